Background: an optimization exercise with open tools, aiming at small area. Do not read the settings as production practice. RTL that was checked went through simulation tests only; none was proved equivalent to the original. Runs are listed by start time; runs that overlapped did not see each other's results, and the first one shown may already differ from the original design. The series may have gaps, and a smaller design here may also do less where the tests do not look. For run 1, only the layout was checked, not whether the RTL still works.

### design.v
module oneD_DCT( input clk,rst,
               input signed [9:0] x0,x1,x2,x3,x4,x5,x6,x7,
               output reg signed [9:0] xo0,xo1,xo2,xo3,xo4,xo5,xo6,xo7);
reg signed [9:0] a0,a1,a2,a3,a4,a5,a6,a7;
wire signed [9:0] b0,b1,b2,b3,b4,b5,b6,b7;
wire signed [9:0] c0,c1,c2,c3,c4,c5,c6,c7;
wire signed [9:0] d0,d1,d2,d3,d4,d5,d6,d7,d8;
wire signed [9:0] e0,e1,e2,e3,e4,e5,e6,e7,e8;
wire signed [9:0] f0,f1,f2,f3,f4,f5,f6,f7;
wire signed [9:0] s0,s1,s2,s3,s4,s5,s6,s7;
localparam  signed [9:0] m1 =10'b0010110101 ,    
           		m2 =10'b0001100001 ,             
          		m3 =10'b0010001010 ;             
localparam signed [9:0] m4 =10'b0101001110 ;     
always@(posedge clk)
begin
    if(rst)
        begin
            a0 <= 0;
            a1 <= 0;
            a2 <= 0;
            a3 <= 0;
            a4 <= 0;
            a5 <= 0;
            a6 <= 0;
            a7 <= 0;
            xo0 <= 10'd0;
            xo1 <= 10'd0;
            xo2 <= 10'd0;
            xo3 <= 10'd0;
            xo4 <= 10'd0;
            xo5 <= 10'd0;
            xo6 <= 10'd0;
            xo7 <= 10'd0;
        end
    else 
	begin
            a0 <= x0;
            a1 <= x1;
            a2 <= x2;
            a3 <= x3;
            a4 <= x4;
            a5 <= x5;
            a6 <= x6;
            a7 <= x7;
            xo0 <= s0;
            xo1 <= s1;
            xo2 <= s2;
            xo3 <= s3;
            xo4 <= s4;
            xo5 <= s5;
            xo6 <= s6;
            xo7 <= s7;
            end
end
assign b0 = a0 + a7;
assign b1 = a1 + a6;
assign b2 = a2 - a4;
assign b3 = a1 - a6;
assign b4 = a2 + a5;
assign b5 = a3 + a4;
assign b6 = a2 - a5;
assign b7 = a0 - a7;
assign c0 = b0 + b5;
assign c1 = b1 - b4;
assign c2 = b2 + b6;
assign c3 = b1 + b4;
assign c4 = b0 - b5;
assign c5 = b3 + b7;
assign c6 = b3 + b6;
assign c7 = b7;
assign d0 = c0 + c3;
assign d1 = c0 - c3;
assign d2 = c2;
assign d3 = c1 + c4;
assign d4 = c2 - c5;
assign d5 = c4;
assign d6 = c5;
assign d7 = c6;
assign d8 = c7;
assign e0 = d0;
assign e1 = d1;
wire signed [19:0] p2 = m3 * d2;
wire signed [19:0] p3 = m1 * d7;
wire signed [19:0] p4 = m4 * d6;
wire signed [19:0] p6 = m1 * d3;
wire signed [19:0] p7 = m2 * d4;
assign e2 = p2[17:8] + (p2[19] & (|p2[7:0]));    
assign e3 = p3[17:8] + (p3[19] & (|p3[7:0]));    
assign e4 = p4[17:8] + (p4[19] & (|p4[7:0]));    
assign e5 = d5;
assign e6 = p6[17:8] + (p6[19] & (|p6[7:0]));    
assign e7 = p7[17:8] + (p7[19] & (|p7[7:0]));    
assign e8 = d8;
assign f0 = e0;
assign f1 = e1;
assign f2 = e5 + e6;
assign f3 = e5 - e6;
assign f4 = e3 + e8;
assign f5 = e8 - e3;
assign f6 = e2 + e7;
assign f7 = e4 + e7;
assign s0 = f0;
assign s1 = f4 + f7;
assign s2 = f2;
assign s3 = f5 - f6;
assign s4 = f1;
assign s5 = f5 + f6;
assign s6 = f3;
assign s7 = f4 - f7;
endmodule
module top (    input clk,rst, enin, enout,
                input signed [9:0] datain,
                output reg signed [9:0] dataout);
reg signed [9:0] seg [7:0][7:0];   
reg signed [9:0] seg_r [7:0][7:0];   
reg signed [9:0] seg_c [7:0][7:0];   
reg signed [9:0] seg_q [7:0][7:0];   
reg [3:0] i,j,u,v;    
integer ri,rj;    
reg [2:0] k,n;
wire [2:0] l;
reg [1:0] s;
reg [9:0]  x0,x1,x2,x3,x4,x5,x6,x7;
wire [9:0] xo0,xo1,xo2,xo3,xo4,xo5,xo6,xo7;
function signed [9:0] q50;
    input [2:0] r, c;
    case ({r, c})
        6'o00: q50 = 10'd16;
        6'o01: q50 = 10'd11;
        6'o02: q50 = 10'd10;
        6'o03: q50 = 10'd16;
        6'o04: q50 = 10'd24;
        6'o05: q50 = 10'd40;
        6'o06: q50 = 10'd51;
        6'o07: q50 = 10'd61;
        6'o10: q50 = 10'd12;
        6'o11: q50 = 10'd12;
        6'o12: q50 = 10'd14;
        6'o13: q50 = 10'd19;
        6'o14: q50 = 10'd26;
        6'o15: q50 = 10'd58;
        6'o16: q50 = 10'd60;
        6'o17: q50 = 10'd55;
        6'o20: q50 = 10'd14;
        6'o21: q50 = 10'd13;
        6'o22: q50 = 10'd16;
        6'o23: q50 = 10'd24;
        6'o24: q50 = 10'd40;
        6'o25: q50 = 10'd57;
        6'o26: q50 = 10'd69;
        6'o27: q50 = 10'd56;
        6'o30: q50 = 10'd14;
        6'o31: q50 = 10'd17;
        6'o32: q50 = 10'd22;
        6'o33: q50 = 10'd29;
        6'o34: q50 = 10'd51;
        6'o35: q50 = 10'd87;
        6'o36: q50 = 10'd80;
        6'o37: q50 = 10'd62;
        6'o40: q50 = 10'd18;
        6'o41: q50 = 10'd22;
        6'o42: q50 = 10'd37;
        6'o43: q50 = 10'd56;
        6'o44: q50 = 10'd68;
        6'o45: q50 = 10'd109;
        6'o46: q50 = 10'd103;
        6'o47: q50 = 10'd77;
        6'o50: q50 = 10'd24;
        6'o51: q50 = 10'd35;
        6'o52: q50 = 10'd55;
        6'o53: q50 = 10'd64;
        6'o54: q50 = 10'd81;
        6'o55: q50 = 10'd104;
        6'o56: q50 = 10'd113;
        6'o57: q50 = 10'd92;
        6'o60: q50 = 10'd49;
        6'o61: q50 = 10'd64;
        6'o62: q50 = 10'd78;
        6'o63: q50 = 10'd87;
        6'o64: q50 = 10'd103;
        6'o65: q50 = 10'd121;
        6'o66: q50 = 10'd120;
        6'o67: q50 = 10'd101;
        6'o70: q50 = 10'd72;
        6'o71: q50 = 10'd92;
        6'o72: q50 = 10'd95;
        6'o73: q50 = 10'd98;
        6'o74: q50 = 10'd112;
        6'o75: q50 = 10'd100;
        6'o76: q50 = 10'd103;
        6'o77: q50 = 10'd99;
        default: q50 = 10'd0;
    endcase
endfunction
always@( posedge clk)
begin
    if(rst) begin
		for (ri = 0; ri < 8; ri = ri + 1) begin
    		for (rj = 0; rj < 8; rj = rj + 1) begin
     			 seg[ri][rj] <= 8'd0;
  			end
  		end
    		{i,j,u,v} <= 0;
		dataout <= 10'd0;
    end
    else if(enin &&(i<8))
    begin
		seg[i][j] <= datain;
      	if(j==7) begin
            j <= 0;
            i <= i+1;
		end
        else
        	j <= j+1;
    end
	else if(enout&&(u<8))
	begin
		dataout <= seg_q[u][v];
      	if(v==7) begin
            v <= 0;
            u <= u+1;
		end
        else
        	v <= v+1;
	end
end
always @( posedge clk)
begin
	if(rst)
		{k,s} <=0;
    else if(!rst && !enin)
    begin
        if(s<2) begin
            {x0,x1,x2,x3,x4,x5,x6,x7} <= {seg[k][0],seg[k][1],seg[k][2],seg[k][3],seg[k][4],seg[k][5],seg[k][6],seg[k][7]};
            {seg_r[l][0],seg_r[l][1],seg_r[l][2],seg_r[l][3],seg_r[l][4],seg_r[l][5],seg_r[l][6],seg_r[l][7]}  <= {xo0,xo1,xo2,xo3,xo4,xo5,xo6,xo7};
            k <= k+1;
            if(k==7)
                s <= s+1;
         end
        else begin
            {x0,x1,x2,x3,x4,x5,x6,x7} <= {seg_r[0][k],seg_r[1][k],seg_r[2][k],seg_r[3][k],seg_r[4][k],seg_r[5][k],seg_r[6][k],seg_r[7][k]};
            {seg_c[0][l],seg_c[1][l],seg_c[2][l],seg_c[3][l],seg_c[4][l],seg_c[5][l],seg_c[6][l],seg_c[7][l]}  <= {xo0,xo1,xo2,xo3,xo4,xo5,xo6,xo7};
            k <= k+1;
            if(k==7)
                s <= s+1;
        end
    end
end    
always @( posedge clk)
begin
	if(rst)
		n <=0;
 	else if(!rst && !enin) begin
        if(s<2)
         begin
            {seg_q[n][0],seg_q[n][1],seg_q[n][2],seg_q[n][3],seg_q[n][4],seg_q[n][5],seg_q[n][6],seg_q[n][7]}
                <= { seg_c[n][0]/q50(n,3'd0),seg_c[n][1]/q50(n,3'd1),seg_c[n][2]/q50(n,3'd2),seg_c[n][3]/q50(n,3'd3),seg_c[n][4]/q50(n,3'd4),seg_c[n][5]/q50(n,3'd5),seg_c[n][6]/q50(n,3'd6),seg_c[n][7]/q50(n,3'd7)};
            n <= n+1;
         end
    end
end 
assign l = k+5;
oneD_DCT r1( clk,rst,
            x0,x1,x2,x3,x4,x5,x6,x7,
            xo0,xo1,xo2,xo3,xo4,xo5,xo6,xo7);
endmodule
### run.sh
#!/bin/bash
# synth_recipe.tcl (not shown) runs the flow's synth.tcl, then flattens the netlist and writes it again
# the make line also repeats each setting of config.mk as NAME=value (left out here)
make -C /OpenROAD-flow-scripts/flow DESIGN_CONFIG=/design/flow/config.mk WORK_HOME=/design/flow/orfs CLKGATE_MAP_FILE= SYNTH_SCRIPT=/design/flow/synth_recipe.tcl finish
### config.mk
export PLATFORM = sky130hd
export DESIGN_NAME = top
export DESIGN_NICKNAME = top
export VERILOG_FILES = /design/flow/design.v
export SDC_FILE = /design/flow/constraint.sdc
export NUM_CORES = 4
export LEC_CHECK = 0
export CAP_MARGIN = 20
export CORE_MARGIN = 2
export CORE_UTILIZATION = 40
export PLACE_DENSITY = 0.6
export SLEW_MARGIN = 20
### constraint.sdc
create_clock -name core_clock -period 20.0 [get_ports {clk}]
set_input_delay 4.0000 -clock core_clock [delete_from_list [all_inputs] [get_ports {clk}]]
set_output_delay 4.0000 -clock core_clock [all_outputs]
set_load 0.01 [all_outputs]
==> results of run 1 <==
logic make-up after synthesis:
logic type	Yosys count	share of synthesized area, %
compound gates	1814	8.41
buf+inv	1025	2.87
mux	1019	11.0
xor+xnor	492	3.09
fa+ha+maj	979	9.19
simple gates	2521	9.10
flops	2766	56.3
critical path: cells and delay by family (launching register included):
kind | cells | cell delay [ns]
AOI/OAI and AO/OA | 41 | 7.76
xor gates and xnor gates | 1 | 0.16
adders and majority gates | 10 | 2.96
buffers and inverters | 10 | 1.77
DFF | 1 | 0.47
muxes | 7 | 2.26
and+or+nand+nor | 16 | 3.47
registers in the layout (all words and copies together), names as in the netlist, 608 cells and up:
signal and count:
seg_c 608, seg_q 640, seg_r 608, seg 640
worst max-delay path by stage:
stage               from      endpoint  depth (start not counted)
floorplan           n[0]  seg_q[12][9]                         90
global placement    n[0]  seg_q[44][7]                         83
detailed placement  n[1]   seg_q[4][8]                         81
CTS                 n[0]  seg_q[60][7]                         83
global route        n[0]  seg_q[44][9]                         85
finish              n[0]  seg_q[44][9]                         85
cells in the final DEF, fill, tap and decap left out, types with 26 or more instances in the layout:
cell,instances
mux2_2,156
mux4_2,428
dfxtp_2,55
xnor2_1,315
buf_4,333
a22oi_1,86
clkbuf_16,301
a21o_1,124
and3_1,31
or3_1,37
nand3_1,80
nor3_1,228
nor2b_1,164
clkinv_1,56
nand2_1,295
a21boi_0,33
ha_1,846
or2_2,104
o21a_1,184
dfxtp_1,126
o2bb2ai_1,42
a31oi_1,32
and2_1,675
mux2i_1,426
a221oi_1,86
nor2_1,656
edfxtp_1,2576
xor2_1,147
o21ai_0,352
nand4_1,26
o31ai_1,46
fa_1,131
a211oi_1,41
inv_1,523
o21bai_1,101
clkbuf_1,63
clkinv_2,54
o211ai_1,29
nand2b_1,76
a21oi_1,419
per-layer routing:
| layer | up-vias | share of wire, % | global-route usage (%) |
|---|---|---|---|
| met4 | 2 | 3.3 | 7.59 |
| met2 | 3747 | 48 | 39.0 |
| met1 | 46200 | 41 | 31.1 |
| met5 | - | 0.0025 | 0 |
| li1 | 40200 | - | - |
| met3 | 646 | 7.7 | 2.93 |
cell type report:
class | instances | area, sq um
well taps | 4773 | 5970
clock buffers | 372 | 7870
clock inverters | 166 | 1650
multi-input cells | 6825 | 59500
fillers | 31500 | 197000
repair buffers | 381 | 3090
diodes | 17 | 42.5
inverters | 525 | 1970
flip-flops and latches | 2766 | 81300
stage by stage:
stage               std cells  worst slack [ns]  cell area (sq um)  TNS (ns)
global placement        15200            -0.367             151000    -13.32
finish                  15800             0.906             161000         0
global route            15800           -0.0438             161000     -1.18
detailed placement      15200            -0.834             151000    -31.48
CTS                     15800           0.00883             161000         0
floorplan               10600            0.0153             144000         0
what timing repair did:
action                                  CTS  global route
hold buffers                              0             0
gates cloned                              0             1
pin swaps                                 0            12
setup buffers                             2            21
endpoints found under the setup margin   66           400
gates resized for setup                   8            84
==> results_dict.tcl, run 1 <==
set metrics [dict create \
    outcome "timing/DRC/antenna clean" \
    r2r_cells 85 \
    whs_ns 0.449 \
    antenna_found_initial 50 \
    vias 90900 \
    slowest_stage "mux4_2" \
    die_y_microns 604 \
    drt_iter0_markers 10100 \
    ios 24 \
    gp_congestion 0.909 \
    r2r-start "n[0]" \
    holdPathStages 1 \
    finalHoldViolCount 0 \
    root_buffer "clkbuf_16" \
    yosysTopAreaCell "edfxtp_1" \
    fin_nets 11800 \
    rrSetupSlack_ns 0.91 \
    synth.avg_cell_area_sq_um 13.6 \
    max_slew.worst_pin.slew_ns 1.26 \
    cp_max_fo 13 \
    cp.arrival_ns 19.71 \
    hpwl_microns 288000 \
    post-route-period-util_pct 95.5 \
    drt_wl_total_microns 431000 \
    netlist_area_sq_um 144000 \
    fin_skew_ns 0.114 \
    synthCells 10600 \
    timing.rr.end "seg_q[44][9]" \
    final_layout_size_suffix_gt1_share_pct 15.5 \
    path_clk_slew_ns 0.07 \
    layout_min_cycle_time_ns 19.09 \
    netlist.area_leader.share_pct 53.7 \
    hold_path.class "register to register" \
    clockBufferDepth 4 \
    yosys_warnings 2 \
    relSlewSlack_pct 15.8 \
    drc_errors 0 \
    area_growth_syn_to_layout_pct 12.0 \
    min_to "r1.a2[7]" \
    cts_buffers 295 \
    overflow 0 \
    grt_pass1_vias 89700 \
    critPathCaptureType "register" \
    setup_viol 0 \
    cts_tree "done" \
    synth-edff-count 2576 \
    antenna_left 0 \
    die_w_microns 604 \
    vias_per_cell 5.74 \
    cts_max_level 5 \
    crit_path_max_incr_delay_ns 0.51 \
    start_kind "register" \
    synth-seq-cells 2766 \
    dr.pass1.iters 6 \
    grt_start_max_net_pins 121 \
    insertion_delay_ns 0.96 \
    cts_sinks 2766 \
    core_area_sq_um 359000 \
    port_buffers 23 \
    finalMaxSlewViolations 0 \
    row_count 220 \
    synth_area_leaders "edfxtp_1 (54%), ha_1 (7.4%), mux4_2 (6.7%)" \
    min-delay-start "x2[7]" \
    fin_util_pct 45.0 \
    synth_nets 11600 \
    ys_top_cells_by_count "edfxtp_1 (2576), ha_1 (847), and2_1 (675), nor2_1 (675), inv_1 (523)" \
    die-area_sq_um 365000 \
    grt_pass1_wl_microns 620000 \
    critPathKind "register to register" \
    synth_cell_types 106 \
    yosysSeqAreaShare_pct 56.3 \
    drv_cap 0 \
    yosys_most_used_dff "edfxtp_1" \
    drt-wirelength-per-cell_microns 27.3 \
    fmax_mhz 52.4 \
    start_util_pct 40.2 \
    synth_most_common_cell "edfxtp_1" \
    required_ns 20.62 \
    async_reset_ff_share_pct 0 \
    grt_usage_pct 23.2 \
]
Power of run 1 is left out: the tool's default activity adds up to more than one toggle a clock period on the data nets, which glitch-free logic cannot reach.
==> inputs of run 2 (changes only) <==
==> design.v (replaced) <==
module oneD_DCT(input [79:0] x, output [79:0] y);
function [9:0] ad; input [9:0] a, b; input ci; integer i; reg c; begin
  c = ci; for (i=0;i<10;i=i+1) begin ad[i] = a[i]^b[i]^c; c = (a[i]&b[i])|(a[i]&c)|(b[i]&c); end end endfunction
function [9:0] sb; input [9:0] a, b; begin sb = ad(a, ~b, 1'b1); end endfunction
function [19:0] ad20; input [19:0] a, b; input ci; integer i; reg c; begin
  c = ci; for (i=0;i<20;i=i+1) begin ad20[i] = a[i]^b[i]^c; c = (a[i]&b[i])|(a[i]&c)|(b[i]&c); end end endfunction
function [9:0] fin; input [19:0] p; input neg; reg [19:0] q; begin q = ad20(p, {12'd0,{8{neg}}}, 1'b0); fin = q[17:8]; end endfunction
wire [9:0] a0=x[9:0],a1=x[19:10],a2=x[29:20],a3=x[39:30],a4=x[49:40],a5=x[59:50],a6=x[69:60],a7=x[79:70];
wire [9:0] b0,b1,b2,b3,b4,b5,b6,b7,c0,c1,c2,c3,c4,c5,c6,c7,d0,d1,d2,d3,d4,d5,d6,d7,d8,e2,e3,e4,e6,e7,f2,f3,f4,f5,f6,f7;
assign b0 = ad(a0,a7,0); assign b1 = ad(a1,a6,0); assign b2 = sb(a2,a4); assign b3 = sb(a1,a6);
assign b4 = ad(a2,a5,0); assign b5 = ad(a3,a4,0); assign b6 = sb(a2,a5); assign b7 = sb(a0,a7);
assign c0 = ad(b0,b5,0); assign c1 = sb(b1,b4); assign c2 = ad(b2,b6,0); assign c3 = ad(b1,b4,0);
assign c4 = sb(b0,b5); assign c5 = ad(b3,b7,0); assign c6 = ad(b3,b6,0); assign c7 = b7;
assign d0 = ad(c0,c3,0); assign d1 = sb(c0,c3); assign d2 = c2; assign d3 = ad(c1,c4,0); assign d4 = sb(c2,c5);
assign d5 = c4; assign d6 = c5; assign d7 = c6; assign d8 = c7;
wire [19:0] x2={{10{d2[9]}},d2}, x7={{10{d7[9]}},d7}, x6={{10{d6[9]}},d6}, x3={{10{d3[9]}},d3}, x4={{10{d4[9]}},d4};
wire [19:0] p2 = ad20(ad20(x2<<7, x2<<3, 0), x2<<1, 0);
wire [19:0] p3 = ad20(ad20(ad20(x7<<7, x7<<5,0), ad20(x7<<4, x7<<2,0),0), x7, 0);
wire [19:0] p6 = ad20(ad20(ad20(x3<<7, x3<<5,0), ad20(x3<<4, x3<<2,0),0), x3, 0);
wire [19:0] p4 = ad20(ad20(x6<<8, x6<<6,0), ad20(x6<<4, ~(x6<<1),1), 0);
wire [19:0] p7 = ad20(ad20(x4<<6, x4<<5, 0), x4, 0);
assign e2 = fin(p2, d2[9]); assign e3 = fin(p3, d7[9]); assign e4 = fin(p4, d6[9]); assign e6 = fin(p6, d3[9]); assign e7 = fin(p7, d4[9]);
assign f2 = ad(d5,e6,0); assign f3 = sb(d5,e6); assign f4 = ad(e3,d8,0); assign f5 = sb(d8,e3); assign f6 = ad(e2,e7,0); assign f7 = ad(e4,e7,0);
assign y = {sb(f4,f7), f3, ad(f5,f6,0), d1, sb(f5,f6), f2, ad(f4,f7,0), d0};
endmodule
module quant(input [9:0] x, input [5:0] idx, output [9:0] q);
reg [6:0] d;
always @* case (idx)
    6'o00: d = 16;  6'o01: d = 11;  6'o02: d = 10;  6'o03: d = 16;  6'o04: d = 24;  6'o05: d = 40;  6'o06: d = 51;  6'o07: d = 61;
    6'o10: d = 12;  6'o11: d = 12;  6'o12: d = 14;  6'o13: d = 19;  6'o14: d = 26;  6'o15: d = 58;  6'o16: d = 60;  6'o17: d = 55;
    6'o20: d = 14;  6'o21: d = 13;  6'o22: d = 16;  6'o23: d = 24;  6'o24: d = 40;  6'o25: d = 57;  6'o26: d = 69;  6'o27: d = 56;
    6'o30: d = 14;  6'o31: d = 17;  6'o32: d = 22;  6'o33: d = 29;  6'o34: d = 51;  6'o35: d = 87;  6'o36: d = 80;  6'o37: d = 62;
    6'o40: d = 18;  6'o41: d = 22;  6'o42: d = 37;  6'o43: d = 56;  6'o44: d = 68;  6'o45: d = 109; 6'o46: d = 103; 6'o47: d = 77;
    6'o50: d = 24;  6'o51: d = 35;  6'o52: d = 55;  6'o53: d = 64;  6'o54: d = 81;  6'o55: d = 104; 6'o56: d = 113; 6'o57: d = 92;
    6'o60: d = 49;  6'o61: d = 64;  6'o62: d = 78;  6'o63: d = 87;  6'o64: d = 103; 6'o65: d = 121; 6'o66: d = 120; 6'o67: d = 101;
    6'o70: d = 72;  6'o71: d = 92;  6'o72: d = 95;  6'o73: d = 98;  6'o74: d = 112; 6'o75: d = 100; 6'o76: d = 103; 6'o77: d = 99;
endcase
wire s = x[9];
wire [9:0] ax = s ? (~x + 10'd1) : x;    
reg [10:0] r;
reg [5:0] qq;
reg [12:0] t;
integer j;
always @* begin
    r = {1'b0, ax};
    for (j = 5; j >= 0; j = j - 1) begin
        t = {2'b0, r} - ({6'd0, d} << j);
        qq[j] = ~t[12];
        if (~t[12]) r = t[10:0];
    end
end
assign q = s ? -{4'd0, qq} : {4'd0, qq};
endmodule
module top (input clk, rst, enin, enout,
            input signed [9:0] datain,
            output reg signed [9:0] dataout);
reg [9:0] W [0:63];
reg [9:0] IN;           
reg       iv;           
reg       rowend;       
reg [6:0] pc;           
reg [3:0] cs;           
reg [6:0] rc;           
wire colrun = ~cs[3] & colgo;
reg colgo;
wire [79:0] ein, eout;
assign ein = colrun ? {W[56],W[48],W[40],W[32],W[24],W[16],W[8],W[0]}
                    : {IN,W[63],W[62],W[61],W[60],W[59],W[58],W[57]};
oneD_DCT eng(.x(ein), .y(eout));
wire [9:0] y0=eout[9:0], y1=eout[19:10], y2=eout[29:20], y3=eout[39:30],
           y4=eout[49:40], y5=eout[59:50], y6=eout[69:60], y7=eout[79:70];
wire rd = enout & colgo & cs[3] & ~rc[6];
wire [9:0] q;
quant qu(.x(W[56]), .idx(rc[5:0]), .q(q));
integer i;
always @(posedge clk) begin
    if (rst) begin
        iv <= 1'b0; rowend <= 1'b0; pc <= 7'd0; cs <= 4'd0; colgo <= 1'b0; rc <= 7'd0;
        dataout <= 10'd0;
    end else begin
        iv <= enin & ~pc[6];
        if (enin & ~pc[6]) begin
            IN <= datain;
            rowend <= (pc[2:0] == 3'd7);
            pc <= pc + 7'd1;
        end
        if (iv & rowend & pc[6] & ~colgo) colgo <= 1'b1;
        if (colrun) cs <= cs + 4'd1;
        if (rd) begin
            dataout <= q;
            rc <= rc + 7'd1;
        end
    end
end
wire shift = iv | colrun | rd;
always @(posedge clk) begin
    if (shift) begin
        for (i = 0; i < 63; i = i + 1) W[i] <= W[i+1];
        W[63] <= colrun ? y0 : (iv ? IN : W[0]);
        if (iv & rowend) begin
            W[56] <= y0; W[57] <= y1; W[58] <= y2; W[59] <= y3;
            W[60] <= y4; W[61] <= y5; W[62] <= y6; W[63] <= y7;
        end
        if (colrun) begin
            W[7] <= y1; W[15] <= y2; W[23] <= y3; W[31] <= y4;
            W[39] <= y5; W[47] <= y6; W[55] <= y7;
        end
    end
end
endmodule
==> run 2 against run 1 <==
Effect of this change: largest cell class unchanged; hold slack got worse by 0.059 ns; clock skew decreased by 0.080 ns; still clean; routed wire length decreased by 82%; final area decreased by 74%; critical endpoint is now dataout[2]; setup slack improved by 3.8 ns; die area decreased by 73%; first-iteration DRC count decreased by 82%; synthesized cell count decreased by 72%.
==> results_dict.tcl, run 2 <==
set metrics [dict create \
    die_w_microns 311 \
    die-area_sq_um 97000 \
    cts_sinks 688 \
    rsz0062_at_grt "false" \
    regArea_sq_um 20300 \
    yosysSeqAreaShare_pct 53.6 \
    final_cells 4279 \
    row_count 112 \
    overflow 0 \
    layout_min_cycle_time_ns 15.31 \
    synth-seq-cells 688 \
    area_growth_syn_to_layout_pct 10.8 \
    post-place-cells 4146 \
    die_y_microns 311 \
    synth_area_leaders "edfxtp_1 (52%), fa_1 (14%), ha_1 (5.8%)" \
    dr.pass1.iters 6 \
    start_kind "register" \
    finalMaxSlewViolations 0 \
    hold_path.class "register to register" \
    drt-wirelength-per-cell_microns 18.4 \
    synthCells 2924 \
    cts_setup_buffers 0 \
    drv_cap 0 \
    hpwl_microns 58400 \
    synth.avg_cell_area_sq_um 12.9 \
    synth-edff-count 650 \
    cp_max_fo 14 \
    cp.arrival_ns 15.86 \
    cts_hold_buf 0 \
    finalHoldViolCount 0 \
    insertion_delay_ns 0.63 \
    yosysTopAreaCell "edfxtp_1" \
    ios 24 \
    drc_errors 0 \
    largest_register_ffs 640 \
    cts-resized-gates 0 \
    fmax_mhz 65.3 \
    grt_start_max_net_pins 180 \
    fin_nets 3416 \
    drt_iter0_markers 1807 \
    grt_pass1_wl_microns 122000 \
    vias_per_cell 4.93 \
    mostFrequentLayoutCell "edfxtp_1" \
    crit_path_max_incr_delay_ns 0.66 \
    fin_tns_setup_ns 0 \
    yosys_warnings 5 \
    core_area_sq_um 93500 \
    fin_skew_ns 0.0337 \
    yosys_most_used_dff "edfxtp_1" \
    port_buffers 23 \
    max_slew.worst_pin.slew_ns 1.12 \
    mostFrequentLayoutCells "edfxtp_1 (650), nand2_1 (379), inv_1 (327)" \
    final_cell_area_sq_um 41900 \
    gp_congestion 0.878 \
    cts_max_level 3 \
    cp_common_cell "o21ai_0" \
    critPathCaptureType "register" \
    clockBufferDepth 3 \
    post-route-period-util_pct 76.5 \
    vias 21100 \
    root_buffer "clkbuf_16" \
    fillers 8473 \
    relSlewSlack_pct 25.2 \
    antenna_found_initial 3 \
    synth_most_common_cell "edfxtp_1" \
    ys_top_cells_by_count "edfxtp_1 (650), nand2_1 (381), inv_1 (327)" \
    path_clk_slew_ns 0.06 \
    netlist_area_sq_um 37800 \
    critPathKind "register to register" \
    slowest_stage "a211oi_2" \
    netlist.area_leader.share_pct 51.6 \
    synth_cell_types 80 \
    multi_input_area_sq_um 16000 \
    async_reset_ff_share_pct 0 \
    fin_util_pct 44.8 \
    setup_viol 0 \
    outcome "timing/DRC/antenna clean" \
    drt_wl_total_microns 78700 \
    synth_nets 3373 \
    grt_usage_pct 16.4 \
    required_ns 20.55 \
    grt_pass1_vias 20700 \
    final_layout_size_suffix_gt1_share_pct 6.22 \
    cts_tree "done" \
    antenna_left 0 \
    start_util_pct 40.5 \
    place_area_sq_um 39500 \
    cts_buffers 73 \
    top_register "W" \
]
[run 2: cell types whose count changed after synthesis, sizes merged, moves of 284 or more]
cell | before | now
ha | 847 | 175
mux4 | 432 | 1
nor2 | 675 | 94
and2 | 676 | 10
mux2i | 431 | 58
clkbuf | 348 | 64
edfxtp | 2576 | 650
a21oi | 423 | 82
[run 2: final timing paths]
kind | from | slack (ns) | end | cells past startpoint
worst max-delay path | W[56][0] | 4.69 | dataout[2] | 70
worst min-delay path | W[25][3] | 0.39 | W[24][3] | 0
worst max register to register | W[56][0] | 4.69 | dataout[2] | 70
worst min register to register | W[25][3] | 0.39 | W[24][3] | 0
[run 2: logic make-up after synthesis]
kind of cell | share of synthesized area [%]
compound gates | 6.60
flops | 53.6
xor+xnor | 6.14
buf+inv | 4.08
fa+ha+maj | 20.5
simple gates | 7.04
mux | 1.99
other cells | 0.00992
[run 2: critical path, delay by kind of cell (launching register included)]
family	cells	cell delay, ns
adder cells (fa/ha/maj)	8	2.19
AND/OR/NAND/NOR	16	2.07
buffers and inverters	4	0.74
multiplexers	5	1.81
flip-flops	1	0.44
XOR/XNOR	2	0.40
AO/OA/AOI/OAI	35	7.55
[run 2: layer usage]
layer	track usage, %	vias to the layer above	share of wire (%)
met4	4.42	2	2.1
met5	0	-	0.017
met2	24.9	400	45
met3	2.74	103	4.8
li1	-	10100	-
met1	24.4	10500	48
[run 2: stage by stage]
stage | hold WS [ns] | setup slack (ns)
after detailed placement | 0.405 | 4.77
after global placement | 0.400 | 4.94
final | 0.390 | 4.69
after CTS | 0.399 | 4.66
after global routing | 0.399 | 2.75
after floorplan | 0.400 | 0.914
[run 2: cell type report]
type,count,share of cell area [%]
Multi-Input combinational cell,1829,38.3
Sequential cell,688,48.4
Clock inverter,42,0.893
Inverter,329,2.95
Tap cell,1254,3.75
Timing Repair Buffer,46,1.02
Clock buffer,90,4.72
Antenna cell,1,0.00597
Power of run 2 is left out for the same reason.
==> inputs of run 3 (changes only) <==
--- a/config.mk
+++ b/config.mk
@@ -9,4 +9,5 @@
 export CORE_MARGIN = 2
 export CORE_UTILIZATION = 40
+export CTS_BUF_LIST = sky130_fd_sc_hd__clkbuf_4
 export PLACE_DENSITY = 0.6
 export SLEW_MARGIN = 20
==> run 3 against run 2 <==
Effect of this change: synthesized area unchanged; cell count up 4.2%; critical endpoint unchanged; register-to-register slack worse by 0.02 ns; first-iteration DRC count down 7.3%; critical path depth unchanged; synthesized cell count unchanged; die area unchanged.
==> results_dict.tcl, run 3 <==
set metrics [dict create \
    vias_per_cell 4.87 \
    rrSetupSlack_ns 4.68 \
    largest_register_ffs 640 \
    critPathKind "register to register" \
    antenna_left 0 \
    port_buffers 23 \
    grt_pass1_vias 21400 \
    synth-edff-count 650 \
    cp.arrival_ns 16.30 \
    setup_viol 0 \
    vias 21700 \
    antenna_found_initial 4 \
    cts-resized-gates 0 \
    crit_path_max_incr_delay_ns 0.65 \
    hpwl_microns 58400 \
    synth.avg_cell_area_sq_um 12.9 \
    cp_common_cell "o21ai_0" \
    cts_max_level 4 \
    cts_setup_buffers 0 \
    fin_skew_ns 0.0926 \
    clockBufferDepth 3 \
    slowest_stage "a211oi_2" \
    r2r-start "W[56][0]" \
    fmax_mhz 65.3 \
    netlist_area_sq_um 37800 \
    cts_hold_buf 0 \
    die-area_sq_um 97000 \
    grt_start_max_net_pins 180 \
    critPathCaptureType "register" \
    row_count 112 \
    post-route-period-util_pct 76.6 \
    synth_nets 3373 \
    finalHoldViolCount 0 \
    fin_tns_setup_ns 0 \
    timing.rr.end "dataout[2]" \
    synth_area_leaders "edfxtp_1 (52%), fa_1 (14%), ha_1 (5.8%)" \
    synth-seq-cells 688 \
    layout_min_cycle_time_ns 15.32 \
    drt-wirelength-per-cell_microns 17.9 \
    cp_max_fo 14 \
    cts_sinks 688 \
    yosysSeqAreaShare_pct 53.6 \
    yosys_warnings 5 \
    area_growth_syn_to_layout_pct 10.6 \
    path_clk_slew_ns 0.07 \
    drt_iter0_markers 1675 \
    hold_path.class "register to register" \
    final_cell_area_sq_um 41800 \
    start_util_pct 40.5 \
    max_slew.worst_pin.slew_ns 1.17 \
    relSlewSlack_pct 21.7 \
    dr.pass1.iters 5 \
    r2r_cells 70 \
    min_to "W[51][8]" \
    holdPathStages 0 \
    outcome "timing/DRC/antenna clean" \
    min-delay-start "W[52][8]" \
    async_reset_ff_share_pct 0 \
    whs_ns 0.358 \
    grt_usage_pct 16.8 \
    die_y_microns 311 \
    mostFrequentLayoutCell "edfxtp_1" \
    yosys_most_used_dff "edfxtp_1" \
    fin_nets 3520 \
    cts_buffers 177 \
    synth_most_common_cell "edfxtp_1" \
    drt_wl_total_microns 79800 \
    top_register "W" \
    drc_errors 0 \
    start_kind "register" \
    die_w_microns 311 \
    place_area_sq_um 39500 \
    gp_congestion 0.878 \
    insertion_delay_ns 1.10 \
    synthCells 2924 \
    grt_pass1_wl_microns 124000 \
    ys_top_cells_by_count "edfxtp_1 (650), nand2_1 (381), inv_1 (327)" \
    root_buffer "clkbuf_4" \
    drv_cap 0 \
    required_ns 20.98 \
    rsz0062_at_grt "false" \
    cts_tree "done" \
    overflow 0 \
    mostFrequentLayoutCells "edfxtp_1 (650), nand2_1 (379), inv_1 (327)" \
    final_layout_size_suffix_gt1_share_pct 11.1 \
    ios 24 \
    core_area_sq_um 93500 \
    netlist.area_leader.share_pct 51.6 \
    synth_cell_types 80 \
    yosysTopAreaCell "edfxtp_1" \
    finalMaxSlewViolations 0 \
]
run 3: cell counts after synthesis:
No cell type changed its count.
run 3: final cells by class:
class / instances / area [sq um]
sequential: 688 / 20300
timing repair buffer: 46 / 428
fill: 8581 / 51600
clock buffer: 243 / 1820
tap: 1254 / 1570
multi-input combinational: 1829 / 16000
antenna: 5 / 12.5
inverter: 329 / 1230
clock inverter: 66 / 460
run 3: cell families (layout without fill, tap and decap cells):
logic type	Yosys count	in the layout	synth area share, %
flops	688	688	53.6
simple gates	615	615	7.04
fa+ha+maj	469	469	20.5
compound gates	415	415	6.60
buf+inv	407	684	4.08
xor+xnor	257	257	6.14
mux	72	72	1.99
other cells	1	6	0.00992
run 3: worst max-delay path by stage:
stage | to | start | cells after the start | slack, ns
final | dataout[2] | W[56][0] | 70 | 4.68
after CTS | dataout[2] | W[56][0] | 70 | 4.63
after detailed placement | dataout[2] | W[56][0] | 70 | 4.77
after global placement | dataout[2] | W[56][0] | 70 | 4.94
after global routing | dataout[2] | W[56][0] | 70 | 2.73
after floorplan | W[0][0] | enout | 2 | 0.91
run 3: routing by layer:
metal / routed length [microns] / GRT usage, % / part of all wire (%)
met5: 14 / 0 / 0.018
met4: 1650 / 5.53 / 2.1
met3: 4480 / 3.91 / 5.6
met2: 35600 / 24.9 / 45
met1: 38000 / 24.3 / 48
run 3: worst max-delay path, delay by kind of cell, from the launching register on:
family          cells  cell delay [ns]
mux                 5             1.82
xor+xnor            2             0.40
simple gates       16             2.07
fa+ha+maj           8             2.19
compound gates     35             7.55
flops               1             0.44
buf+inv             4             0.74
run 3: stage by stage:
step                utilization [%]  instances  worst slack [ns]
global placement               42.3       4146              4.94
global route                   44.8       4458              2.73
finish                         44.8       4460              4.68
detailed placement             42.3       4146              4.77
CTS                            44.7       4455              4.63
floorplan                         -       2924             0.914
Power of run 3 is left out for the same reason.
==> inputs of run 4 (changes only) <==
--- a/config.mk
+++ b/config.mk
@@ -8,6 +8,7 @@
 export CAP_MARGIN = 20
 export CORE_MARGIN = 2
-export CORE_UTILIZATION = 40
-export CTS_BUF_LIST = sky130_fd_sc_hd__clkbuf_4
-export PLACE_DENSITY = 0.6
+export CORE_UTILIZATION = 65
+export CTS_BUF_LIST = sky130_fd_sc_hd__clkbuf_2
+export CTS_CLUSTER_SIZE = 20
+export PLACE_DENSITY = 0.75
 export SLEW_MARGIN = 20
==> run 4 against run 3 <==
Effect of this change: still clean on timing, DRC and antenna; global-route usage up 12 points; synthesized area unchanged; via count up 3.7%; first-iteration DRC count up 5.3%; count of clock-buffer cells in the layout down 11; fmax up 1.1%; clock skew up 0.0056 ns; non-clock buffer count up 3; critical path type unchanged.
==> results_dict.tcl, run 4 <==
set metrics [dict create \
    crit_path_max_incr_delay_ns 0.67 \
    cts_sinks 688 \
    port_buffers 23 \
    yosysSeqAreaShare_pct 53.6 \
    synth_area_leaders "edfxtp_1 (52%), fa_1 (14%), ha_1 (5.8%)" \
    synth_cell_types 80 \
    synth-seq-cells 688 \
    relSlewSlack_pct 22.2 \
    ios 24 \
    overflow 0 \
    mostFrequentLayoutCell "edfxtp_1" \
    die_w_microns 245 \
    netlist.area_leader.share_pct 51.6 \
    critPathKind "register to register" \
    drt_wl_total_microns 82800 \
    cp_common_cell "o21ai_0" \
    finalMaxSlewViolations 0 \
    drv_cap 0 \
    vias 22500 \
    root_buffer "clkbuf_2" \
    cts_tree "done" \
    outcome "timing/DRC/antenna clean" \
    cts-resized-gates 0 \
    finalHoldViolCount 0 \
    netlist_area_sq_um 37800 \
    drt-wirelength-per-cell_microns 20.9 \
    regArea_sq_um 20300 \
    gp_congestion 0.930 \
    clockBufferDepth 3 \
    synth-edff-count 650 \
    top_register "W" \
    synthCells 2924 \
    mostFrequentLayoutCells "edfxtp_1 (650), nand2_1 (379), inv_1 (327)" \
    cp.arrival_ns 16.42 \
    rsz0062_at_grt "false" \
    pre_cts_ws_ns 5.00 \
    multi_input_area_sq_um 16000 \
    ys_top_cells_by_count "edfxtp_1 (650), nand2_1 (381), inv_1 (327)" \
    synth_most_common_cell "edfxtp_1" \
    grt_pass1_vias 22800 \
    required_ns 21.27 \
    vias_per_cell 5.69 \
    critPathCaptureType "register" \
    setup_viol 0 \
    grt_pass1_wl_microns 129000 \
    worst_slack_ns 4.84 \
    cts_buffers 165 \
    fin_nets 3511 \
    cts_hold_buf 0 \
    grt_start_max_net_pins 199 \
    antenna_left 0 \
    yosysTopAreaCell "edfxtp_1" \
    antenna_found_initial 4 \
    slowest_stage "a211oi_2" \
    synth_nets 3373 \
    hold_path.class "register to register" \
    start_kind "register" \
    drc_errors 0 \
    hpwl_microns 61500 \
    async_reset_ff_share_pct 0 \
    area_growth_syn_to_layout_pct 7.10 \
    synth.avg_cell_area_sq_um 12.9 \
    fmax_mhz 66.0 \
    yosys_most_used_dff "edfxtp_1" \
    grt_usage_pct 28.7 \
    fin_tns_setup_ns 0 \
    layout_min_cycle_time_ns 15.16 \
    post-route-period-util_pct 75.8 \
    cp_max_fo 15 \
    whs_ns 0.382 \
    fin_skew_ns 0.0982 \
    cts_max_level 4 \
    row_count 88 \
    fillers 3963 \
    final_layout_size_suffix_gt1_share_pct 10.7 \
    yosys_warnings 5 \
    core_area_sq_um 57600 \
    die-area_sq_um 60100 \
    largest_register_ffs 640 \
    dr.pass1.iters 5 \
    drt_iter0_markers 1764 \
    cts_setup_buffers 0 \
    start_util_pct 65.7 \
    die_y_microns 245 \
    fin_util_pct 70.3 \
    max_slew.worst_pin.slew_ns 1.17 \
    path_clk_slew_ns 0.12 \
    insertion_delay_ns 1.39 \
]
==> run 4: cell counts after synthesis <==
Identical to the previous run, type by type.
==> run 4: path summary, 6_finish.rpt <==
check / from / to / slack (ns) / cells past startpoint
min reg2reg: W[10][8] / W[9][8] / 0.38 / 0
max reg2reg: W[56][0] / dataout[2] / 4.84 / 70
min: W[10][8] / W[9][8] / 0.38 / 0
max: W[56][0] / dataout[2] / 4.84 / 70
==> run 4: area by class of cell <==
type,instances,area share (%)
flip-flops and latches,688,50.1
multi-input cells,1829,39.6
inverters,329,3.05
clock buffers,232,2.87
well taps,765,2.36
repair buffers,49,1.11
clock inverters,61,0.930
diodes,6,0.0371
==> run 4: critical path: cells and delay by family, from the launching register on <==
| kind | cells | cell delay, ns |
|---|---|---|
| buf+inv | 4 | 0.73 |
| xor+xnor | 2 | 0.44 |
| flops | 1 | 0.47 |
| fa+ha+maj | 8 | 2.18 |
| compound gates | 35 | 7.38 |
| simple gates | 16 | 2.11 |
| mux | 5 | 1.76 |
==> run 4: kinds of logic (layout without fill, tap and decap cells) <==
| group | Yosys count | count (layout) | synth area share (%) |
|---|---|---|---|
| other cells | 1 | 7 | 0.00992 |
| simple gates | 615 | 615 | 7.04 |
| flops | 688 | 688 | 53.6 |
| fa+ha+maj | 469 | 469 | 20.5 |
| buf+inv | 407 | 671 | 4.08 |
| compound gates | 415 | 415 | 6.60 |
| xor+xnor | 257 | 257 | 6.14 |
| mux | 72 | 72 | 1.99 |
==> run 4: stage by stage <==
step / std cells / cell area [sq um]
after floorplan: 2924 / 37800
after global placement: 3660 / 38900
after detailed placement: 3660 / 38900
after CTS: 3953 / 40500
after global routing: 3957 / 40500
final: 3959 / 40500
==> run 4: metal layers <==
layer	track usage (%)	up-vias	share of wire, %
met2	42.7	837	46
met4	8.66	4	2.0
li1	-	10400	-
met1	42.3	11100	45
met5	0	-	0.033
met3	7.15	131	7.8
Power of run 4 is left out for the same reason.
==> inputs of run 5 (changes only) <==
==> design.v (replaced) <==
module oneD_DCT(input [79:0] x, output [79:0] y);
function [9:0] ad; input [9:0] a, b; input ci; integer i; reg c; begin
  c = ci; for (i = 0; i < 10; i = i + 1) {c, ad[i]} = a[i] + b[i] + c; end endfunction
function [17:0] ad18; input [17:0] a, b; integer i; reg c; begin
  c = 1'b0; for (i = 0; i < 18; i = i + 1) {c, ad18[i]} = a[i] + b[i] + c; end endfunction
function [17:0] sx; input [9:0] d; sx = {{8{d[9]}}, d}; endfunction
function [9:0] m138; input [9:0] d; reg [17:0] v; begin v = sx(d);             
  v = ad18(ad18(v << 7, v << 3), v << 1); m138 = v[17:8]; end endfunction
function [9:0] m181; input [9:0] d; reg [17:0] v, t; begin v = sx(d);           
  t = ad18(v, v << 2); t = ad18(t << 5, t << 2); t = ad18(t, v); m181 = t[17:8]; end endfunction
function [9:0] m334; input [9:0] d; reg [17:0] v, t; begin v = sx(d);           
  t = ad18(v, v << 2); t = ad18(t, t << 5); t = ad18(t << 1, v << 2); m334 = t[17:8]; end endfunction
function [9:0] m97; input [9:0] d; reg [17:0] v, t; begin v = sx(d);            
  t = ad18(v, v << 1); t = ad18(t << 5, v); m97 = t[17:8]; end endfunction
wire [9:0] a0=x[9:0],a1=x[19:10],a2=x[29:20],a3=x[39:30],a4=x[49:40],a5=x[59:50],a6=x[69:60],a7=x[79:70];
wire [9:0] b0 = ad(a0, a7, 1'b0),  b7 = ad(a0, ~a7, 1'b1);
wire [9:0] b1 = ad(a1, a6, 1'b0),  b3 = ad(a1, ~a6, 1'b1);
wire [9:0] b4 = ad(a2, a5, 1'b0),  b6 = ad(a2, ~a5, 1'b1);
wire [9:0] b2 = ad(a2, ~a4, 1'b1);
wire [9:0] nb5 = ad(~a3, ~a4, 1'b1);                  
wire [9:0] c0 = ad(b0, ~nb5, 1'b0), c4 = ad(b0, nb5, 1'b1);
wire [9:0] c3 = ad(b1, b4, 1'b0),   c1 = ad(b1, ~b4, 1'b1);
wire [9:0] c2 = ad(b2, b6, 1'b0);
wire [9:0] c5 = ad(b3, b7, 1'b0);
wire [9:0] c6 = ad(b3, b6, 1'b0);
wire [9:0] c7 = b7;
wire [9:0] d0 = ad(c0, c3, 1'b0),   d1 = ad(c0, ~c3, 1'b1);
wire [9:0] d3 = ad(c1, c4, 1'b0);
wire [9:0] d4 = ad(c2, ~c5, 1'b1);
wire [9:0] h2 = m138(c2), h3 = m181(c6), h4 = m334(c5), h6 = m181(d3), h7 = m97(d4);
wire k2 = c2[9] & (|c2[6:0]);
wire k3 = c6[9] & (|c6[7:0]);
wire k4 = c5[9] & (|c5[6:0]);
wire k6 = d3[9] & (|d3[7:0]);
wire k7 = d4[9] & (|d4[7:0]);
wire [9:0] f2 = ad(c4, h6, k6),  f3 = ad(c4, ~h6, ~k6);
wire [9:0] f4 = ad(c7, h3, k3),  f5 = ad(c7, ~h3, ~k3);
wire [9:0] g6 = ad(h2, h7, k2),  g7 = ad(h4, h7, k4);    
wire [9:0] s1 = ad(f4, g7, k7),  s7 = ad(f4, ~g7, ~k7);
wire [9:0] s5 = ad(f5, g6, k7),  s3 = ad(f5, ~g6, ~k7);
assign y = {s7, f3, s5, d1, s3, f2, s1, d0};
endmodule
module quant(input [9:0] x, input [5:0] idx, output [9:0] q);
reg [6:0] d;
always @* case (idx)
    6'o00: d = 16;  6'o01: d = 11;  6'o02: d = 10;  6'o03: d = 16;  6'o04: d = 24;  6'o05: d = 40;  6'o06: d = 51;  6'o07: d = 61;
    6'o10: d = 12;  6'o11: d = 12;  6'o12: d = 14;  6'o13: d = 19;  6'o14: d = 26;  6'o15: d = 58;  6'o16: d = 60;  6'o17: d = 55;
    6'o20: d = 14;  6'o21: d = 13;  6'o22: d = 16;  6'o23: d = 24;  6'o24: d = 40;  6'o25: d = 57;  6'o26: d = 69;  6'o27: d = 56;
    6'o30: d = 14;  6'o31: d = 17;  6'o32: d = 22;  6'o33: d = 29;  6'o34: d = 51;  6'o35: d = 87;  6'o36: d = 80;  6'o37: d = 62;
    6'o40: d = 18;  6'o41: d = 22;  6'o42: d = 37;  6'o43: d = 56;  6'o44: d = 68;  6'o45: d = 109; 6'o46: d = 103; 6'o47: d = 77;
    6'o50: d = 24;  6'o51: d = 35;  6'o52: d = 55;  6'o53: d = 64;  6'o54: d = 81;  6'o55: d = 104; 6'o56: d = 113; 6'o57: d = 92;
    6'o60: d = 49;  6'o61: d = 64;  6'o62: d = 78;  6'o63: d = 87;  6'o64: d = 103; 6'o65: d = 121; 6'o66: d = 120; 6'o67: d = 101;
    6'o70: d = 72;  6'o71: d = 92;  6'o72: d = 95;  6'o73: d = 98;  6'o74: d = 112; 6'o75: d = 100; 6'o76: d = 103; 6'o77: d = 99;
endcase
function [8:0] ad8; input [7:0] a, b; input ci; integer i; reg c; begin
  c = ci; for (i = 0; i < 8; i = i + 1) {c, ad8[i]} = a[i] + b[i] + c; ad8[8] = c; end endfunction
function [9:0] inc; input [9:0] a; input ci; integer i; reg c; begin
  c = ci; for (i = 0; i < 10; i = i + 1) begin inc[i] = a[i] ^ c; c = a[i] & c; end end endfunction
wire s = x[9];
wire [9:0] ax = inc(x ^ {10{s}}, s);    
reg [12:0] r;
reg [5:0] qq;
reg [8:0] t;
integer j;
always @* begin
    r = {3'd0, ax};
    for (j = 5; j >= 0; j = j - 1) begin
        t = ad8(r[j +: 8], {1'b1, ~d}, 1'b1);    
        qq[j] = t[8];
        if (t[8]) r[j +: 8] = t[7:0];
    end
end
assign q = inc({4'd0, qq} ^ {10{s}}, s);
endmodule
module top (input clk, rst, enin, enout,
            input signed [9:0] datain,
            output reg signed [9:0] dataout);
reg [9:0] W [0:63];
reg [9:0] IN;           
reg       iv;           
reg [6:0] pc;           
reg       colgo;        
reg [3:0] cs;           
reg [6:0] rc;           
wire rowend = iv & (pc[2:0] == 3'd0);    
wire colrun = colgo & ~cs[3];
wire rd = enout & cs[3] & ~rc[6];
wire [79:0] ein, eout;
assign ein = colgo ? {W[56],W[48],W[40],W[32],W[24],W[16],W[8],W[0]}
                   : {IN,W[63],W[62],W[61],W[60],W[59],W[58],W[57]};
oneD_DCT eng(.x(ein), .y(eout));
wire [9:0] y0=eout[9:0], y1=eout[19:10], y2=eout[29:20], y3=eout[39:30],
           y4=eout[49:40], y5=eout[59:50], y6=eout[69:60], y7=eout[79:70];
wire [9:0] q;
quant qu(.x(W[56]), .idx(rc[5:0]), .q(q));
always @(posedge clk) IN <= datain;
always @(posedge clk) begin
    if (rst) begin
        iv <= 1'b0; pc <= 7'd0; cs <= 4'd0; colgo <= 1'b0; rc <= 7'd0;
        dataout <= 10'd0;
    end else begin
        iv <= enin & ~pc[6];
        if (enin & ~pc[6]) pc <= pc + 7'd1;
        if (rowend & pc[6]) colgo <= 1'b1;
        if (colrun) cs <= cs + 4'd1;
        if (rd) begin
            dataout <= q;
            rc <= rc + 7'd1;
        end
    end
end
integer i;
wire shift = iv | colrun | rd;
always @(posedge clk) begin
    if (shift) begin
        for (i = 0; i < 63; i = i + 1) W[i] <= W[i+1];
        W[63] <= colrun ? y0 : (iv ? IN : W[0]);
        if (rowend) begin
            W[56] <= y0; W[57] <= y1; W[58] <= y2; W[59] <= y3;
            W[60] <= y4; W[61] <= y5; W[62] <= y6; W[63] <= y7;
        end
        if (colrun) begin
            W[7] <= y1; W[15] <= y2; W[23] <= y3; W[31] <= y4;
            W[39] <= y5; W[47] <= y6; W[55] <= y7;
        end
    end
end
endmodule
--- a/config.mk
+++ b/config.mk
@@ -9,6 +9,7 @@
 export CORE_MARGIN = 2
 export CORE_UTILIZATION = 65
-export CTS_BUF_LIST = sky130_fd_sc_hd__clkbuf_2
-export CTS_CLUSTER_SIZE = 20
+export CTS_BUF_LIST = sky130_fd_sc_hd__clkbuf_8
+export CTS_CLUSTER_DIAMETER = 40
+export CTS_CLUSTER_SIZE = 15
 export PLACE_DENSITY = 0.75
 export SLEW_MARGIN = 20
==> run 5 against run 4 <==
Effect of this change: largest cell class unchanged; fmax fell by 19%; synthesized cell count decreased by 17%; first-iteration DRC count decreased by 31%; critical path type unchanged.
==> results_dict.tcl, run 5 <==
set metrics [dict create \
    root_buffer "clkbuf_8" \
    path_clk_slew_ns 0.07 \
    relSlewSlack_pct 28.2 \
    slowest_stage "edfxtp_1" \
    cts_sinks 685 \
    grt_pass1_vias 19400 \
    die-area_sq_um 56900 \
    cp_common_cell "fa_1" \
    cp.arrival_ns 19.37 \
    cp_max_fo 10 \
    ys_top_cells_by_count "edfxtp_1 (640), fa_1 (375), inv_1 (335)" \
    die_w_microns 238 \
    synth-seq-cells 685 \
    netlist.area_leader.share_pct 53.8 \
    synth.avg_cell_area_sq_um 14.7 \
    synth_area_leaders "edfxtp_1 (54%), fa_1 (21%), inv_1 (3.5%)" \
    synth_cell_types 75 \
    layout_min_cycle_time_ns 18.80 \
    netlist_area_sq_um 35700 \
    overflow 0 \
    fin_nets 2979 \
    drt_iter0_markers 1217 \
    row_count 85 \
    critPathCaptureType "register" \
    post-place-cells 3099 \
    drv_cap 0 \
    mostFrequentLayoutCell "edfxtp_1" \
    grt_usage_pct 26.3 \
    gp_congestion 0.908 \
    fin_skew_ns 0.0532 \
    synth_nets 2917 \
    setup_viol 0 \
    start_util_pct 66.1 \
    grt_pass1_wl_microns 111000 \
    critPathKind "register to register" \
    final_layout_size_suffix_gt1_share_pct 8.62 \
    insertion_delay_ns 0.70 \
    required_ns 20.57 \
    crit_path_max_incr_delay_ns 0.46 \
    antenna_left 0 \
    final_cells 3260 \
    fillers 3490 \
    vias 18300 \
    die_y_microns 238 \
    hpwl_microns 52500 \
    area_growth_syn_to_layout_pct 8.20 \
    finalHoldViolCount 0 \
    port_buffers 23 \
    cts_buffers 82 \
    core_area_sq_um 54000 \
    drt-wirelength-per-cell_microns 21.5 \
    synth_most_common_cell "edfxtp_1" \
    start_kind "register" \
    synthCells 2435 \
    clockBufferDepth 3 \
    fmax_mhz 53.2 \
    vias_per_cell 5.61 \
    outcome "timing/DRC/antenna clean" \
    yosysSeqAreaShare_pct 56.3 \
    post-route-period-util_pct 94.0 \
    top_register "W" \
    async_reset_ff_share_pct 0 \
    drc_errors 0 \
    cts_max_level 3 \
    cts_hold_buf 0 \
    ios 24 \
    cts_tree "done" \
    drt_wl_total_microns 70000 \
    dr.pass1.iters 7 \
    max_slew.worst_pin.slew_ns 1.08 \
    yosys_most_used_dff "edfxtp_1" \
    antenna_found_initial 2 \
    largest_register_ffs 640 \
    n_antenna_cell 0 \
    grt_start_max_net_pins 181 \
    mostFrequentLayoutCells "edfxtp_1 (640), fa_1 (374), inv_1 (342)" \
    yosysTopAreaCell "edfxtp_1" \
    finalMaxSlewViolations 0 \
    yosys_warnings 5 \
    hold_path.class "register to register" \
    synth-edff-count 640 \
]
==> run 5: cell count changes after synthesis, moves of 18 or more <==
cell	before	now
nor2_1	93	42
fa_1	260	375
nand2b_1	25	6
ha_1	175	93
nand2_1	381	331
xor2_1	75	35
o21ai_0	187	112
a21oi_1	82	33
xnor2_1	176	42
mux2i_1	58	90
maj3_1	18	0
==> run 5: metrics by stage <==
| step | setup slack (ns) | utilization (%) | TNS [ns] | cell area (sq um) | hold slack, ns |
|---|---|---|---|---|---|
| floorplan | 0.773 | - | 0 | 35700 | 0.400 |
| global placement | 0.538 | 67.9 | 0 | 36700 | 0.400 |
| detailed placement | 0.318 | 67.9 | 0 | 36700 | 0.405 |
| CTS | 0.306 | 71.4 | 0 | 38600 | 0.389 |
| global route | -0.0204 | 71.5 | -0.0204 | 38700 | 0.395 |
| finish | 1.20 | 71.5 | 0 | 38700 | 0.396 |
==> run 5: timing repair <==
item                       4_1_cts  5_1_grt
setup endpoints to repair        0        7
gates resized for setup          0        5
setup buffers                    0       10
==> run 5: critical path, delay by kind of cell, from the launching register on <==
| family | cells | cell delay, ns |
|---|---|---|
| muxes | 2 | 0.39 |
| buffers and inverters | 16 | 1.26 |
| xor gates and xnor gates | 1 | 0.19 |
| DFF | 1 | 0.46 |
| AOI/OAI and AO/OA | 13 | 2.16 |
| and+or+nand+nor | 3 | 0.30 |
| adders and majority gates | 49 | 13.91 |
==> run 5: metal layers <==
metal / routed length (microns) / track usage (%) / vias to the layer above
li1: - / - / 8320
met5: 0 / 0 / -
met4: 2610 / 10.1 / 0
met1: 29700 / 37.4 / 9301
met3: 3350 / 3.64 / 128
met2: 34300 / 42.3 / 530
==> run 5: logic make-up (layout without fill, tap and decap cells) <==
| group | count (synthesis) | in the layout | synth area share (%) |
|---|---|---|---|
| buffers and inverters | 408 | 537 | 4.35 |
| AOI/OAI and AO/OA | 237 | 237 | 4.06 |
| adders and majority gates | 468 | 468 | 24.3 |
| muxes | 114 | 114 | 3.32 |
| and+or+nand+nor | 431 | 431 | 4.93 |
| DFF | 685 | 685 | 56.3 |
| xor gates and xnor gates | 92 | 92 | 2.75 |
==> run 5: area by class of cell <==
class / count / area (sq um) / share of cell area (%)
clock buffers: 83 / 1140 / 2.96
clock inverters: 68 / 724 / 1.87
inverters: 336 / 1260 / 3.26
multi-input cells: 1342 / 14100 / 36.4
flip-flops and latches: 685 / 20100 / 52.1
well taps: 696 / 871 / 2.25
repair buffers: 50 / 445 / 1.15
==> run 5: worst paths after layout <==
kind	from	endpoint	slack (ns)	cells after the start
worst min-delay path	W[55][2]	W[54][2]	0.40	0
worst max-delay path	W[56][9]	dataout[6]	1.20	84
worst min register to register	W[55][2]	W[54][2]	0.40	0
worst max register to register	W[56][9]	dataout[6]	1.20	84
Power of run 5 is left out for the same reason.
==> inputs of run 6 (changes only) <==
--- a/config.mk
+++ b/config.mk
@@ -9,7 +9,7 @@
 export CORE_MARGIN = 2
 export CORE_UTILIZATION = 65
-export CTS_BUF_LIST = sky130_fd_sc_hd__clkbuf_8
-export CTS_CLUSTER_DIAMETER = 40
-export CTS_CLUSTER_SIZE = 15
+export CTS_BUF_LIST = sky130_fd_sc_hd__clkbuf_16
+export CTS_CLUSTER_DIAMETER = 60
+export CTS_CLUSTER_SIZE = 25
 export PLACE_DENSITY = 0.75
 export SLEW_MARGIN = 20
==> run 6 against run 5 <==
Effect of this change: hold slack improved by 0.011 ns; clock skew decreased by 0.024 ns; global-route usage down 0.34 points; critical endpoint unchanged.
==> results_dict.tcl, run 6 <==
set metrics [dict create \
    finalMaxSlewViolations 0 \
    drv_cap 0 \
    vias_per_cell 5.64 \
    cts_tree "done" \
    cts_sinks 685 \
    yosys_most_used_dff "edfxtp_1" \
    setup_viol 0 \
    pre_cts_ws_ns 0.318 \
    fin_tns_setup_ns 0 \
    hold_path.class "register to register" \
    drc_errors 0 \
    root_buffer "clkbuf_16" \
    start_util_pct 66.1 \
    synth-seq-cells 685 \
    synth_cell_types 75 \
    cp.arrival_ns 19.26 \
    synthCells 2435 \
    rsz0062_at_grt "false" \
    insertion_delay_ns 0.61 \
    dr.pass1.iters 5 \
    wl_met1_microns 29500 \
    cts_max_level 2 \
    hpwl_microns 52500 \
    worst_slack_ns 1.23 \
    synth_area_leaders "edfxtp_1 (54%), fa_1 (21%), inv_1 (3.5%)" \
    mostFrequentLayoutCells "edfxtp_1 (640), fa_1 (374), inv_1 (340)" \
    cts_buffers 42 \
    top_register "W" \
    crit_family "adder cells" \
    grt_pass1_wl_microns 110000 \
    met3_wirelength_microns 3130 \
    fillers 3540 \
    async_reset_ff_share_pct 0 \
    netlist.area_leader.share_pct 53.8 \
    post-route-period-util_pct 93.8 \
    max_slew.worst_pin.slew_ns 1.07 \
    rrSetupSlack_ns 1.23 \
    vias 17900 \
    min-delay-start "W[15][3]" \
    core_area_sq_um 54000 \
    final_cell_area_sq_um 38200 \
    min_to "W[14][3]" \
    layout_min_cycle_time_ns 18.77 \
    yosys_warnings 5 \
    netlist_area_sq_um 35700 \
    fin_nets 2940 \
    drt-wirelength-per-cell_microns 21.9 \
    r2r_cells 84 \
    drt_wl_total_microns 69600 \
    r2r-start "W[56][9]" \
    die_y_microns 238 \
    routed.top_layer "met4" \
    clockBufferDepth 3 \
    start_kind "register" \
    overflow 0 \
    required_ns 20.49 \
    holdPathStages 0 \
    largest_register_ffs 640 \
    cp_max_fo 10 \
    final_layout_size_suffix_gt1_share_pct 5.96 \
    ys_top_cells_by_count "edfxtp_1 (640), fa_1 (375), inv_1 (335)" \
    slowest_stage "edfxtp_1" \
    row_count 85 \
    route.met2.wl_microns 34200 \
    fin_skew_ns 0.0293 \
    whs_ns 0.407 \
    path_clk_slew_ns 0.10 \
    yosysTopAreaCell "edfxtp_1" \
    critPathBufInv 16 \
    finalHoldViolCount 0 \
    mostFrequentLayoutCell "edfxtp_1" \
    die-area_sq_um 56900 \
    crit_path_max_incr_delay_ns 0.47 \
    place_area_sq_um 36700 \
    synth_nets 2917 \
    antenna_found_initial 2 \
    grt_start_max_net_pins 181 \
    synth_most_common_cell "edfxtp_1" \
    area_growth_syn_to_layout_pct 7.05 \
    grt_pass1_vias 18900 \
    outcome "timing/DRC/antenna clean" \
    critPathKind "register to register" \
    drt_iter0_markers 1327 \
    critPathCaptureType "register" \
    relSlewSlack_pct 28.4 \
    grt_usage_pct 26.0 \
    ios 24 \
    gp_congestion 0.908 \
    fmax_mhz 53.3 \
    port_buffers 23 \
    timing.rr.end "dataout[6]" \
    yosysSeqAreaShare_pct 56.3 \
    antenna_left 0 \
    synth-edff-count 640 \
    synth.avg_cell_area_sq_um 14.7 \
    die_w_microns 238 \
    cp_common_cell "fa_1" \
]
-- run 6: logic make-up (layout without fill, tap and decap cells) --
family	Yosys count	count (layout)	share of synthesized area, %
xor+xnor	92	92	2.75
mux	114	114	3.32
compound gates	237	237	4.06
fa+ha+maj	468	468	24.3
flops	685	685	56.3
buf+inv	408	456	4.35
other cells	0	1	0
simple gates	431	431	4.93
-- run 6: how the worst max path moves through the flow --
stage / cells after the start / to / startpoint
4_1_cts: 85 / dataout[6] / W[56][9]
3_5_place_dp: 85 / dataout[6] / W[56][9]
5_1_grt: 85 / dataout[6] / W[56][9]
2_1_floorplan: 4 / W[0][0] / enout
6_report: 84 / dataout[6] / W[56][9]
3_3_place_gp: 85 / dataout[6] / W[56][9]
-- run 6: final cells by class --
cell class | instances | area (sq um) | area share (%)
Antenna cell | 1 | 2.50 | 0.00654
Tap cell | 696 | 871 | 2.28
Sequential cell | 685 | 20100 | 52.6
Multi-Input combinational cell | 1342 | 14100 | 36.8
Timing Repair Buffer | 51 | 473 | 1.24
Clock inverter | 26 | 344 | 0.900
Inverter | 336 | 1260 | 3.30
Clock buffer | 43 | 1080 | 2.81
-- run 6: worst reg2reg max path, delay by kind of cell (launching register included) --
kind / cells / cell delay (ns)
mux: 2 / 0.40
flops: 1 / 0.47
fa+ha+maj: 49 / 13.95
simple gates: 3 / 0.32
compound gates: 13 / 2.08
buf+inv: 16 / 1.27
xor+xnor: 1 / 0.19
-- run 6: timing repair --
item | 4_1_cts | 5_1_grt
hold buffers | 0 | 0
setup endpoints to repair | 0 | 8
gates resized for setup | 0 | 7
buffers inserted | 0 | 10
-- run 6: through the flow --
| stage | cells | util (%) |
|---|---|---|
| after floorplan | 2435 | - |
| after global placement | 3099 | 67.9 |
| after detailed placement | 3099 | 67.9 |
| after CTS | 3168 | 70.5 |
| after global routing | 3179 | 70.8 |
| final | 3180 | 70.8 |
-- run 6: routing by layer --
| layer | global-route usage (%) | vias to the layer above |
|---|---|---|
| li1 | - | 8205 |
| met1 | 37.2 | 9163 |
| met2 | 42.2 | 450 |
| met3 | 2.97 | 111 |
| met4 | 9.55 | 0 |
| met5 | 0 | - |
Power of run 6 is left out for the same reason.
==> inputs of run 7 (changes only) <==
==> config.mk (replaced) <==
export PLATFORM = sky130hd
export DESIGN_NAME = top
export DESIGN_NICKNAME = top
export VERILOG_FILES = /design/flow/design.v
export SDC_FILE = /design/flow/constraint.sdc
export NUM_CORES = 4
export LEC_CHECK = 0
export CAP_MARGIN = 0
export CORE_MARGIN = 2
export CORE_UTILIZATION = 80
export CTS_BUF_LIST = sky130_fd_sc_hd__clkbuf_16
export CTS_CLUSTER_DIAMETER = 60
export CTS_CLUSTER_SIZE = 28
export PLACE_DENSITY = 0.9
export SLEW_MARGIN = 0
==> run 7 against run 6 <==
Effect of this change: still clean on timing, DRC and antenna; clock skew increased by 0.0098 ns; routed wire length increased by 46%; die area decreased by 18%; fmax decreased by 0.89%; synthesized area unchanged; via count increased by 22%; first-iteration DRC count increased to 3.5 times the previous value; sequential share of layout area increased by 0.25 points; highest routed layer is now met5.
==> results_dict.tcl, run 7 <==
set metrics [dict create \
    drt_wl_total_microns 101000 \
    yosys_most_used_dff "edfxtp_1" \
    worst_slack_ns 1.06 \
    grt_pass1_wl_microns 151000 \
    cp.arrival_ns 19.45 \
    relSlewSlack_pct 17.5 \
    cts_tree "done" \
    required_ns 20.51 \
    mostFrequentLayoutCells "edfxtp_1 (640), fa_1 (375), inv_1 (339)" \
    top_register "W" \
    synth_nets 2917 \
    drc_errors 0 \
    yosys_warnings 5 \
    fmax_mhz 52.8 \
    antenna_found_initial 6 \
    drv_cap 0 \
    fin_nets 2931 \
    row_count 77 \
    crit_path_max_incr_delay_ns 0.50 \
    synthCells 2435 \
    fin_util_pct 86.3 \
    mostFrequentLayoutCell "edfxtp_1" \
    synth-seq-cells 685 \
    grt_pass1_vias 23100 \
    vias 21900 \
    synth_cell_types 75 \
    fin_skew_ns 0.0391 \
    r2r_cells 83 \
    insertion_delay_ns 0.65 \
    start_kind "register" \
    critPathKind "register to register" \
    synth.avg_cell_area_sq_um 14.7 \
    root_buffer "clkbuf_16" \
    hpwl_microns 63000 \
    synth-edff-count 640 \
    overflow 0 \
    final_layout_size_suffix_gt1_share_pct 5.69 \
    grt_most_used_layer "met2" \
    drt_iter0_markers 4590 \
    cts_buffers 41 \
    die-area_sq_um 46400 \
    async_reset_ff_share_pct 0 \
    clockBufferDepth 3 \
    cp_common_cell "fa_1" \
    largest_register_ffs 640 \
    cts_max_level 2 \
    netlist.area_leader.share_pct 53.8 \
    slowest_stage "edfxtp_1" \
    hold_path.class "register to register" \
    cp_max_fo 18 \
    use_met1_pct 56.0 \
    rsz0062_at_grt "false" \
    grt.met3_usage_pct 14.6 \
    drt-wirelength-per-cell_microns 33.0 \
    finalHoldViolCount 0 \
    die_y_microns 215 \
    yosysSeqAreaShare_pct 56.3 \
    vias_per_cell 7.13 \
    die_w_microns 215 \
    pre_cts_ws_ns 0.755 \
    layout_min_cycle_time_ns 18.94 \
    holdPathStages 0 \
    critPathCaptureType "register" \
    yosysTopAreaCell "edfxtp_1" \
    dr.pass1.iters 7 \
    netlist_area_sq_um 35700 \
    synth_most_common_cell "edfxtp_1" \
    path_clk_slew_ns 0.11 \
    grtUsageMet2_pct 70.5 \
    area_growth_syn_to_layout_pct 6.54 \
    outcome "timing/DRC/antenna clean" \
    ios 24 \
    cts_hold_buf 0 \
    gp_congestion 0.969 \
    post-route-period-util_pct 94.7 \
    synth_area_leaders "edfxtp_1 (54%), fa_1 (21%), inv_1 (3.5%)" \
    max_slew.worst_pin.slew_ns 1.24 \
    fin_tns_setup_ns 0 \
    finalMaxSlewViolations 0 \
    grt_usage_pct 46.4 \
    start_util_pct 81.0 \
    grt_start_max_net_pins 102 \
    port_buffers 23 \
    cts_sinks 685 \
    ys_top_cells_by_count "edfxtp_1 (640), fa_1 (375), inv_1 (335)" \
    setup_viol 0 \
    core_area_sq_um 44100 \
    antenna_left 0 \
]
-- run 7: cell counts after synthesis --
Identical to the previous run, type by type.
-- run 7: final timing paths --
kind,slack [ns],end,startpoint
setup reg to reg,1.06,dataout[6],W[56][9]
hold / removal,0.42,W[30][4],W[31][4]
setup / recovery,1.06,dataout[6],W[56][9]
hold reg to reg,0.42,W[30][4],W[31][4]
-- run 7: timing repair --
item	4_1_cts	5_1_grt
buffers inserted	0	0
setup endpoints to repair	0	4
resized for setup	0	4
-- run 7: critical path, delay by kind of cell, from the launching register on --
family / cells / cell delay [ns]
mux: 2 / 0.43
simple gates: 4 / 0.45
flops: 1 / 0.50
compound gates: 13 / 2.34
buf+inv: 14 / 0.90
xor+xnor: 1 / 0.20
fa+ha+maj: 49 / 14.00
-- run 7: cell families (layout without fill, tap and decap cells) --
kind of cell               Yosys count  in the layout  synth area share [%]
DFF                                685            685                  56.3
adders and majority gates          468            468                  24.3
other                                0              1                     0
xor gates and xnor gates            92             92                  2.75
buffers and inverters              408            452                  4.35
and+or+nand+nor                    431            431                  4.93
muxes                              114            114                  3.32
AOI/OAI and AO/OA                  237            237                  4.06
-- run 7: layout make-up --
cell class	count	area, sq um
Sequential cell	685	20100
Multi-Input combinational cell	1342	14100
Fill cell	1699	6060
Inverter	336	1260
Clock buffer	43	1080
Tap cell	592	741
Clock inverter	30	394
Timing Repair Buffer	43	380
Antenna cell	1	2.50
-- run 7: stage by stage --
stage,hold WS [ns],cell area (sq um),instances
final,0.419,38100,3072
after global routing,0.424,38100,3071
after CTS,0.421,38000,3071
after detailed placement,0.405,36600,2998
after global placement,0.401,36600,2998
after floorplan,0.400,35700,2435
-- run 7: metal layers --
layer	vias to the layer above	wire length (microns)
li1	8186	-
met1	10400	30300
met2	2465	46200
met3	826	13900
met4	2	11000
met5	-	12
Power of run 7 is left out for the same reason.
==> inputs of run 8 (changes only) <==
--- a/design.v
+++ b/design.v
@@ -79,11 +79,11 @@
 reg [9:0] IN;           
 reg       iv;           
-reg [6:0] pc;           
+reg [7:0] pc;           
 reg       colgo;        
 reg [3:0] cs;           
-reg [6:0] rc;           
+wire take = enin & ~pc[6] & ~pc[7];
 wire rowend = iv & (pc[2:0] == 3'd0);    
 wire colrun = colgo & ~cs[3];
-wire rd = enout & cs[3] & ~rc[6];
+wire rd = enout & cs[3] & pc[6];
 wire [79:0] ein, eout;
 assign ein = colgo ? {W[56],W[48],W[40],W[32],W[24],W[16],W[8],W[0]}
@@ -93,21 +93,17 @@
            y4=eout[49:40], y5=eout[59:50], y6=eout[69:60], y7=eout[79:70];
 wire [9:0] q;
-quant qu(.x(W[56]), .idx(rc[5:0]), .q(q));
+quant qu(.x(W[56]), .idx(pc[5:0]), .q(q));
 always @(posedge clk) IN <= datain;
 always @(posedge clk) begin
     if (rst) begin
-        iv <= 1'b0; pc <= 7'd0; cs <= 4'd0; colgo <= 1'b0; rc <= 7'd0;
-        dataout <= 10'd0;
+        iv <= 1'b0; pc <= 8'd0; cs <= 4'd0; colgo <= 1'b0;
     end else begin
-        iv <= enin & ~pc[6];
-        if (enin & ~pc[6]) pc <= pc + 7'd1;
+        iv <= take;
+        if (take | rd) pc <= pc + 8'd1;
         if (rowend & pc[6]) colgo <= 1'b1;
         if (colrun) cs <= cs + 4'd1;
-        if (rd) begin
-            dataout <= q;
-            rc <= rc + 7'd1;
-        end
     end
 end
+always @(posedge clk) if (~rst & rd) dataout <= q;
 integer i;
 wire shift = iv | colrun | rd;
==> config.mk (replaced) <==
export PLATFORM = sky130hd
export DESIGN_NAME = top
export DESIGN_NICKNAME = top
export VERILOG_FILES = /design/flow/design.v
export SDC_FILE = /design/flow/constraint.sdc
export NUM_CORES = 4
export LEC_CHECK = 0
export CAP_MARGIN = 20
export CORE_MARGIN = 2
export CORE_UTILIZATION = 65
export CTS_BUF_LIST = sky130_fd_sc_hd__clkbuf_16
export CTS_CLUSTER_DIAMETER = 60
export CTS_CLUSTER_SIZE = 25
export PLACE_DENSITY = 0.75
export SLEW_MARGIN = 20
==> run 8 against run 7 <==
Effect of this change: sequential share of layout area about the same; synthesized cell count decreased by 1.5%; synthesized area is 0.47% lower; via count shrank 18%; final area down 0.20%; routed wire length is 30% lower; global-route usage fell by 20 points; core utilization down 16 points; first-iteration DRC count decreased by 73%.
==> results_dict.tcl, run 8 <==
set metrics [dict create \
    cp_common_cell "fa_1" \
    grt_pass1_vias 18900 \
    r2r-start "W[56][9]" \
    antenna_left 0 \
    dr.pass1.iters 5 \
    core_area_sq_um 53900 \
    gp_congestion 0.934 \
    max_slew.worst_pin.slew_ns 1.01 \
    rrSetupSlack_ns 1.10 \
    fmax_mhz 52.9 \
    async_reset_ff_share_pct 0 \
    ios 24 \
    pre_cts_ws_ns 0.578 \
    row_count 85 \
    fin_nets 2893 \
    grt.met3_usage_pct 3.41 \
    cts_tree "done" \
    drc_errors 0 \
    synth.avg_cell_area_sq_um 14.8 \
    synth_nets 2880 \
    hold_path.class "register to register" \
    yosys_most_used_dff "edfxtp_1" \
    regArea_sq_um 20100 \
    netlist.area_leader.share_pct 54.7 \
    yosysTopAreaCell "edfxtp_1" \
    synthCells 2399 \
    r2r_cells 79 \
    largest_register_ffs 640 \
    path_clk_slew_ns 0.09 \
    vias 17900 \
    yosysSeqAreaShare_pct 56.5 \
    port_buffers 23 \
    relSlewSlack_pct 32.5 \
    crit_end "dataout[6]" \
    synth-edff-count 648 \
    synth_most_common_cell "edfxtp_1" \
    cp.arrival_ns 19.25 \
    ys_top_cells_by_count "edfxtp_1 (648), fa_1 (375), inv_1 (337)" \
    grt_start_max_net_pins 215 \
    finalHoldViolCount 0 \
    grt_most_used_layer "met2" \
    fin_tns_setup_ns 0 \
    drv_cap 0 \
    cts_hold_buf 0 \
    use_met1_pct 39.5 \
    required_ns 20.35 \
    synth_area_leaders "edfxtp_1 (55%), fa_1 (21%), inv_1 (3.6%)" \
    cp_max_fo 9 \
    slowest_stage "edfxtp_1" \
    fin_skew_ns 0.0313 \
    die_y_microns 238 \
    n_antenna_cell 0 \
    synth-seq-cells 679 \
    cts-resized-gates 0 \
    grt_usage_pct 26.7 \
    overflow 0 \
    drt_wl_total_microns 71200 \
    crit_path_max_incr_delay_ns 0.48 \
    cts_buffers 41 \
    multi_input_area_sq_um 14000 \
    cts_setup_buffers 0 \
    insertion_delay_ns 0.60 \
    outcome "timing/DRC/antenna clean" \
    timing.rr.end "dataout[6]" \
    critPathCaptureType "register" \
    mostFrequentLayoutCells "edfxtp_1 (648), fa_1 (374), inv_1 (343)" \
    setup_viol 0 \
    cts_max_level 2 \
    cts_sinks 679 \
    synth_cell_types 66 \
    critPathKind "register to register" \
    drt_iter0_markers 1232 \
    root_buffer "clkbuf_16" \
    hpwl_microns 52900 \
    final_cells 3135 \
    grt_pass1_wl_microns 111000 \
    grtUsageMet2_pct 41.7 \
    post-route-period-util_pct 94.5 \
    vias_per_cell 5.70 \
    die_w_microns 238 \
    netlist_area_sq_um 35600 \
    area_growth_syn_to_layout_pct 6.83 \
    rsz0062_at_grt "false" \
    worst_slack_ns 1.10 \
    layout_min_cycle_time_ns 18.90 \
    clockBufferDepth 3 \
    die-area_sq_um 56600 \
    start_kind "register" \
    fillers 3538 \
    antenna_found_initial 1 \
    start_util_pct 65.9 \
    finalMaxSlewViolations 0 \
    yosys_warnings 5 \
    top_register "W" \
    post-place-cells 3064 \
    mostFrequentLayoutCell "edfxtp_1" \
    crit_start "W[56][9]" \
    final_layout_size_suffix_gt1_share_pct 5.29 \
    drt-wirelength-per-cell_microns 22.7 \
]
[run 8: cell types whose count changed in the layout (fill, tap and decap cells not counted), sizes merged, moves of 4 or more]
cell,delta
nand3,+6
nand2,-30
o21ai,-7
clkinv,-8
nor2,-6
clkinvlp,+4
edfxtp,+8
a211oi,-4
xnor2,+6
dfxtp,-14
[run 8: logic make-up after synthesis]
group                    count (synthesis)  share of synthesized area, %
buffers and inverters                  408                          4.37
XOR/XNOR                                98                          2.77
AND/OR/NAND/NOR                        399                          4.61
adder cells (fa/ha/maj)                467                          24.4
flip-flops                             679                          56.5
AO/OA/AOI/OAI                          230                          3.93
multiplexers                           118                          3.49
[run 8: worst min path at each step]
| stage | from | end | slack [ns] | cells past startpoint |
|---|---|---|---|---|
| 5_1_grt | W[28][3] | W[27][3] | 0.42 | 0 |
| 6_report | W[28][3] | W[27][3] | 0.42 | 0 |
| 2_1_floorplan | W[1][0] | W[0][0] | 0.40 | 0 |
| 4_1_cts | W[12][3] | W[11][3] | 0.42 | 0 |
| 3_3_place_gp | W[20][9] | W[19][9] | 0.40 | 0 |
| 3_5_place_dp | W[11][7] | W[10][7] | 0.40 | 0 |
[run 8: final cells by class]
cell class,instances,area share (%)
clock buffers,43,2.83
clock inverters,27,0.824
inverters,337,3.33
multi-input cells,1312,36.8
flip-flops and latches,679,52.9
well taps,696,2.29
repair buffers,41,1.08
[run 8: worst max-delay path: cells and delay by family (launching register included)]
kind	cells	cell delay, ns
adder cells (fa/ha/maj)	49	13.92
AO/OA/AOI/OAI	12	2.38
buffers and inverters	14	0.87
flip-flops	1	0.48
multiplexers	2	0.48
AND/OR/NAND/NOR	1	0.29
XOR/XNOR	1	0.19
[run 8: through the flow]
| step | util [%] | hold slack [ns] | area, sq um |
|---|---|---|---|
| finish | 70.4 | 0.417 | 38000 |
| floorplan | - | 0.400 | 35600 |
| global route | 70.4 | 0.421 | 38000 |
| detailed placement | 67.8 | 0.405 | 36600 |
| CTS | 70.4 | 0.419 | 37900 |
| global placement | 67.8 | 0.400 | 36600 |
[run 8: per-layer routing]
metal | wire length [microns] | up-vias
li1 | - | 8085
met1 | 31500 | 9171
met2 | 33800 | 469
met3 | 3120 | 148
met4 | 2820 | 2
met5 | 13 | -
Power of run 8 is left out for the same reason.
==> inputs of run 9 (changes only) <==
==> flow/run.sh (new file) <==
#!/bin/bash
# Standard layout, with one netlist pass between synthesis and floorplan: flow/fapol.py
# re-polarises the full adders of the synthesised netlist so that fewer inverters are needed.
# Registers and every other cell are left as synthesis made them.
set -euo pipefail
R=orfs/results/$FLOW_PLATFORM/top/base
bash standard.sh synth > standard_synth.log 2>&1
cp $R/1_2_yosys.v $R/1_2_yosys.std.v
python3 flow/fapol.py $R/1_2_yosys.std.v $R/1_2_yosys.pol.v > fapol.log 2>&1
mv $R/1_2_yosys.pol.v $R/1_2_yosys.v
rm -f $R/1_synth.odb $R/1_synth.sdc
bash standard.sh > standard_finish.log 2>&1
==> flow/fapol.py (new file) <==
#!/usr/bin/env python3
"""Re-polarise full adders in a mapped sky130 netlist to need fewer inverters.
A full adder is self-dual: fa(~a,~b,~c) = ~fa(a,b,c) on both outputs. Each fa_1 may be
flipped (inputs and outputs taken complemented); inverters are then re-inserted only where a
consumer needs the other polarity of a signal. The function of every output and register input
is unchanged. usage: fapol.py IN.v OUT.v"""
import re, sys, random, math
from collections import defaultdict

src = open(sys.argv[1]).read()
pat = re.compile(r'^(\s*)(sky130_fd_sc_hd__\w+)\s+(\S+)\s*\((.*?)\);\s*$', re.S | re.M)
cells = []
spans = []
for m in pat.finditer(src):
    ind, t, n, b = m.groups()
    pins = [(a, x.strip()) for a, x in re.findall(r'\.(\w+)\(([^()]*)\)', b)]
    cells.append([t, n, pins])
    spans.append(m.span())
mod_m = re.search(r'module\s+(\S+)\s*\((.*?)\);', src, re.S)
ports = set()
for m in re.finditer(r'^\s*(input|output)\s+(\[[^\]]*\]\s*)?(\S+)\s*;', src, re.M):
    ports.add(m.group(3))
def netbase(net):  # name of the port/wire a net bit belongs to
    net = net.strip()
    if net.startswith('\\'):
        return net.split(' ')[0]
    return net.split('[')[0]
OUTPINS = {'X', 'Y', 'SUM', 'COUT', 'Q', 'Q_N', 'HI', 'LO'}
def esc(v): return v + ' ' if v.startswith('\\') else v
def isinv(t): return re.fullmatch(r'sky130_fd_sc_hd__inv_\d+', t) is not None
isfa = [c[0] == 'sky130_fd_sc_hd__fa_1' for c in cells]
# inverters that drive a port net are kept as ordinary cells
keep = [False] * len(cells)
invmap = {}
for i, (t, n, p) in enumerate(cells):
    if isinv(t):
        d = dict(p)
        if netbase(d['Y']) in ports: keep[i] = True
        else: invmap[d['Y']] = d['A']
def base(net):
    pol = 0
    while net in invmap:
        net = invmap[net]; pol ^= 1
    return net, pol
drv = {}
for i, (t, n, p) in enumerate(cells):
    if isinv(t) and not keep[i]: continue
    for k, v in p:
        if k in OUTPINS: drv[v] = i
cons = defaultdict(list)   # base net -> [(cell, pin index, pol)]
for i, (t, n, p) in enumerate(cells):
    if isinv(t) and not keep[i]: continue
    for j, (k, v) in enumerate(p):
        if k in OUTPINS: continue
        b, pol = base(v)
        cons[b].append((i, j, pol))
# nets read by nothing but that an assign or port uses: refuse to touch designs with assigns
if re.search(r'^\s*assign\s', src, re.M):
    sys.exit('netlist has assign statements; not handled')
mode = [0] * len(cells)
def cost(b):
    d = drv.get(b); dm = mode[d] if d is not None else 0
    for (i, j, pol) in cons[b]:
        if pol ^ mode[i] ^ dm: return 1
    return 0
nets = list(cons)
cellnets = defaultdict(set)
for b in nets:
    d = drv.get(b)
    if d is not None: cellnets[d].add(b)
    for (i, j, pol) in cons[b]: cellnets[i].add(b)
fas = [i for i in range(len(cells)) if isfa[i]]
random.seed(1)
start = sum(cost(b) for b in nets)
best = start; bestmode = mode[:]
T0 = 1.0; N = 300000
for step in range(N):
    i = random.choice(fas)
    ns = cellnets[i]
    before = sum(cost(b) for b in ns)
    mode[i] ^= 1
    d = sum(cost(b) for b in ns) - before
    T = max(0.02, T0 * (1 - step / N))
    if not (d <= 0 or random.random() < math.exp(-d / T)):
        mode[i] ^= 1
    if step % 5000 == 0 or step == N - 1:
        c = sum(cost(b) for b in nets)
        if c < best: best = c; bestmode = mode[:]
mode = bestmode
print(f'fapol: inverted nets {start} -> {best}, fa flipped {sum(mode)}', file=sys.stderr)
# rebuild: every consumer pin connects to its base net or to one new inverter of it
newinv = {}
newcells = []
for b in nets:
    d = drv.get(b); dm = mode[d] if d is not None else 0
    for (i, j, pol) in cons[b]:
        need = pol ^ mode[i] ^ dm
        k, v = cells[i][2][j]
        if need:
            if b not in newinv:
                nm = f'_fapol_{len(newinv)}_'
                newinv[b] = nm
                newcells.append(f'  sky130_fd_sc_hd__inv_1 _fapolinv_{len(newinv)}_ (\n    .A({esc(b)}),\n    .Y({nm})\n  );\n')
            cells[i][2][j] = (k, newinv[b])
        else:
            cells[i][2][j] = (k, b)
out = []
pos = 0
for i, (s, e) in enumerate(spans):
    out.append(src[pos:s]); pos = e
    t, n, p = cells[i]
    if isinv(t) and not keep[i]: continue
    body = ',\n'.join(f'    .{k}({esc(v)})' for k, v in p)
    out.append(f'  {t} {n} (\n{body}\n  );')
out.append(src[pos:])
res = ''.join(out)
decl = ''.join(f'  wire {nm};\n' for nm in newinv.values())
i = res.index(';', mod_m.end() - 1) + 1 if False else mod_m.end()
res = res[:i] + '\n' + decl + res[i:]
res = res.replace('endmodule', ''.join(newcells) + 'endmodule', 1)
open(sys.argv[2], 'w').write(res)
==> standard.sh (new file) <==
#!/bin/bash
# synth_recipe.tcl (not shown) runs the flow's synth.tcl, then flattens the netlist and writes it again
# the make line also repeats each setting of config.mk as NAME=value (left out here)
make -C /OpenROAD-flow-scripts/flow DESIGN_CONFIG=/design/flow/config.mk WORK_HOME=/design/flow/orfs CLKGATE_MAP_FILE= SYNTH_SCRIPT=/design/flow/synth_recipe.tcl "${@:-finish}"
removed: run.sh
==> run 9 against run 8 <==
Effect of this change: sequential share of layout area up 0.56 points; setup slack worse by 0.0081 ns; largest cell class unchanged; count of clock-buffer cells in the layout is 2 higher; register-to-register slack is essentially flat; non-clock buffer count grew 2; routed wire length grew 1.2%; still clean on timing, DRC and antenna; fmax about the same; global-route usage increased by 0.64 points; flip-flop and latch count unchanged; cell count fell by 4.4%.
==> results_dict.tcl, run 9 <==
set metrics [dict create \
    crit_family "adder cells" \
    area_growth_syn_to_layout_pct 7.33 \
    hpwl_microns 53300 \
    route.met2.wl_microns 34800 \
    critPathBufInv 13 \
    r2r-start "W[56][1]" \
    cts_buffers 43 \
    drt_wl_total_microns 72000 \
    cp_common_cell "fa_1" \
    layout_min_cycle_time_ns 18.91 \
    routed.top_layer "met5" \
    r2r_cells 79 \
    antenna_left 0 \
    synth.avg_cell_area_sq_um 15.5 \
    drt_iter0_markers 1600 \
    fin_nets 2754 \
    root_buffer "clkbuf_16" \
    relSlewSlack_pct 28.5 \
    netlist_area_sq_um 35000 \
    cp.arrival_ns 19.27 \
    clockBufferDepth 3 \
    start_util_pct 65.5 \
    die-area_sq_um 55700 \
    slowest_stage "fa_1" \
    critPathKind "register to register" \
    fin_tns_setup_ns 0 \
    cp_max_fo 16 \
    final_layout_size_suffix_gt1_share_pct 5.87 \
    whs_ns 0.406 \
    n_antenna_cell 0 \
    post-route-period-util_pct 94.6 \
    drc_errors 0 \
    required_ns 20.36 \
    critPathCaptureType "register" \
    die_w_microns 236 \
    fin_util_pct 70.3 \
    cts_setup_buffers 0 \
    grt_pass1_vias 18600 \
    top_register "W" \
    multi_input_area_sq_um 14000 \
    grt_start_max_net_pins 198 \
    hold_path.class "register to register" \
    synth_nets 2737 \
    rsz0062_at_grt "false" \
    yosys_warnings 5 \
    start_kind "register" \
    cts_tree "done" \
    grt_pass1_wl_microns 112000 \
    largest_register_ffs 640 \
    cts_hold_buf 0 \
    cts_max_level 2 \
    crit_path_max_incr_delay_ns 0.48 \
    holdPathStages 0 \
    min-delay-start "W[42][8]" \
    setup_viol 0 \
    cts-resized-gates 0 \
    timing.rr.end "dataout[6]" \
    core_area_sq_um 53500 \
    met3_wirelength_microns 4470 \
    gp_congestion 0.946 \
    mostFrequentLayoutCells "edfxtp_1 (648), fa_1 (375), nand2_1 (301)" \
    antenna_found_initial 3 \
    synthCells 2256 \
    row_count 85 \
    min_to "W[41][8]" \
    dr.pass1.iters 5 \
    max_slew.worst_pin.slew_ns 1.07 \
    finalMaxSlewViolations 0 \
    overflow 0 \
    grt_usage_pct 27.3 \
    finalHoldViolCount 0 \
    mostFrequentLayoutCell "edfxtp_1" \
    cp.depth 79 \
    cts_sinks 679 \
    die_y_microns 236 \
    port_buffers 23 \
    insertion_delay_ns 0.62 \
    drt-wirelength-per-cell_microns 24.0 \
    fillers 3450 \
    rrSetupSlack_ns 1.09 \
    drv_cap 0 \
    ios 24 \
    vias_per_cell 5.83 \
    vias 17500 \
    outcome "timing/DRC/antenna clean" \
    fin_skew_ns 0.0404 \
    fmax_mhz 52.9 \
    wl_met1_microns 29500 \
    regArea_sq_um 20100 \
    path_clk_slew_ns 0.10 \
]
run 9: metrics by stage:
step | instances | cell area, sq um | setup WS (ns)
after floorplan | 2256 | 35000 | 0.767
after global placement | 2924 | 36000 | 0.696
after detailed placement | 2924 | 36000 | 0.583
after CTS | 2997 | 37600 | 0.454
after global routing | 2997 | 37600 | 0.0258
final | 2997 | 37600 | 1.09
run 9: how the worst max path moves through the flow:
stage / from / endpoint / slack, ns
after floorplan: W[56][9] / dataout[6] / 0.77
after global placement: W[56][9] / dataout[6] / 0.70
after detailed placement: W[56][9] / dataout[6] / 0.58
after CTS: W[56][1] / dataout[6] / 0.45
after global routing: W[56][1] / dataout[6] / 0.03
final: W[56][1] / dataout[6] / 1.09
run 9: layout make-up:
| class | instances | area share (%) |
|---|---|---|
| clock buffers | 45 | 3.00 |
| clock inverters | 28 | 1.11 |
| inverters | 194 | 1.94 |
| multi-input cells | 1312 | 37.2 |
| flip-flops and latches | 679 | 53.4 |
| well taps | 696 | 2.32 |
| repair buffers | 43 | 1.05 |
run 9: per-layer routing:
layer,up-vias,global-route usage (%)
li1,7804,-
met1,8929,38.8
met2,604,43.4
met3,134,4.32
met4,2,10.9
met5,-,0
Power of run 9 is left out for the same reason.
==> inputs of run 10 (changes only) <==
--- a/design.v
+++ b/design.v
@@ -43,13 +43,13 @@
 module quant(input [9:0] x, input [5:0] idx, output [9:0] q);
 reg [6:0] d;
-always @* case (idx)
-    6'o00: d = 16;  6'o01: d = 11;  6'o02: d = 10;  6'o03: d = 16;  6'o04: d = 24;  6'o05: d = 40;  6'o06: d = 51;  6'o07: d = 61;
-    6'o10: d = 12;  6'o11: d = 12;  6'o12: d = 14;  6'o13: d = 19;  6'o14: d = 26;  6'o15: d = 58;  6'o16: d = 60;  6'o17: d = 55;
-    6'o20: d = 14;  6'o21: d = 13;  6'o22: d = 16;  6'o23: d = 24;  6'o24: d = 40;  6'o25: d = 57;  6'o26: d = 69;  6'o27: d = 56;
-    6'o30: d = 14;  6'o31: d = 17;  6'o32: d = 22;  6'o33: d = 29;  6'o34: d = 51;  6'o35: d = 87;  6'o36: d = 80;  6'o37: d = 62;
-    6'o40: d = 18;  6'o41: d = 22;  6'o42: d = 37;  6'o43: d = 56;  6'o44: d = 68;  6'o45: d = 109; 6'o46: d = 103; 6'o47: d = 77;
-    6'o50: d = 24;  6'o51: d = 35;  6'o52: d = 55;  6'o53: d = 64;  6'o54: d = 81;  6'o55: d = 104; 6'o56: d = 113; 6'o57: d = 92;
-    6'o60: d = 49;  6'o61: d = 64;  6'o62: d = 78;  6'o63: d = 87;  6'o64: d = 103; 6'o65: d = 121; 6'o66: d = 120; 6'o67: d = 101;
-    6'o70: d = 72;  6'o71: d = 92;  6'o72: d = 95;  6'o73: d = 98;  6'o74: d = 112; 6'o75: d = 100; 6'o76: d = 103; 6'o77: d = 99;
+always @* case (idx)    
+    6'o00: d = 72;   6'o01: d = 92;   6'o02: d = 95;   6'o03: d = 98;   6'o04: d = 112;  6'o05: d = 100;  6'o06: d = 103;  6'o07: d = 99;
+    6'o10: d = 16;   6'o11: d = 11;   6'o12: d = 10;   6'o13: d = 16;   6'o14: d = 24;   6'o15: d = 40;   6'o16: d = 51;   6'o17: d = 61;
+    6'o20: d = 12;   6'o21: d = 12;   6'o22: d = 14;   6'o23: d = 19;   6'o24: d = 26;   6'o25: d = 58;   6'o26: d = 60;   6'o27: d = 55;
+    6'o30: d = 14;   6'o31: d = 13;   6'o32: d = 16;   6'o33: d = 24;   6'o34: d = 40;   6'o35: d = 57;   6'o36: d = 69;   6'o37: d = 56;
+    6'o40: d = 14;   6'o41: d = 17;   6'o42: d = 22;   6'o43: d = 29;   6'o44: d = 51;   6'o45: d = 87;   6'o46: d = 80;   6'o47: d = 62;
+    6'o50: d = 18;   6'o51: d = 22;   6'o52: d = 37;   6'o53: d = 56;   6'o54: d = 68;   6'o55: d = 109;  6'o56: d = 103;  6'o57: d = 77;
+    6'o60: d = 24;   6'o61: d = 35;   6'o62: d = 55;   6'o63: d = 64;   6'o64: d = 81;   6'o65: d = 104;  6'o66: d = 113;  6'o67: d = 92;
+    6'o70: d = 49;   6'o71: d = 64;   6'o72: d = 78;   6'o73: d = 87;   6'o74: d = 103;  6'o75: d = 121;  6'o76: d = 120;  6'o77: d = 101;
 endcase
 function [8:0] ad8; input [7:0] a, b; input ci; integer i; reg c; begin
@@ -79,14 +79,13 @@
 reg [9:0] IN;           
 reg       iv;           
-reg [7:0] pc;           
-reg       colgo;        
-reg [3:0] cs;           
-wire take = enin & ~pc[6] & ~pc[7];
-wire rowend = iv & (pc[2:0] == 3'd0);    
-wire colrun = colgo & ~cs[3];
-wire rd = enout & cs[3] & pc[6];
+reg [7:0] pc;
+wire loading = ~pc[6] & ~pc[7];
+wire take    = enin & loading;
+wire rowend  = iv & (pc[2:0] == 3'd0);              
+wire colrun  = ~iv & (pc[7:3] == 5'b01000);         
+wire rd      = enout & ((pc[6] & (pc[5:3] != 3'd0)) | (pc[7] & ~pc[3]));   
 wire [79:0] ein, eout;
-assign ein = colgo ? {W[56],W[48],W[40],W[32],W[24],W[16],W[8],W[0]}
-                   : {IN,W[63],W[62],W[61],W[60],W[59],W[58],W[57]};
+assign ein = (loading | iv) ? {IN,W[63],W[62],W[61],W[60],W[59],W[58],W[57]}
+                            : {W[56],W[48],W[40],W[32],W[24],W[16],W[8],W[0]};
 oneD_DCT eng(.x(ein), .y(eout));
 wire [9:0] y0=eout[9:0], y1=eout[19:10], y2=eout[29:20], y3=eout[39:30],
@@ -97,10 +96,8 @@
 always @(posedge clk) begin
     if (rst) begin
-        iv <= 1'b0; pc <= 8'd0; cs <= 4'd0; colgo <= 1'b0;
+        iv <= 1'b0; pc <= 8'd0;
     end else begin
         iv <= take;
-        if (take | rd) pc <= pc + 8'd1;
-        if (rowend & pc[6]) colgo <= 1'b1;
-        if (colrun) cs <= cs + 4'd1;
+        if (take | colrun | rd) pc <= pc + 8'd1;
     end
 end
==> run 10 against run 9 <==
Effect of this change: still clean; cell count down 2.1%; global-route usage fell by 1.4 points; via count shrank 2.7%; clock skew down 0.0094 ns; final area down 0.91%; routed wire length down 5.4%; highest routed layer unchanged.
==> results_dict.tcl, run 10 <==
set metrics [dict create \
    holdPathStages 0 \
    finalMaxSlewViolations 0 \
    synth_nets 2678 \
    setup_viol 0 \
    min-delay-start "W[18][6]" \
    crit_start "W[56][9]" \
    row_count 84 \
    core_area_sq_um 52700 \
    min_to "W[17][6]" \
    start_util_pct 65.9 \
    clockBufferDepth 3 \
    finalHoldViolCount 0 \
    vias_per_cell 5.79 \
    rrSetupSlack_ns 1.26 \
    r2r_cells 79 \
    mostFrequentLayoutCell "edfxtp_1" \
    grt_start_max_net_pins 184 \
    timing.rr.end "dataout[6]" \
    fin_nets 2699 \
    fin_skew_ns 0.0311 \
    drv_cap 0 \
    netlist_area_sq_um 34700 \
    whs_ns 0.416 \
    r2r-start "W[56][9]" \
    vias 17000 \
    drt_wl_total_microns 68200 \
    drt-wirelength-per-cell_microns 23.2 \
    cts_hold_buf 0 \
    top_register "W" \
    required_ns 20.38 \
    grt_usage_pct 25.9 \
    post-route-period-util_pct 93.7 \
    drt_iter0_markers 1461 \
    synth.avg_cell_area_sq_um 15.8 \
    ios 24 \
    outcome "timing/DRC/antenna clean" \
    dr.pass1.iters 5 \
    antenna_found_initial 1 \
    hpwl_microns 51000 \
    overflow 0 \
    die-area_sq_um 55300 \
    antenna_left 0 \
    yosys_warnings 5 \
    die_w_microns 235 \
    port_buffers 23 \
    cts_max_level 2 \
    largest_register_ffs 640 \
    max_slew.worst_pin.slew_ns 1.08 \
    relSlewSlack_pct 28.3 \
    fmax_mhz 53.4 \
    layout_min_cycle_time_ns 18.74 \
    hold_path.class "register to register" \
    cp_max_fo 11 \
    synthCells 2199 \
    cp.arrival_ns 19.11 \
    path_clk_slew_ns 0.09 \
    root_buffer "clkbuf_16" \
    die_y_microns 235 \
    final_layout_size_suffix_gt1_share_pct 6.45 \
    cts_tree "done" \
    cp_common_cell "fa_1" \
    grt_pass1_wl_microns 107000 \
    cts_buffers 40 \
    area_growth_syn_to_layout_pct 7.26 \
    gp_congestion 0.885 \
    grt_pass1_vias 18300 \
    mostFrequentLayoutCells "edfxtp_1 (648), fa_1 (371), nand2_1 (283)" \
    slowest_stage "edfxtp_1" \
    n_antenna_cell 0 \
    cts_sinks 674 \
    critPathKind "register to register" \
    start_kind "register" \
    critPathCaptureType "register" \
    drc_errors 0 \
    insertion_delay_ns 0.61 \
    crit_path_max_incr_delay_ns 0.48 \
]
run 10: cell types whose count changed in the layout (fill, tap and decap cells not counted), sizes merged, moves of 5 or more:
cell    delta
clkbuf     -5
nand3      -6
dfxtp      -5
o21ai     -13
nand2     -17
o211ai     -5
nand2b     -6
o22ai      +7
run 10: cell type report:
cell class	instances	area [sq um]
sequential	674	20000
multi-input combinational	1263	13800
clock buffer	40	1000
clock inverter	29	420
inverter	196	737
fill	3353	15400
tap	688	861
timing repair buffer	45	448
run 10: worst max-delay path by stage:
stage                       endpoint  slack [ns]
after floorplan           dataout[6]        0.50
after global placement    dataout[6]        0.41
after detailed placement  dataout[6]        0.12
after CTS                 dataout[6]        0.08
after global routing      dataout[6]      -0.006
final                     dataout[6]        1.26
run 10: layer usage:
metal	global-route usage [%]	vias up	share of wire, %
met5	0	-	0.012
met4	10.7	2	4.4
met3	3.83	133	5.1
met2	41.1	496	49
met1	36.8	8723	42
li1	-	7641	-
run 10: per-stage QoR:
step | setup WS [ns] | utilization, % | setup TNS, ns | std cells | cell area [sq um]
final | 1.26 | 70.7 | 0 | 2935 | 37200
after global routing | -0.00589 | 70.7 | -0.00589 | 2935 | 37200
after CTS | 0.0834 | 70.5 | 0 | 2933 | 37100
after detailed placement | 0.116 | 67.8 | 0 | 2864 | 35700
after global placement | 0.411 | 67.8 | 0 | 2864 | 35700
after floorplan | 0.497 | - | 0 | 2199 | 34700
run 10: critical path, delay by kind of cell, from the launching register on:
| family | cells | cell delay (ns) |
|---|---|---|
| xor+xnor | 1 | 0.18 |
| fa+ha+maj | 49 | 14.09 |
| simple gates | 1 | 0.15 |
| compound gates | 12 | 2.13 |
| mux | 2 | 0.38 |
| flops | 1 | 0.48 |
| buf+inv | 14 | 1.09 |
run 10: what timing repair did:
action / CTS / global route
resized for setup: 0 / 22
setup buffers: 0 / 1
endpoints found under the hold margin: 0 / 0
setup endpoints to repair: 0 / 8
Power of run 10 is left out for the same reason.
==> inputs of run 11 (changes only) <==
--- a/flow/fapol.py
+++ b/flow/fapol.py
@@ -30,4 +30,11 @@
 def isinv(t): return re.fullmatch(r'sky130_fd_sc_hd__inv_\d+', t) is not None
 isfa = [c[0] == 'sky130_fd_sc_hd__fa_1' for c in cells]
+P = 'sky130_fd_sc_hd__'
+SWAP = {'xor2_1': ('xnor2_1', 'X', 'Y', 0.0), 'xnor2_1': ('xor2_1', 'Y', 'X', 0.0),
+        'mux2i_1': ('mux2_1', 'Y', 'X', 1.2512), 'mux2_1': ('mux2i_1', 'X', 'Y', -1.2512),
+        'nand2_1': ('and2_1', 'Y', 'X', 2.5024), 'nor2_1': ('or2_1', 'Y', 'X', 2.5024),
+        'a21oi_1': ('a21o_1', 'Y', 'X', 2.5024), 'o21ai_0': ('o21a_1', 'Y', 'X', 2.5024),
+        'and2_1': ('nand2_1', 'X', 'Y', -2.5024), 'or2_1': ('nor2_1', 'X', 'Y', -2.5024)}
+isswap = [c[0][len(P):] in SWAP for c in cells]
 # inverters that drive a port net are kept as ordinary cells
 keep = [False] * len(cells)
@@ -59,9 +66,11 @@
     sys.exit('netlist has assign statements; not handled')
 mode = [0] * len(cells)
+INV = 3.7536
+def flipcost(i): return SWAP[cells[i][0][len(P):]][3] if (isswap[i] and mode[i]) else 0.0
 def cost(b):
     d = drv.get(b); dm = mode[d] if d is not None else 0
     for (i, j, pol) in cons[b]:
-        if pol ^ mode[i] ^ dm: return 1
-    return 0
+        if pol ^ (mode[i] if isfa[i] else 0) ^ dm: return INV
+    return 0.0
 nets = list(cons)
 cellnets = defaultdict(set)
@@ -70,5 +79,5 @@
     if d is not None: cellnets[d].add(b)
     for (i, j, pol) in cons[b]: cellnets[i].add(b)
-fas = [i for i in range(len(cells)) if isfa[i]]
+fas = [i for i in range(len(cells)) if isfa[i] or isswap[i]]
 random.seed(1)
 start = sum(cost(b) for b in nets)
@@ -78,15 +87,15 @@
     i = random.choice(fas)
     ns = cellnets[i]
-    before = sum(cost(b) for b in ns)
+    before = sum(cost(b) for b in ns) + flipcost(i)
     mode[i] ^= 1
-    d = sum(cost(b) for b in ns) - before
+    d = sum(cost(b) for b in ns) + flipcost(i) - before
     T = max(0.02, T0 * (1 - step / N))
     if not (d <= 0 or random.random() < math.exp(-d / T)):
         mode[i] ^= 1
     if step % 5000 == 0 or step == N - 1:
-        c = sum(cost(b) for b in nets)
+        c = sum(cost(b) for b in nets) + sum(flipcost(k) for k in fas)
         if c < best: best = c; bestmode = mode[:]
 mode = bestmode
-print(f'fapol: inverted nets {start} -> {best}, fa flipped {sum(mode)}', file=sys.stderr)
+print(f'fapol: inverter+swap area {start:.1f} -> {best:.1f}, fa flipped {sum(mode[i] for i in fas if isfa[i])}, gates swapped {sum(mode[i] for i in fas if isswap[i])}', file=sys.stderr)
 # rebuild: every consumer pin connects to its base net or to one new inverter of it
 newinv = {}
@@ -95,5 +104,5 @@
     d = drv.get(b); dm = mode[d] if d is not None else 0
     for (i, j, pol) in cons[b]:
-        need = pol ^ mode[i] ^ dm
+        need = pol ^ (mode[i] if isfa[i] else 0) ^ dm
         k, v = cells[i][2][j]
         if need:
@@ -111,4 +120,8 @@
     t, n, p = cells[i]
     if isinv(t) and not keep[i]: continue
+    if isswap[i] and mode[i]:
+        nt, po, pn, _ = SWAP[t[len(P):]]
+        t = P + nt
+        p = [(pn if k == po else k, v) for k, v in p]
     body = ',\n'.join(f'    .{k}({esc(v)})' for k, v in p)
     out.append(f'  {t} {n} (\n{body}\n  );')
--- a/config.mk
+++ b/config.mk
@@ -10,6 +10,6 @@
 export CORE_UTILIZATION = 65
 export CTS_BUF_LIST = sky130_fd_sc_hd__clkbuf_16
-export CTS_CLUSTER_DIAMETER = 60
-export CTS_CLUSTER_SIZE = 25
+export CTS_CLUSTER_DIAMETER = 80
+export CTS_CLUSTER_SIZE = 30
 export PLACE_DENSITY = 0.75
 export SLEW_MARGIN = 20
==> run 11 against run 10 <==
Effect of this change: still clean; first-iteration DRC count increased by 5.9%; flip-flop and latch count unchanged; cell count decreased by 0.72%; critical endpoint unchanged.
==> results_dict.tcl, run 11 <==
set metrics [dict create \
    die-area_sq_um 55300 \
    drt_wl_total_microns 68000 \
    cp_common_cell "fa_1" \
    fillers 3436 \
    final_layout_size_suffix_gt1_share_pct 5.39 \
    cts_tree "done" \
    grt_pass1_wl_microns 107000 \
    hpwl_microns 51200 \
    grt_start_max_net_pins 195 \
    layout_min_cycle_time_ns 18.83 \
    cp.arrival_ns 19.21 \
    ios 24 \
    critPathCaptureType "register" \
    start_util_pct 65.9 \
    final_cell_area_sq_um 36700 \
    largest_register_ffs 640 \
    gp_congestion 0.894 \
    fin_tns_setup_ns 0 \
    min_to "W[14][4]" \
    core_area_sq_um 52700 \
    vias 16900 \
    root_buffer "clkbuf_16" \
    cp_max_fo 17 \
    fmax_mhz 53.1 \
    n_antenna_cell 0 \
    grt_usage_pct 25.7 \
    critPathBufInv 16 \
    rrSetupSlack_ns 1.17 \
    synthCells 2190 \
    routed.top_layer "met4" \
    drt-wirelength-per-cell_microns 23.3 \
    crit_start "W[56][9]" \
    post-route-period-util_pct 94.2 \
    regArea_sq_um 20000 \
    min-delay-start "W[15][4]" \
    r2r_cells 80 \
    wl_met1_microns 29200 \
    overflow 0 \
    grt_pass1_vias 17900 \
    cts_buffers 29 \
    insertion_delay_ns 0.63 \
    holdPathStages 0 \
    clockBufferDepth 3 \
    outcome "timing/DRC/antenna clean" \
    setup_viol 0 \
    fin_nets 2682 \
    vias_per_cell 5.81 \
    crit_path_max_incr_delay_ns 0.46 \
    met3_wirelength_microns 3140 \
    synth.avg_cell_area_sq_um 15.8 \
    die_y_microns 235 \
    cts_sinks 674 \
    place_area_sq_um 35700 \
    antenna_left 0 \
    area_growth_syn_to_layout_pct 5.80 \
    antenna_found_initial 1 \
    port_buffers 23 \
    mostFrequentLayoutCells "edfxtp_1 (648), fa_1 (375), nand2_1 (281)" \
    synth_nets 2669 \
    drv_cap 0 \
    top_register "W" \
    r2r-start "W[56][9]" \
    hold_path.class "register to register" \
    yosys_warnings 5 \
    fin_skew_ns 0.0329 \
    whs_ns 0.395 \
    die_w_microns 235 \
    cts_max_level 1 \
    required_ns 20.38 \
    max_slew.worst_pin.slew_ns 1.10 \
    drt_iter0_markers 1547 \
    slowest_stage "fa_1" \
    start_kind "register" \
    drc_errors 0 \
    crit_family "adder cells" \
    multi_input_area_sq_um 13800 \
    row_count 84 \
    route.met2.wl_microns 33500 \
    finalMaxSlewViolations 0 \
    timing.rr.end "dataout[6]" \
    finalHoldViolCount 0 \
    path_clk_slew_ns 0.11 \
    relSlewSlack_pct 26.3 \
    mostFrequentLayoutCell "edfxtp_1" \
    dr.pass1.iters 6 \
    netlist_area_sq_um 34700 \
    critPathKind "register to register" \
]
run 11: layer usage:
layer,up-vias,track usage (%)
li1,7608,-
met1,8791,37.9
met2,435,41.6
met3,98,2.95
met4,0,7.04
met5,-,0
run 11: through the flow:
stage	cells	setup WS, ns	utilization, %
after detailed placement	2855	0.318	67.8
final	2914	1.17	69.7
after global placement	2855	0.664	67.8
after CTS	2909	0.268	69.6
after floorplan	2190	0.497	-
after global routing	2914	-0.0103	69.7
run 11: cell type report:
type / instances / area share [%]
Clock inverter: 25 / 0.579
Inverter: 187 / 1.92
Tap cell: 688 / 2.34
Sequential cell: 674 / 54.4
Multi-Input combinational cell: 1263 / 37.6
Clock buffer: 29 / 1.98
Timing Repair Buffer: 48 / 1.20
run 11: worst max path at each step:
stage	end	cells past startpoint	slack (ns)
2_1_floorplan	dataout[6]	82	0.50
3_3_place_gp	dataout[6]	80	0.66
3_5_place_dp	dataout[6]	80	0.32
4_1_cts	dataout[6]	80	0.27
5_1_grt	dataout[6]	80	-0.01
6_report	dataout[6]	80	1.17
run 11: timing repair:
action	CTS	global route
gates resized for setup	0	12
setup endpoints to repair	0	7
setup buffers	0	5
hold buffers	0	0
Power of run 11 is left out for the same reason.
==> inputs of run 12 (changes only) <==
--- a/design.v
+++ b/design.v
@@ -77,15 +77,13 @@
             output reg signed [9:0] dataout);
 reg [9:0] W [0:63];
-reg [9:0] IN;           
-reg       iv;           
 reg [7:0] pc;
-wire loading = ~pc[6] & ~pc[7];
-wire take    = enin & loading;
-wire rowend  = iv & (pc[2:0] == 3'd0);              
-wire colrun  = ~iv & (pc[7:3] == 5'b01000);         
-wire rd      = enout & ((pc[6] & (pc[5:3] != 3'd0)) | (pc[7] & ~pc[3]));   
+wire take   = enin & ~pc[6] & ~pc[7];                   
+wire rowrun = pc[6] & ~pc[7];                           
+wire rowend = rowrun & (pc[2:0] == 3'd0);
+wire colrun = pc[7] & (pc[6:3] == 4'd0);                
+wire rd     = enout & pc[7] & (pc[6:3] != 4'd0) & ~(pc[6] & (pc[5:3] == 3'b001));   
 wire [79:0] ein, eout;
-assign ein = (loading | iv) ? {IN,W[63],W[62],W[61],W[60],W[59],W[58],W[57]}
-                            : {W[56],W[48],W[40],W[32],W[24],W[16],W[8],W[0]};
+assign ein = rowrun ? {W[7],W[6],W[5],W[4],W[3],W[2],W[1],W[0]}
+                    : {W[56],W[48],W[40],W[32],W[24],W[16],W[8],W[0]};
 oneD_DCT eng(.x(ein), .y(eout));
 wire [9:0] y0=eout[9:0], y1=eout[19:10], y2=eout[29:20], y3=eout[39:30],
@@ -93,23 +91,18 @@
 wire [9:0] q;
 quant qu(.x(W[56]), .idx(pc[5:0]), .q(q));
-always @(posedge clk) IN <= datain;
 always @(posedge clk) begin
-    if (rst) begin
-        iv <= 1'b0; pc <= 8'd0;
-    end else begin
-        iv <= take;
-        if (take | colrun | rd) pc <= pc + 8'd1;
-    end
+    if (rst) pc <= 8'd0;
+    else if (take | rowrun | colrun | rd) pc <= pc + 8'd1;
 end
 always @(posedge clk) if (~rst & rd) dataout <= q;
 integer i;
-wire shift = iv | colrun | rd;
+wire shift = take | rowrun | colrun | rd;
 always @(posedge clk) begin
     if (shift) begin
         for (i = 0; i < 63; i = i + 1) W[i] <= W[i+1];
-        W[63] <= colrun ? y0 : (iv ? IN : W[0]);
+        W[63] <= (colrun | rowend) ? y0 : (take ? datain : W[0]);
         if (rowend) begin
-            W[56] <= y0; W[57] <= y1; W[58] <= y2; W[59] <= y3;
-            W[60] <= y4; W[61] <= y5; W[62] <= y6; W[63] <= y7;
+            W[0] <= y1; W[1] <= y2; W[2] <= y3; W[3] <= y4;
+            W[4] <= y5; W[5] <= y6; W[6] <= y7;
         end
         if (colrun) begin
==> run 12 against run 11 <==
Effect of this change: routed wire length down 1.9%; clock skew up 0.0029 ns; synthesized cell count down 1.2%; critical path type unchanged.
==> results_dict.tcl, run 12 <==
set metrics [dict create \
    outcome "timing/DRC/antenna clean" \
    fin_skew_ns 0.0358 \
    start_util_pct 65.5 \
    top_register "W" \
    cp_max_fo 12 \
    mostFrequentLayoutCell "edfxtp_1" \
    hpwl_microns 49500 \
    final_layout_size_suffix_gt1_share_pct 5.12 \
    ios 24 \
    netlist_area_sq_um 34300 \
    drt-wirelength-per-cell_microns 23.2 \
    clockBufferDepth 3 \
    rrSetupSlack_ns 1.22 \
    cts_sinks 663 \
    critPathCaptureType "register" \
    cp_common_cell "fa_1" \
    rsz0062_at_grt "false" \
    synth_nets 2641 \
    min_to "W[14][3]" \
    die-area_sq_um 54700 \
    core_area_sq_um 52400 \
    dr.pass1.iters 6 \
    relSlewSlack_pct 30.2 \
    max_slew.worst_pin.slew_ns 1.05 \
    synth.avg_cell_area_sq_um 15.9 \
    drv_cap 0 \
    critPathKind "register to register" \
    grt_pass1_vias 17500 \
    die_w_microns 234 \
    finalHoldViolCount 0 \
    grt_usage_pct 25.9 \
    grtUsageMet2_pct 41.5 \
    use_met1_pct 38.5 \
    timing.rr.end "dataout[6]" \
    setup_viol 0 \
    crit_path_max_incr_delay_ns 0.46 \
    n_antenna_cell 0 \
    required_ns 20.37 \
    min-delay-start "W[15][3]" \
    r2r-start "W[56][9]" \
    vias_per_cell 5.82 \
    mostFrequentLayoutCells "edfxtp_1 (648), fa_1 (375), nand2_1 (262)" \
    slowest_stage "edfxtp_1" \
    drc_errors 0 \
    hold_path.class "register to register" \
    grt_pass1_wl_microns 105000 \
    area_growth_syn_to_layout_pct 5.97 \
    gp_congestion 0.924 \
    fin_nets 2651 \
    finalMaxSlewViolations 0 \
    overflow 0 \
    largest_register_ffs 640 \
    cts_max_level 1 \
    drt_wl_total_microns 66700 \
    drt_iter0_markers 1428 \
    root_buffer "clkbuf_16" \
    fmax_mhz 53.3 \
    antenna_left 0 \
    port_buffers 23 \
    r2r_cells 79 \
    cts_buffers 31 \
    grt_most_used_layer "met2" \
    cts_tree "done" \
    row_count 84 \
    cts_setup_buffers 0 \
    start_kind "register" \
    post-route-period-util_pct 93.9 \
    synthCells 2163 \
    grt_start_max_net_pins 201 \
    cp.arrival_ns 19.14 \
    holdPathStages 0 \
    antenna_found_initial 0 \
    vias 16700 \
    insertion_delay_ns 0.62 \
    layout_min_cycle_time_ns 18.78 \
    grt.met3_usage_pct 2.60 \
    path_clk_slew_ns 0.11 \
    die_y_microns 234 \
    yosys_warnings 5 \
    fin_tns_setup_ns 0 \
]
[run 12: how the worst max path moves through the flow]
stage / startpoint / end / slack [ns]
floorplan: W[56][9] / dataout[6] / 0.28
global placement: W[56][9] / dataout[6] / 0.27
detailed placement: W[56][9] / dataout[6] / 0.24
CTS: W[56][9] / dataout[6] / 0.18
global route: W[56][9] / dataout[6] / 0.03
finish: W[56][9] / dataout[6] / 1.22
[run 12: metal layers]
metal  share of wire (%)  routed length (microns)  vias up
met1                  43                    29000     8642
li1                    -                        -     7490
met2                  48                    32300      498
met3                 4.7                     3110      107
met4                 3.4                     2280        0
met5                   0                        0        -
[run 12: critical path, delay by kind of cell (launching register included)]
family | cells | cell delay, ns
fa+ha+maj | 49 | 14.29
xor+xnor | 1 | 0.17
compound gates | 14 | 2.33
mux | 1 | 0.21
buf+inv | 13 | 0.91
flops | 1 | 0.46
simple gates | 1 | 0.14
[run 12: through the flow]
stage | hold slack (ns) | instance area [sq um] | util (%) | instances | setup WS [ns]
finish | 0.416 | 36400 | 69.4 | 2876 | 1.22
global route | 0.421 | 36400 | 69.4 | 2876 | 0.0261
CTS | 0.419 | 36400 | 69.3 | 2876 | 0.177
detailed placement | 0.405 | 35300 | 67.4 | 2828 | 0.240
global placement | 0.400 | 35300 | 67.4 | 2828 | 0.268
floorplan | 0.400 | 34300 | - | 2163 | 0.277
[run 12: area by class of cell]
| class | count | area (sq um) |
|---|---|---|
| fillers | 3356 | 16100 |
| inverters | 189 | 714 |
| well taps | 688 | 861 |
| multi-input cells | 1247 | 13600 |
| repair buffers | 41 | 382 |
| clock inverters | 17 | 256 |
| flip-flops and latches | 663 | 19800 |
| clock buffers | 31 | 776 |
[run 12: what timing repair did]
item	in CTS	in global routing
setup endpoints to repair	0	6
gates resized for setup	0	9
hold buffers	0	0
Power of run 12 is left out for the same reason.
==> inputs of run 13 (changes only) <==
--- a/config.mk
+++ b/config.mk
@@ -6,5 +6,5 @@
 export NUM_CORES = 4
 export LEC_CHECK = 0
-export CAP_MARGIN = 20
+export CAP_MARGIN = 0
 export CORE_MARGIN = 2
 export CORE_UTILIZATION = 65
@@ -13,3 +13,3 @@
 export CTS_CLUSTER_SIZE = 30
 export PLACE_DENSITY = 0.75
-export SLEW_MARGIN = 20
+export SLEW_MARGIN = 0
==> run 13 against run 12 <==
Effect of this change: fmax unchanged; synthesized cell count is the same; hold slack worse by 0.00055 ns; largest cell class unchanged; register-to-register slack about the same; synthesized area is the same; die area did not move.
==> results_dict.tcl, run 13 <==
set metrics [dict create \
    outcome "timing/DRC/antenna clean" \
    crit_start "W[56][9]" \
    required_ns 20.37 \
    fmax_mhz 53.3 \
    relSlewSlack_pct 22.5 \
    slowest_stage "edfxtp_1" \
    fin_tns_setup_ns 0 \
    final_cell_area_sq_um 36400 \
    r2r_cells 79 \
    cts_tree "done" \
    synth_nets 2641 \
    drc_errors 0 \
    die-area_sq_um 54700 \
    start_kind "register" \
    setup_viol 0 \
    vias_per_cell 5.82 \
    rsz0062_at_grt "false" \
    drt-wirelength-per-cell_microns 23.2 \
    die_y_microns 234 \
    drt_iter0_markers 1432 \
    grt_pass1_vias 17500 \
    row_count 84 \
    timing.rr.end "dataout[6]" \
    mostFrequentLayoutCell "edfxtp_1" \
    insertion_delay_ns 0.62 \
    place_area_sq_um 35300 \
    mostFrequentLayoutCells "edfxtp_1 (648), fa_1 (375), nand2_1 (262)" \
    post-route-period-util_pct 93.9 \
    die_w_microns 234 \
    yosys_warnings 5 \
    fin_skew_ns 0.0345 \
    cts_max_level 1 \
    holdPathStages 0 \
    drt_wl_total_microns 66700 \
    grt_start_max_net_pins 201 \
    synth.avg_cell_area_sq_um 15.9 \
    clockBufferDepth 3 \
    cp_max_fo 12 \
    cts_setup_buffers 0 \
    synthCells 2163 \
    cp.arrival_ns 19.14 \
    start_util_pct 65.5 \
    antenna_found_initial 0 \
    overflow 0 \
    root_buffer "clkbuf_16" \
    r2r-start "W[56][9]" \
    hold_path.class "register to register" \
    cts_buffers 31 \
    final_layout_size_suffix_gt1_share_pct 5.12 \
    port_buffers 23 \
    layout_min_cycle_time_ns 18.78 \
    core_area_sq_um 52400 \
    drv_cap 0 \
    min-delay-start "W[15][3]" \
    hpwl_microns 49500 \
    critPathKind "register to register" \
    vias 16700 \
    area_growth_syn_to_layout_pct 5.96 \
    finalMaxSlewViolations 0 \
    fillers 3356 \
    ios 24 \
    crit_path_max_incr_delay_ns 0.46 \
    cts_hold_buf 0 \
    largest_register_ffs 640 \
    gp_congestion 0.924 \
    cts_sinks 663 \
    netlist_area_sq_um 34300 \
    cp_common_cell "fa_1" \
    top_register "W" \
    dr.pass1.iters 7 \
    finalHoldViolCount 0 \
    n_antenna_cell 0 \
    rrSetupSlack_ns 1.22 \
    fin_nets 2651 \
    fin_util_pct 69.4 \
    max_slew.worst_pin.slew_ns 1.16 \
    critPathCaptureType "register" \
    antenna_left 0 \
    path_clk_slew_ns 0.11 \
    cts-resized-gates 0 \
    min_to "W[14][3]" \
    grt_pass1_wl_microns 105000 \
    grt_usage_pct 25.9 \
]
run 13: per-layer routing:
metal  vias up  share of wire, %  track usage [%]
li1       7490                 -                -
met1      8641                43             38.5
met2       502                48             41.5
met3       109               4.7             2.60
met4         0               3.5             7.99
met5         -                 0                0
run 13: final cells by class:
class	instances	area, sq um	share of cell area, %
Clock inverter	17	256	0.705
Inverter	189	714	1.96
Tap cell	688	861	2.37
Timing Repair Buffer	41	378	1.04
Multi-Input combinational cell	1247	13600	37.5
Sequential cell	663	19800	54.3
Clock buffer	31	776	2.13
run 13: per-stage QoR:
step,std cells,setup WS [ns],hold WS [ns]
floorplan,2163,0.277,0.400
global placement,2828,0.268,0.400
detailed placement,2828,0.240,0.405
CTS,2876,0.177,0.419
global route,2876,0.0261,0.421
finish,2876,1.22,0.415
run 13: worst max-delay path: cells and delay by family (launching register included):
kind            cells  cell delay, ns
fa+ha+maj          49           14.29
mux                 1            0.21
compound gates     14            2.33
simple gates        1            0.14
xor+xnor            1            0.17
flops               1            0.46
buf+inv            13            0.91
run 13: worst max-delay path by stage:
stage,to,slack (ns),cells after the start
detailed placement,dataout[6],0.24,79
global route,dataout[6],0.03,79
CTS,dataout[6],0.18,79
finish,dataout[6],1.22,79
global placement,dataout[6],0.27,79
floorplan,dataout[6],0.28,83
Power of run 13 is left out for the same reason.
==> inputs of run 14 (changes only) <==
==> flow/run.sh (replaced) <==
#!/bin/bash
# Standard layout, with two changes: the port buffers that placement inserts are the
# smallest buffer cell (BUFFER_PORTS_ARGS), and one netlist pass runs between synthesis and
# floorplan: flow/fapol.py re-polarises the full adders of the synthesised netlist so that
# fewer inverters are needed. Registers and every other cell are left as synthesis made them.
set -euo pipefail
R=orfs/results/$FLOW_PLATFORM/top/base
export BUFFER_PORTS_ARGS="-buffer_cell sky130_fd_sc_hd__buf_1"
bash standard.sh synth > standard_synth.log 2>&1
cp $R/1_2_yosys.v $R/1_2_yosys.std.v
python3 flow/fapol.py $R/1_2_yosys.std.v $R/1_2_yosys.pol.v > fapol.log 2>&1
mv $R/1_2_yosys.pol.v $R/1_2_yosys.v
rm -f $R/1_synth.odb $R/1_synth.sdc
bash standard.sh > standard_finish.log 2>&1
--- a/config.mk
+++ b/config.mk
@@ -6,5 +6,5 @@
 export NUM_CORES = 4
 export LEC_CHECK = 0
-export CAP_MARGIN = 0
+export CAP_MARGIN = 20
 export CORE_MARGIN = 2
 export CORE_UTILIZATION = 65
@@ -13,3 +13,3 @@
 export CTS_CLUSTER_SIZE = 30
 export PLACE_DENSITY = 0.75
-export SLEW_MARGIN = 0
+export SLEW_MARGIN = 20
==> run 14 against run 13 <==
Effect of this change: global-route usage fell by 0.64 points; hold slack got worse by 0.0091 ns; count of clock-buffer cells in the layout did not move; cell count did not move; register-to-register slack got worse by 0.14 ns; fmax fell by 0.74%.
==> results_dict.tcl, run 14 <==
set metrics [dict create \
    slowest_stage "fa_1" \
    antenna_found_initial 0 \
    cts_tree "done" \
    setup_viol 0 \
    mostFrequentLayoutCell "edfxtp_1" \
    drt_wl_total_microns 65000 \
    final_layout_size_suffix_gt1_share_pct 5.30 \
    synth_nets 2641 \
    area_growth_syn_to_layout_pct 5.69 \
    cts-resized-gates 0 \
    drc_errors 0 \
    die_y_microns 234 \
    relSlewSlack_pct 31.2 \
    drt_iter0_markers 1298 \
    grt_pass1_vias 17500 \
    cts_setup_buffers 0 \
    cts_max_level 1 \
    antenna_left 0 \
    synth.avg_cell_area_sq_um 15.9 \
    port_buffers 23 \
    path_clk_slew_ns 0.10 \
    crit_path_max_incr_delay_ns 0.47 \
    critPathKind "register to register" \
    hold_path.class "register to register" \
    fin_tns_setup_ns 0 \
    gp_congestion 0.917 \
    outcome "timing/DRC/antenna clean" \
    cts_hold_buf 0 \
    core_area_sq_um 52400 \
    critPathCaptureType "register" \
    finalHoldViolCount 0 \
    mostFrequentLayoutCells "edfxtp_1 (648), fa_1 (375), nand2_1 (262)" \
    max_slew.worst_pin.slew_ns 1.03 \
    die-area_sq_um 54700 \
    dr.pass1.iters 6 \
    overflow 0 \
    post-route-period-util_pct 94.6 \
    clockBufferDepth 3 \
    grt_start_max_net_pins 151 \
    vias 16700 \
    layout_min_cycle_time_ns 18.92 \
    fillers 3384 \
    top_register "W" \
    die_w_microns 234 \
    netlist_area_sq_um 34300 \
    insertion_delay_ns 0.64 \
    largest_register_ffs 640 \
    start_kind "register" \
    fin_skew_ns 0.0512 \
    grt_pass1_wl_microns 102000 \
    fmax_mhz 52.9 \
    row_count 84 \
    drv_cap 0 \
    cts_buffers 31 \
    cp.arrival_ns 19.32 \
    yosys_warnings 5 \
    rsz0062_at_grt "false" \
    cp_common_cell "fa_1" \
    cts_sinks 663 \
    finalMaxSlewViolations 0 \
    vias_per_cell 5.79 \
    drt-wirelength-per-cell_microns 22.6 \
    start_util_pct 65.5 \
    ios 24 \
    root_buffer "clkbuf_16" \
    synthCells 2163 \
    grt_usage_pct 25.3 \
    n_antenna_cell 0 \
    cp_max_fo 12 \
    hpwl_microns 48800 \
    required_ns 20.40 \
    fin_nets 2653 \
]
run 14: worst paths after layout:
check	start	to	slack, ns	cells after the start
worst max-delay path	W[56][9]	dataout[6]	1.09	79
worst min register to register	W[33][7]	W[32][7]	0.41	0
worst max register to register	W[56][9]	dataout[6]	1.09	79
worst min-delay path	W[33][7]	W[32][7]	0.41	0
run 14: area by class of cell:
class	instances	area [sq um]	share of cell area, %
Inverter	189	714	1.97
Clock inverter	15	282	0.776
Timing Repair Buffer	43	269	0.741
Multi-Input combinational cell	1247	13600	37.6
Sequential cell	663	19800	54.4
Tap cell	688	861	2.37
Clock buffer	31	776	2.14
run 14: routing by layer:
layer	part of all wire (%)	vias to the layer above	global-route usage, %
met3	5.3	121	3.54
li1	-	7498	-
met5	0	-	0
met2	47	500	39.3
met1	43	8545	37.1
met4	4.5	0	9.95
run 14: through the flow:
step           instance area [sq um]  worst slack (ns)  std cells  util [%]  hold WS, ns
2_1_floorplan                  34300             0.277       2163         -        0.400
3_3_place_gp                   35200             0.369       2829      67.1        0.400
3_5_place_dp                   35200             0.163       2829      67.1        0.405
4_1_cts                        36300             0.122       2875      69.1        0.403
5_1_grt                        36300            0.0160       2876      69.2        0.406
6_report                       36300              1.09       2876      69.2        0.406
run 14: critical path: cells and delay by family (launching register included):
kind / cells / cell delay (ns)
DFF: 1 / 0.46
muxes: 1 / 0.22
AOI/OAI and AO/OA: 14 / 2.41
buffers and inverters: 13 / 0.93
and+or+nand+nor: 1 / 0.13
adders and majority gates: 49 / 14.36
xor gates and xnor gates: 1 / 0.18
Power of run 14 is left out for the same reason.
==> inputs of run 15 (changes only) <==
--- a/config.mk
+++ b/config.mk
@@ -8,8 +8,9 @@
 export CAP_MARGIN = 20
 export CORE_MARGIN = 2
-export CORE_UTILIZATION = 65
+export CORE_UTILIZATION = 75
 export CTS_BUF_LIST = sky130_fd_sc_hd__clkbuf_16
 export CTS_CLUSTER_DIAMETER = 80
 export CTS_CLUSTER_SIZE = 30
-export PLACE_DENSITY = 0.75
+export GPL_TIMING_DRIVEN = 0
+export PLACE_DENSITY = 0.85
 export SLEW_MARGIN = 20
==> run 15 against run 14 <==
Effect of this change: sequential share of layout area fell by 0.57 points; synthesized area did not move; global-route usage rose by 13 points; cell count fell by 0.45%.
==> results_dict.tcl, run 15 <==
set metrics [dict create \
    fmax_mhz 51.6 \
    crit_family "adder cells" \
    vias_per_cell 6.76 \
    fin_skew_ns 0.0460 \
    yosys_warnings 5 \
    synth_nets 2641 \
    die-area_sq_um 47500 \
    grt_pass1_vias 20500 \
    post-route-period-util_pct 96.9 \
    cp_common_cell "ha_1" \
    layout_min_cycle_time_ns 19.38 \
    clockBufferDepth 3 \
    r2r_cells 83 \
    fin_tns_setup_ns 0 \
    mostFrequentLayoutCell "edfxtp_1" \
    critPathKind "register to register" \
    start_kind "register" \
    relSlewSlack_pct 18.1 \
    gp_congestion 0.968 \
    insertion_delay_ns 0.65 \
    start_util_pct 75.8 \
    ios 24 \
    die_w_microns 218 \
    cp.arrival_ns 19.79 \
    grt_start_max_net_pins 114 \
    fin_nets 2726 \
    antenna_found_initial 4 \
    finalMaxSlewViolations 0 \
    cts_max_level 1 \
    cts_buffers 30 \
    cts_sinks 663 \
    root_buffer "clkbuf_16" \
    row_count 78 \
    slowest_stage "edfxtp_1" \
    holdPathStages 0 \
    synthCells 2163 \
    largest_register_ffs 640 \
    grt_pass1_wl_microns 130000 \
    dr.pass1.iters 6 \
    outcome "timing/DRC/antenna clean" \
    drv_cap 0 \
    hpwl_microns 61900 \
    top_register "W" \
    cts_tree "done" \
    hold_path.class "register to register" \
    crit_path_max_incr_delay_ns 0.51 \
    setup_viol 0 \
    grt_usage_pct 38.7 \
    critPathCaptureType "register" \
    n_antenna_cell 0 \
    mostFrequentLayoutCells "edfxtp_1 (648), fa_1 (361), nand2_1 (263)" \
    area_growth_syn_to_layout_pct 6.81 \
    port_buffers 23 \
    core_area_sq_um 45300 \
    max_slew.worst_pin.slew_ns 1.23 \
    final_layout_size_suffix_gt1_share_pct 6.98 \
    synth.avg_cell_area_sq_um 15.9 \
    die_y_microns 218 \
    drc_errors 0 \
    cp_max_fo 10 \
    required_ns 20.41 \
    netlist_area_sq_um 34300 \
    critPathBufInv 17 \
    drt_wl_total_microns 87500 \
    drt_iter0_markers 2706 \
    cp.depth 83 \
    drt-wirelength-per-cell_microns 30.6 \
    overflow 0 \
    vias 19300 \
    antenna_left 0 \
    finalHoldViolCount 0 \
    path_clk_slew_ns 0.13 \
]
-- run 15: changes by cell type in the layout (fill, tap and decap cells not counted), sizes merged --
cell    before  now
inv        193  198
buf         43   76
clkbuf      31   71
bufinv       3    0
-- run 15: cell type report --
cell class | instances | area (sq um)
Timing Repair Buffer | 53 | 435
Fill cell | 2230 | 8600
Buffer | 64 | 345
Clock buffer | 30 | 751
Tap cell | 600 | 751
Sequential cell | 663 | 19800
Inverter | 189 | 714
Multi-Input combinational cell | 1247 | 13700
Clock inverter | 17 | 223
-- run 15: repair_timing --
| item | in CTS | in global routing |
|---|---|---|
| setup buffers | 1 | 21 |
| hold buffers | 0 | 0 |
| resized for setup | 24 | 23 |
| pin swaps | 2 | 5 |
| setup endpoints to repair | 8 | 8 |
-- run 15: through the flow --
step | utilization (%) | setup WS (ns) | hold WS, ns | area (sq um) | std cells
final | 81.0 | 0.621 | 0.402 | 36700 | 2863
after global routing | 81.0 | -0.111 | 0.417 | 36700 | 2863
after CTS | 80.5 | 0.0448 | 0.409 | 36400 | 2842
after detailed placement | 78.2 | -2.23 | 0.405 | 35400 | 2794
after global placement | 77.7 | -1.35 | 0.400 | 35200 | 2786
after floorplan | - | 0.277 | 0.400 | 34300 | 2163
-- run 15: routing by layer --
layer	global-route usage [%]	wire length (microns)
met1	49.7	28700
met2	60.1	41500
met3	8.93	10000
met4	25.6	7310
met5	0	41
-- run 15: path summary, 6_finish.rpt --
kind,endpoint,from,slack [ns]
hold reg to reg,W[32][4],W[33][4],0.40
setup / recovery,dataout[6],W[56][9],0.62
setup reg to reg,dataout[6],W[56][9],0.62
hold / removal,W[32][4],W[33][4],0.40
Power of run 15 is left out for the same reason.
==> inputs of run 16 (changes only) <==
--- a/design.v
+++ b/design.v
@@ -43,13 +43,14 @@
 module quant(input [9:0] x, input [5:0] idx, output [9:0] q);
 reg [6:0] d;
-always @* case (idx)    
-    6'o00: d = 72;   6'o01: d = 92;   6'o02: d = 95;   6'o03: d = 98;   6'o04: d = 112;  6'o05: d = 100;  6'o06: d = 103;  6'o07: d = 99;
-    6'o10: d = 16;   6'o11: d = 11;   6'o12: d = 10;   6'o13: d = 16;   6'o14: d = 24;   6'o15: d = 40;   6'o16: d = 51;   6'o17: d = 61;
-    6'o20: d = 12;   6'o21: d = 12;   6'o22: d = 14;   6'o23: d = 19;   6'o24: d = 26;   6'o25: d = 58;   6'o26: d = 60;   6'o27: d = 55;
-    6'o30: d = 14;   6'o31: d = 13;   6'o32: d = 16;   6'o33: d = 24;   6'o34: d = 40;   6'o35: d = 57;   6'o36: d = 69;   6'o37: d = 56;
-    6'o40: d = 14;   6'o41: d = 17;   6'o42: d = 22;   6'o43: d = 29;   6'o44: d = 51;   6'o45: d = 87;   6'o46: d = 80;   6'o47: d = 62;
-    6'o50: d = 18;   6'o51: d = 22;   6'o52: d = 37;   6'o53: d = 56;   6'o54: d = 68;   6'o55: d = 109;  6'o56: d = 103;  6'o57: d = 77;
-    6'o60: d = 24;   6'o61: d = 35;   6'o62: d = 55;   6'o63: d = 64;   6'o64: d = 81;   6'o65: d = 104;  6'o66: d = 113;  6'o67: d = 92;
-    6'o70: d = 49;   6'o71: d = 64;   6'o72: d = 78;   6'o73: d = 87;   6'o74: d = 103;  6'o75: d = 121;  6'o76: d = 120;  6'o77: d = 101;
+wire [2:0] row = idx[5:3] - 3'd1;    
+always @* case ({row, idx[2:0]})
+    6'o00: d = 16;   6'o01: d = 11;   6'o02: d = 10;   6'o03: d = 16;   6'o04: d = 24;   6'o05: d = 40;   6'o06: d = 51;   6'o07: d = 61;
+    6'o10: d = 12;   6'o11: d = 12;   6'o12: d = 14;   6'o13: d = 19;   6'o14: d = 26;   6'o15: d = 58;   6'o16: d = 60;   6'o17: d = 55;
+    6'o20: d = 14;   6'o21: d = 13;   6'o22: d = 16;   6'o23: d = 24;   6'o24: d = 40;   6'o25: d = 57;   6'o26: d = 69;   6'o27: d = 56;
+    6'o30: d = 14;   6'o31: d = 17;   6'o32: d = 22;   6'o33: d = 29;   6'o34: d = 51;   6'o35: d = 87;   6'o36: d = 80;   6'o37: d = 62;
+    6'o40: d = 18;   6'o41: d = 22;   6'o42: d = 37;   6'o43: d = 56;   6'o44: d = 68;   6'o45: d = 109;  6'o46: d = 103;  6'o47: d = 77;
+    6'o50: d = 24;   6'o51: d = 35;   6'o52: d = 55;   6'o53: d = 64;   6'o54: d = 81;   6'o55: d = 104;  6'o56: d = 113;  6'o57: d = 92;
+    6'o60: d = 49;   6'o61: d = 64;   6'o62: d = 78;   6'o63: d = 87;   6'o64: d = 103;  6'o65: d = 121;  6'o66: d = 120;  6'o67: d = 101;
+    6'o70: d = 72;   6'o71: d = 92;   6'o72: d = 95;   6'o73: d = 98;   6'o74: d = 112;  6'o75: d = 100;  6'o76: d = 103;  6'o77: d = 99;
 endcase
 function [8:0] ad8; input [7:0] a, b; input ci; integer i; reg c; begin
--- a/config.mk
+++ b/config.mk
@@ -8,9 +8,8 @@
 export CAP_MARGIN = 20
 export CORE_MARGIN = 2
-export CORE_UTILIZATION = 75
+export CORE_UTILIZATION = 65
 export CTS_BUF_LIST = sky130_fd_sc_hd__clkbuf_16
 export CTS_CLUSTER_DIAMETER = 80
 export CTS_CLUSTER_SIZE = 30
-export GPL_TIMING_DRIVEN = 0
-export PLACE_DENSITY = 0.85
+export PLACE_DENSITY = 0.75
 export SLEW_MARGIN = 20
==> run 16 against run 15 <==
Effect of this change: still clean on timing, DRC and antenna; synthesized cell count is 1.2% lower; register-to-register slack better by 0.31 ns; routed wire length is 21% lower; via count is 12% lower; hold slack hardly changed; die area is 14% higher; synthesized area is 0.92% lower; count of clock-buffer cells in the layout is 1 higher; critical endpoint unchanged.
==> results_dict.tcl, run 16 <==
set metrics [dict create \
    pre_cts_ws_ns 0.0935 \
    crit_path_max_incr_delay_ns 0.46 \
    cp_max_fo 4 \
    die-area_sq_um 54200 \
    rsz0062_at_grt "false" \
    drc_errors 0 \
    grt_most_used_layer "met2" \
    start_util_pct 66.1 \
    cts_buffers 30 \
    layout_min_cycle_time_ns 19.07 \
    hpwl_microns 50700 \
    die_w_microns 233 \
    cts_max_level 1 \
    yosys_warnings 5 \
    area_growth_syn_to_layout_pct 6.42 \
    drt_wl_total_microns 68700 \
    fin_skew_ns 0.0506 \
    cts_sinks 656 \
    final_cell_area_sq_um 36200 \
    antenna_found_initial 0 \
    outcome "timing/DRC/antenna clean" \
    cts_hold_buf 0 \
    finalHoldViolCount 0 \
    grt_usage_pct 27.3 \
    drt-wirelength-per-cell_microns 24.0 \
    finalMaxSlewViolations 0 \
    max_slew.worst_pin.slew_ns 1.03 \
    worst_slack_ns 0.934 \
    post-route-period-util_pct 95.3 \
    critPathKind "register to register" \
    row_count 83 \
    required_ns 20.38 \
    top_register "W" \
    hold_path.class "register to register" \
    mostFrequentLayoutCell "edfxtp_1" \
    synth.avg_cell_area_sq_um 15.9 \
    r2r_cells 73 \
    cp_common_cell "ha_1" \
    fin_nets 2654 \
    port_buffers 23 \
    critPathCaptureType "register" \
    whs_ns 0.402 \
    drv_cap 0 \
    relSlewSlack_pct 31.5 \
    grt_pass1_wl_microns 109000 \
    final_cells 2864 \
    start_kind "register" \
    cts_tree "done" \
    cp.arrival_ns 19.45 \
    ios 24 \
    gp_congestion 0.908 \
    post-place-cells 2818 \
    grt_start_max_net_pins 96 \
    slowest_stage "edfxtp_1" \
    dr.pass1.iters 5 \
    place_area_sq_um 35200 \
    vias 17000 \
    final_layout_size_suffix_gt1_share_pct 7.69 \
    synthCells 2138 \
    grt_pass1_vias 18000 \
    n_antenna_cell 0 \
    fmax_mhz 52.4 \
    setup_viol 0 \
    holdPathStages 0 \
    synth_nets 2620 \
    mostFrequentLayoutCells "edfxtp_1 (648), fa_1 (355), nand2_1 (275)" \
    overflow 0 \
    use_met1_pct 40.4 \
    die_y_microns 233 \
    drt_iter0_markers 1654 \
    root_buffer "clkbuf_16" \
    clockBufferDepth 3 \
    insertion_delay_ns 0.63 \
    core_area_sq_um 51500 \
    antenna_left 0 \
    grtUsageMet2_pct 43.4 \
    netlist_area_sq_um 34000 \
    largest_register_ffs 640 \
    path_clk_slew_ns 0.11 \
    grt.met3_usage_pct 2.89 \
    vias_per_cell 5.92 \
]
-- run 16: worst paths after layout --
check / slack, ns / to / from
hold / removal: 0.40 / W[17][7] / W[18][7]
setup / recovery: 0.93 / dataout[6] / W[56][9]
hold reg to reg: 0.40 / W[17][7] / W[18][7]
setup reg to reg: 0.93 / dataout[6] / W[56][9]
-- run 16: what timing repair did --
| item | CTS | global route |
|---|---|---|
| hold endpoints to repair | 0 | 0 |
| resized for setup | 0 | 14 |
| setup buffers | 0 | 2 |
| endpoints found under the setup margin | 0 | 8 |
-- run 16: per-layer routing --
metal  vias to the layer above  wire length [microns]
met4                         0                   2590
met1                      8809                  29500
met3                       143                   3500
met5                         -                      0
met2                       572                  33100
li1                       7426                      -
-- run 16: through the flow --
stage          TNS, ns  util, %
6_report             0     70.3
5_1_grt              0     70.3
4_1_cts              0     70.2
3_5_place_dp         0     68.2
3_3_place_gp         0     68.2
2_1_floorplan  -0.0422        -
-- run 16: worst max-delay path: cells and delay by family (launching register included) --
| kind | cells | cell delay [ns] |
|---|---|---|
| buf+inv | 4 | 0.20 |
| flops | 1 | 0.46 |
| compound gates | 14 | 2.01 |
| fa+ha+maj | 50 | 15.51 |
| simple gates | 3 | 0.32 |
| mux | 2 | 0.32 |
-- run 16: final cells by class --
type	instances	area (sq um)
Clock buffer	31	776
Clock inverter	13	221
Fill cell	3272	15300
Inverter	177	664
Multi-Input combinational cell	1240	13700
Sequential cell	656	19600
Tap cell	680	851
Timing Repair Buffer	67	428
Power of run 16 is left out for the same reason.
==> inputs of run 17 (changes only) <==
--- a/config.mk
+++ b/config.mk
@@ -8,8 +8,8 @@
 export CAP_MARGIN = 20
 export CORE_MARGIN = 2
-export CORE_UTILIZATION = 65
+export CORE_UTILIZATION = 60
 export CTS_BUF_LIST = sky130_fd_sc_hd__clkbuf_16
 export CTS_CLUSTER_DIAMETER = 80
 export CTS_CLUSTER_SIZE = 30
-export PLACE_DENSITY = 0.75
+export PLACE_DENSITY = 0.7
 export SLEW_MARGIN = 20
==> run 17 against run 16 <==
Effect of this change: cell count up 2.9%; synthesized cell count unchanged; critical path depth unchanged; routed wire length down 5.1%; largest cell class unchanged; highest routed layer unchanged; register-to-register slack worse by 0.02 ns.
==> results_dict.tcl, run 17 <==
set metrics [dict create \
    outcome "timing/DRC/antenna clean" \
    root_buffer "clkbuf_16" \
    start_util_pct 60.5 \
    grt_usage_pct 23.4 \
    dr.pass1.iters 7 \
    start_kind "register" \
    cts_sinks 656 \
    cts_hold_buf 0 \
    finalMaxSlewViolations 0 \
    critPathCaptureType "register" \
    cp.arrival_ns 19.48 \
    port_buffers 23 \
    core_area_sq_um 56300 \
    cts_max_level 1 \
    top_register "W" \
    synthCells 2138 \
    synth.avg_cell_area_sq_um 15.9 \
    cp_common_cell "fa_2" \
    ios 24 \
    routed.top_layer "met4" \
    crit_path_max_incr_delay_ns 0.46 \
    setup_viol 0 \
    drc_errors 0 \
    whs_ns 0.415 \
    final_layout_size_suffix_gt1_share_pct 8.22 \
    row_count 87 \
    max_slew.worst_pin.slew_ns 1.10 \
    vias 16300 \
    overflow 0 \
    vias_per_cell 5.55 \
    place_area_sq_um 35200 \
    mostFrequentLayoutCell "edfxtp_1" \
    route.met2.wl_microns 31000 \
    final_cell_area_sq_um 36400 \
    drt_wl_total_microns 65200 \
    die-area_sq_um 58600 \
    rsz0062_at_grt "false" \
    relSlewSlack_pct 26.9 \
    required_ns 20.40 \
    netlist_area_sq_um 34000 \
    grt_pass1_vias 17300 \
    path_clk_slew_ns 0.10 \
    die_w_microns 242 \
    drt_iter0_markers 1355 \
    area_growth_syn_to_layout_pct 6.99 \
    cts_tree "done" \
    cts_buffers 31 \
    drv_cap 0 \
    critPathKind "register to register" \
    synth_nets 2620 \
    drt-wirelength-per-cell_microns 22.1 \
    clockBufferDepth 3 \
    antenna_found_initial 0 \
    fmax_mhz 52.4 \
    insertion_delay_ns 0.65 \
    gp_congestion 0.905 \
    wl_met1_microns 29100 \
    fin_skew_ns 0.0449 \
    largest_register_ffs 640 \
    slowest_stage "fa_1" \
    mostFrequentLayoutCells "edfxtp_1 (648), fa_1 (354), nand2_1 (275)" \
    post-route-period-util_pct 95.4 \
    yosys_warnings 5 \
    finalHoldViolCount 0 \
    n_antenna_cell 0 \
    die_y_microns 242 \
    grt_pass1_wl_microns 103000 \
    hold_path.class "register to register" \
    hpwl_microns 49400 \
    grt_start_max_net_pins 206 \
    antenna_left 0 \
    cp_max_fo 9 \
    layout_min_cycle_time_ns 19.09 \
    met3_wirelength_microns 2370 \
    fin_nets 2659 \
]
[run 17: changes by cell type in the layout (fill, tap and decap cells not counted), sizes merged]
cell      change
buf           +4
clkinvlp      +2
inv           +2
bufinv        -1
clkinv        -1
[run 17: worst max-delay path, delay by kind of cell, from the launching register on]
family | cells | cell delay [ns]
AOI/OAI and AO/OA | 14 | 2.08
muxes | 2 | 0.33
and+or+nand+nor | 3 | 0.35
xor gates and xnor gates | 1 | 0.18
DFF | 1 | 0.43
buffers and inverters | 4 | 0.18
adders and majority gates | 49 | 15.29
[run 17: repair_timing]
item / in CTS / in global routing
endpoints found under the setup margin: 1 / 6
setup buffers: 2 / 8
cloned: 0 / 0
pin swaps: 1 / 2
gates resized for setup: 1 / 19
[run 17: path summary, 6_finish.rpt]
kind,start,endpoint,slack [ns],depth (start not counted)
setup / recovery,W[56][1],dataout[6],0.91,73
hold / removal,W[51][0],W[50][0],0.42,0
setup reg to reg,W[56][1],dataout[6],0.91,73
hold reg to reg,W[51][0],W[50][0],0.42,0
[run 17: through the flow]
step                      instances  setup TNS (ns)  util, %  worst slack [ns]
final                          2946               0     64.7             0.911
after floorplan                2138         -0.0422        -           -0.0422
after CTS                      2938               0     64.5            0.0218
after global placement         2890               0     62.6             0.223
after global routing           2946               0     64.7            0.0103
after detailed placement       2890         -0.0560     62.6           -0.0560
[run 17: cell type report]
type | instances | area (sq um)
clock buffers | 31 | 776
inverters | 177 | 664
clock inverters | 15 | 249
well taps | 756 | 946
flip-flops and latches | 656 | 19600
multi-input cells | 1240 | 13700
fillers | 3964 | 19900
repair buffers | 71 | 463
[run 17: per-layer routing]
layer,up-vias,global-route usage [%]
met3,106,2.74
li1,7447,-
met2,325,36.7
met5,-,0
met1,8468,34.6
met4,0,8.26
Power of run 17 is left out for the same reason.
==> inputs of run 18 (changes only) <==
--- a/config.mk
+++ b/config.mk
@@ -8,8 +8,8 @@
 export CAP_MARGIN = 20
 export CORE_MARGIN = 2
-export CORE_UTILIZATION = 60
-export CTS_BUF_LIST = sky130_fd_sc_hd__clkbuf_16
+export CORE_UTILIZATION = 65
+export CTS_BUF_LIST = sky130_fd_sc_hd__clkbuf_8 sky130_fd_sc_hd__clkbuf_16
 export CTS_CLUSTER_DIAMETER = 80
 export CTS_CLUSTER_SIZE = 30
-export PLACE_DENSITY = 0.7
+export PLACE_DENSITY = 0.75
 export SLEW_MARGIN = 20
==> run 18 against run 17 <==
Effect of this change: routed wire length increased by 5.4%; die area decreased by 7.6%; critical path depth unchanged; setup slack improved by 0.023 ns; count of clock-buffer cells in the layout unchanged; non-clock buffer count decreased by 4; synthesized area unchanged.
==> results_dict.tcl, run 18 <==
set metrics [dict create \
    hpwl_microns 50700 \
    drv_cap 0 \
    port_buffers 23 \
    die_w_microns 233 \
    cp_max_fo 4 \
    place_area_sq_um 35200 \
    fmax_mhz 52.4 \
    ios 24 \
    grt_usage_pct 27.3 \
    insertion_delay_ns 0.63 \
    grt_pass1_vias 18000 \
    crit_path_max_incr_delay_ns 0.46 \
    die_y_microns 233 \
    overflow 0 \
    post-route-period-util_pct 95.3 \
    die-area_sq_um 54200 \
    clockBufferDepth 3 \
    relSlewSlack_pct 31.5 \
    n_antenna_cell 0 \
    root_buffer "clkbuf_16" \
    fin_nets 2654 \
    start_util_pct 66.1 \
    drc_errors 0 \
    hold_path.class "register to register" \
    final_layout_size_suffix_gt1_share_pct 7.69 \
    grt_start_max_net_pins 96 \
    synth_nets 2620 \
    cts_max_level 1 \
    cts_hold_buf 0 \
    mostFrequentLayoutCells "edfxtp_1 (648), fa_1 (355), nand2_1 (275)" \
    core_area_sq_um 51500 \
    fin_skew_ns 0.0506 \
    dr.pass1.iters 5 \
    vias_per_cell 5.92 \
    grt_pass1_wl_microns 109000 \
    gp_congestion 0.908 \
    antenna_found_initial 0 \
    rsz0062_at_grt "false" \
    drt-wirelength-per-cell_microns 24.0 \
    whs_ns 0.402 \
    cts_buffers 30 \
    row_count 83 \
    area_growth_syn_to_layout_pct 6.42 \
    drt_wl_total_microns 68700 \
    critPathKind "register to register" \
    outcome "timing/DRC/antenna clean" \
    critPathCaptureType "register" \
    slowest_stage "edfxtp_1" \
    drt_iter0_markers 1654 \
    layout_min_cycle_time_ns 19.07 \
    setup_viol 0 \
    antenna_left 0 \
    yosys_warnings 5 \
    mostFrequentLayoutCell "edfxtp_1" \
    start_kind "register" \
    synthCells 2138 \
    top_register "W" \
    cts_sinks 656 \
    netlist_area_sq_um 34000 \
    largest_register_ffs 640 \
    path_clk_slew_ns 0.11 \
    required_ns 20.38 \
    cp.arrival_ns 19.45 \
    final_cell_area_sq_um 36200 \
    vias 17000 \
    cp_common_cell "ha_1" \
    finalHoldViolCount 0 \
    finalMaxSlewViolations 0 \
    synth.avg_cell_area_sq_um 15.9 \
    cts_tree "done" \
    max_slew.worst_pin.slew_ns 1.03 \
]
-- run 18: stage by stage --
step           TNS (ns)  std cells  setup WS (ns)  util, %
3_3_place_gp          0       2818          0.303     68.2
2_1_floorplan   -0.0422       2138        -0.0422        -
6_report              0       2864          0.934     70.3
3_5_place_dp          0       2818         0.0935     68.2
4_1_cts               0       2862         0.0795     70.2
5_1_grt               0       2864         0.0259     70.3
-- run 18: cell type report --
cell class              instances  area, sq um
repair buffers                 67          428
well taps                     680          851
inverters                     177          664
clock buffers                  31          776
fillers                      3272        15300
multi-input cells            1240        13700
clock inverters                13          221
flip-flops and latches        656        19600
-- run 18: layer usage --
metal | vias up | wire length (microns) | GRT usage, % | part of all wire, %
li1 | 7426 | - | - | -
met1 | 8809 | 29500 | 40.4 | 43
met2 | 572 | 33100 | 43.4 | 48
met3 | 143 | 3500 | 2.89 | 5.1
met4 | 0 | 2590 | 8.94 | 3.8
met5 | - | 0 | 0 | 0
-- run 18: worst paths after layout --
check             startpoint    endpoint  slack (ns)  cells past startpoint
hold reg to reg     W[18][7]    W[17][7]        0.40                      0
setup / recovery    W[56][9]  dataout[6]        0.93                     73
hold / removal      W[18][7]    W[17][7]        0.40                      0
setup reg to reg    W[56][9]  dataout[6]        0.93                     73
-- run 18: repair_timing --
item	4_1_cts	5_1_grt
resized for setup	0	14
setup endpoints to repair	0	8
setup buffers	0	2
-- run 18: worst max-delay path, delay by kind of cell, from the launching register on --
| kind | cells | cell delay, ns |
|---|---|---|
| muxes | 2 | 0.32 |
| AOI/OAI and AO/OA | 14 | 2.01 |
| and+or+nand+nor | 3 | 0.32 |
| adders and majority gates | 50 | 15.51 |
| buffers and inverters | 4 | 0.20 |
| DFF | 1 | 0.46 |
Power of run 18 is left out for the same reason.
==> inputs of run 19 (changes only) <==
--- a/config.mk
+++ b/config.mk
@@ -9,7 +9,7 @@
 export CORE_MARGIN = 2
 export CORE_UTILIZATION = 65
-export CTS_BUF_LIST = sky130_fd_sc_hd__clkbuf_8 sky130_fd_sc_hd__clkbuf_16
-export CTS_CLUSTER_DIAMETER = 80
-export CTS_CLUSTER_SIZE = 30
+export CTS_BUF_LIST = sky130_fd_sc_hd__clkbuf_16
+export CTS_CLUSTER_DIAMETER = 60
+export CTS_CLUSTER_SIZE = 25
 export PLACE_DENSITY = 0.75
 export SLEW_MARGIN = 20
==> run 19 against run 18 <==
Effect of this change: still clean; cell count rose by 0.80%; synthesized area did not move; first-iteration DRC count fell by 14%; critical path depth did not move; register-to-register slack barely moved; non-clock buffer count rose by 1; core utilization rose by 0.79 points; final area rose by 1.1%; count of clock-buffer cells in the layout rose by 11; hold slack barely moved; highest routed layer unchanged.
==> results_dict.tcl, run 19 <==
set metrics [dict create \
    grt_pass1_wl_microns 110000 \
    grt_pass1_vias 18200 \
    dr.pass1.iters 5 \
    core_area_sq_um 51500 \
    final_layout_size_suffix_gt1_share_pct 8.56 \
    row_count 83 \
    max_slew.worst_pin.slew_ns 1.03 \
    mostFrequentLayoutCell "edfxtp_1" \
    slowest_stage "edfxtp_1" \
    clockBufferDepth 3 \
    synthCells 2138 \
    cp.arrival_ns 19.40 \
    die-area_sq_um 54200 \
    cts_sinks 656 \
    place_area_sq_um 35200 \
    required_ns 20.33 \
    cp_common_cell "ha_1" \
    hpwl_microns 50700 \
    final_cell_area_sq_um 36600 \
    drt_wl_total_microns 69400 \
    cts_buffers 41 \
    path_clk_slew_ns 0.09 \
    drt-wirelength-per-cell_microns 24.0 \
    final_cells 2887 \
    drv_cap 0 \
    insertion_delay_ns 0.60 \
    antenna_left 0 \
    setup_viol 0 \
    finalHoldViolCount 0 \
    die_y_microns 233 \
    fin_skew_ns 0.0421 \
    cts_max_level 2 \
    synth.avg_cell_area_sq_um 15.9 \
    cts_hold_buf 0 \
    vias_per_cell 5.93 \
    gp_congestion 0.908 \
    fin_util_pct 71.1 \
    mostFrequentLayoutCells "edfxtp_1 (648), fa_1 (355), nand2_1 (275)" \
    area_growth_syn_to_layout_pct 7.62 \
    port_buffers 23 \
    fin_nets 2666 \
    outcome "timing/DRC/antenna clean" \
    layout_min_cycle_time_ns 19.06 \
    regArea_sq_um 19600 \
    start_util_pct 66.1 \
    netlist_area_sq_um 34000 \
    root_buffer "clkbuf_16" \
    top_register "W" \
    n_antenna_cell 0 \
    drc_errors 0 \
    hold_path.class "register to register" \
    finalMaxSlewViolations 0 \
    multi_input_area_sq_um 13700 \
    post-route-period-util_pct 95.3 \
    fillers 3227 \
    yosys_warnings 5 \
    cp_max_fo 4 \
    largest_register_ffs 640 \
    vias 17100 \
    rsz0062_at_grt "false" \
    overflow 0 \
    drt_iter0_markers 1425 \
    ios 24 \
    antenna_found_initial 0 \
    rrSetupSlack_ns 0.94 \
    crit_path_max_incr_delay_ns 0.45 \
    fmax_mhz 52.5 \
    critPathCaptureType "register" \
    critPathKind "register to register" \
    grt_start_max_net_pins 96 \
    die_w_microns 233 \
    synth_nets 2620 \
    cts_tree "done" \
    grt_usage_pct 27.7 \
    post-place-cells 2818 \
    start_kind "register" \
    relSlewSlack_pct 31.5 \
]
-- run 19: what timing repair did --
item | in CTS | in global routing
buffers inserted | 0 | 3
gates resized for setup | 0 | 16
hold endpoints to repair | 0 | 0
setup endpoints to repair | 0 | 7
-- run 19: worst paths after layout --
| path | start | to | depth (start not counted) |
|---|---|---|---|
| worst max register to register | W[56][9] | dataout[6] | 73 |
| worst min register to register | W[18][3] | W[17][3] | 0 |
| worst min-delay path | W[18][3] | W[17][3] | 0 |
| worst max-delay path | W[56][9] | dataout[6] | 73 |
-- run 19: per-layer routing --
layer	GRT usage, %	wire length [microns]	vias to the layer above
met4	9.38	2590	0
met2	44.1	33600	630
met3	3.92	4400	134
met5	0	0	-
met1	40.3	28800	8888
li1	-	-	7463
-- run 19: cell type report --
cell class,instances,area share (%)
Clock buffer,42,2.87
Clock inverter,24,0.912
Inverter,177,1.81
Multi-Input combinational cell,1240,37.3
Sequential cell,656,53.6
Tap cell,680,2.32
Timing Repair Buffer,68,1.19
-- run 19: stage by stage --
step | hold WS (ns) | setup slack [ns] | setup TNS (ns)
after floorplan | 0.400 | -0.0422 | -0.0422
after global placement | 0.401 | 0.303 | 0
after detailed placement | 0.405 | 0.0935 | 0
after CTS | 0.403 | 0.0943 | 0
after global routing | 0.411 | 0.0129 | 0
final | 0.402 | 0.935 | 0
-- run 19: worst max-delay path: cells and delay by family, from the launching register on --
kind                       cells  cell delay [ns]
muxes                          2             0.32
and+or+nand+nor                3             0.32
adders and majority gates     50            15.53
DFF                            1             0.45
AOI/OAI and AO/OA             14             2.00
buffers and inverters          4             0.19
Power of run 19 is left out for the same reason.

-- afterwards: timing with drivers on the ports --
No port has a modelled driver above. Below, the same layouts with a new extraction and two added sets of constraints.
Step 1, drivers: a clkbuf_16 drives clk and a buf_2 each remaining input, both assumed.
Step 2 moves the port delays by t, midway between the first and last clock arrival at a register: inputs arrive t later, outputs are due t later. That takes back most of the time a late clock gives input paths.
Three values: ideal, step 1, step 2; two values: the first two.
run | t, ns | slack for setup (ns) | worst register clock-pin slew, ns
run 1 | 1.007 | 0.906 / 0.906 / 0.906 | 0.07 / 0.07
run 2 | 0.675 | 4.693 / 4.693 / 4.693 | 0.07 / 0.07
run 3 | 1.109 | 4.676 / 4.676 / 4.676 | 0.08 / 0.08
run 4 | 1.395 | 4.845 / 4.845 / 4.845 | 0.12 / 0.12
run 5 | 0.726 | 1.197 / 1.197 / 1.197 | 0.09 / 0.09
run 6 | 0.657 | 1.231 / 1.231 / 1.231 | 0.10 / 0.10
run 7 | 0.685 | 1.062 / 1.062 / 1.062 | 0.12 / 0.12
run 8 | 0.645 | 1.096 / 1.096 / 1.096 | 0.10 / 0.10
run 9 | 0.659 | 1.088 / 1.088 / 1.088 | 0.10 / 0.10
run 10 | 0.657 | 1.264 / 1.264 / 1.264 | 0.10 / 0.10
run 11 | 0.679 | 1.168 / 1.168 / 1.168 | 0.11 / 0.11
run 12 | 0.665 | 1.225 / 1.225 / 1.225 | 0.12 / 0.12
run 13 | 0.664 | 1.225 / 1.225 / 1.225 | 0.12 / 0.12
run 14 | 0.677 | 1.085 / 1.085 / 1.085 | 0.11 / 0.11
run 15 | 0.690 | 0.621 / 0.621 / 0.621 | 0.13 / 0.13
run 16 | 0.670 | 0.934 / 0.934 / 0.934 | 0.11 / 0.11
run 17 | 0.696 | 0.911 / 0.911 / 0.911 | 0.11 / 0.11
run 18 | 0.670 | 0.934 / 0.934 / 0.934 | 0.11 / 0.11
run 19 | 0.641 | 0.935 / 0.935 / 0.935 | 0.09 / 0.09
After both steps every run listed still meets setup and hold.
